Context: an optimization exercise on an open-source flow, tuned for small area, a short achievable clock period and few clock cycles per item. The choices shown serve that exercise and are no tape-out recipe. In this exercise RTL edits were held to simulation tests only and were not proved equivalent to the original. The runs stand in the order in which they began. Some may have run side by side, so a run need not build on the results above it, and the first need not be the original design. Some runs may be left out. An edit can pass the tests and still lose a function that they never use.

`config.mk`:
```
export PLATFORM = sky130hd
export DESIGN_NAME = SHA1_hash
export DESIGN_NICKNAME = SHA1_hash
export VERILOG_FILES = /design/flow/design.v
export SDC_FILE = /design/flow/constraint.sdc
export NUM_CORES = 4
export LEC_CHECK = 0
export CAP_MARGIN = 20
export CORE_MARGIN = 2
export CORE_UTILIZATION = 45
export PLACE_DENSITY = 0.6
export SLEW_MARGIN = 20
```
`design.v`:
```
module SHA1_hash (       
	clk, 		
	nreset, 	
	start_hash,  
	message_addr,	
	message_size, 	
	hash, 	
	done, 		
        port_A_data_in,
        port_A_data_out,
        port_A_addr,
        port_A_we
	);
input	clk;
input	nreset; 
input	start_hash; 
input [31:0] message_addr; 
input [31:0] message_size; 
output [159:0] hash; 
input [31:0] port_A_data_out; 
output [31:0] port_A_data_in;
output [15:0] port_A_addr;
output  port_A_we;
output	done;  
parameter [2:0] State0 = 0,  
					 State1 = 1,  
			       State2 = 2,  
			       State3 = 3,  
			       State4 = 4;  
wire [159:0] hash;
wire [31:0] S_C;
wire [31:0] NEW_A;
reg [31:0] A, B, C, D, E, F, KE, H0, H1, H2, H3, H4;  
reg [511:0] All_W;  
reg [15:0] port_A_addr;  
reg [2:0] state;  
reg [1:0] position;  
reg [3:0] ct_block;  
reg [7:0] ct_pad;  
reg [6:0] ct;  
reg done;  
assign port_A_we = 0;  
assign hash = {H0,H1,H2,H3,H4};  
assign port_A_data_in = 32'h00000000;  
assign S_C = Shift_n(B, 30);  
assign NEW_A = Shift_n(A, 5) + All_W[511:480] + F + KE;  
function [3:0] calc_block;  
	input[31:0] message_size;
	begin
		calc_block = (((message_size << 3) + 7'b1000001) >> 9) + 4'b1;  
	end
endfunction
function [31:0] calc_F;  
	input [31:0] B, C, D; 
	input [6:0] ct;
	begin
		if (ct < 20)
			calc_F = ((B & C)|((~ B) & D));
		else if (ct < 40)
			calc_F = (B ^ C ^ D);
		else if (ct < 60)
			calc_F = ((B & C)|(B & D)|(C & D));
		else
			calc_F = (B ^ C ^ D);
	end
endfunction
function [7:0] calc_padding;  
   input [31:0] message_size; 
	begin 
			calc_padding = (message_size >> 2) + 7'b1;  
	end 
endfunction
function [31:0] Shift_n;  
	input [31:0] inputT;
	input [4:0] n;
	begin
		Shift_n = ((inputT << n) | (inputT >> 32-n));
	end
endfunction
function [31:0] trans_Endian;    
	input [31:0] value;
	trans_Endian = {value[7:0], value[15:8], value[23:16], value[31:24]};
endfunction
function [31:0] calc_K;  
	input [6:0] ct;
	begin
		if (ct < 20)
			calc_K = 32'h5a827999;
		else if (ct < 40)
			calc_K = 32'h6ed9eba1;
		else if (ct < 60)
			calc_K = 32'h8f1bbcdc;
		else
			calc_K = 32'hca62c1d6;
	end
endfunction
always @ (posedge clk or negedge nreset)
begin
	if(!nreset)        
		begin      
			state <= State3; 
			done <= 0;
		end
	else	 
		case(state)
			State3:  
			begin
				if(start_hash) 
				begin
					done <= 0;
					ct <= 0;	
					H0 <= 32'h67452301;
					H1 <= 32'hefcdab89;
					H2 <= 32'h98badcfe;
					H3 <= 32'h10325476;
					H4 <= 32'hc3d2e1f0;
					port_A_addr <= message_addr[15:0];
					ct_block <= calc_block(message_size);
					ct_pad <= calc_padding(message_size);
					position <= message_size[1:0];
					state <= State4;
				end 	
			end
			State4:  
				state <= State0;
			State0:  
			begin
					if (ct_pad != 0)
					begin
						All_W[511:480] <=  trans_Endian(port_A_data_out);  
						ct_pad <= ct_pad - 7'b1;  
						port_A_addr <= port_A_addr + 16'b100;  
						if(ct_pad == 1)  
						begin 
							if(position == 3)
								All_W[487:480] <= 8'h80;		 
							else if(position == 2)
								All_W[495:480] <= 16'h8000;
							else if(position == 1)
								All_W[503:480] <= 24'h800000;
							else if(position == 0)
								All_W[511:480] <= 32'h80000000;
						end
					end
					else
						All_W[511:480] <= 32'h00000000;  
					ct <= 0;		 
					state <= State1;
			end
		   State1:  
			begin  
				port_A_addr <= port_A_addr + 16'b100;
				F <= calc_F(H1,H2,H3,ct); 
				KE <= calc_K(ct) + H4;
				A <= H0;
				B <= H1;
				C <= H2;
				D <= H3;
				E <= H4;
				state <= State2;
			end 
			State2:  
			begin 
				if(ct <= 79)  
				begin 
					B <= A;
				   C <= S_C;
				   D <= C;
			      E <= D;
					All_W <= All_W >> 32;  
				   A <= NEW_A;  
				   F <= calc_F(A,S_C,C,ct+1);  
					KE <= calc_K(ct+1) + D;  
					if(ct < 15) 
					begin 
						if(ct_pad >= 1)
						begin
							All_W[511:480] <= trans_Endian(port_A_data_out);
							if(ct < 14)  
								port_A_addr <= port_A_addr + 16'b100;	
							ct_pad <= ct_pad - 7'b1;  
							if(ct_pad == 1)  
							begin 
								if(position == 3)
									All_W[487:480] <= 8'h80;		 
								else if(position == 2)
									All_W[495:480] <= 16'h8000;
								else if(position == 1)
									All_W[503:480] <= 24'h800000;
								else if(position == 0)
									All_W[511:480] <= 32'h80000000;
							end
						end 	
						else if (ct_pad == 0 && ct == 14 && ct_block == 1)  
							All_W[511:480] <= message_size << 3;  
					end 
					else
						All_W[511:480] <= Shift_n(((All_W[31:0]^All_W[95:64])^(All_W[287:256]^All_W[447:416])), 1);	 
					state <= State2;
					ct <= ct + 7'b1;
				end 	
				else  
				begin 
					H0 <= A + H0; 
					H1 <= B + H1;
					H2 <= C + H2;
					H3 <= D + H3;
					H4 <= E + H4;
				   if(ct_block == 1)  
					begin
						done <= 1;			 
						state <= State3;  
					end
					else
					begin
						ct_block <= ct_block - 4'b1;  
						state <= State0;  
					end
				end 		
			end 	
		endcase 		
end 
endmodule	
```
`run.sh`:
```
#!/bin/bash
# synth_recipe.tcl (not shown) runs the flow's synth.tcl, then flattens the netlist and writes it again
# the make line also repeats each setting of config.mk as NAME=value (left out here)
make -C /OpenROAD-flow-scripts/flow DESIGN_CONFIG=/design/flow/config.mk WORK_HOME=/design/flow/orfs CLKGATE_MAP_FILE= SYNTH_SCRIPT=/design/flow/synth_recipe.tcl finish
```
`constraint.sdc`:
```
create_clock -name core_clock -period 6.3 [get_ports {clk}]
set_input_delay 1.2600 -clock core_clock [delete_from_list [all_inputs] [get_ports {clk}]]
set_output_delay 1.2600 -clock core_clock [all_outputs]
set_load 0.01 [all_outputs]
```
==> results of run 1 <==
## flip-flops by register name (all words and copies together), names as in the netlist, 3 cells and up
name         count
H0              32
ct_pad           8
B               32
KE              32
H1              32
H2              32
ct               7
ct_block         4
E               32
C               32
F               32
All_W          512
A               32
state            3
D               32
H4              32
port_A_addr     16
H3              32
## cells in the final DEF (no fill, tap or decap), drive strengths merged, types with 9 or more instances in the layout
cell type and n:
clkdlybuf4s50 256, nor3b 10, a221oi 68, o31a 10
o211ai 14, nand2 621, buf 40, o21bai 32
nand2b 22, nor3 53, o31ai 21, a21oi 278
a22oi 18, mux2i 78, and3 43, nor2b 36
xnor2 230, inv 120, a21boi 19, o21ai 239
a211oi 30, nor2 268, clkinv 52, a31oi 30
nand3 70, ha 235, o21a 30, or2 12
nor4 9, fa 132, clkbuf 119, a21o 91
or3 26, a211o 9, conb 33, nand4 14
edfxtp 933, and2 16, xor2 107
## per-stage QoR
step                      instances  hold slack, ns  worst slack [ns]  cell area [um^2]
after floorplan                4246           0.400             0.847             50500
after global placement         5860           0.400             0.848             54600
after detailed placement       5860           0.405             0.780             54600
after CTS                      6047           0.414             0.748             57900
after global routing           6047           0.421             0.389             57900
final                          6047           0.404             0.648             57900
## final timing paths
kind | from | to | cells past startpoint | slack [ns]
max in group asynchronous | nreset | state[0]$_DFFE_PN1P_ | 1 | 5.13
min in group asynchronous | nreset | done$_DFFE_PN0P_ | 1 | 0.85
max | ct[0]$_SDFFCE_PN0P_ | KE[31]$_DFFE_PP_ | 20 | 0.65
min reg2reg | All_W[358]$_DFFE_PP_ | All_W[326]$_DFFE_PP_ | 0 | 0.40
max reg2reg | ct[0]$_SDFFCE_PN0P_ | KE[31]$_DFFE_PP_ | 20 | 0.65
min | All_W[358]$_DFFE_PP_ | All_W[326]$_DFFE_PP_ | 0 | 0.40
## cells in the mapped netlist (all sizes together), types with 16 or more instances
cell type,count
edfxtp,933
nand2,621
a21oi,278
nor2,268
o21ai,239
ha,235
xnor2,230
fa,132
inv,115
clkbuf,114
xor2,107
a21o,91
mux2i,78
nand3,70
a221oi,68
buf,56
nor3,53
and3,43
nor2b,36
o21bai,32
a211oi,30
a31oi,30
o21a,30
or3,26
nand2b,22
o31ai,21
a21boi,19
a22oi,18
and2,16
## cells by family after synthesis
group	Yosys count	share of synthesized area
adder cells (fa/ha/maj)	374	0.112
AO/OA/AOI/OAI	972	0.124
other	1	0.0000744
flip-flops	937	0.558
buffers and inverters	285	0.0241
XOR/XNOR	337	0.0586
multiplexers	80	0.0159
AND/OR/NAND/NOR	1228	0.107
## per-layer routing
metal	GRT usage	wire length (um)
met1	0.349	63900
met2	0.387	65500
met3	0.0417	9250
met4	0.0813	4640
met5	0	13
## final cells by class
| class | count | share of cell area |
|---|---|---|
| sequential | 937 | 0.486 |
| timing repair buffer | 296 | 0.0510 |
| multi-input combinational | 3024 | 0.367 |
| inverter | 115 | 0.00746 |
| tap | 1488 | 0.0322 |
| clock buffer | 119 | 0.0452 |
| clock inverter | 68 | 0.0112 |
==> flow_metrics.env, run 1 <==
export IMPL_crit_buf_inv=2
export IMPL_cts_repair_resized=0
export IMPL_setup_tns_final_ns=0
export IMPL_cts_setup_buffers=0
export IMPL_synth_area_um2=50400
export IMPL_relSlewSlack=0.262
export IMPL_antenna_cells=0
export IMPL_drive_gt1_frac=0.0509
export IMPL_drtIter0Drc=3201
export IMPL_ys_types=89
export IMPL_cts_root_buf="clkbuf_16"
export IMPL_worstPathMaxFanout=12
export IMPL_start_util=0.455
export IMPL_setup_violations=0
export IMPL_tightestPinTransition_ns=1.10
export IMPL_fin_util=0.522
export IMPL_cp_required_ns=6.73
export IMPL_synth_edf_count=933
export IMPL_die_x_um=339
export IMPL_nets=4942
export IMPL_core_area_um2=111000
export IMPL_async_reset_ff_frac=0.00427
export IMPL_hpwl_um=103000
export IMPL_cts_buffer_depth=3
export IMPL_ys_seq_elements=937
export IMPL_synth_warnings=1
export IMPL_wl_per_cell_um=23.7
export IMPL_crit_family="compound AO/OA/AOI/OAI gates"
export IMPL_finalCriticalPeriod_ns=5.65
export IMPL_slowest_stage="edfxtp_1"
export IMPL_gp_congestion=0.919
export IMPL_htreeDepth=3
export IMPL_hold_path_class="reg -> reg"
export IMPL_cts_tree="built"
export IMPL_fmax_ghz=0.177
export IMPL_max_cap_viol_count=0
export IMPL_arrival_ns=6.08
export IMPL_antenna_found_initial=4
export IMPL_synth_top_cell_by_area="edfxtp_1"
export IMPL_finalCritPeriodShare=0.897
export IMPL_clock_sinks=937
export IMPL_status="complete, no violations"
export IMPL_grt_ovfl_total=0
export IMPL_grt_pass1_wl_um=213000
export IMPL_slew_violations=0
export IMPL_hold_buffers=0
export IMPL_cp_cell_sequence="ha_1 -> nand3_2 -> or3_1 -> nand2_1 -> nor3_2 -> buf_4 -> nor2_2 -> inv_1 -> ha_1 -> a21oi_1 -> nor3_1 -> o31a_1 -> o31ai_1 -> and3_1 -> a211o_1 -> nand2_1 -> a211oi_2 -> o2111ai_1 -> and3_1 -> o32a_1"
export IMPL_fp_dieH_um=339
export IMPL_start_kind="register"
export IMPL_seq_area_frac_synth=0.558
export IMPL_area_growth_pct=14.9
export IMPL_drtPass1Iterations=5
export IMPL_io_pin_count=309
export IMPL_synth_area_top_cells="edfxtp_1 56%, ha_1 5.8%, fa_1 5.2%"
export IMPL_dieArea_um2=115000
export IMPL_nFillCells=9594
export IMPL_post_route_drc_count=0
export IMPL_finalClockSkew_ns=0.0597
export IMPL_numCtsBuffers=102
export IMPL_ant_nets=0
export IMPL_synthFlopType="edfxtp_1"
export IMPL_synth_top_area_frac=0.556
export IMPL_vias=34500
export IMPL_multi_input_area_um2=21300
export IMPL_critPathCaptureType="register"
export IMPL_wl_um=143000
export IMPL_critPathKind="reg -> reg"
export IMPL_regArea_um2=28100
export IMPL_clk_pin_slew_ns=0.06
export IMPL_max_stage_delay_ns=0.49
export IMPL_finalHoldViolCount=0
export IMPL_rsz0062_at_grt="no"
export IMPL_syn_inst=4214
export IMPL_first_global_vias=33400
export IMPL_clkLatencyLatePin_ns=0.73
export IMPL_synth_area_per_cell_um2=12.0
export IMPL_grt_util_all_layers=0.247
export IMPL_vias_per_cell=5.70
export IMPL_portBuffers=256
export IMPL_rows=122
export IMPL_grt_max_degree=131
Testbench counts, summed over its fixed seeds: cycles 68,916, messages 96.
Power of run 1 is not shown: the default activity estimate is doubtful for this run.
==> inputs of run 2 (changes only) <==
==> design.v (replaced) <==
module SHA1_hash (
	clk,
	nreset,
	start_hash,
	message_addr,
	message_size,
	hash,
	done,
	port_A_data_in,
	port_A_data_out,
	port_A_addr,
	port_A_we
	);
input          clk;
input          nreset;
input          start_hash;
input  [31:0]  message_addr;
input  [31:0]  message_size;
output [159:0] hash;
output         done;
output [31:0]  port_A_data_in;
input  [31:0]  port_A_data_out;
output [15:0]  port_A_addr;
output         port_A_we;
reg         busy, done, first;
reg  [6:0]  p;
reg         isT, rot, x30, tph, memsel, adinc, is13;
reg  [1:0]  rngF, rngK;
reg  [2:0]  ivi;
reg  [31:0] A, B, C, G, J;
reg  [31:0] H0, H1, H2, H3, H4;
reg  [511:0] W;              
reg  [13:0] addr;
reg  [7:0]  wc;              
reg         over;            
reg  [1:0]  sz;              
reg  [3:0]  blk;             
assign port_A_we      = 1'b0;
assign port_A_data_in = 32'h0;
assign port_A_addr    = {addr, 2'b00};
assign hash           = {H0, H1, H2, H3, H4};
wire start_go = start_hash & ~busy;
wire [6:0] pinc = (p == 7'd80) ? 7'd0 : p + 7'd1;
function [1:0] rng;
	input [6:0] q;
	rng = (q < 20) ? 2'd0 : (q < 40) ? 2'd1 : (q < 60) ? 2'd2 : 2'd3;
endfunction
always @(posedge clk) begin
	if (start_go) begin
		p      <= 7'd77;
		isT    <= 1'b0;
		rot    <= 1'b1;
		x30    <= 1'b1;
		tph    <= 1'b0;
		memsel <= 1'b0;
		adinc  <= 1'b0;
		is13   <= 1'b0;
		rngF   <= 2'd3;
		rngK   <= 2'd3;
		ivi    <= 3'd4;
	end else begin
		p      <= pinc;
		isT    <= (pinc == 7'd0);
		rot    <= (pinc >= 7'd77) || (pinc == 7'd0);
		x30    <= (pinc >= 7'd77) && (pinc <= 7'd79);
		tph    <= (pinc == 7'd80) || (pinc == 7'd0);
		memsel <= (pinc >= 7'd79) || (pinc <= 7'd13);
		adinc  <= (pinc >= 7'd78) || (pinc <= 7'd12);
		is13   <= (pinc == 7'd13);
		rngF   <= rng(pinc);
		rngK   <= (pinc == 7'd80) ? 2'd0 : rng(pinc + 7'd1);
		ivi    <= (pinc == 7'd0) ? 3'd0 : (pinc == 7'd80) ? 3'd1 :
		          (pinc == 7'd79) ? 3'd2 : (pinc == 7'd78) ? 3'd3 : 3'd4;
	end
end
wire [6:0] nbs = message_size[9:3] + 7'd1;    
always @(posedge clk or negedge nreset) begin
	if (!nreset) begin
		busy <= 1'b0;
		done <= 1'b0;
	end else if (start_go) begin
		busy <= 1'b1;
		done <= 1'b0;
	end else if (busy && isT && !first && blk == 4'd0) begin
		busy <= 1'b0;
		done <= 1'b1;
	end
end
always @(posedge clk) begin
	if (start_go) begin
		first <= 1'b1;
		blk   <= nbs[6:3];
	end else if (isT) begin
		first <= 1'b0;
		if (!first && blk != 4'd0)
			blk <= blk - 4'd1;
	end
end
always @(posedge clk) begin
	if (start_go)
		addr <= message_addr[15:2];
	else if (adinc)
		addr <= addr + 14'd1;
end
always @(posedge clk) begin
	if (start_go) begin
		wc   <= message_size[9:2];
		over <= 1'b0;
		sz   <= message_size[1:0];
	end else if (memsel) begin
		if (wc == 8'd0)
			over <= 1'b1;
		else
			wc <= wc - 8'd1;
	end
end
wire [31:0] mbe = {port_A_data_out[7:0], port_A_data_out[15:8],
                   port_A_data_out[23:16], port_A_data_out[31:24]};
reg  [31:0] mmask, mpad;
always @* begin
	if (over) begin
		mmask = 32'h0;
		mpad  = 32'h0;
	end else if (wc == 8'd0) begin
		case (sz)
			2'd0: begin mmask = 32'h00000000; mpad = 32'h80000000; end
			2'd1: begin mmask = 32'hff000000; mpad = 32'h00800000; end
			2'd2: begin mmask = 32'hffff0000; mpad = 32'h00008000; end
			default: begin mmask = 32'hffffff00; mpad = 32'h00000080; end
		endcase
	end else begin
		mmask = 32'hffffffff;
		mpad  = 32'h0;
	end
end
wire        islen = is13 && blk == 4'd0;
wire [31:0] wlen  = islen ? {19'd0, message_size[9:0], 3'd0} : 32'h0;
wire [31:0] wmem  = (mbe & mmask) | mpad | wlen;
wire [31:0] wx  = W[447:416] ^ W[287:256] ^ W[95:64] ^ W[31:0];
wire [31:0] wnw = memsel ? wmem : {wx[30:0], wx[31]};
always @(posedge clk)
	W <= {wnw, W[511:32]};
wire [31:0] Bi = isT ? H0 : A;
wire [31:0] Ci = isT ? H1 : {B[1:0], B[31:2]};
wire [31:0] Ds = tph ? H2 : C;
reg [31:0] fv, Kv, IVv;
always @* begin
	case (rngF)
		2'd0:    fv = (Bi & Ci) | (~Bi & Ds);
		2'd2:    fv = (Bi & Ci) | (Bi & Ds) | (Ci & Ds);
		default: fv = Bi ^ Ci ^ Ds;
	endcase
	case (rngK)
		2'd0:    Kv = 32'h5a827999;
		2'd1:    Kv = 32'h6ed9eba1;
		2'd2:    Kv = 32'h8f1bbcdc;
		default: Kv = 32'hca62c1d6;
	endcase
	case (ivi)
		3'd0:    IVv = 32'h67452301;
		3'd1:    IVv = 32'hefcdab89;
		3'd2:    IVv = 32'h98badcfe;
		3'd3:    IVv = 32'h10325476;
		default: IVv = 32'hc3d2e1f0;
	endcase
end
wire [31:0] Xv   = first ? IVv : (x30 ? {A[1:0], A[31:2]} : A);
wire [31:0] Hop  = first ? 32'h0 : H4;
wire [31:0] hsum = Hop + Xv;
wire [31:0] Anew = {A[26:0], A[31:27]} + G;
always @(posedge clk) begin
	A <= isT ? hsum : Anew;
	B <= Bi;
	C <= Ci;
	G <= fv + J;
	J <= Ds + Kv + W[511:480];
end
always @(posedge clk) begin
	if (busy && rot) begin
		H0 <= hsum;
		H1 <= H0;
		H2 <= H1;
		H3 <= H2;
		H4 <= H3;
	end
end
endmodule
==> run 2 against run 1 <==
- setup slack improved by 0.38 ns
- die area shrank 34%
- sequential cell count fell by 52
- count of clock-buffer cells in the layout unchanged
- synthesized area is 34% lower
- critical path type unchanged
- critical endpoint is now G[28]$_DFF_P_
==> flow_metrics.env, run 2 <==
export IMPL_synth_area_per_cell_um2=12.2
export IMPL_io_pin_count=309
export IMPL_slew_violations=0
export IMPL_cp_common_cell="mux2_2"
export IMPL_drtPass1Iterations=25
export IMPL_portBuffers=233
export IMPL_finalHoldViolCount=0
export IMPL_slowest_stage="dfxtp_4"
export IMPL_synthFlopType="dfxtp_1"
export IMPL_dieArea_um2=76200
export IMPL_cp_required_ns=6.85
export IMPL_synth_top_area_frac=0.418
export IMPL_clkLatencyLatePin_ns=0.65
export IMPL_relSlewSlack=0.240
export IMPL_antenna_cells=0
export IMPL_final_cell_mix="691 x dfxtp_1, 233 x clkdlybuf4s50_1, 188 x edfxtp_1"
export IMPL_antenna_found_initial=5
export IMPL_yosysMostFrequentCell="dfxtp_1"
export IMPL_syn_inst=2734
export IMPL_r2r_setup_slack_ns=1.03
export IMPL_ys_types=73
export IMPL_whs_ns=0.317
export IMPL_finalClockSkew_ns=0.0227
export IMPL_numCtsBuffers=89
export IMPL_max_cap_viol_count=0
export IMPL_cts_buffer_depth=3
export IMPL_fp_dieH_um=276
export IMPL_seq_area_frac_synth=0.589
export IMPL_wl_um=80400
export IMPL_ys_seq_elements=885
export IMPL_ant_nets=0
export IMPL_synth_top_cell_by_area="dfxtp_1"
export IMPL_finalCriticalPeriod_ns=5.27
export IMPL_critPathCaptureType="register"
export IMPL_hold_buffers=0
export IMPL_post_route_drc_count=0
export IMPL_worstPathMaxFanout=38
export IMPL_htreeDepth=3
export IMPL_synth_area_top_cells="dfxtp_1 42%, edfxtp_1 17%, ha_1 5.3%"
export IMPL_cts_setup_buffers=0
export IMPL_hold_path_class="reg -> reg"
export IMPL_wl_per_cell_um=19.9
export IMPL_status="complete, no violations"
export IMPL_synth_warnings=1
export IMPL_gp_congestion=0.893
export IMPL_async_reset_ff_frac=0.00226
export IMPL_vias=20800
export IMPL_grt_util_all_layers=0.208
export IMPL_clock_sinks=885
export IMPL_setup_tns_final_ns=0
export IMPL_synth_edf_count=188
export IMPL_crit_family="compound AO/OA/AOI/OAI gates"
export IMPL_drtIter0Drc=1433
export IMPL_largest_register_ffs=512
export IMPL_rsz0062_at_grt="no"
export IMPL_clk_pin_slew_ns=0.06
export IMPL_synth_common_cells="695 x dfxtp_1, 188 x edfxtp_1, 174 x xnor2_1, 158 x o21ai_0, 150 x nand2_1"
export IMPL_vias_per_cell=5.14
export IMPL_core_area_um2=73100
export IMPL_grt_pass1_wl_um=124000
export IMPL_cts_repair_resized=0
export IMPL_cts_root_buf="clkbuf_16"
export IMPL_crit_buf_inv=1
export IMPL_setup_violations=0
export IMPL_final_common_cell="dfxtp_1"
export IMPL_critPathKind="reg -> reg"
export IMPL_die_x_um=276
export IMPL_arrival_ns=5.82
export IMPL_drive_gt1_frac=0.102
export IMPL_regMostFlops="W"
export IMPL_nFillCells=6179
export IMPL_cts_tree="built"
export IMPL_first_global_vias=20800
export IMPL_start_util=0.456
export IMPL_tightestPinTransition_ns=1.14
export IMPL_max_stage_delay_ns=0.48
export IMPL_rows=99
export IMPL_area_growth_pct=19.0
export IMPL_cp_cell_sequence="buf_4 -> mux2_2 -> fa_1 -> nand2_1 -> o21ai_0 -> mux2_2 -> ha_1 -> a211oi_1 -> nor2_1 -> o221a_2 -> a311o_1 -> o21a_1 -> a221o_1 -> a41oi_2 -> a211o_2 -> or4b_1 -> o211ai_1"
export IMPL_finalCritPeriodShare=0.837
export IMPL_fmax_ghz=0.190
export IMPL_nets=3311
export IMPL_grt_ovfl_total=0
export IMPL_synth_area_um2=33300
export IMPL_start_kind="register"
export IMPL_hpwl_um=60000
export IMPL_grt_max_degree=161
==> run 2: final cells by class <==
| type | count | area, um^2 | area share |
|---|---|---|---|
| multi-input combinational | 1699 | 13000 | 0.328 |
| clock buffer | 119 | 2460 | 0.0621 |
| clock inverter | 49 | 569 | 0.0144 |
| tap | 959 | 1200 | 0.0303 |
| inverter | 82 | 308 | 0.00777 |
| sequential | 885 | 19600 | 0.495 |
| timing repair buffer | 250 | 2470 | 0.0624 |
==> run 2: path summary, 6_finish.rpt <==
check | cells after the start | start | endpoint
worst max-delay path | 17 | isT$_SDFF_PP0_ | G[28]$_DFF_P_
worst min-delay path | 0 | W[298]$_DFF_P_ | W[266]$_DFF_P_
worst max register to register | 17 | isT$_SDFF_PP0_ | G[28]$_DFF_P_
worst min register to register | 0 | W[298]$_DFF_P_ | W[266]$_DFF_P_
max in group asynchronous | 1 | nreset | busy$_DFFE_PN0P_
min in group asynchronous | 1 | nreset | done$_DFFE_PN0P_
==> run 2: layer usage <==
layer | track usage | vias to the layer above | routed length [um]
li1 | - | 10000 | -
met1 | 0.294 | 10100 | 38400
met2 | 0.331 | 529 | 36400
met3 | 0.0319 | 108 | 3780
met4 | 0.0646 | 2 | 1900
met5 | 0 | - | 13
==> run 2: kinds of logic after synthesis <==
group                      Yosys count  share of synthesized area
AOI/OAI and AO/OA                  525                     0.0974
adders and majority gates          205                     0.0912
muxes                              199                     0.0648
xor gates and xnor gates           242                     0.0636
other                                1                   0.000113
and+or+nand+nor                    493                     0.0693
DFF                                885                      0.589
buffers and inverters              184                     0.0247
==> run 2: worst reg2reg max path, stage by stage (launching register included) <==
cell	delay (ns)
dfxtp_4	0.48
buf_4	0.48
mux2_2	0.47
fa_1	0.42
nand2_1	0.06
o21ai_0	0.08
mux2_2	0.30
ha_1	0.35
a211oi_1	0.23
nor2_1	0.09
o221a_2	0.25
a311o_1	0.40
o21a_1	0.23
a221o_1	0.37
a41oi_2	0.26
a211o_2	0.20
or4b_1	0.43
o211ai_1	0.11
==> run 2: through the flow <==
step           cell area, um^2  utilization  cells  setup slack, ns
6_report                 39600        0.542   4043             1.03
5_1_grt                  39600        0.542   4043            0.693
4_1_cts                  39600        0.542   4043             1.00
3_5_place_dp             36600        0.501   3875             1.02
3_3_place_gp             36600        0.501   3875             1.10
2_1_floorplan            33400            -   2768             1.10
Testbench counts for the RTL of run 2, summed over its fixed seeds: cycles 67,644, messages 96.
Power of run 2 is left out: the tool's default activity adds up to more than one toggle a clock period on the data nets, which glitch-free logic cannot reach.
==> inputs of run 3 (changes only) <==
--- a/config.mk
+++ b/config.mk
@@ -10,3 +10,4 @@
 export CORE_UTILIZATION = 45
 export PLACE_DENSITY = 0.6
+export SETUP_SLACK_MARGIN = 3.5
 export SLEW_MARGIN = 20
==> run 3 against run 2 <==
- still clean on timing, DRC and antenna
- worst hold slack lost 0.00073 ns
- synthesized cell count is the same
- first-iteration DRC count rose by 14%
- die area unchanged
- global-route usage grew 1.2 points
==> flow_metrics.env, run 3 <==
export IMPL_synth_top_cell_by_area="dfxtp_1"
export IMPL_crit_family="compound AO/OA/AOI/OAI gates"
export IMPL_crit_buf_inv=1
export IMPL_clk_pin_slew_ns=0.06
export IMPL_placed_area_um2=37000
export IMPL_critPathCaptureType="register"
export IMPL_hold_path_class="reg -> reg"
export IMPL_hold_depth=0
export IMPL_core_area_um2=73100
export IMPL_hpwl_um=59300
export IMPL_synth_common_cells="695 x dfxtp_1, 188 x edfxtp_1, 174 x xnor2_1, 158 x o21ai_0, 150 x nand2_1"
export IMPL_cp_required_ns=6.87
export IMPL_critPathKind="reg -> reg"
export IMPL_synth_area_per_cell_um2=12.2
export IMPL_syn_inst=2734
export IMPL_async_reset_ff_frac=0.00226
export IMPL_tightestPinTransition_ns=0.926
export IMPL_portBuffers=233
export IMPL_start_kind="register"
export IMPL_finalCritPeriodShare=0.732
export IMPL_regMostFlops="W"
export IMPL_vias=22000
export IMPL_max_stage_delay_ns=0.43
export IMPL_fmax_ghz=0.217
export IMPL_setup_ws_ns=1.69
export IMPL_post_route_drc_count=0
export IMPL_nets=3581
export IMPL_grt_pass1_wl_um=131000
export IMPL_start_util=0.456
export IMPL_synthFlopType="dfxtp_1"
export IMPL_synth_area_top_cells="dfxtp_1 42%, edfxtp_1 17%, ha_1 5.3%"
export IMPL_io_pin_count=309
export IMPL_area_growth_pct=31.8
export IMPL_rows=99
export IMPL_cts_tree="built"
export IMPL_cts_buffer_depth=3
export IMPL_clock_sinks=885
export IMPL_relSlewSlack=0.383
export IMPL_final_area_um2=43900
export IMPL_min_from="W[309]$_DFF_P_"
export IMPL_ant_nets=0
export IMPL_wl_per_cell_um=19.9
export IMPL_grt_ovfl_total=0
export IMPL_r2r_setup_slack_ns=1.69
export IMPL_grt_util_all_layers=0.220
export IMPL_status="complete, no violations"
export IMPL_slowest_stage="or4b_1"
export IMPL_ys_seq_elements=885
export IMPL_worstPathMaxFanout=5
export IMPL_numCtsBuffers=90
export IMPL_wl_um=85800
export IMPL_cts_root_buf="clkbuf_16"
export IMPL_htreeDepth=3
export IMPL_rr_endpoint="G[28]$_DFF_P_"
export IMPL_vias_per_cell=5.11
export IMPL_synth_top_area_frac=0.418
export IMPL_clkLatencyLatePin_ns=0.65
export IMPL_drive_gt1_frac=0.255
export IMPL_seq_area_frac_synth=0.589
export IMPL_antenna_found_initial=2
export IMPL_yosysMostFrequentCell="dfxtp_1"
export IMPL_cp_cell_sequence="buf_12 -> mux2_4 -> fa_2 -> nand2_1 -> o21ai_1 -> mux2_4 -> ha_4 -> fa_2 -> a211oi_2 -> nor2_2 -> o31a_1 -> a311o_1 -> o21a_1 -> a221o_1 -> a41oi_2 -> a211o_2 -> or4b_1 -> o211ai_1"
export IMPL_fp_dieH_um=276
export IMPL_final_common_cell="dfxtp_1"
export IMPL_synth_warnings=1
export IMPL_finalHoldViolCount=0
export IMPL_place_ws_ns=1.10
export IMPL_max_cap_viol_count=0
export IMPL_rsz0062_at_grt="yes"
export IMPL_finalCriticalPeriod_ns=4.61
export IMPL_final_cell_mix="681 x dfxtp_1, 188 x edfxtp_1, 169 x buf_4"
export IMPL_setup_tns_final_ns=0
export IMPL_largest_register_ffs=512
export IMPL_synth_edf_count=188
export IMPL_synth_area_um2=33300
export IMPL_whs_ns=0.316
export IMPL_arrival_ns=5.18
export IMPL_setup_violations=0
export IMPL_rr_worst_depth=18
export IMPL_drtPass1Iterations=25
export IMPL_grt_max_degree=62
export IMPL_first_global_vias=22400
export IMPL_slew_violations=0
export IMPL_gp_congestion=0.906
export IMPL_r2r_start="isT$_SDFF_PP0_"
export IMPL_dieArea_um2=76200
export IMPL_drtIter0Drc=1636
export IMPL_die_x_um=276
export IMPL_finalClockSkew_ns=0.0217
export IMPL_ys_types=73
export IMPL_min_to="W[277]$_DFF_P_"
run 3: cell counts after synthesis:
Identical to the previous run, type by type.
run 3: worst max path at each step:
stage,startpoint,endpoint,slack [ns],cells past startpoint
after floorplan,isT$_SDFF_PP0_,G[28]$_DFF_P_,1.78,19
after global placement,tph$_SDFF_PP0_,G[28]$_DFF_P_,1.13,17
after detailed placement,tph$_SDFF_PP0_,G[28]$_DFF_P_,1.10,17
after CTS,isT$_SDFF_PP0_,G[28]$_DFF_P_,1.71,18
after global routing,isT$_SDFF_PP0_,G[28]$_DFF_P_,1.57,18
final,isT$_SDFF_PP0_,G[28]$_DFF_P_,1.69,18
run 3: layer usage:
layer	part of all wire	GRT usage	vias up
met5	0.00015	0	-
met4	0.035	0.0797	2
met3	0.048	0.0330	144
met2	0.46	0.356	564
met1	0.46	0.302	10700
li1	-	-	10600
run 3: layout make-up:
type                            count  area [um^2]
Tap cell                          959         1200
Clock buffer                      125         2560
Clock inverter                     43          581
Timing Repair Buffer              518         4850
Fill cell                        5790        29200
Sequential cell                   885        19600
Multi-Input combinational cell   1699        14700
Timing Repair inverter              1         8.76
Antenna cell                        1         2.50
Inverter                           82          338
run 3: timing repair:
item	CTS	global route
buffers inserted	212	57
cloned	4	0
hold buffers	0	0
setup endpoints to repair	292	138
pin swaps	87	63
endpoints found under the hold margin	0	0
gates resized for setup	536	162
run 3: per-stage QoR:
step                      std cells   util
after floorplan                2768      -
after global placement         3871  0.506
after detailed placement       3871  0.506
after CTS                      4255  0.587
after global routing           4312  0.601
final                          4313  0.601
run 3: kinds of logic (layout without fill, tap and decap cells):
group,Yosys count,count (layout),share of synthesized area
flip-flops,885,885,0.589
AO/OA/AOI/OAI,525,525,0.0974
AND/OR/NAND/NOR,493,493,0.0693
XOR/XNOR,242,242,0.0636
adder cells (fa/ha/maj),205,205,0.0912
multiplexers,199,199,0.0648
buffers and inverters,184,769,0.0247
other,1,36,0.000113
Power of run 3 is left out for the same reason.
==> inputs of run 4 (changes only) <==
--- a/design.v
+++ b/design.v
@@ -167,12 +167,18 @@
 wire [31:0] Xv   = first ? IVv : (x30 ? {A[1:0], A[31:2]} : A);
 wire [31:0] Hop  = first ? 32'h0 : H4;
-wire [31:0] hsum = Hop + Xv;
-wire [31:0] Anew = {A[26:0], A[31:27]} + G;
+wire [31:0] hsum, Anew, Gn, Jn;
+sha1_add32 u_hadd (.a(Hop), .b(Xv), .s(hsum));
+sha1_add32 u_aadd (.a({A[26:0], A[31:27]}), .b(G), .s(Anew));
+sha1_add32 u_gadd (.a(fv), .b(J), .s(Gn));
+wire [31:0] jw  = W[511:480];
+wire [31:0] jcs = Ds ^ Kv ^ jw;
+wire [31:0] jcc = (Ds & Kv) | (Ds & jw) | (Kv & jw);
+sha1_add32 u_jadd (.a(jcs), .b({jcc[30:0], 1'b0}), .s(Jn));
 always @(posedge clk) begin
 	A <= isT ? hsum : Anew;
 	B <= Bi;
 	C <= Ci;
-	G <= fv + J;
-	J <= Ds + Kv + W[511:480];
+	G <= Gn;
+	J <= Jn;
 end
 always @(posedge clk) begin
@@ -186,2 +192,24 @@
 end
 endmodule
+module sha1_add32 (a, b, s);
+input  [31:0] a, b;
+output [31:0] s;
+wire [31:0] g0 = a & b, p0 = a ^ b;
+wire [31:0] g1, p1, g2, p2, g3, p3, g4, p4, g5;
+genvar i;
+generate
+	for (i = 0; i < 32; i = i + 1) begin : pf
+		if (i >= 1)  begin assign g1[i] = g0[i] | (p0[i] & g0[i-1]);  assign p1[i] = p0[i] & p0[i-1];  end
+		else         begin assign g1[i] = g0[i];                      assign p1[i] = p0[i];             end
+		if (i >= 2)  begin assign g2[i] = g1[i] | (p1[i] & g1[i-2]);  assign p2[i] = p1[i] & p1[i-2];  end
+		else         begin assign g2[i] = g1[i];                      assign p2[i] = p1[i];             end
+		if (i >= 4)  begin assign g3[i] = g2[i] | (p2[i] & g2[i-4]);  assign p3[i] = p2[i] & p2[i-4];  end
+		else         begin assign g3[i] = g2[i];                      assign p3[i] = p2[i];             end
+		if (i >= 8)  begin assign g4[i] = g3[i] | (p3[i] & g3[i-8]);  assign p4[i] = p3[i] & p3[i-8];  end
+		else         begin assign g4[i] = g3[i];                      assign p4[i] = p3[i];             end
+		if (i >= 16) begin assign g5[i] = g4[i] | (p4[i] & g4[i-16]); end
+		else         begin assign g5[i] = g4[i];                      end
+	end
+endgenerate
+assign s = p0 ^ {g5[30:0], 1'b0};
+endmodule
==> run 4 against run 3 <==
- cell count rose by 1.2%
- via count rose by 2.4%
- critical path type unchanged
- sequential cell count did not move
- design area rose by 1.3%
==> flow_metrics.env, run 4 <==
export IMPL_cp_required_ns=6.82
export IMPL_setup_ws_ns=2.33
export IMPL_worstPathMaxFanout=6
export IMPL_rsz0062_at_grt="yes"
export IMPL_fmax_ghz=0.252
export IMPL_drtIter0Drc=1303
export IMPL_final_area_um2=44500
export IMPL_ys_types=74
export IMPL_max_cap_viol_count=0
export IMPL_finalHoldViolCount=0
export IMPL_start_kind="register"
export IMPL_synth_top_cell_by_area="dfxtp_1"
export IMPL_status="complete, no violations"
export IMPL_slowest_stage="mux2_2"
export IMPL_grt_ovfl_total=0
export IMPL_largest_register_ffs=512
export IMPL_relSlewSlack=0.316
export IMPL_synth_edf_count=188
export IMPL_rr_worst_depth=14
export IMPL_wl_um=86500
export IMPL_slew_violations=0
export IMPL_first_global_vias=22400
export IMPL_synth_area_um2=33400
export IMPL_path_depth=14
export IMPL_cp_cell_sequence="buf_12 -> mux2_2 -> fa_2 -> ha_4 -> a21o_1 -> a21o_1 -> a21oi_2 -> o31a_2 -> o311ai_4 -> a221o_2 -> a221o_2 -> a211o_1 -> a221oi_2 -> xnor2_1"
export IMPL_core_area_um2=73200
export IMPL_grt_util_all_layers=0.219
export IMPL_placed_area_um2=37000
export IMPL_regArea_um2=19700
export IMPL_ant_nets=0
export IMPL_setup_tns_final_ns=0
export IMPL_antenna_found_initial=2
export IMPL_finalClockSkew_ns=0.0281
export IMPL_synth_area_per_cell_um2=12.0
export IMPL_crit_start="tph$_SDFF_PP0_"
export IMPL_synth_top_area_frac=0.417
export IMPL_fp_dieH_um=276
export IMPL_crit_family="compound AO/OA/AOI/OAI gates"
export IMPL_synth_area_top_cells="dfxtp_1 42%, edfxtp_1 17%, ha_1 5.2%"
export IMPL_r2r_setup_slack_ns=2.33
export IMPL_arrival_ns=4.50
export IMPL_fin_util=0.607
export IMPL_drive_gt1_frac=0.263
export IMPL_vias_per_cell=5.17
export IMPL_grt_pass1_wl_um=130000
export IMPL_synth_common_cells="695 x dfxtp_1, 188 x edfxtp_1, 183 x xnor2_1, 144 x a21oi_1, 140 x ha_1"
export IMPL_start_util=0.456
export IMPL_hold_path_class="reg -> reg"
export IMPL_portBuffers=233
export IMPL_async_reset_ff_frac=0.00226
export IMPL_syn_inst=2782
export IMPL_io_pin_count=309
export IMPL_critPathCaptureType="register"
export IMPL_r2r_start="tph$_SDFF_PP0_"
export IMPL_final_common_cell="dfxtp_1"
export IMPL_clk_pin_slew_ns=0.06
export IMPL_crit_buf_inv=1
export IMPL_setup_violations=0
export IMPL_ys_seq_elements=885
export IMPL_place_ws_ns=1.56
export IMPL_seq_area_frac_synth=0.587
export IMPL_regMostFlops="W"
export IMPL_numCtsBuffers=88
export IMPL_drtPass1Iterations=5
export IMPL_cts_buffer_depth=3
export IMPL_wl_per_cell_um=19.8
export IMPL_yosysMostFrequentCell="dfxtp_1"
export IMPL_dieArea_um2=76400
export IMPL_synthFlopType="dfxtp_1"
export IMPL_crit_end="J[30]$_DFF_P_"
export IMPL_nets=3632
export IMPL_cts_root_buf="clkbuf_16"
export IMPL_hold_buffers=0
export IMPL_clock_sinks=885
export IMPL_hold_depth=0
export IMPL_gp_congestion=0.884
export IMPL_htreeDepth=3
export IMPL_final_cell_mix="679 x dfxtp_1, 189 x buf_4, 188 x edfxtp_1"
export IMPL_clkLatencyLatePin_ns=0.66
export IMPL_nFillCells=5758
export IMPL_grt_max_degree=69
export IMPL_finalCriticalPeriod_ns=3.97
export IMPL_tightestPinTransition_ns=1.03
export IMPL_rows=99
export IMPL_finalCritPeriodShare=0.631
export IMPL_cts_tree="built"
export IMPL_critPathKind="reg -> reg"
export IMPL_rr_endpoint="J[30]$_DFF_P_"
export IMPL_max_stage_delay_ns=0.42
export IMPL_hpwl_um=58200
export IMPL_synth_warnings=1
export IMPL_area_growth_pct=33.1
export IMPL_post_route_drc_count=0
export IMPL_vias=22600
export IMPL_die_x_um=276
export IMPL_multi_input_area_um2=15000
==> run 4: how the worst min path moves through the flow <==
stage,slack [ns],endpoint,start
2_1_floorplan,0.31,W[0]$_DFF_P_,W[32]$_DFF_P_
3_3_place_gp,0.31,W[125]$_DFF_P_,W[157]$_DFF_P_
3_5_place_dp,0.31,W[164]$_DFF_P_,W[196]$_DFF_P_
4_1_cts,0.32,W[116]$_DFF_P_,W[148]$_DFF_P_
5_1_grt,0.32,W[199]$_DFF_P_,W[231]$_DFF_P_
6_report,0.31,W[359]$_DFF_P_,W[391]$_DFF_P_
==> run 4: per-stage QoR <==
stage / hold WS [ns] / cells
2_1_floorplan: 0.310 / 2816
3_3_place_gp: 0.310 / 3922
3_5_place_dp: 0.312 / 3922
4_1_cts: 0.318 / 4276
5_1_grt: 0.322 / 4364
6_report: 0.315 / 4365
==> run 4: layer usage <==
| layer | global-route usage | share of wire | vias to the layer above |
|---|---|---|---|
| met3 | 0.0342 | 0.051 | 140 |
| li1 | - | - | 10700 |
| met4 | 0.0736 | 0.027 | 0 |
| met1 | 0.284 | 0.44 | 11100 |
| met5 | 0 | 0 | - |
| met2 | 0.372 | 0.49 | 620 |
==> run 4: logic make-up (layout without fill, tap and decap cells) <==
| group | after synthesis | in the layout | synth area share |
|---|---|---|---|
| other cells | 1 | 36 | 0.000112 |
| simple gates | 529 | 529 | 0.0781 |
| mux | 150 | 150 | 0.0490 |
| compound gates | 530 | 530 | 0.101 |
| flops | 885 | 885 | 0.587 |
| fa+ha+maj | 203 | 203 | 0.0902 |
| xor+xnor | 242 | 242 | 0.0635 |
| buf+inv | 242 | 831 | 0.0312 |
==> run 4: timing repair <==
action	CTS	global route
cloned	6	0
pin swaps	141	148
buffers inserted	183	88
resized for setup	539	185
setup endpoints to repair	327	109
==> run 4: cell type report <==
| type | count | share of cell area |
|---|---|---|
| clock inverters | 42 | 0.0124 |
| flip-flops and latches | 885 | 0.442 |
| repair buffers | 526 | 0.111 |
| inverters | 139 | 0.0124 |
| clock buffers | 123 | 0.0575 |
| multi-input cells | 1689 | 0.337 |
| diodes | 1 | 0.0000563 |
| well taps | 959 | 0.0270 |
| repair inverters | 1 | 0.000197 |
==> run 4: worst register-to-register path, stage by stage (launching register included) <==
cell	delay, ns
dfxtp_4	0.40
buf_12	0.15
mux2_2	0.43
fa_2	0.39
ha_4	0.26
a21o_1	0.18
a21o_1	0.17
a21oi_2	0.16
o31a_2	0.16
o311ai_4	0.13
a221o_2	0.39
a221o_2	0.38
a211o_1	0.28
a221oi_2	0.24
xnor2_1	0.11
Testbench counts for the RTL of run 4, summed over its fixed seeds: cycles 67,644, messages 96.
Power of run 4 is left out for the same reason.
==> inputs of run 5 (changes only) <==
==> design.v (replaced) <==
module SHA1_hash (
	clk,
	nreset,
	start_hash,
	message_addr,
	message_size,
	hash,
	done,
	port_A_data_in,
	port_A_data_out,
	port_A_addr,
	port_A_we
	);
input          clk;
input          nreset;
input          start_hash;
input  [31:0]  message_addr;
input  [31:0]  message_size;
output [159:0] hash;
output         done;
output [31:0]  port_A_data_in;
input  [31:0]  port_A_data_out;
output [15:0]  port_A_addr;
output         port_A_we;
reg         busy, done, first;
reg  [6:0]  p;
reg         isT1, isT12, cld, rot, x30, memsel, adinc, is14;
reg         fch, fpar, fmaj;
reg  [1:0]  rngK;
reg  [2:0]  ivi;
reg  [31:0] A, B, C, G, J;
reg  [31:0] H0, H1, H2, H3, H4;
reg  [511:0] W;              
reg  [13:0] addr;
reg  [7:0]  wc;              
reg         over;            
reg  [1:0]  sz;              
reg  [3:0]  blk;             
assign port_A_we      = 1'b0;
assign port_A_data_in = 32'h0;
assign port_A_addr    = {addr, 2'b00};
assign hash           = {H0, H1, H2, H3, H4};
wire start_go = start_hash & ~busy;
wire [6:0] pinc = (p == 7'd81) ? 7'd0 : p + 7'd1;
wire [6:0] rf   = pinc - 7'd1;       
function [1:0] rng;
	input [6:0] q;
	rng = (q < 20) ? 2'd0 : (q < 40) ? 2'd1 : (q < 60) ? 2'd2 : 2'd3;
endfunction
always @(posedge clk) begin
	if (start_go) begin
		p      <= 7'd78;
		isT1   <= 1'b0;
		isT12  <= 1'b0;
		cld    <= 1'b0;
		rot    <= 1'b1;
		x30    <= 1'b1;
		memsel <= 1'b0;
		adinc  <= 1'b0;
		is14   <= 1'b0;
		fch    <= 1'b0;
		fpar   <= 1'b1;
		fmaj   <= 1'b0;
		rngK   <= 2'd3;
		ivi    <= 3'd4;
	end else begin
		p      <= pinc;
		isT1   <= (pinc == 7'd0);
		isT12  <= (pinc <= 7'd1);
		cld    <= (pinc == 7'd81) || (pinc == 7'd0);
		rot    <= (pinc >= 7'd78) || (pinc == 7'd0);
		x30    <= (pinc >= 7'd78) && (pinc <= 7'd80);
		memsel <= (pinc == 7'd81) || (pinc <= 7'd14);
		adinc  <= (pinc >= 7'd80) || (pinc <= 7'd13);
		is14   <= (pinc == 7'd14);
		fch    <= (rng(rf) == 2'd0);
		fpar   <= (rng(rf) == 2'd1) || (rng(rf) == 2'd3);
		fmaj   <= (rng(rf) == 2'd2);
		rngK   <= rng(pinc);
		ivi    <= (pinc == 7'd0) ? 3'd0 : (pinc == 7'd81) ? 3'd1 :
		          (pinc == 7'd80) ? 3'd2 : (pinc == 7'd79) ? 3'd3 : 3'd4;
	end
end
wire [6:0] nbs = message_size[9:3] + 7'd1;    
always @(posedge clk or negedge nreset) begin
	if (!nreset) begin
		busy <= 1'b0;
		done <= 1'b0;
	end else if (start_go) begin
		busy <= 1'b1;
		done <= 1'b0;
	end else if (busy && isT1 && !first && blk == 4'd0) begin
		busy <= 1'b0;
		done <= 1'b1;
	end
end
always @(posedge clk) begin
	if (start_go) begin
		first <= 1'b1;
		blk   <= nbs[6:3];
	end else if (isT1) begin
		first <= 1'b0;
		if (!first && blk != 4'd0)
			blk <= blk - 4'd1;
	end
end
always @(posedge clk) begin
	if (start_go)
		addr <= message_addr[15:2];
	else if (adinc)
		addr <= addr + 14'd1;
end
always @(posedge clk) begin
	if (start_go) begin
		wc   <= message_size[9:2];
		over <= 1'b0;
		sz   <= message_size[1:0];
	end else if (memsel) begin
		if (wc == 8'd0)
			over <= 1'b1;
		else
			wc <= wc - 8'd1;
	end
end
wire [31:0] mbe = {port_A_data_out[7:0], port_A_data_out[15:8],
                   port_A_data_out[23:16], port_A_data_out[31:24]};
reg  [31:0] mmask, mpad;
always @* begin
	if (over) begin
		mmask = 32'h0;
		mpad  = 32'h0;
	end else if (wc == 8'd0) begin
		case (sz)
			2'd0: begin mmask = 32'h00000000; mpad = 32'h80000000; end
			2'd1: begin mmask = 32'hff000000; mpad = 32'h00800000; end
			2'd2: begin mmask = 32'hffff0000; mpad = 32'h00008000; end
			default: begin mmask = 32'hffffff00; mpad = 32'h00000080; end
		endcase
	end else begin
		mmask = 32'hffffffff;
		mpad  = 32'h0;
	end
end
wire        islen = is14 && blk == 4'd0;
wire [31:0] wlen  = islen ? {19'd0, message_size[9:0], 3'd0} : 32'h0;
wire [31:0] wmem  = (mbe & mmask) | mpad | wlen;
wire [31:0] wx  = W[447:416] ^ W[287:256] ^ W[95:64] ^ W[31:0];
wire [31:0] wnw = memsel ? wmem : {wx[30:0], wx[31]};
always @(posedge clk)
	W <= {wnw, W[511:32]};
wire [31:0] Cr = {B[1:0], B[31:2]};            
reg [31:0] Kv, IVv;
always @* begin
	case (rngK)
		2'd0:    Kv = 32'h5a827999;
		2'd1:    Kv = 32'h6ed9eba1;
		2'd2:    Kv = 32'h8f1bbcdc;
		default: Kv = 32'hca62c1d6;
	endcase
	case (ivi)
		3'd0:    IVv = 32'h67452301;
		3'd1:    IVv = 32'hefcdab89;
		3'd2:    IVv = 32'h98badcfe;
		3'd3:    IVv = 32'h10325476;
		default: IVv = 32'hc3d2e1f0;
	endcase
end
wire [31:0] fv = ({32{fch}}  & ((A & Cr) | (~A & C))) |
                 ({32{fpar}} & (A ^ Cr ^ C)) |
                 ({32{fmaj}} & ((A & Cr) | (A & C) | (Cr & C)));
wire [31:0] Xv   = first ? IVv : (x30 ? {A[1:0], A[31:2]} : A);
wire [31:0] Hop  = first ? 32'h0 : H4;
wire [31:0] hsum, Anew, Gn, Jn;
sha1_add32 u_hadd (.a(Hop), .b(Xv), .s(hsum));
sha1_add32 u_aadd (.a({A[26:0], A[31:27]}), .b(G), .s(Anew));
sha1_add32 u_gadd (.a(fv), .b(J), .s(Gn));
wire [31:0] jw  = W[511:480];
wire [31:0] jcs = C ^ Kv ^ jw;
wire [31:0] jcc = (C & Kv) | (C & jw) | (Kv & jw);
sha1_add32 u_jadd (.a(jcs), .b({jcc[30:0], 1'b0}), .s(Jn));
always @(posedge clk) begin
	A <= isT12 ? H0 : Anew;
	B <= isT1 ? {H1[29:0], H1[31:30]} : A;
	C <= cld ? H2 : Cr;
	G <= Gn;
	J <= Jn;
end
always @(posedge clk) begin
	if (busy && rot) begin
		H0 <= hsum;
		H1 <= H0;
		H2 <= H1;
		H3 <= H2;
		H4 <= H3;
	end
end
endmodule
module sha1_add32 (a, b, s);
input  [31:0] a, b;
output [31:0] s;
wire [31:0] g0, p0, g1, p1, g2, p2, g3, p3, g4, p4, g5, p5;
sha1_pg          u_pg (.a(a), .b(b), .g(g0), .p(p0));
sha1_pfx #(1)    u_l1 (.gi(g0), .pi(p0), .go(g1), .po(p1));
sha1_pfx #(2)    u_l2 (.gi(g1), .pi(p1), .go(g2), .po(p2));
sha1_pfx #(4)    u_l3 (.gi(g2), .pi(p2), .go(g3), .po(p3));
sha1_pfx #(8)    u_l4 (.gi(g3), .pi(p3), .go(g4), .po(p4));
sha1_pfx #(16)   u_l5 (.gi(g4), .pi(p4), .go(g5), .po(p5));
sha1_sum         u_s  (.p(p0), .c(g5), .s(s));
endmodule
module sha1_pg (a, b, g, p);
input  [31:0] a, b;
output [31:0] g, p;
assign g = a & b;
assign p = a ^ b;
endmodule
module sha1_pfx (gi, pi, go, po);
parameter D = 1;
input  [31:0] gi, pi;
output [31:0] go, po;
genvar i;
generate
	for (i = 0; i < 32; i = i + 1) begin : b
		if (i >= D) begin
			assign go[i] = gi[i] | (pi[i] & gi[i-D]);
		end else begin
			assign go[i] = gi[i];
		end
		if (i >= 2*D) begin
			assign po[i] = pi[i] & pi[i-D];
		end else begin
			assign po[i] = pi[i];
		end
	end
endgenerate
endmodule
module sha1_sum (p, c, s);
input  [31:0] p, c;
output [31:0] s;
assign s = p ^ {c[30:0], 1'b0};
endmodule
--- a/config.mk
+++ b/config.mk
@@ -10,4 +10,6 @@
 export CORE_UTILIZATION = 45
 export PLACE_DENSITY = 0.6
-export SETUP_SLACK_MARGIN = 3.5
+export SETUP_SLACK_MARGIN = 3.6
 export SLEW_MARGIN = 20
+export SYNTH_HIERARCHICAL = 1
+export SYNTH_MINIMUM_KEEP_SIZE = 0
==> run 5 against run 4 <==
- count of clock-buffer cells in the layout grew 8
- non-clock buffer count fell by 20
- maximum frequency grew 20%
- highest routed layer is now met5
- synthesized cell count up 11%
- synthesized area is 10% higher
- via count rose by 8.7%
- cell count increased by 6.5%
- clock skew up 0.024 ns
==> flow_metrics.env, run 5 <==
export IMPL_wl_um=113000
export IMPL_max_stage_delay_ns=0.74
export IMPL_setup_ws_ns=2.99
export IMPL_finalClockSkew_ns=0.0522
export IMPL_synth_area_per_cell_um2=11.9
export IMPL_wl_per_cell_um=24.3
export IMPL_gp_congestion=0.951
export IMPL_rr_worst_depth=10
export IMPL_setup_tns_final_ns=0
export IMPL_final_cell_mix="632 x dfxtp_1, 480 x a21o_1, 306 x and2_1"
export IMPL_fmax_ghz=0.302
export IMPL_rsz0062_at_grt="yes"
export IMPL_cp_cell_sequence="fa_1 -> a222oi_1 -> inv_1 -> ha_4 -> a21o_1 -> a21o_1 -> a21o_1 -> a21o_1 -> a21o_1 -> xor2_2"
export IMPL_critPathKind="reg -> reg"
export IMPL_grt_ovfl_total=0
export IMPL_place_ws_ns=2.54
export IMPL_htreeDepth=3
export IMPL_rr_endpoint="G[29]$_DFF_P_"
export IMPL_min_to="W[438]$_DFF_P_"
export IMPL_antenna_found_initial=7
export IMPL_max_cap_viol_count=0
export IMPL_relSlewSlack=0.442
export IMPL_hold_path_class="reg -> reg"
export IMPL_numCtsBuffers=89
export IMPL_finalCriticalPeriod_ns=3.31
export IMPL_grt_util_all_layers=0.261
export IMPL_post_route_drc_count=0
export IMPL_worstPathMaxFanout=4
export IMPL_drtIter0Drc=2111
export IMPL_cts_root_buf="clkbuf_16"
export IMPL_largest_register_ffs=512
export IMPL_r2r_setup_slack_ns=2.99
export IMPL_min_from="W[470]$_DFF_P_"
export IMPL_synth_warnings=7
export IMPL_slew_violations=0
export IMPL_cp_common_cell="a21o_1"
export IMPL_slowest_stage="a222oi_1"
export IMPL_dieArea_um2=84100
export IMPL_finalCritPeriodShare=0.526
export IMPL_hold_buffers=0
export IMPL_fp_dieH_um=290
export IMPL_setup_violations=0
export IMPL_crit_buf_inv=1
export IMPL_cp_required_ns=6.80
export IMPL_clock_sinks=887
export IMPL_syn_inst=3098
export IMPL_start_util=0.456
export IMPL_rows=104
export IMPL_final_common_cell="dfxtp_1"
export IMPL_cts_buffer_depth=3
export IMPL_grt_pass1_wl_um=164000
export IMPL_area_growth_pct=26.4
export IMPL_vias=24500
export IMPL_stdcell_count=4648
export IMPL_vias_per_cell=5.28
export IMPL_regMostFlops="W"
export IMPL_start_kind="register"
export IMPL_first_global_vias=24700
export IMPL_core_area_um2=80700
export IMPL_clkLatencyLatePin_ns=0.67
export IMPL_drtPass1Iterations=8
export IMPL_status="complete, no violations"
export IMPL_cts_tree="built"
export IMPL_crit_family="compound AO/OA/AOI/OAI gates"
export IMPL_hold_depth=0
export IMPL_r2r_start="C[18]$_DFF_P_"
export IMPL_portBuffers=233
export IMPL_finalHoldViolCount=0
export IMPL_io_pin_count=309
export IMPL_hpwl_um=82800
export IMPL_ant_nets=0
export IMPL_arrival_ns=3.81
export IMPL_grt_max_degree=65
export IMPL_tightestPinTransition_ns=0.837
export IMPL_critPathCaptureType="register"
export IMPL_synth_area_um2=36800
export IMPL_die_x_um=290
export IMPL_drive_gt1_frac=0.250
export IMPL_whs_ns=0.304
export IMPL_nets=3815
export IMPL_clk_pin_slew_ns=0.07
export IMPL_placed_cells=4220
==> run 5: worst max path at each step <==
stage | start | end | slack, ns | depth (start not counted)
after detailed placement | ivi[1]$_SDFF_PP0_ | H0[21]$_DFFE_PP_ | 2.54 | 10
after global routing | A[22]$_DFF_P_ | G[29]$_DFF_P_ | 2.96 | 10
final | C[18]$_DFF_P_ | G[29]$_DFF_P_ | 2.99 | 10
after global placement | ivi[1]$_SDFF_PP0_ | H0[21]$_DFFE_PP_ | 2.53 | 10
after floorplan | ivi[1]$_SDFF_PP0_ | H0[25]$_DFFE_PP_ | 3.60 | 11
after CTS | C[18]$_DFF_P_ | G[29]$_DFF_P_ | 3.02 | 10
==> run 5: worst reg2reg max path, delay by kind of cell, from the launching register on <==
kind / cells / cell delay [ns]
AO/OA/AOI/OAI: 6 / 1.66
adder cells (fa/ha/maj): 2 / 0.79
flip-flops: 1 / 0.35
buffers and inverters: 1 / 0.19
XOR/XNOR: 1 / 0.17
==> run 5: per-stage QoR <==
step,util,instance area [um^2]
floorplan,-,37000
global placement,0.487,39300
detailed placement,0.487,39300
CTS,0.560,45100
global route,0.576,46500
finish,0.576,46500
==> run 5: area by class of cell <==
cell class | instances | area, um^2
diodes | 2 | 5.00
clock buffers | 131 | 2630
clock inverters | 33 | 517
fillers | 6755 | 34200
inverters | 103 | 403
multi-input cells | 1925 | 17400
flip-flops and latches | 887 | 19800
well taps | 1060 | 1330
repair buffers | 506 | 4390
repair inverters | 1 | 6.26
==> run 5: repair_timing <==
| action | in CTS | in global routing |
|---|---|---|
| resized for setup | 554 | 168 |
| setup endpoints to repair | 264 | 91 |
| setup buffers | 196 | 62 |
| pin swaps | 157 | 157 |
| gates cloned | 3 | 1 |
==> run 5: routing by layer <==
layer,wire length [um],up-vias,share of wire,track usage
li1,-,11300,-,-
met5,7,-,0.000062,0
met2,50700,831,0.45,0.410
met3,7630,128,0.068,0.0430
met1,52600,12200,0.47,0.380
met4,2070,2,0.018,0.0558
Testbench counts for the RTL of run 5, summed over its fixed seeds: cycles 68,472, messages 96.
Power of run 5 is left out for the same reason.
==> inputs of run 6 (changes only) <==
--- a/design.v
+++ b/design.v
@@ -25,7 +25,8 @@
 reg         busy, done, first;
 reg  [6:0]  p;
-reg         isT1, isT12, cld, rot, x30, memsel, adinc, is14;
+reg         isT1, isT12, cld, rot, memsel, adinc, is14;
 reg         fch, fpar, fmaj;
-reg  [1:0]  rngK;
+reg         k0, k1, k2, k3;
+reg         xiv, x30, xa, nfirst;
 reg  [2:0]  ivi;
 reg  [31:0] A, B, C, G, J;
@@ -55,5 +56,5 @@
 		cld    <= 1'b0;
 		rot    <= 1'b1;
-		x30    <= 1'b1;
+		x30    <= 1'b0;
 		memsel <= 1'b0;
 		adinc  <= 1'b0;
@@ -62,5 +63,11 @@
 		fpar   <= 1'b1;
 		fmaj   <= 1'b0;
-		rngK   <= 2'd3;
+		k0     <= 1'b0;
+		k1     <= 1'b0;
+		k2     <= 1'b0;
+		k3     <= 1'b1;
+		xiv    <= 1'b1;
+		xa     <= 1'b0;
+		nfirst <= 1'b0;
 		ivi    <= 3'd4;
 	end else begin
@@ -70,5 +77,5 @@
 		cld    <= (pinc == 7'd81) || (pinc == 7'd0);
 		rot    <= (pinc >= 7'd78) || (pinc == 7'd0);
-		x30    <= (pinc >= 7'd78) && (pinc <= 7'd80);
+		x30    <= !(first && !isT1) && (pinc >= 7'd78) && (pinc <= 7'd80);
 		memsel <= (pinc == 7'd81) || (pinc <= 7'd14);
 		adinc  <= (pinc >= 7'd80) || (pinc <= 7'd13);
@@ -77,5 +84,11 @@
 		fpar   <= (rng(rf) == 2'd1) || (rng(rf) == 2'd3);
 		fmaj   <= (rng(rf) == 2'd2);
-		rngK   <= rng(pinc);
+		k0     <= (rng(pinc) == 2'd0);
+		k1     <= (rng(pinc) == 2'd1);
+		k2     <= (rng(pinc) == 2'd2);
+		k3     <= (rng(pinc) == 2'd3);
+		xiv    <= first && !isT1;
+		xa     <= !(first && !isT1) && ((pinc == 7'd81) || (pinc == 7'd0));
+		nfirst <= !(first && !isT1);
 		ivi    <= (pinc == 7'd0) ? 3'd0 : (pinc == 7'd81) ? 3'd1 :
 		          (pinc == 7'd80) ? 3'd2 : (pinc == 7'd79) ? 3'd3 : 3'd4;
@@ -152,10 +165,6 @@
 reg [31:0] Kv, IVv;
 always @* begin
-	case (rngK)
-		2'd0:    Kv = 32'h5a827999;
-		2'd1:    Kv = 32'h6ed9eba1;
-		2'd2:    Kv = 32'h8f1bbcdc;
-		default: Kv = 32'hca62c1d6;
-	endcase
+	Kv = ({32{k0}} & 32'h5a827999) | ({32{k1}} & 32'h6ed9eba1) |
+	     ({32{k2}} & 32'h8f1bbcdc) | ({32{k3}} & 32'hca62c1d6);
 	case (ivi)
 		3'd0:    IVv = 32'h67452301;
@@ -167,8 +176,8 @@
 end
 wire [31:0] fv = ({32{fch}}  & ((A & Cr) | (~A & C))) |
-                 ({32{fpar}} & (A ^ Cr ^ C)) |
+                 (({32{fpar}} & A) ^ ({32{fpar}} & Cr) ^ ({32{fpar}} & C)) |
                  ({32{fmaj}} & ((A & Cr) | (A & C) | (Cr & C)));
-wire [31:0] Xv   = first ? IVv : (x30 ? {A[1:0], A[31:2]} : A);
-wire [31:0] Hop  = first ? 32'h0 : H4;
+wire [31:0] Xv   = ({32{xiv}} & IVv) | ({32{x30}} & {A[1:0], A[31:2]}) | ({32{xa}} & A);
+wire [31:0] Hop  = {32{nfirst}} & H4;
 wire [31:0] hsum, Anew, Gn, Jn;
 sha1_add32 u_hadd (.a(Hop), .b(Xv), .s(hsum));
@@ -176,6 +185,7 @@
 sha1_add32 u_gadd (.a(fv), .b(J), .s(Gn));
 wire [31:0] jw  = W[511:480];
-wire [31:0] jcs = C ^ Kv ^ jw;
-wire [31:0] jcc = (C & Kv) | (C & jw) | (Kv & jw);
+wire [31:0] jcs, jcc;
+sha1_xor3 u_jcs (.a(C), .b(Kv), .c(jw), .y(jcs));
+sha1_maj  u_jcc (.a(C), .b(Kv), .c(jw), .y(jcc));
 sha1_add32 u_jadd (.a(jcs), .b({jcc[30:0], 1'b0}), .s(Jn));
 always @(posedge clk) begin
@@ -211,6 +221,26 @@
 input  [31:0] a, b;
 output [31:0] g, p;
-assign g = a & b;
-assign p = a ^ b;
+sha1_and2 u_g (.a(a), .b(b), .y(g));
+sha1_xor2 u_p (.a(a), .b(b), .y(p));
+endmodule
+module sha1_and2 (a, b, y);
+input  [31:0] a, b;
+output [31:0] y;
+assign y = a & b;
+endmodule
+module sha1_xor2 (a, b, y);
+input  [31:0] a, b;
+output [31:0] y;
+assign y = a ^ b;
+endmodule
+module sha1_xor3 (a, b, c, y);
+input  [31:0] a, b, c;
+output [31:0] y;
+assign y = a ^ b ^ c;
+endmodule
+module sha1_maj (a, b, c, y);
+input  [31:0] a, b, c;
+output [31:0] y;
+assign y = (a & b) | (a & c) | (b & c);
 endmodule
 module sha1_pfx (gi, pi, go, po);
==> run 6 against run 5 <==
- utilization is 1.1 points lower
- count of clock-buffer cells in the layout down 1
- via count is 4.1% higher
- critical endpoint is now G[31]$_DFF_P_
- synthesized cell count increased by 7.0%
- largest cell class unchanged
==> flow_metrics.env, run 6 <==
export IMPL_start_util=0.454
export IMPL_first_global_vias=26200
export IMPL_rsz0062_at_grt="yes"
export IMPL_drive_gt1_frac=0.242
export IMPL_critPathKind="reg -> reg"
export IMPL_finalCritPeriodShare=0.458
export IMPL_antenna_found_initial=1
export IMPL_final_common_cell="dfxtp_1"
export IMPL_post_route_drc_count=0
export IMPL_gp_congestion=0.910
export IMPL_min_to="W[14]$_DFF_P_"
export IMPL_finalHoldViolCount=0
export IMPL_rr_endpoint="G[31]$_DFF_P_"
export IMPL_drtIter0Drc=1448
export IMPL_max_cap_viol_count=0
export IMPL_finalCriticalPeriod_ns=2.89
export IMPL_cp_required_ns=6.81
export IMPL_drtPass1Iterations=5
export IMPL_rows=106
export IMPL_critPathCaptureType="register"
export IMPL_whs_ns=0.315
export IMPL_vias=25500
export IMPL_htreeDepth=3
export IMPL_r2r_start="fpar$_SDFF_PP1_"
export IMPL_ant_nets=0
export IMPL_synth_area_per_cell_um2=11.4
export IMPL_vias_per_cell=5.27
export IMPL_regMostFlops="W"
export IMPL_cts_buffer_depth=3
export IMPL_grt_max_degree=69
export IMPL_r2r_setup_slack_ns=3.41
export IMPL_hold_depth=0
export IMPL_largest_register_ffs=512
export IMPL_syn_inst=3315
export IMPL_min_from="W[46]$_DFF_P_"
export IMPL_grt_pass1_wl_um=166000
export IMPL_hold_path_class="reg -> reg"
export IMPL_rr_worst_depth=13
export IMPL_synth_area_um2=37900
export IMPL_arrival_ns=3.39
export IMPL_final_cell_mix="641 x dfxtp_1, 482 x a21o_1, 440 x and2_1"
export IMPL_tightestPinTransition_ns=0.974
export IMPL_slew_violations=0
export IMPL_clock_sinks=892
export IMPL_wl_per_cell_um=23.3
export IMPL_dieArea_um2=86600
export IMPL_area_growth_pct=24.6
export IMPL_hold_buffers=0
export IMPL_clkLatencyLatePin_ns=0.67
export IMPL_worstPathMaxFanout=13
export IMPL_io_pin_count=309
export IMPL_die_x_um=294
export IMPL_fp_dieH_um=294
export IMPL_setup_tns_final_ns=0
export IMPL_core_area_um2=83600
export IMPL_hpwl_um=83600
export IMPL_synth_warnings=7
export IMPL_nets=3790
export IMPL_start_kind="register"
export IMPL_fmax_ghz=0.347
export IMPL_clk_pin_slew_ns=0.07
export IMPL_grt_ovfl_total=0
export IMPL_cts_tree="built"
export IMPL_grt_util_all_layers=0.257
export IMPL_setup_violations=0
export IMPL_status="complete, no violations"
export IMPL_cts_root_buf="clkbuf_16"
export IMPL_wl_um=113000
export IMPL_finalClockSkew_ns=0.0480
export IMPL_numCtsBuffers=94
export IMPL_relSlewSlack=0.351
export IMPL_portBuffers=233
export IMPL_nFillCells=7071
==> run 6: how the worst max path moves through the flow <==
stage	from	cells past startpoint	to	slack, ns
floorplan	fpar$_SDFF_PP1_	13	G[24]$_DFF_P_	3.64
global placement	fpar$_SDFF_PP1_	12	G[21]$_DFF_P_	2.36
detailed placement	fpar$_SDFF_PP1_	12	G[21]$_DFF_P_	2.29
global route	fpar$_SDFF_PP1_	13	G[30]$_DFF_P_	3.34
finish	fpar$_SDFF_PP1_	13	G[31]$_DFF_P_	3.41
CTS	k3$_SDFF_PP1_	11	J[26]$_DFF_P_	3.41
==> run 6: through the flow <==
step,instance area [um^2],util,instances,setup slack [ns]
after global routing,47200,0.565,4844,3.34
after CTS,46500,0.556,4798,3.41
after global placement,40400,0.483,4449,2.36
after detailed placement,40400,0.483,4449,2.29
after floorplan,38100,-,3353,3.64
final,47300,0.566,4846,3.41
==> run 6: final cells by class <==
| class | count | area [um^2] | area share |
|---|---|---|---|
| Sequential cell | 892 | 19900 | 0.420 |
| Multi-Input combinational cell | 2218 | 18300 | 0.388 |
| Timing Repair Buffer | 464 | 4230 | 0.0896 |
| Clock buffer | 130 | 2790 | 0.0589 |
| Tap cell | 1080 | 1350 | 0.0286 |
| Clock inverter | 47 | 653 | 0.0138 |
| Inverter | 13 | 57.6 | 0.00122 |
| Antenna cell | 2 | 5.00 | 0.000106 |
==> run 6: metal layers <==
layer  track usage  vias to the layer above  share of wire
li1              -                    12000              -
met1         0.332                    12700           0.44
met2         0.441                      646           0.48
met3        0.0315                      164          0.041
met4        0.0977                        0          0.039
met5             0                        -              0
==> run 6: worst max-delay path, stage by stage (launching register included) <==
cell	delay, ns
dfxtp_4	0.40
buf_12	0.16
buf_4	0.13
a21boi_1	0.20
o32a_1	0.18
nor2_1	0.07
nor3_4	0.37
xor2_2	0.15
and2_1	0.20
and2_1	0.16
and2_1	0.17
and2_1	0.16
a21o_1	0.21
xor2_1	0.17
==> run 6: timing repair <==
action / 4_1_cts / 5_1_grt
gates resized for setup: 549 / 138
buffers inserted: 166 / 46
setup endpoints to repair: 268 / 102
pin swaps: 157 / 116
cloned: 6 / 0
Testbench counts for the RTL of run 6, summed over its fixed seeds: cycles 68,472, messages 96.
Power of run 6 is left out for the same reason.
==> inputs of run 7 (changes only) <==
--- a/design.v
+++ b/design.v
@@ -25,10 +25,10 @@
 reg         busy, done, first;
 reg  [6:0]  p;
-reg         isT1, isT12, cld, rot, memsel, adinc, is14;
+reg         isT1, isT12, cld, rot, memsel, adinc, is15;
 reg         fch, fpar, fmaj;
 reg         k0, k1, k2, k3;
 reg         xiv, x30, xa, nfirst;
 reg  [2:0]  ivi;
-reg  [31:0] A, B, C, G, J;
+reg  [31:0] A, B, C, D, F, J;
 reg  [31:0] H0, H1, H2, H3, H4;
 reg  [511:0] W;              
@@ -59,5 +59,5 @@
 		memsel <= 1'b0;
 		adinc  <= 1'b0;
-		is14   <= 1'b0;
+		is15   <= 1'b0;
 		fch    <= 1'b0;
 		fpar   <= 1'b1;
@@ -78,14 +78,14 @@
 		rot    <= (pinc >= 7'd78) || (pinc == 7'd0);
 		x30    <= !(first && !isT1) && (pinc >= 7'd78) && (pinc <= 7'd80);
-		memsel <= (pinc == 7'd81) || (pinc <= 7'd14);
-		adinc  <= (pinc >= 7'd80) || (pinc <= 7'd13);
-		is14   <= (pinc == 7'd14);
+		memsel <= (pinc <= 7'd15);
+		adinc  <= (pinc == 7'd81) || (pinc <= 7'd14);
+		is15   <= (pinc == 7'd15);
 		fch    <= (rng(rf) == 2'd0);
 		fpar   <= (rng(rf) == 2'd1) || (rng(rf) == 2'd3);
 		fmaj   <= (rng(rf) == 2'd2);
-		k0     <= (rng(pinc) == 2'd0);
-		k1     <= (rng(pinc) == 2'd1);
-		k2     <= (rng(pinc) == 2'd2);
-		k3     <= (rng(pinc) == 2'd3);
+		k0     <= (rng(rf) == 2'd0);
+		k1     <= (rng(rf) == 2'd1);
+		k2     <= (rng(rf) == 2'd2);
+		k3     <= (rng(rf) == 2'd3);
 		xiv    <= first && !isT1;
 		xa     <= !(first && !isT1) && ((pinc == 7'd81) || (pinc == 7'd0));
@@ -155,5 +155,5 @@
 	end
 end
-wire        islen = is14 && blk == 4'd0;
+wire        islen = is15 && blk == 4'd0;
 wire [31:0] wlen  = islen ? {19'd0, message_size[9:0], 3'd0} : 32'h0;
 wire [31:0] wmem  = (mbe & mmask) | mpad | wlen;
@@ -180,18 +180,14 @@
 wire [31:0] Xv   = ({32{xiv}} & IVv) | ({32{x30}} & {A[1:0], A[31:2]}) | ({32{xa}} & A);
 wire [31:0] Hop  = {32{nfirst}} & H4;
-wire [31:0] hsum, Anew, Gn, Jn;
+wire [31:0] hsum, Anew, Jn;
 sha1_add32 u_hadd (.a(Hop), .b(Xv), .s(hsum));
-sha1_add32 u_aadd (.a({A[26:0], A[31:27]}), .b(G), .s(Anew));
-sha1_add32 u_gadd (.a(fv), .b(J), .s(Gn));
-wire [31:0] jw  = W[511:480];
-wire [31:0] jcs, jcc;
-sha1_xor3 u_jcs (.a(C), .b(Kv), .c(jw), .y(jcs));
-sha1_maj  u_jcc (.a(C), .b(Kv), .c(jw), .y(jcc));
-sha1_add32 u_jadd (.a(jcs), .b({jcc[30:0], 1'b0}), .s(Jn));
+sha1_add3  u_aadd (.a({A[26:0], A[31:27]}), .b(F), .c(J), .s(Anew));
+sha1_add3  u_jadd (.a(D), .b(Kv), .c(W[511:480]), .s(Jn));
 always @(posedge clk) begin
 	A <= isT12 ? H0 : Anew;
 	B <= isT1 ? {H1[29:0], H1[31:30]} : A;
 	C <= cld ? H2 : Cr;
-	G <= Gn;
+	D <= C;
+	F <= fv;
 	J <= Jn;
 end
@@ -206,31 +202,56 @@
 end
 endmodule
+module sha1_add3 (a, b, c, s);
+input  [31:0] a, b, c;
+output [31:0] s;
+wire [31:0] cs, cc;
+sha1_xor3 u_s (.a(a), .b(b), .c(c), .y(cs));
+sha1_maj  u_c (.a(a), .b(b), .c(c), .y(cc));
+sha1_add32 u_add (.a(cs), .b({cc[30:0], 1'b0}), .s(s));
+endmodule
 module sha1_add32 (a, b, s);
 input  [31:0] a, b;
 output [31:0] s;
-wire [31:0] g0, p0, g1, p1, g2, p2, g3, p3, g4, p4, g5, p5;
-sha1_pg          u_pg (.a(a), .b(b), .g(g0), .p(p0));
-sha1_pfx #(1)    u_l1 (.gi(g0), .pi(p0), .go(g1), .po(p1));
-sha1_pfx #(2)    u_l2 (.gi(g1), .pi(p1), .go(g2), .po(p2));
-sha1_pfx #(4)    u_l3 (.gi(g2), .pi(p2), .go(g3), .po(p3));
-sha1_pfx #(8)    u_l4 (.gi(g3), .pi(p3), .go(g4), .po(p4));
-sha1_pfx #(16)   u_l5 (.gi(g4), .pi(p4), .go(g5), .po(p5));
-sha1_sum         u_s  (.p(p0), .c(g5), .s(s));
-endmodule
-module sha1_pg (a, b, g, p);
-input  [31:0] a, b;
-output [31:0] g, p;
-sha1_and2 u_g (.a(a), .b(b), .y(g));
-sha1_xor2 u_p (.a(a), .b(b), .y(p));
-endmodule
-module sha1_and2 (a, b, y);
-input  [31:0] a, b;
-output [31:0] y;
+wire [31:0] g0, p0, g1, g2, g3, g4, g5;
+wire [31:2] p1;
+wire [31:4] p2;
+wire [31:8] p3;
+wire [31:16] p4;
+sha1_and #(32) u_g (.a(a), .b(b), .y(g0));
+sha1_xor #(32) u_p (.a(a), .b(b), .y(p0));
+assign g1[0] = g0[0];
+sha1_ao  #(31) u_g1 (.g(g0[31:1]),  .p(p0[31:1]),  .c(g0[30:0]), .y(g1[31:1]));
+sha1_and #(30) u_p1 (.a(p0[31:2]),  .b(p0[30:1]),  .y(p1[31:2]));
+assign g2[1:0] = g1[1:0];
+sha1_ao  #(30) u_g2 (.g(g1[31:2]),  .p(p1[31:2]),  .c(g1[29:0]), .y(g2[31:2]));
+sha1_and #(28) u_p2 (.a(p1[31:4]),  .b(p1[29:2]),  .y(p2[31:4]));
+assign g3[3:0] = g2[3:0];
+sha1_ao  #(28) u_g3 (.g(g2[31:4]),  .p(p2[31:4]),  .c(g2[27:0]), .y(g3[31:4]));
+sha1_and #(24) u_p3 (.a(p2[31:8]),  .b(p2[27:4]),  .y(p3[31:8]));
+assign g4[7:0] = g3[7:0];
+sha1_ao  #(24) u_g4 (.g(g3[31:8]),  .p(p3[31:8]),  .c(g3[23:0]), .y(g4[31:8]));
+sha1_and #(16) u_p4 (.a(p3[31:16]), .b(p3[23:8]),  .y(p4[31:16]));
+assign g5[15:0] = g4[15:0];
+sha1_ao  #(16) u_g5 (.g(g4[31:16]), .p(p4[31:16]), .c(g4[15:0]), .y(g5[31:16]));
+assign s[0] = p0[0];
+sha1_xor #(31) u_s (.a(p0[31:1]), .b(g5[30:0]), .y(s[31:1]));
+endmodule
+module sha1_and (a, b, y);
+parameter N = 32;
+input  [N-1:0] a, b;
+output [N-1:0] y;
 assign y = a & b;
 endmodule
-module sha1_xor2 (a, b, y);
-input  [31:0] a, b;
-output [31:0] y;
+module sha1_xor (a, b, y);
+parameter N = 32;
+input  [N-1:0] a, b;
+output [N-1:0] y;
 assign y = a ^ b;
+endmodule
+module sha1_ao (g, p, c, y);
+parameter N = 32;
+input  [N-1:0] g, p, c;
+output [N-1:0] y;
+assign y = g | (p & c);
 endmodule
 module sha1_xor3 (a, b, c, y);
@@ -244,27 +265,2 @@
 assign y = (a & b) | (a & c) | (b & c);
 endmodule
-module sha1_pfx (gi, pi, go, po);
-parameter D = 1;
-input  [31:0] gi, pi;
-output [31:0] go, po;
-genvar i;
-generate
-	for (i = 0; i < 32; i = i + 1) begin : b
-		if (i >= D) begin
-			assign go[i] = gi[i] | (pi[i] & gi[i-D]);
-		end else begin
-			assign go[i] = gi[i];
-		end
-		if (i >= 2*D) begin
-			assign po[i] = pi[i] & pi[i-D];
-		end else begin
-			assign po[i] = pi[i];
-		end
-	end
-endgenerate
-endmodule
-module sha1_sum (p, c, s);
-input  [31:0] p, c;
-output [31:0] s;
-assign s = p ^ {c[30:0], 1'b0};
-endmodule
==> run 7 against run 6 <==
- synthesized cell count decreased by 8.7%
- worst hold slack barely moved
- largest cell class unchanged
- clock skew is 0.016 ns lower
- sequential cell count increased by 30
- routed wire length is 9.9% lower
==> flow_metrics.env, run 7 <==
export IMPL_status="complete, no violations"
export IMPL_first_global_vias=24000
export IMPL_finalCritPeriodShare=0.449
export IMPL_synth_area_per_cell_um2=12.0
export IMPL_drtPass1Iterations=5
export IMPL_min_to="W[417]$_DFF_P_"
export IMPL_grt_ovfl_total=0
export IMPL_area_growth_pct=24.2
export IMPL_synth_warnings=7
export IMPL_setup_violations=0
export IMPL_rr_worst_depth=10
export IMPL_start_util=0.454
export IMPL_cp_common_cell="a21o_1"
export IMPL_r2r_setup_slack_ns=3.47
export IMPL_rows=104
export IMPL_clkLatencyLatePin_ns=0.67
export IMPL_grt_max_degree=161
export IMPL_final_common_cell="dfxtp_1"
export IMPL_clk_pin_slew_ns=0.06
export IMPL_setup_tns_final_ns=0
export IMPL_rsz0062_at_grt="yes"
export IMPL_finalCriticalPeriod_ns=2.83
export IMPL_wl_per_cell_um=22.0
export IMPL_arrival_ns=3.36
export IMPL_relSlewSlack=0.273
export IMPL_cp_required_ns=6.83
export IMPL_wl_um=102000
export IMPL_fmax_ghz=0.353
export IMPL_nets=3582
export IMPL_slew_violations=0
export IMPL_post_route_drc_count=0
export IMPL_cts_buffer_depth=3
export IMPL_portBuffers=233
export IMPL_largest_register_ffs=512
export IMPL_regMostFlops="W"
export IMPL_worstPathMaxFanout=6
export IMPL_r2r_start="k1$_SDFF_PP0_"
export IMPL_gp_congestion=0.849
export IMPL_critPathCaptureType="register"
export IMPL_max_stage_delay_ns=0.39
export IMPL_start_kind="register"
export IMPL_nFillCells=6823
export IMPL_die_x_um=289
export IMPL_clock_sinks=922
export IMPL_io_pin_count=309
export IMPL_syn_inst=3027
export IMPL_htreeDepth=3
export IMPL_min_from="W[449]$_DFF_P_"
export IMPL_hold_depth=0
export IMPL_rr_endpoint="J[29]$_DFF_P_"
export IMPL_max_cap_viol_count=0
export IMPL_cts_tree="built"
export IMPL_hold_path_class="reg -> reg"
export IMPL_grt_pass1_wl_um=149000
export IMPL_finalHoldViolCount=0
export IMPL_vias=23800
export IMPL_vias_per_cell=5.15
export IMPL_grt_util_all_layers=0.241
export IMPL_core_area_um2=80300
export IMPL_cts_root_buf="clkbuf_16"
export IMPL_crit_family="compound AO/OA/AOI/OAI gates"
export IMPL_slowest_stage="dfxtp_4"
export IMPL_final_cell_mix="680 x dfxtp_1, 371 x and2_1, 362 x a21o_1"
export IMPL_drive_gt1_frac=0.205
export IMPL_fp_dieH_um=289
export IMPL_synth_area_um2=36400
export IMPL_cp_cell_sequence="or2_4 -> or2_4 -> maj3_2 -> xor2_4 -> and2_4 -> a21o_1 -> a21o_1 -> a21o_1 -> a21o_1 -> xor2_1"
export IMPL_ant_nets=0
export IMPL_critPathKind="reg -> reg"
export IMPL_hpwl_um=73100
export IMPL_numCtsBuffers=94
export IMPL_dieArea_um2=83300
export IMPL_tightestPinTransition_ns=1.09
export IMPL_finalClockSkew_ns=0.0320
export IMPL_drtIter0Drc=1450
export IMPL_crit_buf_inv=0
export IMPL_antenna_found_initial=7
-- run 7: changes by cell type in the layout (fill, tap and decap cells not counted), moves of 27 or more --
| cell | change |
|---|---|
| nor3_1 | +52 |
| and2_1 | -69 |
| xor3_1 | +31 |
| o32a_1 | -31 |
| a21oi_1 | +37 |
| and2_4 | -51 |
| dfxtp_2 | -33 |
| nand2_1 | +27 |
| nor2_1 | +59 |
| xor2_1 | -52 |
| a21o_1 | -120 |
| dfxtp_1 | +39 |
-- run 7: final cells by class --
cell class / count / area, um^2 / share of cell area
Antenna cell: 1 / 2.50 / 0.0000553
Clock buffer: 121 / 2520 / 0.0558
Clock inverter: 56 / 746 / 0.0165
Inverter: 13 / 57.6 / 0.00127
Multi-Input combinational cell: 2031 / 16500 / 0.365
Sequential cell: 922 / 20500 / 0.453
Tap cell: 1060 / 1330 / 0.0293
Timing Repair Buffer: 413 / 3560 / 0.0786
-- run 7: worst register-to-register path, stage by stage (launching register included) --
cell and delay (ns):
dfxtp_4 0.39, or2_4 0.31, or2_4 0.30, maj3_2 0.37, xor2_4 0.18, and2_4 0.17, a21o_1 0.20, a21o_1 0.18
a21o_1 0.17, a21o_1 0.23, xor2_1 0.18
-- run 7: how the worst max path moves through the flow --
stage	from	end	slack, ns	cells after the start
CTS	ivi[2]$_SDFF_PP1_	H0[31]$_DFFE_PP_	3.46	10
detailed placement	start_hash	x30$_SDFF_PP0_	2.80	8
finish	k1$_SDFF_PP0_	J[29]$_DFF_P_	3.47	10
global route	k1$_SDFF_PP0_	J[29]$_DFF_P_	3.44	10
floorplan	k2$_SDFF_PP0_	J[30]$_DFF_P_	3.57	12
global placement	start_hash	x30$_SDFF_PP0_	2.82	8
-- run 7: timing repair --
item,in CTS,in global routing
pin swaps,30,61
setup buffers,130,38
endpoints found under the setup margin,256,78
cloned,0,1
gates resized for setup,352,129
hold buffers,0,0
-- run 7: per-layer routing --
layer	part of all wire	vias up	track usage	wire length, um
li1	-	11300	-	-
met3	0.041	154	0.0300	4190
met2	0.47	653	0.391	47500
met5	0	-	0	0
met4	0.035	0	0.0912	3560
met1	0.46	11700	0.329	46400
-- run 7: metrics by stage --
step                hold slack, ns  utilization  setup WS, ns  cell area, um^2  std cells
floorplan                    0.310            -          3.57            36700       3065
CTS                          0.307        0.554          3.46            44500       4577
finish                       0.316        0.564          3.47            45300       4617
detailed placement           0.312        0.497          2.80            39900       4270
global route                 0.327        0.564          3.44            45300       4616
global placement             0.310        0.497          2.82            39900       4270
Testbench counts for the RTL of run 7, summed over its fixed seeds: cycles 68,472, messages 96.
Power of run 7 is left out for the same reason.
==> inputs of run 8 (changes only) <==
--- a/config.mk
+++ b/config.mk
@@ -8,6 +8,6 @@
 export CAP_MARGIN = 20
 export CORE_MARGIN = 2
-export CORE_UTILIZATION = 45
-export PLACE_DENSITY = 0.6
+export CORE_UTILIZATION = 65
+export PLACE_DENSITY = 0.75
 export SETUP_SLACK_MARGIN = 3.6
 export SLEW_MARGIN = 20
==> run 8 against run 7 <==
- still clean
- clock skew grew 0.016 ns
- global-route usage grew 14 points
- sequential cell count is the same
- utilization grew 24 points
- critical path depth is the same
- critical path type unchanged
==> flow_metrics.env, run 8 <==
export IMPL_wl_met2_um=54900
export IMPL_drtIter0Drc=2661
export IMPL_grt_util_all_layers=0.382
export IMPL_drtPass1Iterations=5
export IMPL_wl_um=115000
export IMPL_slew_violations=0
export IMPL_max_stage_delay_ns=0.39
export IMPL_relSlewSlack=0.295
export IMPL_drive_gt1_frac=0.202
export IMPL_regMostFlops="W"
export IMPL_dieArea_um2=58000
export IMPL_finalClockSkew_ns=0.0479
export IMPL_setup_tns_final_ns=0
export IMPL_tightestPinTransition_ns=1.06
export IMPL_hold_path_class="reg -> reg"
export IMPL_cts_tree="built"
export IMPL_finalHoldViolCount=0
export IMPL_grt_pass1_wl_um=163000
export IMPL_synth_warnings=7
export IMPL_setup_violations=0
export IMPL_top_layer_used="met5"
export IMPL_ant_nets=0
export IMPL_wl_per_cell_um=26.9
export IMPL_antenna_found_initial=5
export IMPL_finalCriticalPeriod_ns=3.11
export IMPL_critPathKind="reg -> reg"
export IMPL_final_common_cell="dfxtp_1"
export IMPL_cp_cell_sequence="or2_4 -> or2_4 -> xor3_1 -> xor2_4 -> and2_1 -> and2_1 -> and2_1 -> and2_1 -> a21o_4 -> xor2_1"
export IMPL_crit_family="simple AND/OR/NAND/NOR gates"
export IMPL_clkLatencyLatePin_ns=0.67
export IMPL_syn_inst=3027
export IMPL_start_kind="register"
export IMPL_cp_common_cell="and2_1"
export IMPL_slowest_stage="dfxtp_4"
export IMPL_htreeDepth=3
export IMPL_worstPathMaxFanout=9
export IMPL_first_global_vias=26000
export IMPL_synth_area_per_cell_um2=12.0
export IMPL_core_area_um2=55300
export IMPL_nets=3554
export IMPL_cts_buffer_depth=3
export IMPL_finalCritPeriodShare=0.493
export IMPL_rows=86
export IMPL_drt_met1_wl_um=44300
export IMPL_vias_per_cell=6.07
export IMPL_nFillCells=2984
export IMPL_hpwl_um=71900
export IMPL_io_pin_count=309
export IMPL_largest_register_ffs=512
export IMPL_r2r_setup_slack_ns=3.19
export IMPL_vias=25900
export IMPL_critPathCaptureType="register"
export IMPL_portBuffers=233
export IMPL_status="complete, no violations"
export IMPL_arrival_ns=3.66
export IMPL_routed_wl_met3_um=10000
export IMPL_grt_ovfl_total=0
export IMPL_max_cap_viol_count=0
export IMPL_numCtsBuffers=86
export IMPL_hold_buffers=0
export IMPL_cts_root_buf="clkbuf_16"
export IMPL_crit_buf_inv=0
export IMPL_cp_required_ns=6.86
export IMPL_die_x_um=241
export IMPL_area_growth_pct=22.4
export IMPL_fp_dieH_um=241
export IMPL_start_util=0.659
export IMPL_clock_sinks=922
export IMPL_clk_pin_slew_ns=0.08
export IMPL_gp_congestion=0.946
export IMPL_post_route_drc_count=0
export IMPL_rsz0062_at_grt="yes"
export IMPL_grt_max_degree=85
export IMPL_final_cell_mix="684 x dfxtp_1, 374 x and2_1, 364 x a21o_1"
export IMPL_fmax_ghz=0.322
export IMPL_synth_area_um2=36400
run 8: worst register-to-register path: stages (launching register included):
cell and delay (ns):
dfxtp_4 0.39, or2_4 0.30, or2_4 0.33, xor3_1 0.34, xor2_4 0.27, and2_1 0.24
and2_1 0.21, and2_1 0.26, and2_1 0.21, a21o_4 0.18, xor2_1 0.26
run 8: stage by stage:
stage | setup WS [ns] | util | hold WS (ns) | std cells | instance area, um^2
final | 3.19 | 0.806 | 0.323 | 4270 | 44600
after floorplan | 3.57 | - | 0.310 | 3065 | 36700
after CTS | 3.38 | 0.789 | 0.320 | 4212 | 43600
after global placement | 2.90 | 0.714 | 0.310 | 3961 | 39500
after global routing | 3.21 | 0.806 | 0.328 | 4268 | 44600
after detailed placement | 2.83 | 0.714 | 0.312 | 3961 | 39500
run 8: metal layers:
| metal | up-vias | global-route usage |
|---|---|---|
| met2 | 1594 | 0.639 |
| met4 | 4 | 0.159 |
| met3 | 411 | 0.0857 |
| met5 | - | 0 |
| li1 | 11200 | - |
| met1 | 12700 | 0.480 |
run 8: path summary, 6_finish.rpt:
check                               startpoint                to  cells after the start
worst min-delay path            W[133]$_DFF_P_    W[101]$_DFF_P_                      0
worst min register to register  W[133]$_DFF_P_    W[101]$_DFF_P_                      0
worst max-delay path             k1$_SDFF_PP0_     J[26]$_DFF_P_                     10
max in group asynchronous               nreset  done$_DFFE_PN0P_                      1
worst max register to register   k1$_SDFF_PP0_     J[26]$_DFF_P_                     10
min in group asynchronous               nreset  busy$_DFFE_PN0P_                      1
run 8: cell type report:
cell class / instances / area [um^2] / share of cell area
Multi-Input combinational cell: 2031 / 16600 / 0.372
Timing Repair Buffer: 393 / 3420 / 0.0767
Sequential cell: 922 / 20500 / 0.459
Inverter: 13 / 55.1 / 0.00123
Tap cell: 748 / 936 / 0.0210
Clock inverter: 54 / 697 / 0.0156
Antenna cell: 2 / 5.00 / 0.000112
Clock buffer: 107 / 2420 / 0.0543
run 8: what timing repair did:
| action | in CTS | in global routing |
|---|---|---|
| resized for setup | 333 | 137 |
| pin swaps | 35 | 62 |
| gates cloned | 2 | 1 |
| endpoints found under the setup margin | 269 | 108 |
| setup buffers | 88 | 55 |
Power of run 8 is left out for the same reason.
==> inputs of run 9 (changes only) <==
--- a/design.v
+++ b/design.v
@@ -27,7 +27,6 @@
 reg         isT1, isT12, cld, rot, memsel, adinc, is15;
 reg         fch, fpar, fmaj;
-reg         k0, k1, k2, k3;
 reg         xiv, x30, xa, nfirst;
-reg  [2:0]  ivi;
+reg  [31:0] Kv, IVv;        
 reg  [31:0] A, B, C, D, F, J;
 reg  [31:0] H0, H1, H2, H3, H4;
@@ -44,5 +43,4 @@
 wire start_go = start_hash & ~busy;
 wire [6:0] pinc = (p == 7'd81) ? 7'd0 : p + 7'd1;
-wire [6:0] rf   = pinc - 7'd1;       
 function [1:0] rng;
 	input [6:0] q;
@@ -63,34 +61,34 @@
 		fpar   <= 1'b1;
 		fmaj   <= 1'b0;
-		k0     <= 1'b0;
-		k1     <= 1'b0;
-		k2     <= 1'b0;
-		k3     <= 1'b1;
 		xiv    <= 1'b1;
 		xa     <= 1'b0;
 		nfirst <= 1'b0;
-		ivi    <= 3'd4;
+		Kv     <= 32'hca62c1d6;
+		IVv    <= 32'hc3d2e1f0;
 	end else begin
 		p      <= pinc;
-		isT1   <= (pinc == 7'd0);
-		isT12  <= (pinc <= 7'd1);
-		cld    <= (pinc == 7'd81) || (pinc == 7'd0);
-		rot    <= (pinc >= 7'd78) || (pinc == 7'd0);
-		x30    <= !(first && !isT1) && (pinc >= 7'd78) && (pinc <= 7'd80);
-		memsel <= (pinc <= 7'd15);
-		adinc  <= (pinc == 7'd81) || (pinc <= 7'd14);
-		is15   <= (pinc == 7'd15);
-		fch    <= (rng(rf) == 2'd0);
-		fpar   <= (rng(rf) == 2'd1) || (rng(rf) == 2'd3);
-		fmaj   <= (rng(rf) == 2'd2);
-		k0     <= (rng(rf) == 2'd0);
-		k1     <= (rng(rf) == 2'd1);
-		k2     <= (rng(rf) == 2'd2);
-		k3     <= (rng(rf) == 2'd3);
+		isT1   <= (p == 7'd81);
+		isT12  <= (p == 7'd81) || (p == 7'd0);
+		cld    <= (p == 7'd80) || (p == 7'd81);
+		rot    <= (p >= 7'd77);
+		x30    <= !(first && !isT1) && (p >= 7'd77) && (p <= 7'd79);
+		memsel <= (p == 7'd81) || (p <= 7'd14);
+		adinc  <= (p >= 7'd80) || (p <= 7'd13);
+		is15   <= (p == 7'd14);
+		fch    <= (rng(p) == 2'd0);
+		fpar   <= (rng(p) == 2'd1) || (rng(p) == 2'd3);
+		fmaj   <= (rng(p) == 2'd2);
+		case (rng(p))
+			2'd0:    Kv <= 32'h5a827999;
+			2'd1:    Kv <= 32'h6ed9eba1;
+			2'd2:    Kv <= 32'h8f1bbcdc;
+			default: Kv <= 32'hca62c1d6;
+		endcase
 		xiv    <= first && !isT1;
-		xa     <= !(first && !isT1) && ((pinc == 7'd81) || (pinc == 7'd0));
+		xa     <= !(first && !isT1) && ((p == 7'd80) || (p == 7'd81));
 		nfirst <= !(first && !isT1);
-		ivi    <= (pinc == 7'd0) ? 3'd0 : (pinc == 7'd81) ? 3'd1 :
-		          (pinc == 7'd80) ? 3'd2 : (pinc == 7'd79) ? 3'd3 : 3'd4;
+		IVv    <= (p == 7'd81) ? 32'h67452301 : (p == 7'd80) ? 32'hefcdab89 :
+		          (p == 7'd79) ? 32'h98badcfe : (p == 7'd78) ? 32'h10325476 :
+		          32'hc3d2e1f0;
 	end
 end
@@ -163,16 +161,4 @@
 	W <= {wnw, W[511:32]};
 wire [31:0] Cr = {B[1:0], B[31:2]};            
-reg [31:0] Kv, IVv;
-always @* begin
-	Kv = ({32{k0}} & 32'h5a827999) | ({32{k1}} & 32'h6ed9eba1) |
-	     ({32{k2}} & 32'h8f1bbcdc) | ({32{k3}} & 32'hca62c1d6);
-	case (ivi)
-		3'd0:    IVv = 32'h67452301;
-		3'd1:    IVv = 32'hefcdab89;
-		3'd2:    IVv = 32'h98badcfe;
-		3'd3:    IVv = 32'h10325476;
-		default: IVv = 32'hc3d2e1f0;
-	endcase
-end
 wire [31:0] fv = ({32{fch}}  & ((A & Cr) | (~A & C))) |
                  (({32{fpar}} & A) ^ ({32{fpar}} & Cr) ^ ({32{fpar}} & C)) |
--- a/config.mk
+++ b/config.mk
@@ -8,6 +8,6 @@
 export CAP_MARGIN = 20
 export CORE_MARGIN = 2
-export CORE_UTILIZATION = 65
-export PLACE_DENSITY = 0.75
+export CORE_UTILIZATION = 45
+export PLACE_DENSITY = 0.6
 export SETUP_SLACK_MARGIN = 3.6
 export SLEW_MARGIN = 20
==> run 9 against run 8 <==
- register-to-register slack better by 0.43 ns
- worst hold slack worse by 0.016 ns
- maximum frequency up 16%
- count of clock-buffer cells in the layout up 23
- non-clock buffer count down 20
- synthesized cell count down 2.5%
- synthesized area down 0.32%
- highest routed layer is now met4
==> flow_metrics.env, run 9 <==
export IMPL_drtIter0Drc=1400
export IMPL_drtPass1Iterations=5
export IMPL_min_from="W[197]$_DFF_P_"
export IMPL_grt_pass1_wl_um=145000
export IMPL_crit_buf_inv=0
export IMPL_area_growth_pct=21.9
export IMPL_fp_dieH_um=288
export IMPL_hpwl_um=72300
export IMPL_die_x_um=288
export IMPL_vias=23200
export IMPL_first_global_vias=23200
export IMPL_synth_warnings=7
export IMPL_tightestPinTransition_ns=1.06
export IMPL_max_stage_delay_ns=0.48
export IMPL_start_kind="register"
export IMPL_rr_endpoint="A[30]$_DFF_P_"
export IMPL_htreeDepth=3
export IMPL_fmax_ghz=0.373
export IMPL_max_cap_viol_count=0
export IMPL_rows=104
export IMPL_cts_buffer_depth=3
export IMPL_arrival_ns=3.21
export IMPL_finalClockSkew_ns=0.0474
export IMPL_finalCritPeriodShare=0.425
export IMPL_fin_util=0.552
export IMPL_vias_per_cell=5.14
export IMPL_drive_gt1_frac=0.170
export IMPL_portBuffers=233
export IMPL_r2r_start="J[5]$_DFF_P_"
export IMPL_setup_tns_final_ns=0
export IMPL_cts_tree="built"
export IMPL_cp_cell_sequence="xor3_2 -> xor2_2 -> and2_1 -> a21o_1 -> a21o_1 -> a21o_1 -> a21o_1 -> xor2_1 -> mux2_2"
export IMPL_regMostFlops="W"
export IMPL_slowest_stage="xor3_2"
export IMPL_r2r_setup_slack_ns=3.62
export IMPL_post_route_drc_count=0
export IMPL_slew_violations=0
export IMPL_hold_path_class="reg -> reg"
export IMPL_wl_per_cell_um=22.4
export IMPL_ant_nets=0
export IMPL_clk_pin_slew_ns=0.06
export IMPL_nFillCells=6981
export IMPL_crit_start="J[5]$_DFF_P_"
export IMPL_largest_register_ffs=512
export IMPL_grt_ovfl_total=0
export IMPL_cts_root_buf="clkbuf_16"
export IMPL_critPathKind="reg -> reg"
export IMPL_regArea_um2=20700
export IMPL_nets=3479
export IMPL_clock_sinks=933
export IMPL_cp_required_ns=6.83
export IMPL_relSlewSlack=0.291
export IMPL_grt_util_all_layers=0.236
export IMPL_worstPathMaxFanout=4
export IMPL_dieArea_um2=83000
export IMPL_final_cell_mix="694 x dfxtp_1, 411 x and2_1, 370 x a21o_1"
export IMPL_final_common_cell="dfxtp_1"
export IMPL_multi_input_area_um2=15700
export IMPL_synth_area_um2=36300
export IMPL_hold_buffers=0
export IMPL_start_util=0.453
export IMPL_setup_violations=0
export IMPL_critPathCaptureType="register"
export IMPL_synth_area_per_cell_um2=12.3
export IMPL_clkLatencyLatePin_ns=0.67
export IMPL_rsz0062_at_grt="yes"
export IMPL_syn_inst=2951
export IMPL_hold_depth=0
export IMPL_io_pin_count=309
export IMPL_crit_family="XOR/XNOR gates"
export IMPL_status="complete, no violations"
export IMPL_cp_common_cell="a21o_1"
export IMPL_rr_worst_depth=9
export IMPL_gp_congestion=0.880
export IMPL_antenna_found_initial=8
export IMPL_wl_um=101000
export IMPL_finalCriticalPeriod_ns=2.68
export IMPL_numCtsBuffers=94
export IMPL_grt_max_degree=71
export IMPL_min_to="W[165]$_DFF_P_"
export IMPL_finalHoldViolCount=0
export IMPL_core_area_um2=80200
run 9: cell types whose count changed in the layout (fill, tap and decap cells not counted), sizes merged, moves of 28 or more:
cell    delta
or4bb     +31
nor4bb    -31
nor2      -91
a211oi    +32
a21oi     -34
a221o     -28
nor4      +31
nor3      -64
nand2     +36
run 9: worst max-delay path by stage:
| stage | endpoint | slack (ns) | cells after the start |
|---|---|---|---|
| global route | A[30]$_DFF_P_ | 3.56 | 9 |
| CTS | H0[31]$_DFFE_PP_ | 3.43 | 9 |
| finish | A[30]$_DFF_P_ | 3.62 | 9 |
| floorplan | blk[0]$_DFFE_PP_ | 3.87 | 4 |
| detailed placement | H0[31]$_DFFE_PP_ | 2.86 | 9 |
| global placement | H0[31]$_DFFE_PP_ | 2.90 | 9 |
run 9: what timing repair did:
item                       CTS  global route
gates resized for setup    290            82
setup buffers              101            29
setup endpoints to repair  251            62
pin swaps                    0            19
hold endpoints to repair     0             0
run 9: final cells by class:
class,count,share of cell area
Sequential cell,933,0.468
Multi-Input combinational cell,1946,0.355
Timing Repair Buffer,373,0.0735
Clock buffer,130,0.0600
Tap cell,1060,0.0299
Clock inverter,44,0.0126
Inverter,16,0.00136
Antenna cell,3,0.000170
run 9: metrics by stage:
step                hold WS [ns]  std cells  setup slack, ns  instance area, um^2
floorplan                  0.310       2994             3.87                36500
global placement           0.310       4198             2.90                39700
detailed placement         0.312       4198             2.86                39700
CTS                        0.306       4473             3.43                43700
global route               0.312       4502             3.56                44300
finish                     0.307       4505             3.62                44300
run 9: worst reg2reg max path, delay by kind of cell (launching register included):
family,cells,cell delay (ns)
flip-flops,1,0.36
AND/OR/NAND/NOR,1,0.19
AO/OA/AOI/OAI,4,0.85
XOR/XNOR,3,0.88
multiplexers,1,0.28
run 9: layer usage:
metal	track usage	vias up	share of wire
li1	-	11000	-
met2	0.399	554	0.48
met5	0	-	0
met3	0.0298	150	0.041
met4	0.0710	0	0.030
met1	0.315	11400	0.45
Testbench counts for the RTL of run 9, summed over its fixed seeds: cycles 68,472, messages 96.
Power of run 9 is left out for the same reason.
==> inputs of run 10 (changes only) <==
==> flow/run.sh (new file) <==
#!/bin/bash
# The standard layout, with the port buffers made as buf_1 cells instead of
# the resizer's default choice (a delay buffer). Full output in standard.log.
set -e
export BUFFER_PORTS_ARGS="-buffer_cell sky130_fd_sc_hd__buf_1"
bash standard.sh > standard.log 2>&1
==> standard.sh (new file) <==
#!/bin/bash
# synth_recipe.tcl (not shown) runs the flow's synth.tcl, then flattens the netlist and writes it again
# the make line also repeats each setting of config.mk as NAME=value (left out here)
make -C /OpenROAD-flow-scripts/flow DESIGN_CONFIG=/design/flow/config.mk WORK_HOME=/design/flow/orfs CLKGATE_MAP_FILE= SYNTH_SCRIPT=/design/flow/synth_recipe.tcl "${@:-finish}"
removed: run.sh
==> run 10 against run 9 <==
- still clean
- global-route usage decreased by 0.72 points
- first-iteration DRC count decreased by 15%
- worst hold slack improved by 0.0090 ns
- via count decreased by 2.3%
- synthesized cell count unchanged
- setup slack improved by 0.0061 ns
- critical path type unchanged
- highest routed layer unchanged
==> flow_metrics.env, run 10 <==
export IMPL_final_area_um2=42600
export IMPL_rr_worst_depth=10
export IMPL_nets=3389
export IMPL_hpwl_um=72000
export IMPL_hold_depth=0
export IMPL_slew_violations=0
export IMPL_wl_um=96700
export IMPL_hold_buffers=0
export IMPL_routed_wl_met3_um=3940
export IMPL_gp_congestion=0.918
export IMPL_setup_tns_final_ns=0
export IMPL_arrival_ns=3.06
export IMPL_antenna_found_initial=6
export IMPL_hold_path_class="reg -> reg"
export IMPL_vias_per_cell=5.13
export IMPL_grt_util_all_layers=0.228
export IMPL_regMostFlops="W"
export IMPL_fmax_ghz=0.374
export IMPL_finalCritPeriodShare=0.424
export IMPL_grt_pass1_wl_um=141000
export IMPL_final_common_cell="dfxtp_1"
export IMPL_drtIter0Drc=1184
export IMPL_core_area_um2=80200
export IMPL_r2r_setup_slack_ns=3.63
export IMPL_htreeDepth=3
export IMPL_finalClockSkew_ns=0.0584
export IMPL_first_global_vias=23100
export IMPL_cts_buffer_depth=3
export IMPL_setup_violations=0
export IMPL_synth_area_um2=36300
export IMPL_area_growth_pct=17.2
export IMPL_max_cap_viol_count=0
export IMPL_finalCriticalPeriod_ns=2.67
export IMPL_wl_met2_um=47700
export IMPL_relSlewSlack=0.339
export IMPL_grt_ovfl_total=0
export IMPL_rsz0062_at_grt="yes"
export IMPL_clock_sinks=933
export IMPL_clkLatencyLatePin_ns=0.68
export IMPL_critPathKind="reg -> reg"
export IMPL_vias=22600
export IMPL_fp_dieH_um=288
export IMPL_final_cell_mix="687 x dfxtp_1, 405 x and2_1, 366 x a21o_1"
export IMPL_cts_root_buf="clkbuf_16"
export IMPL_numCtsBuffers=93
export IMPL_drive_gt1_frac=0.155
export IMPL_syn_inst=2951
export IMPL_cts_tree="built"
export IMPL_start_util=0.453
export IMPL_synth_area_per_cell_um2=12.3
export IMPL_ant_nets=0
export IMPL_synth_warnings=7
export IMPL_wl_per_cell_um=21.9
export IMPL_status="complete, no violations"
export IMPL_grt_max_degree=68
export IMPL_tightestPinTransition_ns=0.989
export IMPL_top_layer_used="met4"
export IMPL_rows=104
export IMPL_drtPass1Iterations=5
export IMPL_placed_area_um2=38200
export IMPL_post_route_drc_count=0
export IMPL_portBuffers=233
export IMPL_finalHoldViolCount=0
export IMPL_largest_register_ffs=512
export IMPL_die_x_um=288
export IMPL_worstPathMaxFanout=16
export IMPL_clk_pin_slew_ns=0.06
export IMPL_drt_met1_wl_um=42300
export IMPL_io_pin_count=309
export IMPL_cp_required_ns=6.69
export IMPL_start_kind="register"
export IMPL_dieArea_um2=83000
export IMPL_whs_ns=0.316
export IMPL_critPathCaptureType="register"
-- run 10: final timing paths --
check,startpoint,end
max in group asynchronous,nreset,busy$_DFFE_PN0P_
setup reg to reg,x30$_SDFF_PP0_,H0[17]$_DFFE_PP_
min in group asynchronous,nreset,done$_DFFE_PN0P_
hold reg to reg,W[293]$_DFF_P_,W[261]$_DFF_P_
hold / removal,W[293]$_DFF_P_,W[261]$_DFF_P_
setup / recovery,x30$_SDFF_PP0_,H0[17]$_DFFE_PP_
-- run 10: metal layers --
layer | vias up | global-route usage
met4 | 0 | 0.0698
met2 | 520 | 0.391
li1 | 10800 | -
met3 | 153 | 0.0334
met1 | 11100 | 0.299
met5 | - | 0
-- run 10: layout make-up --
| class | count | area (um^2) |
|---|---|---|
| Inverter | 16 | 60.1 |
| Multi-Input combinational cell | 1946 | 15800 |
| Clock inverter | 40 | 589 |
| Antenna cell | 3 | 7.51 |
| Fill cell | 7009 | 37600 |
| Clock buffer | 132 | 2690 |
| Timing Repair Buffer | 284 | 1350 |
| Tap cell | 1060 | 1330 |
| Sequential cell | 933 | 20700 |
-- run 10: repair_timing --
| item | 4_1_cts | 5_1_grt |
|---|---|---|
| setup buffers | 8 | 32 |
| cloned | 0 | 0 |
| endpoints found under the setup margin | 74 | 48 |
| hold endpoints to repair | 0 | 0 |
| pin swaps | 10 | 31 |
| resized for setup | 95 | 89 |
-- run 10: per-stage QoR --
stage / worst slack, ns / cells / utilization
final: 3.63 / 4414 / 0.531
after global routing: 3.58 / 4411 / 0.531
after CTS: 3.59 / 4379 / 0.523
after detailed placement: 2.85 / 4199 / 0.477
after global placement: 2.89 / 4199 / 0.477
after floorplan: 3.87 / 2994 / -
-- run 10: worst max-delay path, stage by stage (launching register included) --
cell and delay, ns:
dfxtp_4 0.39, buf_6 0.18, a22oi_1 0.20, nand2_1 0.16, xor2_2 0.23, and2_1 0.20
and2_1 0.20, and2_1 0.26, and2_1 0.19, a21o_1 0.21, xor2_1 0.16
Power of run 10 is left out for the same reason.
==> inputs of run 11 (changes only) <==
--- a/design.v
+++ b/design.v
@@ -168,13 +168,14 @@
 wire [31:0] hsum, Anew, Jn;
 sha1_add32 u_hadd (.a(Hop), .b(Xv), .s(hsum));
-sha1_add3  u_aadd (.a({A[26:0], A[31:27]}), .b(F), .c(J), .s(Anew));
+wire [31:0] Am   = {32{~isT12}} & {A[26:0], A[31:27]};
+sha1_add3  u_aadd (.a(Am), .b(F), .c(J), .s(Anew));
 sha1_add3  u_jadd (.a(D), .b(Kv), .c(W[511:480]), .s(Jn));
 always @(posedge clk) begin
-	A <= isT12 ? H0 : Anew;
+	A <= Anew;
 	B <= isT1 ? {H1[29:0], H1[31:30]} : A;
 	C <= cld ? H2 : Cr;
 	D <= C;
-	F <= fv;
-	J <= Jn;
+	F <= cld ? hsum : fv;
+	J <= {32{~cld}} & Jn;
 end
 always @(posedge clk) begin
==> run.sh (new file) <==
#!/bin/bash
# synth_recipe.tcl (not shown) runs the flow's synth.tcl, then flattens the netlist and writes it again
# the make line also repeats each setting of config.mk as NAME=value (left out here)
make -C /OpenROAD-flow-scripts/flow DESIGN_CONFIG=/design/flow/config.mk WORK_HOME=/design/flow/orfs CLKGATE_MAP_FILE= SYNTH_SCRIPT=/design/flow/synth_recipe.tcl finish
--- a/config.mk
+++ b/config.mk
@@ -14,2 +14,3 @@
 export SYNTH_HIERARCHICAL = 1
 export SYNTH_MINIMUM_KEEP_SIZE = 0
+export TNS_END_PERCENT = 10
removed: flow/run.sh
removed: standard.sh
==> run 11 against run 10 <==
- clock skew grew 0.0053 ns
- setup slack got worse by 0.20 ns
- via count grew 6.3%
- die area rose by 1.5%
- non-clock buffer count is 45 higher
- sequential share of layout area decreased by 2.8 points
- synthesized area up 1.5%
- first-iteration DRC count rose by 21%
- cell count grew 3.9%
- critical path depth fell by 9
- synthesized cell count grew 5.6%
- highest routed layer unchanged
- utilization up 2.6 points
==> flow_metrics.env, run 11 <==
export IMPL_min_to="W[332]$_DFF_P_"
export IMPL_gp_congestion=0.976
export IMPL_portBuffers=233
export IMPL_start_kind="register"
export IMPL_first_global_vias=24800
export IMPL_area_growth_pct=22.0
export IMPL_antenna_found_initial=4
export IMPL_clk_pin_slew_ns=0.06
export IMPL_synth_area_um2=36900
export IMPL_worstPathMaxFanout=2
export IMPL_status="complete, no violations"
export IMPL_drive_gt1_frac=0.164
export IMPL_fp_dieH_um=290
export IMPL_grt_util_all_layers=0.241
export IMPL_cts_buffer_depth=3
export IMPL_synth_warnings=7
export IMPL_dieArea_um2=84300
export IMPL_rows=104
export IMPL_vias_per_cell=5.25
export IMPL_relSlewSlack=0.279
export IMPL_post_route_drc_count=0
export IMPL_wl_per_cell_um=22.6
export IMPL_finalClockSkew_ns=0.0637
export IMPL_fmax_ghz=0.348
export IMPL_setup_violations=0
export IMPL_die_x_um=290
export IMPL_syn_inst=3117
export IMPL_crit_buf_inv=1
export IMPL_cp_required_ns=5.04
export IMPL_finalCritPeriodShare=0.456
export IMPL_start_util=0.456
export IMPL_final_cell_mix="700 x dfxtp_1, 403 x and2_1, 367 x a21o_1"
export IMPL_critPathCaptureType="primary output"
export IMPL_grt_max_degree=154
export IMPL_rr_endpoint="F[18]$_DFF_P_"
export IMPL_core_area_um2=80800
export IMPL_max_cap_viol_count=0
export IMPL_hpwl_um=75000
export IMPL_grt_ovfl_total=0
export IMPL_max_stage_delay_ns=0.57
export IMPL_regMostFlops="W"
export IMPL_critPathKind="reg -> out"
export IMPL_cp_cell_sequence="clkdlybuf4s50_1"
export IMPL_rsz0062_at_grt="yes"
export IMPL_final_common_cell="dfxtp_1"
export IMPL_crit_family="buffers and inverters"
export IMPL_clock_sinks=933
export IMPL_ant_nets=0
export IMPL_io_pin_count=309
export IMPL_drtIter0Drc=1435
export IMPL_clkLatencyLatePin_ns=0.68
export IMPL_htreeDepth=3
export IMPL_vias=24100
export IMPL_path_depth=1
export IMPL_setup_tns_final_ns=0
export IMPL_drtPass1Iterations=7
export IMPL_arrival_ns=1.61
export IMPL_tightestPinTransition_ns=1.08
export IMPL_hold_path_class="reg -> reg"
export IMPL_cts_tree="built"
export IMPL_slowest_stage="clkdlybuf4s50_1"
export IMPL_r2r_start="x30$_SDFF_PP0_"
export IMPL_min_from="W[364]$_DFF_P_"
export IMPL_grt_pass1_wl_um=154000
export IMPL_hold_buffers=0
export IMPL_rr_worst_depth=12
export IMPL_nets=3559
export IMPL_slew_violations=0
export IMPL_r2r_setup_slack_ns=3.50
export IMPL_synth_area_per_cell_um2=11.8
export IMPL_largest_register_ffs=512
export IMPL_numCtsBuffers=95
export IMPL_hold_depth=0
export IMPL_finalCriticalPeriod_ns=2.87
export IMPL_finalHoldViolCount=0
export IMPL_wl_um=104000
export IMPL_cts_root_buf="clkbuf_16"
[run 11: layout make-up]
cell class | count | area (um^2)
fillers | 6822 | 35800
flip-flops and latches | 933 | 20700
multi-input cells | 2066 | 16500
repair buffers | 329 | 3170
clock buffers | 136 | 2750
well taps | 1060 | 1330
clock inverters | 42 | 538
inverters | 19 | 71.3
diodes | 3 | 7.51
[run 11: what timing repair did]
item,in CTS,in global routing
pin swaps,34,20
buffers inserted,77,4
endpoints found under the setup margin,282,253
gates resized for setup,149,107
cloned,1,2
[run 11: how the worst max path moves through the flow]
stage | start | endpoint | slack (ns)
global placement | nfirst$_SDFF_PP0_ | F[21]$_DFF_P_ | 2.85
floorplan | isT12$_SDFF_PP0_ | A[31]$_DFF_P_ | 3.83
detailed placement | Kv[24]$_SDFF_PP0_ | J[28]$_DFF_P_ | 2.82
CTS | H2[20]$_DFFE_PP_ | hash[84] | 3.39
global route | H3[25]$_DFFE_PP_ | hash[57] | 3.37
finish | H2[5]$_DFFE_PP_ | hash[69] | 3.43
[run 11: per-stage QoR]
step / hold slack (ns) / utilization / setup slack, ns / cell area, um^2 / instances
final: 0.319 / 0.557 / 3.43 / 45000 / 4588
after global routing: 0.326 / 0.557 / 3.37 / 45000 / 4585
after CTS: 0.325 / 0.551 / 3.39 / 44500 / 4579
after detailed placement: 0.312 / 0.496 / 2.82 / 40100 / 4323
after global placement: 0.310 / 0.496 / 2.85 / 40100 / 4323
after floorplan: 0.310 / - / 3.83 / 37000 / 3160
[run 11: metal layers]
metal  part of all wire  GRT usage  routed length (um)
met4              0.034     0.0826                3570
met5                  0          0                   0
met2               0.47      0.402               49100
met3              0.043     0.0356                4490
met1               0.45      0.321               46500
Testbench counts for the RTL of run 11, summed over its fixed seeds: cycles 68,472, messages 96.
Power of run 11 is left out for the same reason.
==> inputs of run 12 (changes only) <==
--- a/design.v
+++ b/design.v
@@ -193,5 +193,7 @@
 output [31:0] s;
 wire [31:0] cs, cc;
-sha1_xor3 u_s (.a(a), .b(b), .c(c), .y(cs));
+wire [31:0] bc;
+sha1_xor #(32) u_bc (.a(b), .b(c), .y(bc));
+sha1_xor #(32) u_s  (.a(a), .b(bc), .y(cs));
 sha1_maj  u_c (.a(a), .b(b), .c(c), .y(cc));
 sha1_add32 u_add (.a(cs), .b({cc[30:0], 1'b0}), .s(s));
@@ -242,9 +244,4 @@
 assign y = g | (p & c);
 endmodule
-module sha1_xor3 (a, b, c, y);
-input  [31:0] a, b, c;
-output [31:0] y;
-assign y = a ^ b ^ c;
-endmodule
 module sha1_maj (a, b, c, y);
 input  [31:0] a, b, c;
==> flow/run.sh (new file) <==
#!/bin/bash
# The standard layout, with the port buffers made as buf_1 cells instead of
# the resizer's default choice (a delay buffer). Full output in standard.log.
set -e
export BUFFER_PORTS_ARGS="-buffer_cell sky130_fd_sc_hd__buf_1"
bash standard.sh > standard.log 2>&1
==> standard.sh (new file) <==
#!/bin/bash
# synth_recipe.tcl (not shown) runs the flow's synth.tcl, then flattens the netlist and writes it again
# the make line also repeats each setting of config.mk as NAME=value (left out here)
make -C /OpenROAD-flow-scripts/flow DESIGN_CONFIG=/design/flow/config.mk WORK_HOME=/design/flow/orfs CLKGATE_MAP_FILE= SYNTH_SCRIPT=/design/flow/synth_recipe.tcl "${@:-finish}"
--- a/config.mk
+++ b/config.mk
@@ -14,3 +14,2 @@
 export SYNTH_HIERARCHICAL = 1
 export SYNTH_MINIMUM_KEEP_SIZE = 0
-export TNS_END_PERCENT = 10
removed: run.sh
==> run 12 against run 11 <==
- non-clock buffer count fell by 24
- design area is 3.9% lower
- count of clock-buffer cells in the layout down 8
- setup slack gained 0.14 ns
- critical path depth is 11 higher
- synthesized cell count grew 2.1%
- sequential share of layout area rose by 1.9 points
- critical path type is now reg -> reg
==> flow_metrics.env, run 12 <==
export IMPL_final_common_cell="dfxtp_1"
export IMPL_fp_dieH_um=289
export IMPL_io_pin_count=309
export IMPL_grt_util_all_layers=0.226
export IMPL_numCtsBuffers=94
export IMPL_r2r_start="x30$_SDFF_PP0_"
export IMPL_portBuffers=233
export IMPL_fmax_ghz=0.367
export IMPL_tightestPinTransition_ns=1.04
export IMPL_cp_cell_sequence="buf_12 -> a22oi_1 -> nand2_1 -> xor2_2 -> a21o_1 -> a21o_1 -> a21o_1 -> a21o_4 -> a21o_1 -> xor2_2 -> nand2_1 -> o41ai_2"
export IMPL_critPathCaptureType="register"
export IMPL_syn_inst=3181
export IMPL_start_kind="register"
export IMPL_rsz0062_at_grt="yes"
export IMPL_relSlewSlack=0.309
export IMPL_largest_register_ffs=512
export IMPL_place_ws_ns=2.77
export IMPL_grt_max_degree=153
export IMPL_drive_gt1_frac=0.163
export IMPL_critPathKind="reg -> reg"
export IMPL_crit_start="x30$_SDFF_PP0_"
export IMPL_drtIter0Drc=1446
export IMPL_cts_buffer_depth=3
export IMPL_hold_path_class="reg -> reg"
export IMPL_worstPathMaxFanout=32
export IMPL_cp_required_ns=6.80
export IMPL_setup_violations=0
export IMPL_clock_sinks=933
export IMPL_setup_ws_ns=3.57
export IMPL_wl_per_cell_um=21.0
export IMPL_max_cap_viol_count=0
export IMPL_start_util=0.454
export IMPL_vias_per_cell=5.18
export IMPL_grt_pass1_wl_um=142000
export IMPL_dieArea_um2=83300
export IMPL_wl_um=97400
export IMPL_cts_tree="built"
export IMPL_drtPass1Iterations=6
export IMPL_area_growth_pct=18.5
export IMPL_synth_warnings=7
export IMPL_grt_ovfl_total=0
export IMPL_min_from="W[137]$_DFF_P_"
export IMPL_finalClockSkew_ns=0.0433
export IMPL_finalCriticalPeriod_ns=2.73
export IMPL_final_cell_mix="690 x dfxtp_1, 393 x and2_1, 363 x a21o_1"
export IMPL_setup_tns_final_ns=0
export IMPL_slew_violations=0
export IMPL_slowest_stage="dfxtp_1"
export IMPL_status="complete, no violations"
export IMPL_fin_util=0.538
export IMPL_top_layer_used="met4"
export IMPL_vias=23900
export IMPL_rows=104
export IMPL_core_area_um2=80400
export IMPL_die_x_um=289
export IMPL_cp_common_cell="a21o_1"
export IMPL_post_route_drc_count=0
export IMPL_max_stage_delay_ns=0.33
export IMPL_finalCritPeriodShare=0.433
export IMPL_clk_pin_slew_ns=0.06
export IMPL_cts_root_buf="clkbuf_16"
export IMPL_regMostFlops="W"
export IMPL_finalHoldViolCount=0
export IMPL_arrival_ns=3.23
export IMPL_whs_ns=0.317
export IMPL_hpwl_um=71700
export IMPL_synth_area_um2=36500
export IMPL_wl_met2_um=47300
export IMPL_clkLatencyLatePin_ns=0.67
export IMPL_drt_met1_wl_um=43000
export IMPL_antenna_found_initial=3
export IMPL_gp_congestion=0.874
export IMPL_first_global_vias=23800
export IMPL_routed_wl_met3_um=4260
export IMPL_synth_area_per_cell_um2=11.5
export IMPL_ant_nets=0
export IMPL_nets=3598
export IMPL_htreeDepth=3
[run 12: worst paths after layout]
check,end,slack (ns),cells after the start
worst max-delay path,F[30]$_DFF_P_,3.57,12
worst min-delay path,W[105]$_DFF_P_,0.32,0
worst max register to register,F[30]$_DFF_P_,3.57,12
worst min register to register,W[105]$_DFF_P_,0.32,0
max in group asynchronous,busy$_DFFE_PN0P_,5.78,1
min in group asynchronous,busy$_DFFE_PN0P_,0.38,1
[run 12: layer usage]
metal	vias to the layer above	GRT usage
li1	11500	-
met4	0	0.0751
met3	149	0.0309
met2	666	0.380
met1	11700	0.300
met5	-	0
[run 12: critical path, delay by kind of cell (launching register included)]
kind	cells	cell delay [ns]
buffers and inverters	1	0.17
and+or+nand+nor	2	0.27
AOI/OAI and AO/OA	7	1.38
DFF	1	0.33
xor gates and xnor gates	2	0.41
[run 12: cell type report]
class / instances / area, um^2
Fill cell: 7032 / 37200
Sequential cell: 933 / 20700
Multi-Input combinational cell: 2130 / 16300
Clock buffer: 128 / 2660
Timing Repair Buffer: 305 / 1530
Tap cell: 1060 / 1330
Clock inverter: 47 / 698
Inverter: 19 / 71.3
Antenna cell: 3 / 7.51
[run 12: repair_timing]
action                                  4_1_cts  5_1_grt
resized for setup                            96      147
pin swaps                                    23       75
hold buffers                                  0        0
setup buffers                                15       43
gates cloned                                  0        2
endpoints found under the setup margin       98       69
hold endpoints to repair                      0        0
[run 12: per-stage QoR]
stage                     std cells  area (um^2)
after floorplan                3224        36600
after global placement         4387        38200
after detailed placement       4387        38200
after CTS                      4577        42200
after global routing           4622        43200
final                          4625        43200
Testbench counts for the RTL of run 12, summed over its fixed seeds: cycles 68,472, messages 96.
Power of run 12 is left out for the same reason.
==> inputs of run 13 (changes only) <==
--- a/design.v
+++ b/design.v
@@ -168,14 +168,13 @@
 wire [31:0] hsum, Anew, Jn;
 sha1_add32 u_hadd (.a(Hop), .b(Xv), .s(hsum));
-wire [31:0] Am   = {32{~isT12}} & {A[26:0], A[31:27]};
-sha1_add3  u_aadd (.a(Am), .b(F), .c(J), .s(Anew));
+sha1_add3  u_aadd (.a({A[26:0], A[31:27]}), .b(F), .c(J), .s(Anew));
 sha1_add3  u_jadd (.a(D), .b(Kv), .c(W[511:480]), .s(Jn));
 always @(posedge clk) begin
-	A <= Anew;
+	A <= isT12 ? H0 : Anew;
 	B <= isT1 ? {H1[29:0], H1[31:30]} : A;
 	C <= cld ? H2 : Cr;
 	D <= C;
-	F <= cld ? hsum : fv;
-	J <= {32{~cld}} & Jn;
+	F <= fv;
+	J <= Jn;
 end
 always @(posedge clk) begin
@@ -193,7 +192,5 @@
 output [31:0] s;
 wire [31:0] cs, cc;
-wire [31:0] bc;
-sha1_xor #(32) u_bc (.a(b), .b(c), .y(bc));
-sha1_xor #(32) u_s  (.a(a), .b(bc), .y(cs));
+sha1_xor3 u_s (.a(a), .b(b), .c(c), .y(cs));
 sha1_maj  u_c (.a(a), .b(b), .c(c), .y(cc));
 sha1_add32 u_add (.a(cs), .b({cc[30:0], 1'b0}), .s(s));
@@ -244,4 +241,9 @@
 assign y = g | (p & c);
 endmodule
+module sha1_xor3 (a, b, c, y);
+input  [31:0] a, b, c;
+output [31:0] y;
+assign y = a ^ b ^ c;
+endmodule
 module sha1_maj (a, b, c, y);
 input  [31:0] a, b, c;
--- a/config.mk
+++ b/config.mk
@@ -9,4 +9,6 @@
 export CORE_MARGIN = 2
 export CORE_UTILIZATION = 45
+export CTS_CLUSTER_DIAMETER = 70
+export CTS_CLUSTER_SIZE = 28
 export PLACE_DENSITY = 0.6
 export SETUP_SLACK_MARGIN = 3.6
==> run 13 against run 12 <==
- die area is 0.42% lower
- worst hold slack better by 0.0064 ns
- synthesized cell count is 7.2% lower
- critical path depth is 3 lower
- global-route usage hardly changed
- register-to-register slack better by 0.04 ns
- sequential cell count stayed put
- cell count is 6.7% lower
- first-iteration DRC count is 16% lower
- critical path type unchanged
==> flow_metrics.env, run 13 <==
export IMPL_synth_area_um2=36300
export IMPL_placed_cells=4199
export IMPL_wl_per_cell_um=22.1
export IMPL_fin_util=0.511
export IMPL_critPathCaptureType="register"
export IMPL_nFillCells=7169
export IMPL_crit_buf_inv=0
export IMPL_arrival_ns=3.21
export IMPL_worstPathMaxFanout=4
export IMPL_core_area_um2=80200
export IMPL_wl_um=95400
export IMPL_vias=22200
export IMPL_relSlewSlack=0.349
export IMPL_hold_buffers=0
export IMPL_slowest_stage="xor3_2"
export IMPL_critPathKind="reg -> reg"
export IMPL_antenna_found_initial=6
export IMPL_finalCritPeriodShare=0.427
export IMPL_crit_family="XOR/XNOR gates"
export IMPL_status="complete, no violations"
export IMPL_fp_dieH_um=288
export IMPL_start_kind="register"
export IMPL_numCtsBuffers=52
export IMPL_clk_pin_slew_ns=0.10
export IMPL_area_growth_pct=12.8
export IMPL_cts_tree="built"
export IMPL_setup_violations=0
export IMPL_dieArea_um2=83000
export IMPL_clock_sinks=933
export IMPL_syn_inst=2951
export IMPL_start_util=0.453
export IMPL_max_cap_viol_count=0
export IMPL_synth_area_per_cell_um2=12.3
export IMPL_grt_max_degree=68
export IMPL_final_cell_mix="686 x dfxtp_1, 409 x and2_1, 370 x a21o_1"
export IMPL_r2r_start="J[19]$_DFF_P_"
export IMPL_crit_start="J[19]$_DFF_P_"
export IMPL_finalClockSkew_ns=0.0425
export IMPL_setup_tns_final_ns=0
export IMPL_cp_common_cell="and2_1"
export IMPL_grt_ovfl_total=0
export IMPL_finalCriticalPeriod_ns=2.69
export IMPL_die_x_um=288
export IMPL_slew_violations=0
export IMPL_cp_required_ns=6.82
export IMPL_drtPass1Iterations=5
export IMPL_htreeDepth=2
export IMPL_place_ws_ns=2.85
export IMPL_r2r_setup_slack_ns=3.61
export IMPL_gp_congestion=0.918
export IMPL_cts_root_buf="clkbuf_16"
export IMPL_finalHoldViolCount=0
export IMPL_portBuffers=233
export IMPL_max_stage_delay_ns=0.47
export IMPL_largest_register_ffs=512
export IMPL_path_depth=9
export IMPL_rsz0062_at_grt="yes"
export IMPL_nets=3338
export IMPL_io_pin_count=309
export IMPL_cp_cell_sequence="xor3_2 -> xor2_2 -> and2_1 -> and2_1 -> and2_1 -> and2_1 -> a21o_1 -> xor2_2 -> mux2_2"
export IMPL_rr_worst_depth=9
export IMPL_rows=104
export IMPL_ant_nets=0
export IMPL_final_common_cell="dfxtp_1"
export IMPL_drtIter0Drc=1214
export IMPL_setup_ws_ns=3.61
export IMPL_post_route_drc_count=0
export IMPL_rr_endpoint="A[26]$_DFF_P_"
export IMPL_grt_pass1_wl_um=140000
export IMPL_clkLatencyLatePin_ns=0.65
export IMPL_synth_warnings=7
export IMPL_first_global_vias=22600
export IMPL_multi_input_area_um2=15800
export IMPL_fmax_ghz=0.372
export IMPL_hpwl_um=72000
export IMPL_grt_util_all_layers=0.226
export IMPL_cts_buffer_depth=3
export IMPL_regArea_um2=20700
export IMPL_vias_per_cell=5.15
export IMPL_hold_path_class="reg -> reg"
export IMPL_tightestPinTransition_ns=0.974
export IMPL_stdcell_count=4316
export IMPL_drive_gt1_frac=0.134
export IMPL_crit_end="A[26]$_DFF_P_"
export IMPL_regMostFlops="W"
[run 13: worst min path at each step]
stage,start,to,slack (ns),cells after the start
3_3_place_gp,W[99]$_DFF_P_,W[67]$_DFF_P_,0.31,0
4_1_cts,W[197]$_DFF_P_,W[165]$_DFF_P_,0.32,0
2_1_floorplan,W[32]$_DFF_P_,W[0]$_DFF_P_,0.31,0
3_5_place_dp,W[96]$_DFF_P_,W[64]$_DFF_P_,0.31,0
6_report,W[188]$_DFF_P_,W[156]$_DFF_P_,0.32,0
5_1_grt,W[197]$_DFF_P_,W[165]$_DFF_P_,0.32,0
[run 13: what timing repair did]
action,CTS,global route
pin swaps,4,20
endpoints found under the setup margin,75,48
cloned,0,0
buffers inserted,11,19
resized for setup,79,95
[run 13: layout make-up]
class,count,area share
inverter,16,0.00147
antenna,1,0.0000611
clock inverter,29,0.0111
clock buffer,57,0.0327
tap,1060,0.0324
multi-input combinational,1946,0.386
timing repair buffer,274,0.0310
sequential,933,0.506
[run 13: metal layers]
| layer | vias up | track usage | routed length [um] |
|---|---|---|---|
| met4 | 0 | 0.0641 | 2700 |
| li1 | 10700 | - | - |
| met1 | 11000 | 0.298 | 42500 |
| met2 | 413 | 0.391 | 47100 |
| met3 | 117 | 0.0246 | 3150 |
| met5 | - | 0 | 0 |
[run 13: stage by stage]
stage | hold WS (ns) | area [um^2]
after floorplan | 0.310 | 36500
after global placement | 0.310 | 38200
after detailed placement | 0.312 | 38200
after CTS | 0.318 | 40400
after global routing | 0.316 | 41000
final | 0.324 | 41000
Testbench counts for the RTL of run 13, summed over its fixed seeds: cycles 68,472, messages 96.
Power of run 13 is left out for the same reason.
==> inputs of run 14 (changes only) <==
--- a/design.v
+++ b/design.v
@@ -164,6 +164,6 @@
                  (({32{fpar}} & A) ^ ({32{fpar}} & Cr) ^ ({32{fpar}} & C)) |
                  ({32{fmaj}} & ((A & Cr) | (A & C) | (Cr & C)));
-wire [31:0] Xv   = ({32{xiv}} & IVv) | ({32{x30}} & {A[1:0], A[31:2]}) | ({32{xa}} & A);
-wire [31:0] Hop  = {32{nfirst}} & H4;
+wire [31:0] Xv   = ({32{x30}} & {A[1:0], A[31:2]}) | ({32{xa}} & A);
+wire [31:0] Hop  = ({32{nfirst}} & H4) | ({32{xiv}} & IVv);
 wire [31:0] hsum, Anew, Jn;
 sha1_add32 u_hadd (.a(Hop), .b(Xv), .s(hsum));
@@ -192,5 +192,7 @@
 output [31:0] s;
 wire [31:0] cs, cc;
-sha1_xor3 u_s (.a(a), .b(b), .c(c), .y(cs));
+wire [31:0] bc;
+sha1_xor #(32) u_bc (.a(b), .b(c), .y(bc));
+sha1_xor #(32) u_s  (.a(a), .b(bc), .y(cs));
 sha1_maj  u_c (.a(a), .b(b), .c(c), .y(cc));
 sha1_add32 u_add (.a(cs), .b({cc[30:0], 1'b0}), .s(s));
@@ -241,9 +243,4 @@
 assign y = g | (p & c);
 endmodule
-module sha1_xor3 (a, b, c, y);
-input  [31:0] a, b, c;
-output [31:0] y;
-assign y = a ^ b ^ c;
-endmodule
 module sha1_maj (a, b, c, y);
 input  [31:0] a, b, c;
==> run 14 against run 13 <==
- setup slack better by 0.059 ns
- sequential cell count stayed put
- utilization is 0.052 points higher
- first-iteration DRC count is 12% higher
- worst hold slack worse by 0.0010 ns
==> flow_metrics.env, run 14 <==
export IMPL_gp_congestion=0.923
export IMPL_slowest_stage="edfxtp_1"
export IMPL_cts_root_buf="clkbuf_16"
export IMPL_clock_sinks=933
export IMPL_post_route_drc_count=0
export IMPL_crit_buf_inv=1
export IMPL_clk_pin_slew_ns=0.10
export IMPL_setup_violations=0
export IMPL_nets=3401
export IMPL_worstPathMaxFanout=3
export IMPL_drive_gt1_frac=0.132
export IMPL_ant_nets=0
export IMPL_critPathCaptureType="primary output"
export IMPL_final_common_cell="dfxtp_1"
export IMPL_io_pin_count=309
export IMPL_grt_pass1_wl_um=138000
export IMPL_cp_cell_sequence="buf_1"
export IMPL_crit_family="flip-flops"
export IMPL_r2r_setup_slack_ns=3.67
export IMPL_vias=22500
export IMPL_synth_warnings=7
export IMPL_finalCriticalPeriod_ns=2.63
export IMPL_numCtsBuffers=51
export IMPL_max_stage_delay_ns=0.54
export IMPL_cp_required_ns=5.04
export IMPL_nFillCells=7004
export IMPL_slew_violations=0
export IMPL_core_area_um2=79000
export IMPL_multi_input_area_um2=15400
export IMPL_critPathKind="reg -> out"
export IMPL_dieArea_um2=82000
export IMPL_start_util=0.454
export IMPL_tightestPinTransition_ns=1.05
export IMPL_fp_dieH_um=286
export IMPL_cts_buffer_depth=3
export IMPL_cts_tree="built"
export IMPL_wl_per_cell_um=21.4
export IMPL_rsz0062_at_grt="yes"
export IMPL_finalClockSkew_ns=0.0294
export IMPL_arrival_ns=1.37
export IMPL_largest_register_ffs=512
export IMPL_grt_ovfl_total=0
export IMPL_start_kind="register"
export IMPL_drtPass1Iterations=5
export IMPL_fmax_ghz=0.380
export IMPL_final_cell_mix="680 x dfxtp_1, 377 x and2_1, 372 x a21o_1"
export IMPL_relSlewSlack=0.298
export IMPL_clkLatencyLatePin_ns=0.64
export IMPL_hold_path_class="reg -> reg"
export IMPL_antenna_found_initial=2
export IMPL_area_growth_pct=12.6
export IMPL_portBuffers=233
export IMPL_die_x_um=286
export IMPL_rows=103
export IMPL_finalCritPeriodShare=0.417
export IMPL_hpwl_um=71400
export IMPL_first_global_vias=22500
export IMPL_wl_um=93700
export IMPL_synth_area_um2=35900
export IMPL_hold_buffers=0
export IMPL_drtIter0Drc=1357
export IMPL_setup_tns_final_ns=0
export IMPL_finalHoldViolCount=0
export IMPL_regMostFlops="W"
export IMPL_grt_util_all_layers=0.223
export IMPL_max_cap_viol_count=0
export IMPL_grt_max_degree=83
export IMPL_status="complete, no violations"
export IMPL_syn_inst=3013
export IMPL_vias_per_cell=5.16
export IMPL_regArea_um2=20700
export IMPL_htreeDepth=2
export IMPL_synth_area_per_cell_um2=11.9
run 14: worst paths after layout:
| check | startpoint | to | depth (start not counted) |
|---|---|---|---|
| max in group asynchronous | nreset | done$_DFFE_PN0P_ | 1 |
| min | W[203]$_DFF_P_ | W[171]$_DFF_P_ | 0 |
| max | H2[25]$_DFFE_PP_ | hash[89] | 1 |
| min reg2reg | W[203]$_DFF_P_ | W[171]$_DFF_P_ | 0 |
| min in group asynchronous | nreset | busy$_DFFE_PN0P_ | 1 |
| max reg2reg | F[21]$_DFF_P_ | A[25]$_DFF_P_ | 10 |
run 14: area by class of cell:
type                            count  area share
Clock buffer                       52      0.0317
Clock inverter                     31      0.0111
Inverter                           16     0.00149
Antenna cell                        2    0.000124
Tap cell                         1050      0.0325
Sequential cell                   933       0.512
Timing Repair Buffer              276      0.0308
Multi-Input combinational cell   2008       0.381
run 14: layer usage:
layer / global-route usage / wire [um]
met5: 0 / 0
met3: 0.0277 / 3530
met2: 0.381 / 45600
met4: 0.0565 / 2180
met1: 0.299 / 42300
run 14: per-stage QoR:
stage / worst slack, ns / instances / cell area (um^2) / utilization / hold slack (ns)
after global routing: 3.56 / 4366 / 40400 / 0.512 / 0.332
after global placement: 3.16 / 4253 / 37800 / 0.479 / 0.310
after detailed placement: 3.12 / 4253 / 37800 / 0.479 / 0.312
after CTS: 3.56 / 4341 / 39700 / 0.503 / 0.308
final: 3.67 / 4368 / 40400 / 0.512 / 0.323
after floorplan: 3.87 / 3056 / 36000 / - / 0.310
run 14: timing repair:
item | in CTS | in global routing
gates resized for setup | 52 | 100
pin swaps | 3 | 24
setup buffers | 5 | 25
setup endpoints to repair | 62 | 48
Testbench counts for the RTL of run 14, summed over its fixed seeds: cycles 68,472, messages 96.
Power of run 14 is left out for the same reason.
==> inputs of run 15 (changes only) <==
--- a/config.mk
+++ b/config.mk
@@ -10,7 +10,7 @@
 export CORE_UTILIZATION = 45
 export CTS_CLUSTER_DIAMETER = 70
-export CTS_CLUSTER_SIZE = 28
+export CTS_CLUSTER_SIZE = 34
 export PLACE_DENSITY = 0.6
-export SETUP_SLACK_MARGIN = 3.6
+export SETUP_SLACK_MARGIN = 3.9
 export SLEW_MARGIN = 20
 export SYNTH_HIERARCHICAL = 1
==> run 15 against run 14 <==
- first-iteration DRC count up 6.2%
- via count up 5.2%
- critical path depth up 8
- highest routed layer unchanged
- design area up 9.8%
- global-route usage up 0.97 points
- critical path type is now reg -> reg
- sequential cell count unchanged
- setup slack better by 0.042 ns
==> flow_metrics.env, run 15 <==
export IMPL_start_util=0.454
export IMPL_multi_input_area_um2=16700
export IMPL_gp_congestion=0.914
export IMPL_cts_tree="built"
export IMPL_synth_area_per_cell_um2=11.9
export IMPL_dieArea_um2=82000
export IMPL_rows=103
export IMPL_area_growth_pct=23.7
export IMPL_rr_endpoint="A[27]$_DFF_P_"
export IMPL_critPathKind="reg -> reg"
export IMPL_start_kind="register"
export IMPL_drtIter0Drc=1441
export IMPL_max_cap_viol_count=0
export IMPL_vias_per_cell=5.11
export IMPL_largest_register_ffs=512
export IMPL_final_area_um2=44400
export IMPL_worstPathMaxFanout=9
export IMPL_ant_nets=0
export IMPL_antenna_found_initial=7
export IMPL_final_cell_mix="639 x dfxtp_1, 362 x a21o_1, 288 x buf_4"
export IMPL_finalCritPeriodShare=0.410
export IMPL_cts_buffer_depth=3
export IMPL_portBuffers=233
export IMPL_wl_per_cell_um=21.5
export IMPL_r2r_start="A[1]$_DFF_P_"
export IMPL_clk_pin_slew_ns=0.11
export IMPL_drtPass1Iterations=5
export IMPL_cts_root_buf="clkbuf_16"
export IMPL_regArea_um2=20800
export IMPL_wl_um=99600
export IMPL_setup_violations=0
export IMPL_fmax_ghz=0.387
export IMPL_setup_tns_final_ns=0
export IMPL_whs_ns=0.320
export IMPL_die_x_um=286
export IMPL_regMostFlops="W"
export IMPL_vias=23700
export IMPL_synth_warnings=7
export IMPL_r2r_setup_slack_ns=3.71
export IMPL_grt_util_all_layers=0.232
export IMPL_final_common_cell="dfxtp_1"
export IMPL_placed_area_um2=37800
export IMPL_tightestPinTransition_ns=0.866
export IMPL_finalHoldViolCount=0
export IMPL_grt_pass1_wl_um=144000
export IMPL_hold_path_class="reg -> reg"
export IMPL_io_pin_count=309
export IMPL_cp_required_ns=6.83
export IMPL_synth_area_um2=35900
export IMPL_fp_dieH_um=286
export IMPL_clkLatencyLatePin_ns=0.63
export IMPL_drive_gt1_frac=0.312
export IMPL_relSlewSlack=0.422
export IMPL_rsz0062_at_grt="yes"
export IMPL_hpwl_um=71300
export IMPL_min_to="W[329]$_DFF_P_"
export IMPL_critPathCaptureType="register"
export IMPL_syn_inst=3013
export IMPL_htreeDepth=2
export IMPL_post_route_drc_count=0
export IMPL_numCtsBuffers=50
export IMPL_grt_ovfl_total=0
export IMPL_status="complete, no violations"
export IMPL_first_global_vias=23600
export IMPL_hold_depth=0
export IMPL_rr_worst_depth=9
export IMPL_slew_violations=0
export IMPL_finalCriticalPeriod_ns=2.59
export IMPL_clock_sinks=933
export IMPL_core_area_um2=79000
export IMPL_nets=3666
export IMPL_nFillCells=6595
export IMPL_grt_max_degree=62
export IMPL_finalClockSkew_ns=0.0334
export IMPL_min_from="W[361]$_DFF_P_"
export IMPL_arrival_ns=3.12
[run 15: cell count changes in the layout (fill, tap and decap cells not counted), moves of 36 or more]
cell	before	now
clkbuf_2	0	142
buf_1	233	80
buf_4	37	288
and2_1	377	280
xor2_1	317	237
dfxtp_1	680	639
dfxtp_4	14	50
xor2_2	61	129
and2_4	5	102
[run 15: area by class of cell]
type / instances / area share
Antenna cell: 2 / 0.000113
Multi-Input combinational cell: 2008 / 0.376
Timing Repair Buffer: 542 / 0.0811
Tap cell: 1050 / 0.0296
Inverter: 16 / 0.00135
Clock buffer: 52 / 0.0291
Clock inverter: 34 / 0.0136
Sequential cell: 933 / 0.469
[run 15: per-layer routing]
| metal | share of wire | GRT usage | vias to the layer above |
|---|---|---|---|
| met4 | 0.032 | 0.0660 | 0 |
| met3 | 0.038 | 0.0237 | 141 |
| li1 | - | - | 11200 |
| met1 | 0.44 | 0.310 | 11800 |
| met5 | 0 | 0 | - |
| met2 | 0.49 | 0.401 | 557 |
[run 15: repair_timing]
| item | CTS | global route |
|---|---|---|
| endpoints found under the setup margin | 263 | 244 |
| pin swaps | 111 | 145 |
| gates cloned | 0 | 3 |
| hold buffers | 0 | 0 |
| setup buffers | 214 | 77 |
| resized for setup | 283 | 370 |
[run 15: critical path: stages, from the launching register on]
cell and delay (ns):
dfxtp_4 0.42, maj3_2 0.34, and2_1 0.18, a21o_1 0.22
a21o_1 0.23, a21o_1 0.19, a21o_1 0.20, a21o_1 0.23
xor2_2 0.21, mux2_2 0.27
[run 15: worst max path at each step]
| stage | from | to | slack, ns |
|---|---|---|---|
| after global placement | xa$_SDFF_PP0_ | H0[17]$_DFFE_PP_ | 3.19 |
| after detailed placement | xa$_SDFF_PP0_ | H0[29]$_DFFE_PP_ | 3.17 |
| after floorplan | start_hash | blk[0]$_DFFE_PP_ | 3.96 |
| final | A[1]$_DFF_P_ | A[27]$_DFF_P_ | 3.71 |
| after CTS | H2[4]$_DFFE_PP_ | hash[68] | 3.73 |
| after global routing | J[30]$_DFF_P_ | A[31]$_DFF_P_ | 3.63 |
[run 15: metrics by stage]
step	utilization	setup slack [ns]	std cells
detailed placement	0.479	3.17	4255
global placement	0.479	3.19	4255
global route	0.562	3.63	4635
CTS	0.537	3.73	4555
floorplan	-	3.96	3056
finish	0.562	3.71	4637
Power of run 15 is left out for the same reason.
==> inputs of run 16 (changes only) <==
--- a/config.mk
+++ b/config.mk
@@ -8,9 +8,9 @@
 export CAP_MARGIN = 20
 export CORE_MARGIN = 2
-export CORE_UTILIZATION = 45
+export CORE_UTILIZATION = 55
 export CTS_CLUSTER_DIAMETER = 70
 export CTS_CLUSTER_SIZE = 34
-export PLACE_DENSITY = 0.6
-export SETUP_SLACK_MARGIN = 3.9
+export PLACE_DENSITY = 0.65
+export SETUP_SLACK_MARGIN = 3.6
 export SLEW_MARGIN = 20
 export SYNTH_HIERARCHICAL = 1
==> run 16 against run 15 <==
- clock skew up 0.0053 ns
- critical path depth down 8
- routed wire length shrank 8.7%
- worst hold slack lost 0.0025 ns
- setup slack lost 0.079 ns
- non-clock buffer count decreased by 272
- via count decreased by 5.5%
- maximum frequency down 3.0%
- critical endpoint is now hash[85]
- design area down 10%
- count of clock-buffer cells in the layout decreased by 4
- register-to-register slack worse by 0.06 ns
- highest routed layer unchanged
==> flow_metrics.env, run 16 <==
export IMPL_status="complete, no violations"
export IMPL_drtIter0Drc=1582
export IMPL_critPathKind="reg -> out"
export IMPL_tightestPinTransition_ns=1.05
export IMPL_drtPass1Iterations=5
export IMPL_clock_sinks=933
export IMPL_gp_congestion=0.960
export IMPL_worstPathMaxFanout=3
export IMPL_placed_area_um2=37600
export IMPL_slew_violations=0
export IMPL_clkLatencyLatePin_ns=0.64
export IMPL_r2r_start="x30$_SDFF_PP0_"
export IMPL_crit_start="H2[21]$_DFFE_PP_"
export IMPL_path_depth=1
export IMPL_rr_endpoint="H0[30]$_DFFE_PP_"
export IMPL_post_route_drc_count=0
export IMPL_core_area_um2=64500
export IMPL_rr_worst_depth=9
export IMPL_cp_required_ns=5.04
export IMPL_finalCritPeriodShare=0.423
export IMPL_vias_per_cell=5.38
export IMPL_numCtsBuffers=46
export IMPL_ant_nets=0
export IMPL_final_common_cell="dfxtp_1"
export IMPL_arrival_ns=1.40
export IMPL_hold_path_class="reg -> reg"
export IMPL_die_x_um=259
export IMPL_clk_pin_slew_ns=0.11
export IMPL_syn_inst=3013
export IMPL_start_kind="register"
export IMPL_grt_max_degree=76
export IMPL_synth_area_per_cell_um2=11.9
export IMPL_max_cap_viol_count=0
export IMPL_grt_pass1_wl_um=135000
export IMPL_crit_end="hash[85]"
export IMPL_synth_warnings=7
export IMPL_fmax_ghz=0.375
export IMPL_start_util=0.557
export IMPL_finalHoldViolCount=0
export IMPL_finalClockSkew_ns=0.0387
export IMPL_critPathCaptureType="primary output"
export IMPL_slowest_stage="edfxtp_1"
export IMPL_antenna_found_initial=1
export IMPL_htreeDepth=2
export IMPL_io_pin_count=309
export IMPL_grt_ovfl_total=0
export IMPL_cts_buffer_depth=3
export IMPL_relSlewSlack=0.302
export IMPL_nets=3390
export IMPL_largest_register_ffs=512
export IMPL_setup_violations=0
export IMPL_cts_tree="built"
export IMPL_hold_buffers=0
export IMPL_cp_cell_sequence="buf_1"
export IMPL_portBuffers=233
export IMPL_finalCriticalPeriod_ns=2.66
export IMPL_final_area_um2=40000
export IMPL_wl_um=90900
export IMPL_fp_dieH_um=259
export IMPL_first_global_vias=22500
export IMPL_final_cell_mix="679 x dfxtp_1, 376 x and2_1, 373 x a21o_1"
export IMPL_max_stage_delay_ns=0.57
export IMPL_wl_per_cell_um=21.9
export IMPL_drive_gt1_frac=0.128
export IMPL_synth_area_um2=35900
export IMPL_grt_util_all_layers=0.265
export IMPL_crit_family="flip-flops"
export IMPL_r2r_setup_slack_ns=3.65
export IMPL_setup_tns_final_ns=0
export IMPL_cts_root_buf="clkbuf_16"
export IMPL_vias=22400
export IMPL_crit_buf_inv=1
export IMPL_regMostFlops="W"
export IMPL_hpwl_um=68900
export IMPL_rows=93
export IMPL_area_growth_pct=11.4
export IMPL_rsz0062_at_grt="yes"
export IMPL_dieArea_um2=67300
==> run 16: cell types whose count changed in the layout (fill, tap and decap cells not counted), moves of 72 or more <==
cell	previous run	this run
xor2_2	129	57
and2_1	280	376
buf_4	288	36
and2_4	102	7
buf_1	80	233
clkbuf_2	142	0
xor2_1	237	321
==> run 16: cell type report <==
type | instances | area (um^2)
antenna | 3 | 7.51
clock buffer | 48 | 1200
clock inverter | 27 | 435
fill | 5187 | 24500
inverter | 16 | 60.1
multi-input combinational | 2008 | 15300
sequential | 933 | 20700
tap | 855 | 1070
timing repair buffer | 270 | 1160
==> run 16: layer usage <==
layer	track usage	vias to the layer above	wire, um
met5	0	-	0
met3	0.0316	128	3900
met1	0.359	11000	40900
met2	0.446	520	43600
met4	0.0785	0	2530
li1	-	10700	-
==> run 16: stage by stage <==
step | worst slack [ns] | hold WS (ns) | utilization | instances
floorplan | 3.87 | 0.310 | - | 3056
global placement | 3.18 | 0.310 | 0.583 | 4058
detailed placement | 3.19 | 0.312 | 0.583 | 4058
CTS | 3.55 | 0.311 | 0.609 | 4133
global route | 3.58 | 0.315 | 0.620 | 4157
finish | 3.64 | 0.317 | 0.620 | 4160
==> run 16: how the worst min path moves through the flow <==
stage	depth (start not counted)	startpoint	slack (ns)	endpoint
6_report	0	W[165]$_DFF_P_	0.32	W[133]$_DFF_P_
3_5_place_dp	0	W[121]$_DFF_P_	0.31	W[89]$_DFF_P_
5_1_grt	0	W[165]$_DFF_P_	0.32	W[133]$_DFF_P_
4_1_cts	0	W[165]$_DFF_P_	0.31	W[133]$_DFF_P_
3_3_place_gp	0	W[462]$_DFF_P_	0.31	W[430]$_DFF_P_
2_1_floorplan	0	W[32]$_DFF_P_	0.31	W[0]$_DFF_P_
==> run 16: timing repair <==
item | in CTS | in global routing
pin swaps | 0 | 31
setup endpoints to repair | 54 | 40
resized for setup | 31 | 112
buffers inserted | 0 | 24
Power of run 16 is left out for the same reason.
==> inputs of run 17 (changes only) <==
--- a/config.mk
+++ b/config.mk
@@ -8,9 +8,9 @@
 export CAP_MARGIN = 20
 export CORE_MARGIN = 2
-export CORE_UTILIZATION = 55
+export CORE_UTILIZATION = 45
 export CTS_CLUSTER_DIAMETER = 70
 export CTS_CLUSTER_SIZE = 34
-export PLACE_DENSITY = 0.65
-export SETUP_SLACK_MARGIN = 3.6
+export PLACE_DENSITY = 0.6
+export SETUP_SLACK_MARGIN = 3.3
 export SLEW_MARGIN = 20
 export SYNTH_HIERARCHICAL = 1
==> run 17 against run 16 <==
- largest cell class unchanged
- synthesized area unchanged
- highest routed layer unchanged
- maximum frequency decreased by 7.5%
- critical path type is now reg -> reg
- synthesized cell count unchanged
- count of clock-buffer cells in the layout increased by 5
- critical endpoint is now A[25]$_DFF_P_
- utilization decreased by 12 points
- setup slack got worse by 0.22 ns
- routed wire length increased by 0.67%
- cell count increased by 4.4%
- non-clock buffer count decreased by 24
==> flow_metrics.env, run 17 <==
export IMPL_status="complete, no violations"
export IMPL_start_kind="register"
export IMPL_fmax_ghz=0.347
export IMPL_critPathKind="reg -> reg"
export IMPL_vias=22300
export IMPL_fp_dieH_um=286
export IMPL_final_area_um2=39800
export IMPL_antenna_found_initial=1
export IMPL_first_global_vias=22600
export IMPL_start_util=0.454
export IMPL_cts_root_buf="clkbuf_16"
export IMPL_grt_max_degree=78
export IMPL_setup_violations=0
export IMPL_stdcell_count=4345
export IMPL_cp_required_ns=6.89
export IMPL_area_growth_pct=11.0
export IMPL_wl_um=91500
export IMPL_drive_gt1_frac=0.0884
export IMPL_final_cell_mix="732 x dfxtp_1, 382 x and2_1, 376 x xor2_1"
export IMPL_placed_area_um2=37800
export IMPL_synth_warnings=7
export IMPL_dieArea_um2=82000
export IMPL_gp_congestion=0.939
export IMPL_vias_per_cell=5.14
export IMPL_max_cap_viol_count=0
export IMPL_cts_buffer_depth=3
export IMPL_hold_path_class="reg -> reg"
export IMPL_synth_area_per_cell_um2=11.9
export IMPL_wl_per_cell_um=21.1
export IMPL_drtIter0Drc=1340
export IMPL_min_to="W[349]$_DFF_P_"
export IMPL_portBuffers=233
export IMPL_relSlewSlack=0.286
export IMPL_rr_endpoint="A[25]$_DFF_P_"
export IMPL_finalCriticalPeriod_ns=2.88
export IMPL_numCtsBuffers=50
export IMPL_grt_util_all_layers=0.221
export IMPL_regMostFlops="W"
export IMPL_syn_inst=3013
export IMPL_clkLatencyLatePin_ns=0.64
export IMPL_hold_depth=0
export IMPL_clk_pin_slew_ns=0.11
export IMPL_arrival_ns=3.47
export IMPL_tightestPinTransition_ns=1.07
export IMPL_rsz0062_at_grt="no"
export IMPL_ant_nets=0
export IMPL_htreeDepth=2
export IMPL_io_pin_count=309
export IMPL_grt_ovfl_total=0
export IMPL_drtPass1Iterations=6
export IMPL_nets=3370
export IMPL_slew_violations=0
export IMPL_r2r_setup_slack_ns=3.42
export IMPL_hpwl_um=70900
export IMPL_min_from="W[381]$_DFF_P_"
export IMPL_die_x_um=286
export IMPL_r2r_start="A[18]$_DFF_P_"
export IMPL_setup_tns_final_ns=0
export IMPL_worstPathMaxFanout=9
export IMPL_cts_tree="built"
export IMPL_synth_area_um2=35900
export IMPL_whs_ns=0.313
export IMPL_finalHoldViolCount=0
export IMPL_core_area_um2=79000
export IMPL_post_route_drc_count=0
export IMPL_critPathCaptureType="register"
export IMPL_finalCritPeriodShare=0.457
export IMPL_grt_pass1_wl_um=138000
export IMPL_finalClockSkew_ns=0.0376
export IMPL_final_common_cell="dfxtp_1"
export IMPL_cts_setup_buffers=0
export IMPL_rows=103
export IMPL_placed_cells=4253
export IMPL_rr_worst_depth=9
export IMPL_clock_sinks=933
export IMPL_largest_register_ffs=512
run 17: what timing repair did:
action | in CTS | in global routing
endpoints found under the setup margin | 15 | 11
hold endpoints to repair | 0 | 0
hold buffers | 0 | 0
resized for setup | 2 | 9
run 17: stage by stage:
step / setup slack, ns / utilization
2_1_floorplan: 3.50 / -
3_3_place_gp: 3.18 / 0.479
3_5_place_dp: 3.17 / 0.479
4_1_cts: 3.33 / 0.504
5_1_grt: 3.30 / 0.504
6_report: 3.42 / 0.504
run 17: worst max path at each step:
stage                     start          endpoint  slack (ns)  cells past startpoint
2_1_floorplan  busy$_DFFE_PN0P_   H0[0]$_DFFE_PP_        3.50                      1
3_3_place_gp     x30$_SDFF_PP0_  H0[29]$_DFFE_PP_        3.18                      8
3_5_place_dp     x30$_SDFF_PP0_  H0[29]$_DFFE_PP_        3.17                      8
4_1_cts           A[28]$_DFF_P_     A[31]$_DFF_P_        3.33                      9
5_1_grt           J[10]$_DFF_P_     A[27]$_DFF_P_        3.30                     10
6_report          A[18]$_DFF_P_     A[25]$_DFF_P_        3.42                      9
run 17: layout make-up:
cell class | instances | area, um^2
Fill cell | 7028 | 39200
Sequential cell | 933 | 20600
Multi-Input combinational cell | 2008 | 14900
Tap cell | 1050 | 1310
Clock buffer | 53 | 1300
Timing Repair Buffer | 246 | 972
Clock inverter | 35 | 662
Inverter | 16 | 60.1
Antenna cell | 4 | 10.0
run 17: critical path: stages, from the launching register on:
cell and delay [ns]:
dfxtp_1 0.63, maj3_2 0.30, xor2_1 0.41, and2_1 0.24, and2_1 0.17, and2_1 0.20, and2_1 0.14, a21o_1 0.22
xor2_1 0.30, mux2_2 0.21
run 17: metal layers:
layer / up-vias / part of all wire / global-route usage
met2: 460 / 0.48 / 0.375
met1: 11000 / 0.45 / 0.297
met3: 122 / 0.036 / 0.0248
li1: 10800 / - / -
met4: 0 / 0.030 / 0.0675
met5: - / 0 / 0
Power of run 17 is left out for the same reason.
==> inputs of run 18 (changes only) <==
==> flow/run.sh (replaced) <==
#!/bin/bash
# The standard layout, with the port buffers made as buf_2 cells instead of
# the resizer's default choice (a delay buffer). Full output in standard.log.
set -e
export BUFFER_PORTS_ARGS="-buffer_cell sky130_fd_sc_hd__buf_2"
bash standard.sh > standard.log 2>&1
--- a/config.mk
+++ b/config.mk
@@ -12,5 +12,5 @@
 export CTS_CLUSTER_SIZE = 34
 export PLACE_DENSITY = 0.6
-export SETUP_SLACK_MARGIN = 3.3
+export SETUP_SLACK_MARGIN = 3.6
 export SLEW_MARGIN = 20
 export SYNTH_HIERARCHICAL = 1
==> run 18 against run 17 <==
- synthesized area unchanged
- largest cell class unchanged
- global-route usage increased by 0.33 points
- maximum frequency increased by 8.6%
- utilization rose by 1.2 points
- via count is 0.77% higher
- count of clock-buffer cells in the layout rose by 1
- highest routed layer unchanged
- synthesized cell count stayed put
- die area unchanged
- sequential cell count unchanged
==> flow_metrics.env, run 18 <==
export IMPL_status="complete, no violations"
export IMPL_wl_met2_um=45000
export IMPL_regArea_um2=20700
export IMPL_setup_tns_final_ns=0
export IMPL_max_cap_viol_count=0
export IMPL_grt_max_degree=77
export IMPL_slew_violations=0
export IMPL_finalCritPeriodShare=0.421
export IMPL_vias=22500
export IMPL_cts_buffer_depth=3
export IMPL_nets=3398
export IMPL_hold_depth=0
export IMPL_drtIter0Drc=1472
export IMPL_synth_area_per_cell_um2=11.9
export IMPL_nFillCells=7000
export IMPL_cts_root_buf="clkbuf_16"
export IMPL_syn_inst=3013
export IMPL_hold_buffers=0
export IMPL_vias_per_cell=5.15
export IMPL_synth_warnings=7
export IMPL_fmax_ghz=0.377
export IMPL_core_area_um2=79000
export IMPL_clkLatencyLatePin_ns=0.65
export IMPL_wl_per_cell_um=21.5
export IMPL_min_from="W[405]$_DFF_P_"
export IMPL_crit_buf_inv=1
export IMPL_gp_congestion=0.913
export IMPL_cp_required_ns=5.04
export IMPL_cts_tree="built"
export IMPL_start_kind="register"
export IMPL_antenna_found_initial=1
export IMPL_regMostFlops="W"
export IMPL_start_util=0.454
export IMPL_setup_violations=0
export IMPL_arrival_ns=1.39
export IMPL_r2r_start="F[21]$_DFF_P_"
export IMPL_final_common_cell="dfxtp_1"
export IMPL_synth_area_um2=35900
export IMPL_critPathKind="reg -> out"
export IMPL_top_layer_used="met4"
export IMPL_worstPathMaxFanout=3
export IMPL_tightestPinTransition_ns=0.972
export IMPL_crit_family="flip-flops"
export IMPL_grt_ovfl_total=0
export IMPL_slowest_stage="edfxtp_1"
export IMPL_rsz0062_at_grt="yes"
export IMPL_post_route_drc_count=0
export IMPL_dieArea_um2=82000
export IMPL_rr_endpoint="A[25]$_DFF_P_"
export IMPL_max_stage_delay_ns=0.56
export IMPL_rr_worst_depth=10
export IMPL_routed_wl_met3_um=3780
export IMPL_clk_pin_slew_ns=0.11
export IMPL_largest_register_ffs=512
export IMPL_clock_sinks=933
export IMPL_finalClockSkew_ns=0.0461
export IMPL_critPathCaptureType="primary output"
export IMPL_hold_path_class="reg -> reg"
export IMPL_final_cell_mix="676 x dfxtp_1, 372 x a21o_1, 369 x and2_1"
export IMPL_io_pin_count=309
export IMPL_cp_cell_sequence="buf_2"
export IMPL_grt_util_all_layers=0.224
export IMPL_die_x_um=286
export IMPL_fp_dieH_um=286
export IMPL_finalHoldViolCount=0
export IMPL_grt_pass1_wl_um=139000
export IMPL_rows=103
export IMPL_multi_input_area_um2=15400
export IMPL_r2r_setup_slack_ns=3.65
export IMPL_finalCriticalPeriod_ns=2.65
export IMPL_ant_nets=0
export IMPL_relSlewSlack=0.352
export IMPL_first_global_vias=22700
export IMPL_htreeDepth=2
export IMPL_numCtsBuffers=49
export IMPL_area_growth_pct=13.7
export IMPL_drive_gt1_frac=0.206
export IMPL_portBuffers=233
export IMPL_drt_met1_wl_um=42300
export IMPL_min_to="W[373]$_DFF_P_"
export IMPL_drtPass1Iterations=5
export IMPL_hpwl_um=71400
export IMPL_wl_um=93700
-- run 18: area by class of cell --
class | count | share of cell area
Multi-Input combinational cell | 2008 | 0.377
Tap cell | 1050 | 0.0322
Sequential cell | 933 | 0.507
Antenna cell | 1 | 0.0000613
Timing Repair Buffer | 275 | 0.0373
Clock buffer | 54 | 0.0318
Clock inverter | 31 | 0.0128
Inverter | 16 | 0.00147
-- run 18: what timing repair did --
item	4_1_cts	5_1_grt
buffers inserted	9	19
endpoints found under the setup margin	62	47
resized for setup	54	108
pin swaps	12	30
-- run 18: through the flow --
stage / cell area, um^2 / hold slack (ns) / setup WS (ns) / utilization / cells
after global placement: 38100 / 0.310 / 3.17 / 0.482 / 4254
after CTS: 40200 / 0.326 / 3.58 / 0.508 / 4348
after floorplan: 36000 / 0.310 / 3.87 / - / 3056
after detailed placement: 38100 / 0.312 / 3.12 / 0.482 / 4254
final: 40800 / 0.323 / 3.65 / 0.516 / 4368
after global routing: 40800 / 0.323 / 3.55 / 0.516 / 4367
-- run 18: worst max-delay path by stage --
stage,from,endpoint,slack (ns),cells past startpoint
after floorplan,start_hash,blk[0]$_DFFE_PP_,3.87,4
after global placement,xa$_SDFF_PP0_,H0[17]$_DFFE_PP_,3.17,8
after detailed placement,xa$_SDFF_PP0_,H0[31]$_DFFE_PP_,3.12,8
after CTS,xiv$_SDFF_PP1_,H0[17]$_DFFE_PP_,3.58,9
after global routing,F[21]$_DFF_P_,A[25]$_DFF_P_,3.55,10
final,H2[21]$_DFFE_PP_,hash[85],3.65,1
-- run 18: layer usage --
metal	track usage	vias up
met5	0	-
met4	0.0651	0
met3	0.0264	114
met2	0.376	524
met1	0.305	11100
li1	-	10800
Power of run 18 is left out for the same reason.
==> inputs of run 19 (changes only) <==
==> flow/run.sh (replaced) <==
#!/bin/bash
# The standard layout, with the port buffers made as buf_1 cells instead of
# the resizer's default choice (a delay buffer). Full output in standard.log.
set -e
export BUFFER_PORTS_ARGS="-buffer_cell sky130_fd_sc_hd__buf_1"
bash standard.sh > standard.log 2>&1
--- a/config.mk
+++ b/config.mk
@@ -12,5 +12,5 @@
 export CTS_CLUSTER_SIZE = 34
 export PLACE_DENSITY = 0.6
-export SETUP_SLACK_MARGIN = 3.6
+export SETUP_SLACK_MARGIN = 3.7
 export SLEW_MARGIN = 20
 export SYNTH_HIERARCHICAL = 1
==> run 19 against run 18 <==
- still clean on timing, DRC and antenna
- sequential share of layout area decreased by 0.77 points
- utilization increased by 0.96 points
- via count increased by 1.8%
- non-clock buffer count increased by 78
- cell count increased by 1.8%
- routed wire length increased by 1.6%
- highest routed layer unchanged
==> flow_metrics.env, run 19 <==
export IMPL_nets=3475
export IMPL_synth_warnings=7
export IMPL_vias=22900
export IMPL_wl_um=95300
export IMPL_slew_violations=0
export IMPL_r2r_setup_slack_ns=3.68
export IMPL_htreeDepth=2
export IMPL_grt_pass1_wl_um=140000
export IMPL_max_cap_viol_count=0
export IMPL_antenna_found_initial=2
export IMPL_cp_cell_sequence="maj3_2 -> and2_1 -> a21o_1 -> a21o_1 -> a21o_4 -> a21o_1 -> a21o_1 -> xor2_2 -> mux2_4"
export IMPL_vias_per_cell=5.15
export IMPL_drive_gt1_frac=0.179
export IMPL_rsz0062_at_grt="yes"
export IMPL_first_global_vias=22700
export IMPL_area_growth_pct=15.8
export IMPL_relSlewSlack=0.302
export IMPL_drtIter0Drc=1438
export IMPL_finalHoldViolCount=0
export IMPL_rows=103
export IMPL_ant_nets=0
export IMPL_arrival_ns=3.14
export IMPL_grt_max_degree=83
export IMPL_die_x_um=286
export IMPL_slowest_stage="dfxtp_4"
export IMPL_multi_input_area_um2=15800
export IMPL_cts_tree="built"
export IMPL_crit_buf_inv=0
export IMPL_start_util=0.454
export IMPL_fp_dieH_um=286
export IMPL_finalClockSkew_ns=0.0395
export IMPL_cts_root_buf="clkbuf_16"
export IMPL_hold_path_class="reg -> reg"
export IMPL_clkLatencyLatePin_ns=0.64
export IMPL_max_stage_delay_ns=0.43
export IMPL_cp_common_cell="a21o_1"
export IMPL_cts_buffer_depth=3
export IMPL_portBuffers=233
export IMPL_wl_per_cell_um=21.4
export IMPL_finalCriticalPeriod_ns=2.62
export IMPL_synth_area_um2=35900
export IMPL_setup_violations=0
export IMPL_finalCritPeriodShare=0.415
export IMPL_nFillCells=6914
export IMPL_grt_util_all_layers=0.225
export IMPL_cp_required_ns=6.82
export IMPL_grt_ovfl_total=0
export IMPL_regMostFlops="W"
export IMPL_regArea_um2=20800
export IMPL_start_kind="register"
export IMPL_final_common_cell="dfxtp_1"
export IMPL_clk_pin_slew_ns=0.11
export IMPL_drtPass1Iterations=5
export IMPL_core_area_um2=79000
export IMPL_final_cell_mix="656 x dfxtp_1, 368 x a21o_1, 357 x and2_1"
export IMPL_hpwl_um=71400
export IMPL_crit_family="compound AO/OA/AOI/OAI gates"
export IMPL_setup_tns_final_ns=0
export IMPL_clock_sinks=933
export IMPL_synth_area_per_cell_um2=11.9
export IMPL_io_pin_count=309
export IMPL_setup_ws_ns=3.68
export IMPL_critPathKind="reg -> reg"
export IMPL_status="complete, no violations"
export IMPL_gp_congestion=0.923
export IMPL_hold_buffers=0
export IMPL_numCtsBuffers=48
export IMPL_place_ws_ns=3.12
export IMPL_tightestPinTransition_ns=1.05
export IMPL_critPathCaptureType="register"
export IMPL_largest_register_ffs=512
export IMPL_fmax_ghz=0.382
export IMPL_dieArea_um2=82000
export IMPL_worstPathMaxFanout=9
export IMPL_syn_inst=3013
export IMPL_post_route_drc_count=0
==> run 19: cell count changes in the layout (fill, tap and decap cells not counted), sizes merged <==
cell / before / now
bufinv: 0 / 1
buf: 275 / 348
clkinvlp: 0 / 1
diode: 1 / 4
clkbuf: 54 / 55
clkinv: 20 / 11
inv: 27 / 35
==> run 19: what timing repair did <==
action,4_1_cts,5_1_grt
endpoints found under the setup margin,86,73
hold endpoints to repair,0,0
gates resized for setup,93,174
pin swaps,22,79
setup buffers,45,62
==> run 19: path summary, 6_finish.rpt <==
check                          startpoint               end  cells past startpoint
min in group asynchronous          nreset  busy$_DFFE_PN0P_                      1
hold reg to reg            W[203]$_DFF_P_    W[171]$_DFF_P_                      0
max in group asynchronous          nreset  done$_DFFE_PN0P_                      1
setup reg to reg            A[27]$_DFF_P_     A[31]$_DFF_P_                      9
hold / removal             W[203]$_DFF_P_    W[171]$_DFF_P_                      0
setup / recovery            A[27]$_DFF_P_     A[31]$_DFF_P_                      9
==> run 19: stage by stage <==
stage           util  cells  hold WS (ns)  area [um^2]
3_3_place_gp   0.479   4253         0.310        37800
3_5_place_dp   0.479   4253         0.312        37800
5_1_grt        0.526   4442         0.315        41500
2_1_floorplan      -   3056         0.310        36000
6_report       0.526   4446         0.308        41600
4_1_cts        0.509   4380         0.301        40200
==> run 19: final cells by class <==
cell class                      count  share of cell area
Tap cell                         1050              0.0316
Sequential cell                   933               0.499
Timing Repair Buffer              353              0.0449
Clock inverter                     32              0.0134
Inverter                           16             0.00145
Multi-Input combinational cell   2008               0.379
Clock buffer                       50              0.0296
Antenna cell                        4            0.000241
==> run 19: metal layers <==
layer / GRT usage / up-vias / part of all wire
met5: 0 / - / 0
met4: 0.0571 / 0 / 0.026
met3: 0.0269 / 136 / 0.038
met2: 0.382 / 515 / 0.49
met1: 0.304 / 11400 / 0.45
li1: - / 10900 / -
Power of run 19 is left out for the same reason.
==> inputs of run 20 (changes only) <==
--- a/config.mk
+++ b/config.mk
@@ -12,5 +12,5 @@
 export CTS_CLUSTER_SIZE = 34
 export PLACE_DENSITY = 0.6
-export SETUP_SLACK_MARGIN = 3.7
+export SETUP_SLACK_MARGIN = 3.6
 export SLEW_MARGIN = 20
 export SYNTH_HIERARCHICAL = 1
==> run 20 against run 19 <==
- still clean
- utilization down 1.3 points
- sequential cell count unchanged
- setup slack worse by 0.013 ns
- maximum frequency down 0.49%
- largest cell class unchanged
- first-iteration DRC count down 7.4%
- critical path depth down 8
- worst hold slack about the same
- sequential share of layout area up 1.1 points
- routed wire length down 1.6%
- clock skew down 0.0011 ns
- non-clock buffer count down 71
==> flow_metrics.env, run 20 <==
export IMPL_cp_required_ns=5.04
export IMPL_fp_dieH_um=286
export IMPL_multi_input_area_um2=15400
export IMPL_syn_inst=3013
export IMPL_final_common_cell="dfxtp_1"
export IMPL_antenna_found_initial=1
export IMPL_relSlewSlack=0.296
export IMPL_core_area_um2=79000
export IMPL_ant_nets=0
export IMPL_clock_sinks=933
export IMPL_worstPathMaxFanout=3
export IMPL_grt_ovfl_total=0
export IMPL_cp_cell_sequence="buf_1"
export IMPL_met3_usage=0.0281
export IMPL_grt_max_degree=83
export IMPL_fmax_ghz=0.380
export IMPL_wl_per_cell_um=21.4
export IMPL_start_util=0.454
export IMPL_post_route_drc_count=0
export IMPL_synth_warnings=7
export IMPL_die_x_um=286
export IMPL_grt_util_all_layers=0.223
export IMPL_use_met1=0.299
export IMPL_finalCritPeriodShare=0.417
export IMPL_finalCriticalPeriod_ns=2.63
export IMPL_drtPass1Iterations=5
export IMPL_io_pin_count=309
export IMPL_hold_path_class="reg -> reg"
export IMPL_grt_busiest_layer="met2"
export IMPL_cts_buffer_depth=3
export IMPL_max_cap_viol_count=0
export IMPL_rsz0062_at_grt="no"
export IMPL_finalHoldViolCount=0
export IMPL_wl_um=93700
export IMPL_dieArea_um2=82000
export IMPL_met2_usage=0.381
export IMPL_crit_buf_inv=1
export IMPL_rows=103
export IMPL_nets=3404
export IMPL_setup_tns_final_ns=0
export IMPL_cts_tree="built"
export IMPL_critPathKind="reg -> out"
export IMPL_synth_area_per_cell_um2=11.9
export IMPL_clkLatencyLatePin_ns=0.65
export IMPL_cts_root_buf="clkbuf_16"
export IMPL_first_global_vias=22500
export IMPL_hpwl_um=71400
export IMPL_regArea_um2=20700
export IMPL_slowest_stage="edfxtp_1"
export IMPL_final_cell_mix="675 x dfxtp_1, 376 x and2_1, 372 x a21o_1"
export IMPL_status="complete, no violations"
export IMPL_numCtsBuffers=48
export IMPL_place_ws_ns=3.12
export IMPL_tightestPinTransition_ns=1.06
export IMPL_synth_area_um2=35900
export IMPL_max_stage_delay_ns=0.54
export IMPL_vias=22600
export IMPL_nFillCells=7005
export IMPL_vias_per_cell=5.17
export IMPL_stdcell_count=4371
export IMPL_arrival_ns=1.37
export IMPL_critPathCaptureType="primary output"
export IMPL_setup_violations=0
export IMPL_finalClockSkew_ns=0.0384
export IMPL_fin_util=0.513
export IMPL_largest_register_ffs=512
export IMPL_setup_ws_ns=3.67
export IMPL_placed_cells=4253
export IMPL_regMostFlops="W"
export IMPL_slew_violations=0
export IMPL_grt_pass1_wl_um=138000
export IMPL_gp_congestion=0.923
export IMPL_drive_gt1_frac=0.136
export IMPL_start_kind="register"
export IMPL_crit_family="flip-flops"
export IMPL_clk_pin_slew_ns=0.11
export IMPL_htreeDepth=2
export IMPL_antenna_cells=0
export IMPL_drtIter0Drc=1331
export IMPL_area_growth_pct=13.0
export IMPL_portBuffers=233
==> run 20: metal layers <==
layer	wire length, um	share of wire	vias up
li1	-	-	10800
met4	2340	0.025	0
met1	42500	0.45	11200
met2	45700	0.49	475
met3	3230	0.034	129
met5	0	0	-
==> run 20: area by class of cell <==
cell class                 count  share of cell area
tap                         1050              0.0324
clock inverter                32              0.0137
inverter                      16             0.00148
clock buffer                  50              0.0303
multi-input combinational   2008               0.380
sequential                   933               0.511
timing repair buffer         282              0.0317
==> run 20: metrics by stage <==
stage               hold slack [ns]  area (um^2)
CTS                           0.301        39800
finish                        0.309        40500
detailed placement            0.312        37800
floorplan                     0.310        36000
global placement              0.310        37800
global route                  0.307        40500
==> run 20: worst register-to-register path, stage by stage, from the launching register on <==
cell and delay [ns]:
dfxtp_4 0.43, maj3_2 0.34, xor2_1 0.19, buf_4 0.16, and2_1 0.15, a21o_1 0.21
a21o_1 0.21, a21o_1 0.22, a21o_1 0.19, xor2_1 0.18, mux2_2 0.27
==> run 20: timing repair <==
action                                  in CTS  in global routing
setup buffers                                8                 28
pin swaps                                    3                 35
hold buffers                                 0                  0
endpoints found under the setup margin      65                 47
endpoints found under the hold margin        0                  0
resized for setup                           48                114
==> run 20: final timing paths <==
check | start | slack [ns] | end | cells past startpoint
hold / removal | W[405]$_DFF_P_ | 0.31 | W[373]$_DFF_P_ | 0
setup reg to reg | A[0]$_DFF_P_ | 3.68 | A[28]$_DFF_P_ | 10
max in group asynchronous | nreset | 5.76 | done$_DFFE_PN0P_ | 1
setup / recovery | H2[22]$_DFFE_PP_ | 3.67 | hash[86] | 1
min in group asynchronous | nreset | 0.41 | busy$_DFFE_PN0P_ | 1
hold reg to reg | W[405]$_DFF_P_ | 0.31 | W[373]$_DFF_P_ | 0
Power of run 20 is left out for the same reason.
==> inputs of run 21 (changes only) <==
--- a/config.mk
+++ b/config.mk
@@ -11,5 +11,5 @@
 export CTS_CLUSTER_DIAMETER = 70
 export CTS_CLUSTER_SIZE = 34
-export PLACE_DENSITY = 0.6
+export PLACE_DENSITY = 0.72
 export SETUP_SLACK_MARGIN = 3.6
 export SLEW_MARGIN = 20
==> run 21 against run 20 <==
- global-route usage fell by 2.1 points
- critical endpoint is now A[29]$_DFF_P_
- largest cell class unchanged
- count of clock-buffer cells in the layout rose by 2
- critical path depth rose by 8
==> flow_metrics.env, run 21 <==
export IMPL_slowest_stage="dfxtp_2"
export IMPL_crit_end="A[29]$_DFF_P_"
export IMPL_fp_dieH_um=286
export IMPL_r2r_setup_slack_ns=3.58
export IMPL_hold_path_class="reg -> reg"
export IMPL_relSlewSlack=0.421
export IMPL_area_growth_pct=11.1
export IMPL_regMostFlops="W"
export IMPL_portBuffers=233
export IMPL_hold_buffers=0
export IMPL_die_x_um=286
export IMPL_use_met1=0.264
export IMPL_dieArea_um2=82000
export IMPL_setup_tns_final_ns=0
export IMPL_rr_worst_depth=9
export IMPL_rows=103
export IMPL_syn_inst=3013
export IMPL_crit_start="A[30]$_DFF_P_"
export IMPL_drtPass1Iterations=5
export IMPL_rsz0062_at_grt="yes"
export IMPL_cts_root_buf="clkbuf_16"
export IMPL_r2r_start="A[30]$_DFF_P_"
export IMPL_critPathKind="reg -> reg"
export IMPL_ant_nets=0
export IMPL_cts_buffer_depth=3
export IMPL_placed_cells=4251
export IMPL_grt_util_all_layers=0.202
export IMPL_clock_sinks=933
export IMPL_cts_tree="built"
export IMPL_finalCriticalPeriod_ns=2.72
export IMPL_synth_warnings=7
export IMPL_post_route_drc_count=0
export IMPL_final_common_cell="dfxtp_1"
export IMPL_antenna_cells=0
export IMPL_grt_ovfl_total=0
export IMPL_fmax_ghz=0.368
export IMPL_nets=3368
export IMPL_first_global_vias=21600
export IMPL_drtIter0Drc=1287
export IMPL_numCtsBuffers=45
export IMPL_met3_usage=0.0251
export IMPL_finalHoldViolCount=0
export IMPL_placed_area_um2=37800
export IMPL_gp_congestion=0.969
export IMPL_drive_gt1_frac=0.110
export IMPL_worstPathMaxFanout=9
export IMPL_rr_endpoint="A[29]$_DFF_P_"
export IMPL_hpwl_um=64500
export IMPL_max_cap_viol_count=0
export IMPL_finalCritPeriodShare=0.432
export IMPL_vias_per_cell=5.10
export IMPL_slew_violations=0
export IMPL_grt_busiest_layer="met2"
export IMPL_htreeDepth=2
export IMPL_tightestPinTransition_ns=0.866
export IMPL_start_util=0.454
export IMPL_vias=22100
export IMPL_status="complete, no violations"
export IMPL_start_kind="register"
export IMPL_largest_register_ffs=512
export IMPL_clkLatencyLatePin_ns=0.63
export IMPL_arrival_ns=3.24
export IMPL_antenna_found_initial=2
export IMPL_cp_cell_sequence="maj3_2 -> xor2_2 -> and2_1 -> a21o_1 -> a21o_1 -> a21o_1 -> a21o_1 -> xor2_1 -> mux2_2"
export IMPL_core_area_um2=79000
export IMPL_wl_per_cell_um=19.6
export IMPL_synth_area_um2=35900
export IMPL_finalClockSkew_ns=0.0397
export IMPL_stdcell_count=4336
export IMPL_whs_ns=0.327
export IMPL_met2_usage=0.341
export IMPL_synth_area_per_cell_um2=11.9
export IMPL_wl_um=85000
export IMPL_cp_required_ns=6.82
export IMPL_max_stage_delay_ns=0.45
export IMPL_cp_common_cell="a21o_1"
export IMPL_grt_max_degree=78
export IMPL_clk_pin_slew_ns=0.12
export IMPL_critPathCaptureType="register"
export IMPL_setup_violations=0
export IMPL_nFillCells=6967
export IMPL_grt_pass1_wl_um=126000
export IMPL_final_area_um2=39900
export IMPL_io_pin_count=309
export IMPL_final_cell_mix="691 x dfxtp_1, 381 x and2_1, 371 x a21o_1"
-- run 21: worst min-delay path by stage --
stage | startpoint | cells past startpoint | endpoint | slack, ns
after floorplan | W[32]$_DFF_P_ | 0 | W[0]$_DFF_P_ | 0.31
after global placement | W[317]$_DFF_P_ | 0 | W[285]$_DFF_P_ | 0.31
after detailed placement | W[172]$_DFF_P_ | 0 | W[140]$_DFF_P_ | 0.31
after CTS | W[303]$_DFF_P_ | 0 | W[271]$_DFF_P_ | 0.32
after global routing | W[303]$_DFF_P_ | 0 | W[271]$_DFF_P_ | 0.32
final | W[324]$_DFF_P_ | 0 | W[292]$_DFF_P_ | 0.33
-- run 21: critical path: cells and delay by family, from the launching register on --
kind	cells	cell delay (ns)
XOR/XNOR	2	0.43
multiplexers	1	0.29
AO/OA/AOI/OAI	4	0.84
AND/OR/NAND/NOR	1	0.22
flip-flops	1	0.45
adder cells (fa/ha/maj)	1	0.39
-- run 21: per-layer routing --
layer | vias to the layer above | part of all wire
met2 | 495 | 0.47
met4 | 2 | 0.043
met3 | 152 | 0.037
met5 | - | 0.00013
li1 | 10700 | -
met1 | 10800 | 0.45
-- run 21: per-stage QoR --
stage,worst slack (ns),utilization
after floorplan,3.87,-
after global placement,3.09,0.478
after detailed placement,3.08,0.478
after CTS,3.60,0.501
after global routing,3.51,0.505
final,3.58,0.505
-- run 21: timing repair --
| action | in CTS | in global routing |
|---|---|---|
| gates resized for setup | 20 | 78 |
| buffers inserted | 0 | 5 |
| endpoints found under the setup margin | 54 | 37 |
| pin swaps | 0 | 9 |
| gates cloned | 0 | 0 |
-- run 21: area by class of cell --
cell class | count | area (um^2) | area share
repair buffers | 249 | 1010 | 0.0254
multi-input cells | 2008 | 15100 | 0.379
well taps | 1050 | 1310 | 0.0330
flip-flops and latches | 933 | 20700 | 0.518
clock buffers | 52 | 1220 | 0.0307
inverters | 16 | 60.1 | 0.00151
clock inverters | 28 | 488 | 0.0122
Power of run 21 is left out for the same reason.
==> inputs of run 22 (changes only) <==
--- a/config.mk
+++ b/config.mk
@@ -11,5 +11,5 @@
 export CTS_CLUSTER_DIAMETER = 70
 export CTS_CLUSTER_SIZE = 34
-export PLACE_DENSITY = 0.72
+export PLACE_DENSITY = 0.5
 export SETUP_SLACK_MARGIN = 3.6
 export SLEW_MARGIN = 20
==> run 22 against run 21 <==
- still clean
- count of clock-buffer cells in the layout is 1 higher
- register-to-register slack better by 0.07 ns
- global-route usage is 2.9 points higher
- first-iteration DRC count is 3.8% lower
- die area stayed put
- critical endpoint is now A[30]$_DFF_P_
- largest cell class unchanged
==> flow_metrics.env, run 22 <==
export IMPL_status="complete, no violations"
export IMPL_finalClockSkew_ns=0.0403
export IMPL_start_kind="register"
export IMPL_area_growth_pct=12.9
export IMPL_wl_per_cell_um=22.1
export IMPL_slowest_stage="dfxtp_1"
export IMPL_antenna_found_initial=1
export IMPL_critPathKind="reg -> reg"
export IMPL_cts_root_buf="clkbuf_16"
export IMPL_placed_area_um2=37800
export IMPL_worstPathMaxFanout=4
export IMPL_fp_dieH_um=286
export IMPL_fin_util=0.513
export IMPL_start_util=0.454
export IMPL_vias=22600
export IMPL_grt_max_degree=72
export IMPL_final_common_cell="dfxtp_1"
export IMPL_slew_violations=0
export IMPL_io_pin_count=309
export IMPL_syn_inst=3013
export IMPL_nets=3396
export IMPL_critPathCaptureType="register"
export IMPL_setup_violations=0
export IMPL_tightestPinTransition_ns=1.00
export IMPL_ant_nets=0
export IMPL_rr_endpoint="A[30]$_DFF_P_"
export IMPL_regMostFlops="W"
export IMPL_hold_path_class="reg -> reg"
export IMPL_crit_start="F[3]$_DFF_P_"
export IMPL_first_global_vias=22900
export IMPL_clk_pin_slew_ns=0.12
export IMPL_setup_ws_ns=3.65
export IMPL_cp_cell_sequence="xor2_1 -> xor2_1 -> xor2_1 -> a21o_1 -> a21o_1 -> a21o_1 -> a21o_1 -> a21o_1 -> xor2_1 -> mux2_2"
export IMPL_synth_warnings=7
export IMPL_htreeDepth=2
export IMPL_finalCriticalPeriod_ns=2.65
export IMPL_relSlewSlack=0.333
export IMPL_hpwl_um=72900
export IMPL_synth_area_per_cell_um2=11.9
export IMPL_final_area_um2=40500
export IMPL_cts_buffer_depth=3
export IMPL_core_area_um2=79000
export IMPL_grt_pass1_wl_um=142000
export IMPL_gp_congestion=1.01
export IMPL_max_cap_viol_count=0
export IMPL_rsz0062_at_grt="yes"
export IMPL_fmax_ghz=0.378
export IMPL_dieArea_um2=82000
export IMPL_cts_tree="built"
export IMPL_drtIter0Drc=1238
export IMPL_max_stage_delay_ns=0.39
export IMPL_drtPass1Iterations=7
export IMPL_final_cell_mix="677 x dfxtp_1, 377 x and2_1, 369 x a21o_1"
export IMPL_rows=103
export IMPL_cp_common_cell="a21o_1"
export IMPL_min_from="W[55]$_DFF_P_"
export IMPL_post_route_drc_count=0
export IMPL_grt_util_all_layers=0.231
export IMPL_largest_register_ffs=512
export IMPL_finalHoldViolCount=0
export IMPL_die_x_um=286
export IMPL_synth_area_um2=35900
export IMPL_finalCritPeriodShare=0.420
export IMPL_clkLatencyLatePin_ns=0.65
export IMPL_portBuffers=233
export IMPL_clock_sinks=933
export IMPL_grt_ovfl_total=0
export IMPL_r2r_setup_slack_ns=3.65
export IMPL_arrival_ns=3.15
export IMPL_wl_um=96700
export IMPL_hold_depth=0
export IMPL_vias_per_cell=5.17
export IMPL_numCtsBuffers=50
export IMPL_place_ws_ns=3.28
export IMPL_setup_tns_final_ns=0
export IMPL_rr_worst_depth=10
export IMPL_r2r_start="F[3]$_DFF_P_"
export IMPL_hold_buffers=0
export IMPL_drive_gt1_frac=0.132
export IMPL_min_to="W[23]$_DFF_P_"
export IMPL_cp_required_ns=6.80
run 22: per-layer routing:
metal,track usage,vias up,share of wire
met1,0.315,11200,0.46
li1,-,10800,-
met3,0.0211,128,0.033
met2,0.384,489,0.47
met5,0,-,0
met4,0.0801,0,0.036
run 22: how the worst max path moves through the flow:
stage | cells after the start | slack [ns] | endpoint
after floorplan | 4 | 3.87 | blk[0]$_DFFE_PP_
after global placement | 10 | 2.88 | J[27]$_DFF_P_
after detailed placement | 10 | 3.28 | J[27]$_DFF_P_
after CTS | 10 | 3.60 | A[30]$_DFF_P_
after global routing | 10 | 3.53 | A[31]$_DFF_P_
final | 10 | 3.65 | A[30]$_DFF_P_
run 22: area by class of cell:
type / count / area, um^2
diodes: 3 / 7.51
clock buffers: 53 / 1290
clock inverters: 33 / 542
fillers: 7027 / 38500
inverters: 16 / 60.1
multi-input cells: 2008 / 15400
flip-flops and latches: 933 / 20700
well taps: 1050 / 1310
repair buffers: 272 / 1220
run 22: worst max-delay path: cells and delay by family, from the launching register on:
kind                      cells  cell delay (ns)
AOI/OAI and AO/OA             5             1.06
muxes                         1             0.27
xor gates and xnor gates      4             0.80
DFF                           1             0.39
run 22: what timing repair did:
action                     in CTS  in global routing
setup buffers                   1                 24
setup endpoints to repair      52                 55
pin swaps                       1                 26
gates resized for setup        50                107
run 22: through the flow:
step | hold slack [ns] | cells
3_5_place_dp | 0.312 | 4254
4_1_cts | 0.333 | 4341
6_report | 0.327 | 4368
3_3_place_gp | 0.310 | 4254
5_1_grt | 0.337 | 4365
2_1_floorplan | 0.310 | 3056
Power of run 22 is left out for the same reason.

re-timing with driven ports:
In the flow no input, the clock included, has a driving cell. The finished layouts below were timed again as built, in two steps. Step 1 assumes that a clkbuf_16 drives the clock port and a buf_2 every other input. Step 2 adds t to the input delays and takes it off the output delays; t is the mean of the earliest and latest rising clock arrival at the registers after step 1. Input paths then give back, and output paths get back, about the clock's delay inside the block. a / b / c = ideal / step 1 / step 2; a / b = the first two.
run	shift t [ns]	setup WS [ns]	pins driven straight from the clock port
run 1	0.780	0.648 / 0.648 / 0.648	1
run 2	0.695	1.027 / 1.027 / 1.027	1
run 3	0.693	1.691 / 1.691 / 1.691	1
run 4	0.712	2.326 / 2.326 / 2.326	1
run 5	0.704	2.985 / 2.985 / 2.985	1
run 6	0.718	3.415 / 3.415 / 3.073	1
run 7	0.718	3.471 / 3.471 / 3.059	1
run 8	0.712	3.192 / 3.192 / 3.169	1
run 9	0.718	3.621 / 3.555 / 3.109	1
run 10	0.718	3.627 / 3.601 / 3.515	1
run 11	0.712	3.430 / 3.364 / 2.972	1
run 12	0.722	3.573 / 3.573 / 3.243	1
run 13	0.699	3.613 / 3.579 / 3.508	1
run 14	0.696	3.672 / 3.600 / 3.544	1
run 15	0.698	3.714 / 3.655 / 3.481	1
run 16	0.690	3.635 / 3.568 / 3.519	1
run 17	0.692	3.420 / 3.420 / 3.420	1
run 18	0.693	3.648 / 3.575 / 3.288	1
run 19	0.696	3.684 / 3.656 / 3.524	1
run 20	0.695	3.671 / 3.600 / 3.520	1
run 21	0.670	3.580 / 3.580 / 3.517	1
run 22	0.696	3.651 / 3.592 / 3.530	1
After both steps every run listed still meets setup and hold. The setup slack of run 9, which loses most, moves by -0.066 ns with the drivers and by -0.512 ns with both steps.
